Context: an optimization exercise on an open-source flow, tuned for small area. The choices shown serve that exercise and are no tape-out recipe.
Where RTL was checked, it was by simulation tests only, not by an equivalence proof against the original.
The runs stand in the order in which they began. Some may have run side by side, so a run need not build on the results above it, and the first need not be the original design.
Some runs may be left out. An edit can pass the tests and still lose a function that they never use.
The RTL of runs 1, 26 and 27 was laid out without a check of its function.
In runs 4 to 7 and 9 to 29 the design's own scripts or RTL, not TritonCTS, make the clock network.
The clock input has no modelled driver; a real chip could not lean on it and would need a root buffer or a full tree.

===== flow/config.mk =====
export PLATFORM = sky130hd
export DESIGN_NAME = ATM_top
export DESIGN_NICKNAME = ATM_top
export VERILOG_FILES = /design/flow/design.v
export SDC_FILE = /design/flow/constraint.sdc
export NUM_CORES = 4
export LEC_CHECK = 0
export CAP_MARGIN = 20
export CORE_MARGIN = 2
export CORE_UTILIZATION = 40
export PLACE_DENSITY = 0.6
export SLEW_MARGIN = 20

===== flow/constraint.sdc =====
create_clock -name core_clock -period 10.0 [get_ports {clk}]
set_input_delay 2.0000 -clock core_clock [delete_from_list [all_inputs] [get_ports {clk}]]
set_output_delay 2.0000 -clock core_clock [all_outputs]
set_load 0.01 [all_outputs]

===== flow/design.v =====
`timescale 1ns / 1ps
module ATM(
    input            clk,           
    input            rst,           
    input  [1:0]     mode,
    input  [11:0]    keypad,
    input            load,
    output reg [11:0] keypad_buffer,
    output reg [2:0]  pstate,
    output reg [2:0]  nstate,
    output reg        auth,
    output reg [7:0]  bal
);
    parameter IDLE        = 3'b000;
    parameter AUTH        = 3'b001;
    parameter MENU        = 3'b010;
    parameter BALANCE     = 3'b011;
    parameter WITHDRAW    = 3'b100;
    parameter TRANSACTION = 3'b101;
    reg [1:0] acc_idx;
    reg [7:0] withdraw_amt;
    reg [7:0] trans_amt;
    reg [3:0] trans_acc;
    reg [1:0] tgt_idx;
    reg       v_trans_acc;
    reg  [7:0] bal_database [0:3];
    function [3:0] acc_database;
        input [1:0] idx;
        case (idx)
            2'd0: acc_database = 4'hA;
            2'd1: acc_database = 4'hB;
            2'd2: acc_database = 4'hC;
            default: acc_database = 4'hD;
        endcase
    endfunction
    function [7:0] pin_database;
        input [1:0] idx;
        case (idx)
            2'd0: pin_database = 8'h11;
            2'd1: pin_database = 8'h22;
            2'd2: pin_database = 8'h33;
            default: pin_database = 8'h44;
        endcase
    endfunction
    integer i;
    always @(posedge clk) begin
        if (rst) begin
            pstate        <= IDLE;
            nstate        <= IDLE;
            keypad_buffer <= 12'b0;
            auth          <= 1'b0;
            bal           <= 8'b0;
            acc_idx       <= 2'b0;
            bal_database[0] <= 8'd50;
            bal_database[1] <= 8'd175;
            bal_database[2] <= 8'd200;
            bal_database[3] <= 8'd40;
        end
        else begin
            pstate <= nstate;
            if (load)
                keypad_buffer <= keypad;
            case (nstate)
                IDLE: begin
                    auth <= 0;
                    nstate <= AUTH;
                end
                AUTH: begin
                    auth <= 0;
                    if (keypad_buffer != 12'b0) begin
                        for (i=0; i<4; i=i+1) begin
                            if ({acc_database(i[1:0]), pin_database(i[1:0])} == keypad_buffer) begin
                                acc_idx <= i[1:0];
                                auth <= 1;
                                nstate <= MENU;
                            end
                        end
                    end else begin
                        nstate <= AUTH;
                    end
                end
                MENU: begin
                    case (mode)
                        2'b00: nstate <= MENU;          
                        2'b01: nstate <= BALANCE;       
                        2'b10: nstate <= WITHDRAW;      
                        2'b11: nstate <= TRANSACTION;   
                        default: nstate <= IDLE;
                    endcase
                end
                BALANCE: begin
                    bal <= bal_database[acc_idx];
                    nstate <= MENU;
                end
                WITHDRAW: begin
                    if (load && auth) begin
                        withdraw_amt = keypad[7:0];
                        if ((withdraw_amt > 0) && (withdraw_amt <= bal_database[acc_idx])) begin
                            bal_database[acc_idx] <= bal_database[acc_idx] - withdraw_amt;
                            bal <= bal_database[acc_idx] - withdraw_amt;
                            auth <= 0;
                        end
                        nstate <= IDLE;
                    end else begin
                        nstate <= WITHDRAW;
                    end
                end
                TRANSACTION: begin
                    if (load && auth) begin
                        trans_acc = keypad[11:8];
                        trans_amt = keypad[7:0];
                        v_trans_acc = 0;
                        tgt_idx = 2'b0;
                        for (i=0; i<4; i=i+1) begin
                            if (acc_database(i[1:0]) == trans_acc) begin
                                tgt_idx = i[1:0];
                                v_trans_acc = 1;
                            end
                        end
                        if (v_trans_acc && tgt_idx != acc_idx && trans_amt > 0 &&
                            trans_amt <= bal_database[acc_idx] &&
                            ({1'b0, bal_database[tgt_idx]} + {1'b0, trans_amt}) < 9'd255) begin
                            bal_database[acc_idx] <= bal_database[acc_idx] - trans_amt;
                            bal_database[tgt_idx] <= bal_database[tgt_idx] + trans_amt;
                            auth <= 0;
                        end
                        nstate <= IDLE;
                    end else begin
                        nstate <= TRANSACTION;
                    end
                end
                default: nstate <= IDLE;
            endcase
        end
    end
endmodule
module seven_seg_display_bal(
    input            clk,         
    input            rst,         
    input      [7:0] bal,         
    output reg [6:0] seg,      
    output reg [3:0] an,       
    output           dp
);
    assign dp = 1'b1;  
    reg [16:0] refresh_counter;
    always @(posedge clk)
        if (rst)
            refresh_counter <= 17'd0;
        else
            refresh_counter <= refresh_counter + 1'b1;
    wire [1:0] digit_sel = refresh_counter[16:15];
    reg [3:0] ones, tens, hundreds;
    reg [15:0] temp;
    reg [3:0] digit;
    always @(*) begin
        temp     = bal;
        hundreds = temp / 100;
        temp     = temp % 100;
        tens     = temp / 10;
        ones     = temp % 10;
    end
    always @(*) begin
        case (digit_sel)
            2'b00: begin an = 4'b1110; digit = ones;     end
            2'b01: begin an = 4'b1101; digit = tens;     end
            2'b10: begin an = 4'b1011; digit = hundreds; end
            2'b11: begin an = 4'b0111; digit = 4'd0;     end
            default: begin an = 4'b1111; digit = 4'd0;   end
        endcase
    end
    always @(*) begin
        case (digit)
            4'd0: seg = 7'b1000000;
            4'd1: seg = 7'b1111001;
            4'd2: seg = 7'b0100100;
            4'd3: seg = 7'b0110000;
            4'd4: seg = 7'b0011001;
            4'd5: seg = 7'b0010010;
            4'd6: seg = 7'b0000010;
            4'd7: seg = 7'b1111000;
            4'd8: seg = 7'b0000000;
            4'd9: seg = 7'b0010000;
            default: seg = 7'b1111111;
        endcase
    end
endmodule
`timescale 1ns / 1ps
module ATM_top(
    input        clk,         
    input        rst,         
    input  [1:0] mode,
    input  [11:0] keypad,
    input        load,
    output       auth,
    output [2:0] nstate,
    output [6:0] seg,
    output [3:0] an,
    output       dp
);
    wire [7:0] bal;
    ATM atm_fsm(
        .clk(clk),
        .rst(rst),
        .mode(mode),
        .keypad(keypad),
        .nstate(nstate),
        .load(load),
        .auth(auth),
        .bal(bal),
        .keypad_buffer(),
        .pstate()
    );
    seven_seg_display_bal display_unit(
        .clk(clk),
        .rst(rst),
        .bal(bal),
        .seg(seg),
        .an(an),
        .dp(dp)
    );
endmodule

===== flow/run.sh =====
#!/bin/bash
# synth_recipe.tcl (not shown) runs the flow's synth.tcl, then flattens the netlist and writes it again
# the make line also repeats each setting of config.mk as NAME=value (left out here)
make -C /OpenROAD-flow-scripts/flow DESIGN_CONFIG=/design/flow/config.mk WORK_HOME=/design/flow/orfs CLKGATE_MAP_FILE= SYNTH_SCRIPT=/design/flow/synth_recipe.tcl finish

==> flow_summary.json, run 1 <==
{
  "grt_pass1_wl_mm": 25.4,
  "min_period_ns": 7.81,
  "core_area_mm2": 0.0139,
  "crit_start": "atm_fsm.bal[3]$_SDFFE_PP0P_",
  "cpLargestDelayFamily": "simple AND/OR/NAND/NOR gates",
  "syn-num-nets": 674,
  "vias_per_cell": 6.03,
  "ys.flop_type": "dfxtp_1",
  "hold_depth": 1,
  "numCtsBuffers": 9,
  "hold-path-endpoint": "display_unit.refresh_counter[0]$_SDFF_PP0_",
  "critPathKind": "reg2out",
  "critPathLaunchType": "register",
  "mostFrequentLayoutCells": "70 x nor2_1, 45 x dfxtp_1, 37 x nand2_1",
  "final_common_cell": "nor2_1",
  "antenna_cells": 0,
  "ctsHtreeMaxLevel": 3,
  "slowest_delay_ns": 0.53,
  "clk_pin_slew_ns": 0.06,
  "port_buffers": 31,
  "syn-cell-area_mm2": 0.00571,
  "max_cap_violations": 0,
  "crit_path_top_delay_cell": "or3b_1",
  "maxSlewViolCount": 0,
  "gr-total-overflow": 0,
  "finalHoldViolCount": 0,
  "rsz0062_at_grt": "no",
  "die_area_mm2": 0.0152,
  "timing.hold.ws_ns": 0.456,
  "drc_errors": 0,
  "critPathArrivalTime_ns": 5.81,
  "io_pins": 33,
  "die_w_um": 123,
  "clockBufferDepth": 2,
  "grtUsageTotal": 0.218,
  "tightest_slew_ns": 0.932,
  "synth_async_sr_flop_share": 0,
  "cts_sinks": 77,
  "crit_path_end_kind": "output pin",
  "cts_tree": "built",
  "cts_repair_resize_count": 0,
  "area_delta_synth_final_pct": 11.7,
  "r2r_cells": 13,
  "fin_setup_tns_ns": 0,
  "wl_per_cell_um": 19.3,
  "grt_pass1_vias": 4752,
  "status": "complete, no violations",
  "grt_antenna_before_repair": 0,
  "die_h_um": 123,
  "drive_gt1_frac": 0.0926,
  "cts_root_buf": "clkbuf_16",
  "gp_congestion": 0.946,
  "yosys_warnings": 2,
  "syn_inst": 634,
  "start_util": 0.411,
  "drt_iter0_markers": 428,
  "slew_headroom": 0.377,
  "fin_skew_ns": 0.0108,
  "min-delay-start": "display_unit.refresh_counter[0]$_SDFF_PP0_",
  "ys_seq_area_frac": 0.326,
  "worstPathRequired_ns": 8.00,
  "setup_violations": 0,
  "hp-class": "reg2reg",
  "ant_nets": 0,
  "nets": 683,
  "r2r_slack_ns": 5.10,
  "ys_seq_elements": 77,
  "period_share": 0.781,
  "synth_cell_types": 89,
  "clk_latency_ns": 0.34,
  "dr.pass1.iters": 5,
  "vias": 4991,
  "path_depth": 20,
  "totalWireLength_mm": 16.0,
  "synth_area_per_cell_um2": 9.00,
  "path_cells": "nor3_2 > nor2_1 > ha_1 > nor2b_1 > or3b_1 > inv_2 > nor2_1 > nand4b_1 > a31o_2 > o22ai_2 > o22ai_2 > a211oi_1 > o21bai_1 > or2_2 > ha_1 > nand2_1 > nor3b_1 > a2111oi_0 > mux2i_1 > clkdlybuf4s50_1",
  "std_cell_rows": 43,
  "cp_num_buf_inv": 2,
  "r2r_end": "atm_fsm.bal_database[1][5]$_DFFE_PP_",
  "cp_max_fo": 13,
  "ctsHoldBuffers": 0,
  "grt_start_max_net_pins": 45,
  "dp_hpwl_mm": 12.2,
  "post_cts_buffers": 0,
  "synth_edf_count": 32,
  "max_freq_ghz": 0.128
}
[routing by layer]
metal  GRT usage  wire length [µm]
met1       0.285              7010
met2       0.349              7500
met3      0.0341               861
met4       0.110               596
met5           0                 0
[Yosys cell counts, drive strengths merged, types with 3 or more instances]
master	n	area, µm²
inv	36	135
xor2	16	148
xnor2	18	158
a2bb2oi	4	35.0
a2111oi	4	47.6
o22a	3	26.3
nor4	5	31.3
buf	13	98.8
nor3b	4	35.0
or2	7	43.8
nand3	27	135
nor2b	4	25.0
nor3	11	65.1
clkbuf	21	78.8
nand4	3	18.8
ha	21	263
and3	10	67.6
a221oi	4	35.0
dfxtp	45	901
a21o	11	82.6
mux2i	25	250
a211oi	16	120
nand2b	7	43.8
o21bai	4	30.0
o21ai	31	170
o221ai	10	87.6
a21oi	28	151
o22ai	18	125
o21a	10	82.6
or4	4	30.0
o211ai	6	50.1
a22oi	9	81.3
nor2	70	263
nand2	38	145
or3	7	48.8
a31oi	6	67.6
or3b	3	26.3
edfxtp	32	961
mux4	8	180
o31ai	3	41.3
[per-stage QoR]
| stage | util | instances | setup WS (ns) | cell area (µm²) |
|---|---|---|---|---|
| after floorplan | - | 634 | 3.55 | 5710 |
| after global placement | 0.437 | 812 | 2.54 | 6070 |
| after detailed placement | 0.437 | 812 | 2.51 | 6070 |
| after CTS | 0.459 | 828 | 2.22 | 6370 |
| after global routing | 0.459 | 828 | 1.82 | 6370 |
| final | 0.459 | 828 | 2.19 | 6370 |
[cell type report]
| type | instances | area (µm²) |
|---|---|---|
| clock inverters | 7 | 73.8 |
| fillers | 1329 | 7510 |
| well taps | 180 | 225 |
| multi-input cells | 487 | 3530 |
| clock buffers | 9 | 225 |
| inverters | 36 | 135 |
| repair buffers | 32 | 318 |
| flip-flops and latches | 77 | 1860 |
[state kept, by name, summed over array words and instances, names as in the netlist, named ones only]
register                      count
atm_fsm.bal                       8
display_unit.refresh_counter     17
atm_fsm.acc_idx                   2
atm_fsm.bal_database             32
atm_fsm.nstate                    3
atm_fsm.auth                      1
atm_fsm.keypad_buffer            12
[logic make-up after synthesis]
logic type | synth area share
buffers and inverters | 0.0548
XOR/XNOR | 0.0535
other | 0.000657
AO/OA/AOI/OAI | 0.249
AND/OR/NAND/NOR | 0.183
multiplexers | 0.0794
flip-flops | 0.326
adder cells (fa/ha/maj) | 0.0531
[how the worst max path moves through the flow]
stage               slack (ns)                              endpoint
floorplan                 3.55  atm_fsm.bal_database[1][0]$_DFFE_PP_
global placement          2.54  atm_fsm.bal_database[2][3]$_DFFE_PP_
detailed placement        2.51  atm_fsm.bal_database[2][4]$_DFFE_PP_
CTS                       2.22                                seg[6]
global route              1.82                                seg[6]
finish                    2.19                                seg[6]
Power of run 1 is not shown: the default activity estimate is doubtful for this run.
==> run 2, diff against run 1 <==
==> flow/design.v (replaced) <==
`timescale 1ns / 1ps
module ATM(
    input            clk,
    input            rst,
    input  [1:0]     mode,
    input  [11:0]    keypad,
    input            load,
    output [2:0]     nstate,
    output           auth,
    output reg [7:0] bal
);
    reg [2:0] st;
    reg       kv;           
    reg [1:0] ki;           
    reg [1:0] acc;          
    reg [7:0] db0, db1, db2, db3;
    assign nstate = {st[2] & ~st[1], st[1] & ~st[2], st[0]};
    assign auth   = st[2] | st[1];
    wire s_idle = ~st[2] & ~st[1] & ~st[0];
    wire s_auth = st == 3'd1;
    wire s_menu = st == 3'd2;
    wire s_bal  = st == 3'd3;
    wire s_wd   = st == 3'd4;
    wire s_tr   = st == 3'd5;
    wire [3:0] ka = keypad[11:8];
    wire [7:0] kp = keypad[7:0];
    wire m0 = keypad == 12'hA11;
    wire m1 = keypad == 12'hB22;
    wire m2 = keypad == 12'hC33;
    wire m3 = keypad == 12'hD44;
    reg [7:0] src, tgb;
    always @(*) begin
        case (acc)
            2'd0: src = db0;
            2'd1: src = db1;
            2'd2: src = db2;
            default: src = db3;
        endcase
    end
    wire       tv = ka[3] & (ka[2] ^ ka[1]);      
    wire [1:0] ti = {~ka[1], ka[0]};              
    always @(*) begin
        case (ti)
            2'd0: tgb = db0;
            2'd1: tgb = db1;
            2'd2: tgb = db2;
            default: tgb = db3;
        endcase
    end
    wire [7:0] amt  = kp & {8{st[2]}};
    wire [8:0] dif9 = {1'b0, src} - {1'b0, amt};
    wire [7:0] diff = dif9[7:0];
    wire       a_le = ~dif9[8];                   
    wire       a_nz = |kp;
    wire [8:0] sum9 = {1'b0, tgb} + {1'b0, kp};
    wire       s_ok = ~sum9[8] & ~(&sum9[7:0]);   
    wire ok_w = a_nz & a_le;
    wire ok_t = ok_w & tv & (ti != acc) & s_ok;
    wire do_w = s_wd & load & ok_w;
    wire do_t = s_tr & load & ok_t;
    wire we_s = do_w | do_t;      
    wire [3:0] sa = {acc == 2'd3, acc == 2'd2, acc == 2'd1, acc == 2'd0};
    wire [3:0] ta = {ti == 2'd3, ti == 2'd2, ti == 2'd1, ti == 2'd0};
    wire [3:0] we = ({4{we_s}} & sa) | ({4{do_t}} & ta);
    wire we0 = we[0], we1 = we[1], we2 = we[2], we3 = we[3];
    wire [7:0] wd0 = sa[0] ? diff : sum9[7:0];
    wire [7:0] wd1 = sa[1] ? diff : sum9[7:0];
    wire [7:0] wd2 = sa[2] ? diff : sum9[7:0];
    wire [7:0] wd3 = sa[3] ? diff : sum9[7:0];
    always @(posedge clk) begin
        if (rst) begin
            st  <= 3'd0;
            kv  <= 1'b0;
            ki  <= 2'd0;
            acc <= 2'd0;
            bal <= 8'd0;
            db0 <= 8'd50;
            db1 <= 8'd175;
            db2 <= 8'd200;
            db3 <= 8'd40;
        end else begin
            if (load) begin
                kv <= m0 | m1 | m2 | m3;
                ki <= {m2 | m3, m1 | m3};
            end
            case (st)
                3'd1: if (kv) begin st <= 3'd2; acc <= ki; end
                3'd2: case (mode)
                        2'b00: st <= 3'd2;
                        2'b01: st <= 3'd3;
                        2'b10: st <= 3'd4;
                        default: st <= 3'd5;
                      endcase
                3'd3: st <= 3'd2;
                3'd4, 3'd5: if (load) st <= we_s ? 3'd0 : 3'd6;
                default: st <= 3'd1;
            endcase
            if (s_bal | do_w) bal <= diff;
            if (we0) db0 <= wd0;
            if (we1) db1 <= wd1;
            if (we2) db2 <= wd2;
            if (we3) db3 <= wd3;
        end
    end
endmodule
module seven_seg_display_bal(
    input            clk,
    input            rst,
    input      [7:0] bal,
    output reg [6:0] seg,
    output reg [3:0] an,
    output           dp
);
    assign dp = 1'b1;
    reg [14:0] lf;
    reg [1:0]  dg;
    wire z    = ~|lf[13:0];
    wire wrap = lf[14] & z;           
    always @(posedge clk)
        if (rst) begin
            lf <= 15'd0;
            dg <= 2'd0;
        end else begin
            lf <= {lf[13:0], lf[14] ^ lf[13] ^ z};
            if (wrap) dg <= dg + 2'd1;
        end
    function [3:0] a3;
        input [3:0] x;
        case (x)
            4'd5: a3 = 4'd8;
            4'd6: a3 = 4'd9;
            4'd7: a3 = 4'd10;
            4'd8: a3 = 4'd11;
            4'd9: a3 = 4'd12;
            default: a3 = x;
        endcase
    endfunction
    wire [3:0] c1 = a3({1'b0, bal[7:5]});
    wire [3:0] c2 = a3({c1[2:0], bal[4]});
    wire [3:0] c3 = a3({c2[2:0], bal[3]});
    wire [3:0] c4 = a3({1'b0, c1[3], c2[3], c3[3]});
    wire [3:0] c5 = a3({c3[2:0], bal[2]});
    wire [3:0] c6 = a3({c4[2:0], c5[3]});
    wire [3:0] c7 = a3({c5[2:0], bal[1]});
    wire [3:0] hundreds = {2'b0, c4[3], c6[3]};
    wire [3:0] tens     = {c6[2:0], c7[3]};
    wire [3:0] ones     = {c7[2:0], bal[0]};
    reg  [3:0] digit;
    always @(*) begin
        case (dg)
            2'b00: begin an = 4'b1110; digit = ones;     end
            2'b01: begin an = 4'b1101; digit = tens;     end
            2'b10: begin an = 4'b1011; digit = hundreds; end
            default: begin an = 4'b0111; digit = 4'd0;   end
        endcase
    end
    always @(*) begin
        case (digit)
            4'd0: seg = 7'b1000000;
            4'd1: seg = 7'b1111001;
            4'd2: seg = 7'b0100100;
            4'd3: seg = 7'b0110000;
            4'd4: seg = 7'b0011001;
            4'd5: seg = 7'b0010010;
            4'd6: seg = 7'b0000010;
            4'd7: seg = 7'b1111000;
            4'd8: seg = 7'b0000000;
            4'd9: seg = 7'b0010000;
            default: seg = 7'b1111111;
        endcase
    end
endmodule
`timescale 1ns / 1ps
module ATM_top(
    input        clk,         
    input        rst,         
    input  [1:0] mode,
    input  [11:0] keypad,
    input        load,
    output       auth,
    output [2:0] nstate,
    output [6:0] seg,
    output [3:0] an,
    output       dp
);
    wire [7:0] bal;
    ATM atm_fsm(
        .clk(clk),
        .rst(rst),
        .mode(mode),
        .keypad(keypad),
        .load(load),
        .auth(auth),
        .nstate(nstate),
        .bal(bal)
    );
    seven_seg_display_bal display_unit(
        .clk(clk),
        .rst(rst),
        .bal(bal),
        .seg(seg),
        .an(an),
        .dp(dp)
    );
endmodule
--- a/flow/config.mk
+++ b/flow/config.mk
@@ -5,6 +5,7 @@
 export SDC_FILE = /design/flow/constraint.sdc
 export NUM_CORES = 4
 export LEC_CHECK = 0
+export ABC_AREA = 1
 export CAP_MARGIN = 20
 export CORE_MARGIN = 2
 export CORE_UTILIZATION = 40
==> flow_summary.json, run 2 <==
{
  "status": "complete, no violations",
  "cp_num_buf_inv": 7,
  "cts_root_buf": "clkbuf_16",
  "wl_per_cell_um": 15.8,
  "totalWireLength_mm": 14.7,
  "syn-num-nets": 806,
  "largest_reg_flops": 15,
  "max_freq_ghz": 0.170,
  "tightest_slew_ns": 0.970,
  "synth.most_common_cell": "nand2_1",
  "clockBufferDepth": 2,
  "path_cells": "clkdlybuf4s50_1 > inv_1 > nor2_1 > inv_1 > o211ai_1 > o21ai_0 > inv_1 > ha_1 > a21oi_1 > nand2_1 > xnor2_1 > nor4_1 > nand4_1 > nand2_1 > inv_2 > nor2_2 > inv_2 > nand2_2 > inv_2 > nand2_1 > a21oi_1",
  "r2r_end": "atm_fsm.bal[7]$_SDFFE_PP0P_",
  "area_delta_synth_final_pct": 14.8,
  "yosysTopAreaCellShare": 0.272,
  "gp_congestion": 1.03,
  "rsz0062_at_grt": "no",
  "worstPathRequired_ns": 10.26,
  "grt_antenna_before_repair": 0,
  "fillerInstances": 1215,
  "dr.pass1.iters": 5,
  "vias_per_cell": 5.27,
  "clk_latency_ns": 0.33,
  "vias": 4916,
  "fin_setup_tns_ns": 0,
  "r2r_cells": 21,
  "die_h_um": 113,
  "post_cts_buffers": 0,
  "path_depth": 21,
  "dr_wl_met2_mm": 6.55,
  "fin_util": 0.475,
  "slew_headroom": 0.349,
  "regToRegStartpoint": "atm_fsm.acc[1]$_SDFFE_PP0P_",
  "synth_edf_count": 0,
  "core_area_mm2": 0.0116,
  "timing.hold.ws_ns": 0.418,
  "grt_pass1_vias": 4574,
  "critPathKind": "in2reg",
  "synth_cell_types": 41,
  "min_period_ns": 5.88,
  "ant_nets": 0,
  "ys.flop_type": "dfxtp_1",
  "maxSlewViolCount": 0,
  "min-delay-start": "display_unit.lf[6]$_SDFF_PP0_",
  "clk_pin_slew_ns": 0.06,
  "numCtsBuffers": 9,
  "yosysTopAreaCell": "dfxtp_1",
  "wl_met3_um": 929,
  "grt_start_max_net_pins": 38,
  "syn-cell-area_mm2": 0.00479,
  "synth_area_per_cell_um2": 6.30,
  "gr-total-overflow": 0,
  "die_w_um": 113,
  "grt_pass1_wl_mm": 23.9,
  "setup_violations": 0,
  "hold-path-endpoint": "display_unit.lf[7]$_SDFF_PP0_",
  "dp_hpwl_mm": 11.7,
  "start_util": 0.414,
  "mostFrequentLayoutCells": "210 x nand2_1, 105 x inv_1, 82 x o21ai_0",
  "syn_inst": 760,
  "critPathLaunchType": "input port",
  "period_share": 0.588,
  "wl_met1_mm": 7.04,
  "nets": 831,
  "cts_tree": "built",
  "hold_depth": 2,
  "synthTopCellsByCount": "210 x nand2_1, 105 x inv_1, 82 x o21ai_0",
  "synth_async_sr_flop_share": 0,
  "ctsHoldBuffers": 0,
  "std_cell_rows": 39,
  "drive_gt1_frac": 0.0835,
  "ys_seq_area_frac": 0.272,
  "finalHoldViolCount": 0,
  "grtUsageTotal": 0.240,
  "cts_repair_resize_count": 0,
  "crit_path_top_delay_cell": "xnor2_1",
  "drt_iter0_markers": 384,
  "largest-register": "display_unit.lf",
  "top_layer": "met4",
  "slowest_delay_ns": 0.71,
  "drc_errors": 0,
  "cpLargestDelayFamily": "buffers and inverters",
  "r2r_slack_ns": 5.44,
  "die_area_mm2": 0.0129,
  "regArea_mm2": 0.00130,
  "port_buffers": 31,
  "ys_seq_elements": 65,
  "stdcell_count": 933,
  "place_inst": 917,
  "yosys_warnings": 2,
  "io_pins": 33,
  "antenna_cells": 0,
  "critPathArrivalTime_ns": 6.14,
  "fin_skew_ns": 0.00659,
  "multi_input_area_mm2": 0.00296,
  "cp_max_fo": 9,
  "final_common_cell": "nand2_1",
  "synth_area_leaders": "dfxtp_1 27%, nand2_1 16%, o21ai_0 8.6%, inv_1 8.2%, ha_1 7.1%",
  "crit_path_end_kind": "register",
  "ctsHtreeMaxLevel": 3,
  "cts_sinks": 65,
  "max_cap_violations": 0,
  "hp-class": "reg2reg"
}
run 2: cell count changes in the layout (fill, tap and decap cells not counted), moves of 20 or more:
cell | before | now
dfxtp_1 | 45 | 65
edfxtp_1 | 32 | 0
inv_1 | 35 | 105
mux2i_1 | 25 | 0
nand2_1 | 37 | 210
nand3_1 | 27 | 47
nor2_1 | 70 | 40
o21ai_0 | 28 | 82
run 2: cells by family after synthesis:
| group | Yosys count | synth area share |
|---|---|---|
| AO/OA/AOI/OAI | 162 | 0.191 |
| XOR/XNOR | 13 | 0.0238 |
| other | 1 | 0.000783 |
| flip-flops | 65 | 0.272 |
| buffers and inverters | 137 | 0.110 |
| adder cells (fa/ha/maj) | 29 | 0.0789 |
| AND/OR/NAND/NOR | 353 | 0.324 |
run 2: routing by layer:
metal,up-vias,global-route usage
met1,2242,0.343
met3,14,0.0462
li1,2512,-
met5,-,0
met2,148,0.374
met4,0,0.0553
run 2: worst max-delay path by stage:
stage / startpoint / to / slack [ns]
floorplan: keypad[9] / atm_fsm.db1[2]$_SDFFE_PP1P_ / 4.85
global placement: keypad[9] / atm_fsm.db0[6]$_SDFFE_PP0P_ / 3.99
detailed placement: keypad[9] / atm_fsm.db1[5]$_SDFFE_PP1P_ / 3.88
CTS: keypad[9] / atm_fsm.db1[0]$_SDFFE_PP1P_ / 4.20
global route: keypad[9] / atm_fsm.db0[6]$_SDFFE_PP0P_ / 3.74
finish: keypad[9] / atm_fsm.db3[1]$_SDFFE_PP0P_ / 4.12
run 2: layout make-up:
class / instances / area share
multi-input combinational: 558 / 0.539
timing repair buffer: 33 / 0.0592
sequential: 65 / 0.237
inverter: 118 / 0.0811
clock inverter: 5 / 0.00729
clock buffer: 11 / 0.0442
tap: 143 / 0.0326
run 2: through the flow:
stage,worst slack (ns),area (µm²)
after floorplan,4.85,4790
after global placement,3.99,5210
after detailed placement,3.88,5210
after CTS,4.20,5490
after global routing,3.74,5490
final,4.12,5490
run 2: worst min-delay path, cell delays in order (launching register included):
cell,delay (ns)
dfxtp_1,0.30
inv_1,0.05
nor2_1,0.03
Power of run 2 is not shown: the default activity estimate is doubtful for this run.
==> run 3, diff against run 2 <==
==> flow/flow/run.sh (new file) <==
#!/bin/bash
# Own layout flow: the standard synthesis, then the combinational logic
# between the (unchanged) flip-flops is re-mapped for area with a stronger ABC
# script, then the standard layout with small port buffers and a lighter
# clock tree. Each tool's output goes to a log file in the work folder.
set -euo pipefail
WORK=$(pwd)
FLOWDIR=$WORK/flow
YOSYS=${YOSYS_EXE:-/OpenROAD-flow-scripts/tools/install/yosys/bin/yosys}
R=$WORK/orfs/results/$FLOW_PLATFORM/ATM_top/base

# 1. standard synthesis, unchanged
bash standard.sh synth > $WORK/1_synth_standard.log 2>&1

# 2. re-map the combinational logic (flip-flops kept as they are)
cp $R/1_2_yosys.v $WORK/1_2_yosys_standard.v
LIB=$FLOW_HOME/platforms/$FLOW_PLATFORM/lib/sky130_fd_sc_hd__tt_025C_1v80.lib \
TOP=$FLOW_TOP IN=$WORK/1_2_yosys_standard.v OUT=$WORK/1_2_yosys_remap.v \
ABCSCR=$FLOWDIR/remap.abc DONT_USE="*lpflow* *probe*" \
  $YOSYS -c $FLOWDIR/remap.tcl > $WORK/1_remap_yosys.log 2>&1
cp $WORK/1_2_yosys_remap.v $R/1_2_yosys.v
rm -f $R/1_synth.odb $R/1_synth.sdc

# 3. standard layout on the re-mapped netlist
export BUFFER_PORTS_ARGS="-buffer_cell sky130_fd_sc_hd__buf_1"
export CTS_ARGS="${OWN_CTS_ARGS:--sink_clustering_enable -repair_clock_nets -dont_use_dummy_load}"
bash standard.sh finish > $WORK/2_layout_standard.log 2>&1
==> flow/flow/remap.abc (new file) <==
strash; &get -n; &deepsyn -T 30; &put; dch -f; amap; topo
==> flow/flow/remap.tcl (new file) <==
# Re-map the combinational logic of a mapped netlist; sequential cells are
# black boxes, so every flip-flop keeps its instance name and cell type.
yosys -import
set lib $::env(LIB)
read_liberty -ignore_miss_func $lib
read_verilog $::env(IN)
hierarchy -top $::env(TOP)
blackbox sky130_fd_sc_hd__*df* sky130_fd_sc_hd__conb_1
flatten
# names made from flattened cells' pins are hidden so the netlist's own net
# names are kept
yosys rename -hide w:_*_.*
opt_clean
set dus {}
foreach c $::env(DONT_USE) { lappend dus -dont_use $c }
abc -liberty $lib {*}$dus -script $::env(ABCSCR)
opt_clean -purge
hilomap -singleton -hicell sky130_fd_sc_hd__conb_1 HI -locell sky130_fd_sc_hd__conb_1 LO
splitnets
opt_clean -purge
insbuf -buf sky130_fd_sc_hd__buf_1 A X

tee -o $::env(OUT).stat stat -liberty $lib
write_verilog -noattr -noexpr -nohex -nodec $::env(OUT)
==> flow/standard.sh (new file) <==
#!/bin/bash
# synth_recipe.tcl (not shown) runs the flow's synth.tcl, then flattens the netlist and writes it again
# the make line also repeats each setting of config.mk as NAME=value (left out here)
make -C /OpenROAD-flow-scripts/flow DESIGN_CONFIG=/design/flow/config.mk WORK_HOME=/design/flow/orfs CLKGATE_MAP_FILE= SYNTH_SCRIPT=/design/flow/synth_recipe.tcl "${@:-finish}"
removed: flow/run.sh
==> flow_summary.json, run 3 <==
{
  "maxSlewViolCount": 0,
  "io_pins": 33,
  "tightest_slew_ns": 0.940,
  "cts_root_buf": "clkbuf_8",
  "slew_headroom": 0.367,
  "gr-total-overflow": 0,
  "numCtsBuffers": 9,
  "hp-class": "reg2reg",
  "drt_iter0_markers": 484,
  "cts_sinks": 65,
  "r2r_end": "atm_fsm.db0[2]$_SDFFE_PP0P_",
  "grt_antenna_before_repair": 0,
  "syn-num-nets": 559,
  "grt_start_max_net_pins": 35,
  "clockBufferDepth": 2,
  "mostFrequentLayoutCells": "87 x nor2_1, 83 x clkinv_1, 65 x dfxtp_1",
  "vias_per_cell": 6.00,
  "setup_violations": 0,
  "worstPathRequired_ns": 10.19,
  "critPathKind": "in2reg",
  "rsz0062_at_grt": "no",
  "antenna_cells": 0,
  "wl_per_cell_um": 17.2,
  "grt_pass1_vias": 3661,
  "ctsHoldBuffers": 0,
  "grtUsageTotal": 0.245,
  "syn_inst": 542,
  "syn-cell-area_mm2": 0.00373,
  "endpoint": "atm_fsm.db0[3]$_SDFFE_PP0P_",
  "crit_path_end_kind": "register",
  "clk_latency_ns": 0.35,
  "dp_hpwl_mm": 9.07,
  "fin_setup_tns_ns": 0,
  "gp_congestion": 1.01,
  "port_buffers": 31,
  "max_freq_ghz": 0.132,
  "yosys_warnings": 2,
  "grt_pass1_wl_mm": 19.2,
  "die_w_um": 101,
  "ant_nets": 0,
  "cts_tree": "built",
  "drc_errors": 0,
  "nets": 603,
  "totalWireLength_mm": 12.0,
  "synth_area_per_cell_um2": 6.87,
  "min_period_ns": 7.59,
  "die_h_um": 101,
  "fin_util": 0.451,
  "die_area_mm2": 0.0101,
  "largest_reg_flops": 15,
  "cts_repair_resize_count": 0,
  "dr.pass1.iters": 7,
  "clk_pin_slew_ns": 0.09,
  "period_share": 0.759,
  "std_cell_rows": 35,
  "status": "complete, no violations",
  "max_cap_violations": 0,
  "post_cts_buffers": 0,
  "ctsHtreeMaxLevel": 3,
  "core_area_mm2": 0.00915,
  "finalHoldViolCount": 0,
  "drive_gt1_frac": 0.0205,
  "crit_start": "keypad[8]",
  "min-delay-start": "display_unit.lf[12]$_SDFF_PP0_",
  "critPathArrivalTime_ns": 7.77,
  "largest-register": "display_unit.lf",
  "critPathLaunchType": "input port",
  "r2r_slack_ns": 3.81,
  "r2r_cells": 27,
  "vias": 4172,
  "final_common_cell": "nor2_1",
  "regToRegStartpoint": "atm_fsm.acc[0]$_SDFFE_PP0P_",
  "cp_max_fo": 7,
  "fin_skew_ns": 0.0293,
  "area_delta_synth_final_pct": 10.7,
  "start_util": 0.407,
  "fillerInstances": 973
}
-- run 3: area by class of cell --
type	instances	area [µm²]	area share
Multi-Input combinational cell	393	2110	0.512
Sequential cell	65	1300	0.316
Inverter	83	312	0.0755
Timing Repair Buffer	34	139	0.0337
Tap cell	111	139	0.0337
Clock buffer	9	124	0.0300
-- run 3: how the worst min path moves through the flow --
| stage | depth (start not counted) | end | slack, ns |
|---|---|---|---|
| finish | 2 | display_unit.lf[13]$_SDFF_PP0_ | 0.40 |
| detailed placement | 2 | display_unit.lf[12]$_SDFF_PP0_ | 0.41 |
| floorplan | 2 | display_unit.lf[13]$_SDFF_PP0_ | 0.40 |
| global placement | 2 | display_unit.lf[12]$_SDFF_PP0_ | 0.40 |
| global route | 2 | display_unit.lf[13]$_SDFF_PP0_ | 0.43 |
| CTS | 2 | display_unit.lf[13]$_SDFF_PP0_ | 0.40 |
-- run 3: stage by stage --
step	area, µm²	hold WS [ns]	setup slack (ns)	std cells
after floorplan	3730	0.397	3.97	542
after detailed placement	4000	0.408	2.21	686
final	4120	0.395	2.41	695
after global routing	4120	0.425	1.89	695
after CTS	4120	0.400	2.58	695
after global placement	4000	0.401	2.42	686
-- run 3: worst max-delay path, stage by stage --
cell       delay (ns)
buf_1            0.14
clkinv_1         0.15
nor2_1           0.49
clkinv_1         0.31
o22ai_1          0.23
nor2_1           0.06
o21ai_0          0.12
o21ai_0          0.16
nor2_1           0.18
a21oi_1          0.07
nand2_1          0.08
o21ai_0          0.09
nand2_1          0.09
nand2_1          0.06
nand2_1          0.07
o21ai_0          0.09
nand2_1          0.10
o21ai_0          0.28
a2111oi_0        0.33
nor4bb_1         0.37
nor2_1           0.07
o21ai_0          0.47
nor2_1           0.09
o21ai_0          0.75
clkinv_1         0.26
nand3_1          0.38
o22a_1           0.18
o21ai_0          0.07
-- run 3: routing by layer --
metal | wire [µm] | up-vias | global-route usage | share of wire
met3 | 920 | 16 | 0.0395 | 0.077
met1 | 5390 | 1909 | 0.328 | 0.45
met4 | 163 | 0 | 0.0780 | 0.014
met5 | 0 | - | 0 | 0
li1 | - | 2044 | - | -
met2 | 5490 | 203 | 0.404 | 0.46
Power of run 3 is not shown: the default activity estimate is doubtful for this run.
==> run 4, diff against run 3 <==
--- a/flow/flow/run.sh
+++ b/flow/flow/run.sh
@@ -21,7 +21,15 @@
 cp $WORK/1_2_yosys_remap.v $R/1_2_yosys.v
 rm -f $R/1_synth.odb $R/1_synth.sdc
 
-# 3. standard layout on the re-mapped netlist
+# 3. standard floorplan and placement, with small port buffers
 export BUFFER_PORTS_ARGS="-buffer_cell sky130_fd_sc_hd__buf_1"
-export CTS_ARGS="${OWN_CTS_ARGS:--sink_clustering_enable -repair_clock_nets -dont_use_dummy_load}"
-bash standard.sh finish > $WORK/2_layout_standard.log 2>&1
+bash standard.sh place > $WORK/2_place_standard.log 2>&1
+
+# 4. clock distribution (flow/clock.tcl) in place of TritonCTS
+RESULTS_DIR=$R LIB=$FLOW_HOME/platforms/$FLOW_PLATFORM/lib/sky130_fd_sc_hd__tt_025C_1v80.lib \
+PLATFORM_DIR=$FLOW_HOME/platforms/$FLOW_PLATFORM CLOCK_PORT=clk \
+CLKBUF=${OWN_CLKBUF:-sky130_fd_sc_hd__clkbuf_8} NGROUP=${OWN_NGROUP:-4} \
+  ${OPENROAD_EXE:-$FLOW_HOME/../tools/install/OpenROAD/bin/openroad} -no_init -exit $FLOWDIR/clock.tcl > $WORK/3_clock_openroad.log 2>&1
+
+# 5. standard routing and finishing
+bash standard.sh finish > $WORK/4_route_standard.log 2>&1
==> flow/flow/clock.tcl (new file) <==
# Clock distribution in place of TritonCTS: the flip-flops are split into
# NGROUP groups by position (halves by x, then by y), and the clock port drives
# one clock buffer (CLKBUF) per group, placed at the group's centre, which
# drives that group's clock pins. All groups are alike (same buffer, similar
# loads), so no register's clock is made early or late on purpose. Then
# detailed placement and hold repair, as ORFS's cts step does.
set R $::env(RESULTS_DIR)
read_liberty $::env(LIB)
read_db $R/3_place.odb
read_sdc $R/3_place.sdc
source $::env(PLATFORM_DIR)/setRC.tcl
set block [ord::get_db_block]
set clk [$block findNet $::env(CLOCK_PORT)]
set master [[ord::get_db] findMaster $::env(CLKBUF)]
set sinks {}
foreach it [$clk getITerms] {
  set loc [[$it getInst] getLocation]
  lappend sinks [list $it [lindex $loc 0] [lindex $loc 1]]
}
proc split2 {l idx} {
  set l [lsort -integer -index $idx $l]
  set h [expr {[llength $l] / 2}]
  return [list [lrange $l 0 [expr {$h - 1}]] [lrange $l $h end]]
}
set groups [list $sinks]
set ng $::env(NGROUP)
set axis 1
while {[llength $groups] < $ng} {
  set new {}
  foreach g $groups { foreach h [split2 $g $axis] { lappend new $h } }
  set groups $new
  set axis [expr {3 - $axis}]
}
set k 0
foreach g $groups {
  set inst [odb::dbInst_create $block $master clkbuf_$k]
  set net [odb::dbNet_create $block clknet_$k]
  $net setSigType CLOCK
  set xs 0; set ys 0
  foreach s $g {
    set it [lindex $s 0]
    $it disconnect
    $it connect $net
    set xs [expr {$xs + [lindex $s 1]}]; set ys [expr {$ys + [lindex $s 2]}]
  }
  set n [llength $g]
  [$inst findITerm A] connect $clk
  [$inst findITerm X] connect $net
  $inst setLocation [expr {$xs / $n}] [expr {$ys / $n}]
  $inst setPlacementStatus PLACED
  puts "clock buffer clkbuf_$k drives $n sinks"
  incr k
}
set_propagated_clock [all_clocks]
detailed_placement
estimate_parasitics -placement
repair_timing -hold -setup_margin 0 -hold_margin 0
detailed_placement
check_placement
write_db $R/4_1_cts.odb
write_db $R/4_cts.odb
write_sdc $R/4_cts.sdc
==> flow_summary.json, run 4 <==
{
  "gp_congestion": 1.01,
  "crit_start": "keypad[8]",
  "clk_pin_slew_ns": 0.10,
  "grtUsageTotal": 0.232,
  "grt_pass1_wl_mm": 19.1,
  "clk_latency_ns": 0.17,
  "drt_iter0_markers": 441,
  "crit_path_end_kind": "register",
  "ant_nets": 0,
  "die_h_um": 101,
  "syn-num-nets": 559,
  "r2r_cells": 27,
  "yosys_warnings": 2,
  "dr.pass1.iters": 6,
  "drive_gt1_frac": 0.0121,
  "mostFrequentLayoutCells": "87 x nor2_1, 83 x clkinv_1, 65 x dfxtp_1",
  "nets": 598,
  "regToRegStartpoint": "atm_fsm.acc[0]$_SDFFE_PP0P_",
  "drc_errors": 0,
  "max_freq_ghz": 0.131,
  "area_delta_synth_final_pct": 8.83,
  "totalWireLength_mm": 11.7,
  "start_util": 0.407,
  "cpLargestDelayFamily": "compound AO/OA/AOI/OAI gates",
  "gr-total-overflow": 0,
  "final_common_cell": "nor2_1",
  "std_cell_rows": 35,
  "endpoint": "atm_fsm.db0[3]$_SDFFE_PP0P_",
  "core_area_mm2": 0.00915,
  "largest-register": "display_unit.lf",
  "setup_violations": 0,
  "min_period_ns": 7.62,
  "worstPathRequired_ns": 10.03,
  "path_depth": 28,
  "syn-cell-area_mm2": 0.00373,
  "port_buffers": 31,
  "cp_num_buf_inv": 4,
  "cp_max_fo": 7,
  "hp-class": "reg2reg",
  "period_share": 0.762,
  "tightest_slew_ns": 0.924,
  "r2r_end": "atm_fsm.db0[2]$_SDFFE_PP0P_",
  "fin_setup_tns_ns": 0,
  "slew_headroom": 0.377,
  "wl_per_cell_um": 17.0,
  "critPathArrivalTime_ns": 7.65,
  "syn_inst": 542,
  "finalHoldViolCount": 0,
  "fin_skew_ns": 0.0204,
  "synth_area_per_cell_um2": 6.87,
  "critPathLaunchType": "input port",
  "grt_start_max_net_pins": 35,
  "grt_antenna_before_repair": 0,
  "vias": 4131,
  "die_w_um": 101,
  "min-delay-start": "display_unit.lf[11]$_SDFF_PP0_",
  "maxSlewViolCount": 0,
  "antenna_cells": 0,
  "die_area_mm2": 0.0101,
  "rsz0062_at_grt": "no",
  "vias_per_cell": 5.99,
  "critPathKind": "in2reg",
  "r2r_slack_ns": 3.82,
  "status": "complete, no violations",
  "io_pins": 33,
  "max_cap_violations": 0,
  "cpMostUsedCell": "o21ai_0",
  "largest_reg_flops": 15,
  "grt_pass1_vias": 3635,
  "dp_hpwl_mm": 9.07,
  "crit_path_top_delay_cell": "o21ai_0",
  "slowest_delay_ns": 0.74
}
[run 4: changes by cell type in the layout (fill, tap and decap cells not counted)]
| cell | delta |
|---|---|
| clkbuf_8 | -5 |
[run 4: how the worst min path moves through the flow]
stage | cells past startpoint | endpoint | slack [ns]
6_report | 2 | display_unit.lf[12]$_SDFF_PP0_ | 0.42
3_5_place_dp | 2 | display_unit.lf[12]$_SDFF_PP0_ | 0.41
3_3_place_gp | 2 | display_unit.lf[12]$_SDFF_PP0_ | 0.40
2_1_floorplan | 2 | display_unit.lf[13]$_SDFF_PP0_ | 0.40
5_1_grt | 2 | display_unit.lf[13]$_SDFF_PP0_ | 0.45
[run 4: per-stage QoR]
| stage | hold WS, ns | setup slack, ns | std cells | area (µm²) | utilization |
|---|---|---|---|---|---|
| 2_1_floorplan | 0.397 | 3.97 | 542 | 3730 | - |
| 6_report | 0.417 | 2.38 | 690 | 4060 | 0.443 |
| 5_1_grt | 0.449 | 1.71 | 690 | 4060 | 0.443 |
| 3_3_place_gp | 0.401 | 2.42 | 686 | 4000 | 0.437 |
| 3_5_place_dp | 0.408 | 2.21 | 686 | 4000 | 0.437 |
[run 4: area by class of cell]
class / count / area (µm²)
multi-input combinational: 393 / 2110
buffer: 4 / 55.1
sequential: 65 / 1300
timing repair buffer: 34 / 139
inverter: 83 / 312
tap: 111 / 139
fill: 975 / 5100
[run 4: routing by layer]
metal / vias up / wire [µm] / GRT usage
met2: 203 / 5340 / 0.396
li1: 2038 / - / -
met3: 24 / 878 / 0.0125
met5: - / 0 / 0
met1: 1866 / 5240 / 0.325
met4: 0 / 286 / 0.0537
[run 4: worst register-to-register path, delay by kind of cell, from the launching register on]
kind | cells | cell delay [ns]
simple gates | 12 | 2.39
flops | 1 | 0.43
compound gates | 11 | 2.30
buf+inv | 4 | 0.95
Power of run 4 is not shown: the default activity estimate is doubtful for this run.
==> run 5, diff against run 4 <==
--- a/flow/design.v
+++ b/flow/design.v
@@ -7,21 +7,20 @@
     input            load,
     output [2:0]     nstate,
     output           auth,
-    output reg [7:0] bal
+    output [7:0]     bal
 );
     reg [2:0] st;
     reg       kv;           
     reg [1:0] ki;           
     reg [1:0] acc;          
+    reg [7:0] nbal;         
     reg [7:0] db0, db1, db2, db3;
+    assign bal    = ~nbal;
     assign nstate = {st[2] & ~st[1], st[1] & ~st[2], st[0]};
     assign auth   = st[2] | st[1];
-    wire s_idle = ~st[2] & ~st[1] & ~st[0];
-    wire s_auth = st == 3'd1;
-    wire s_menu = st == 3'd2;
-    wire s_bal  = st == 3'd3;
-    wire s_wd   = st == 3'd4;
-    wire s_tr   = st == 3'd5;
+    wire s_bal = st == 3'd3;
+    wire s_wd  = st == 3'd4;
+    wire s_tr  = st == 3'd5;
     wire [3:0] ka = keypad[11:8];
     wire [7:0] kp = keypad[7:0];
     wire m0 = keypad == 12'hA11;
@@ -59,47 +58,46 @@
     wire do_w = s_wd & load & ok_w;
     wire do_t = s_tr & load & ok_t;
     wire we_s = do_w | do_t;      
-    wire [3:0] sa = {acc == 2'd3, acc == 2'd2, acc == 2'd1, acc == 2'd0};
-    wire [3:0] ta = {ti == 2'd3, ti == 2'd2, ti == 2'd1, ti == 2'd0};
-    wire [3:0] we = ({4{we_s}} & sa) | ({4{do_t}} & ta);
-    wire we0 = we[0], we1 = we[1], we2 = we[2], we3 = we[3];
-    wire [7:0] wd0 = sa[0] ? diff : sum9[7:0];
-    wire [7:0] wd1 = sa[1] ? diff : sum9[7:0];
-    wire [7:0] wd2 = sa[2] ? diff : sum9[7:0];
-    wire [7:0] wd3 = sa[3] ? diff : sum9[7:0];
+    wire [3:0] sa  = {acc == 2'd3, acc == 2'd2, acc == 2'd1, acc == 2'd0};
+    wire [3:0] ta  = {ti == 2'd3, ti == 2'd2, ti == 2'd1, ti == 2'd0};
+    wire [3:0] wdv = {4{we_s}} & sa;
+    wire [3:0] wsv = {4{do_t}} & ta;
     always @(posedge clk) begin
         if (rst) begin
-            st  <= 3'd0;
-            kv  <= 1'b0;
-            ki  <= 2'd0;
-            acc <= 2'd0;
-            bal <= 8'd0;
             db0 <= 8'd50;
             db1 <= 8'd175;
             db2 <= 8'd200;
             db3 <= 8'd40;
         end else begin
-            if (load) begin
+            if (wdv[0]) db0 <= diff; else if (wsv[0]) db0 <= sum9[7:0];
+            if (wdv[1]) db1 <= diff; else if (wsv[1]) db1 <= sum9[7:0];
+            if (wdv[2]) db2 <= diff; else if (wsv[2]) db2 <= sum9[7:0];
+            if (wdv[3]) db3 <= diff; else if (wsv[3]) db3 <= sum9[7:0];
+        end
+    end
+    always @(posedge clk) begin
+        if (load) begin
+            ki <= {m2 | m3, m1 | m3};
+        end
+        if (st == 3'd1 && kv)
+            acc <= ki;
+    end
+    always @(posedge clk) begin
+        if (rst) begin
+            st   <= 3'd0;
+            kv   <= 1'b0;
+            nbal <= 8'hff;
+        end else begin
+            if (load)
                 kv <= m0 | m1 | m2 | m3;
-                ki <= {m2 | m3, m1 | m3};
-            end
             case (st)
-                3'd1: if (kv) begin st <= 3'd2; acc <= ki; end
-                3'd2: case (mode)
-                        2'b00: st <= 3'd2;
-                        2'b01: st <= 3'd3;
-                        2'b10: st <= 3'd4;
-                        default: st <= 3'd5;
-                      endcase
+                3'd1: if (kv) st <= 3'd2;
+                3'd2: st <= {mode[1], ~mode[1], mode[0]};
                 3'd3: st <= 3'd2;
                 3'd4, 3'd5: if (load) st <= we_s ? 3'd0 : 3'd6;
                 default: st <= 3'd1;
             endcase
-            if (s_bal | do_w) bal <= diff;
-            if (we0) db0 <= wd0;
-            if (we1) db1 <= wd1;
-            if (we2) db2 <= wd2;
-            if (we3) db3 <= wd3;
+            if (s_bal | do_w) nbal <= ~diff;
         end
     end
 endmodule
@@ -112,16 +110,19 @@
     output           dp
 );
     assign dp = 1'b1;
-    reg [14:0] lf;
-    reg [1:0]  dg;
-    wire z    = ~|lf[13:0];
-    wire wrap = lf[14] & z;           
+    localparam [14:0] POL = 15'h2aaa;
+    reg  [14:0] p;
+    reg  [1:0]  dg;
+    wire [14:0] lf   = p ^ POL;
+    wire        z    = ~|lf[13:0];
+    wire        wrap = lf[14] & z;          
+    wire [14:0] lfn  = {lf[13:0], lf[14] ^ lf[13] ^ z};
     always @(posedge clk)
         if (rst) begin
-            lf <= 15'd0;
+            p  <= POL;
             dg <= 2'd0;
         end else begin
-            lf <= {lf[13:0], lf[14] ^ lf[13] ^ z};
+            p <= lfn ^ POL;
             if (wrap) dg <= dg + 2'd1;
         end
     function [3:0] a3;
@@ -166,7 +167,7 @@
             4'd7: seg = 7'b1111000;
             4'd8: seg = 7'b0000000;
             4'd9: seg = 7'b0010000;
-            default: seg = 7'b1111111;
+            default: seg = 7'bxxxxxxx;
         endcase
     end
 endmodule
==> flow_summary.json, run 5 <==
{
  "status": "complete, no violations",
  "critPathArrivalTime_ns": 7.67,
  "ant_nets": 0,
  "drt_iter0_markers": 411,
  "r2r_end": "atm_fsm.db3[2]$_SDFFE_PP0P_",
  "hp-class": "reg2reg",
  "slowest_delay_ns": 0.43,
  "regToRegStartpoint": "atm_fsm.acc[1]$_DFFE_PP_",
  "cp_max_fo": 5,
  "vias_per_cell": 6.00,
  "setup_violations": 0,
  "tightest_slew_ns": 0.968,
  "critPathLaunchType": "input port",
  "port_buffers": 31,
  "die_w_um": 100,
  "busiest_layer": "met2",
  "drc_errors": 0,
  "max_freq_ghz": 0.131,
  "syn-cell-area_mm2": 0.00370,
  "grt_use_met2": 0.368,
  "gr-usage-met3": 0.0188,
  "final_common_cell": "nor2_1",
  "crit_path_top_delay_cell": "a2111oi_0",
  "fin_setup_tns_ns": 0,
  "crit_path_end_kind": "register",
  "yosys_warnings": 2,
  "min_period_ns": 7.64,
  "slew_headroom": 0.348,
  "largest_reg_flops": 15,
  "cpMostUsedCell": "nor2_1",
  "r2r_slack_ns": 3.08,
  "hold-path-endpoint": "display_unit.p[11]$_SDFF_PP1_",
  "worstPathRequired_ns": 10.03,
  "min-delay-start": "display_unit.p[10]$_SDFF_PP0_",
  "antenna_cells": 0,
  "max_cap_violations": 0,
  "grt_start_max_net_pins": 30,
  "hold_depth": 1,
  "die_area_mm2": 0.0100,
  "maxSlewViolCount": 0,
  "use_met1": 0.317,
  "grt_antenna_before_repair": 0,
  "nets": 591,
  "gr-total-overflow": 0,
  "syn-num-nets": 554,
  "gp_congestion": 1.01,
  "period_share": 0.764,
  "largest-register": "display_unit.p",
  "crit_start": "keypad[0]",
  "area_delta_synth_final_pct": 8.49,
  "die_h_um": 100,
  "vias": 4099,
  "clk_pin_slew_ns": 0.11,
  "fin_util": 0.441,
  "critPathKind": "in2reg",
  "fin_skew_ns": 0.0186,
  "io_pins": 33,
  "start_util": 0.406,
  "grt_pass1_wl_mm": 18.5,
  "grt_pass1_vias": 3727,
  "synth_area_per_cell_um2": 6.89,
  "grtUsageTotal": 0.224,
  "syn_inst": 537,
  "core_area_mm2": 0.00911,
  "wl_per_cell_um": 16.6,
  "fillerInstances": 976,
  "dr.pass1.iters": 5,
  "totalWireLength_mm": 11.3,
  "mostFrequentLayoutCells": "108 x nor2_1, 74 x clkinv_1, 61 x nand2_1, 61 x dfxtp_1, 48 x o21ai_0",
  "dp_hpwl_mm": 8.96,
  "clk_latency_ns": 0.16,
  "rsz0062_at_grt": "no",
  "finalHoldViolCount": 0,
  "timing.hold.ws_ns": 0.394,
  "std_cell_rows": 35,
  "r2r_cells": 31,
  "drive_gt1_frac": 0.00874
}
-- run 5: worst max path at each step --
stage                                        to  cells past startpoint
detailed placement  atm_fsm.db3[2]$_SDFFE_PP0P_                     30
global route        atm_fsm.db3[2]$_SDFFE_PP0P_                     30
floorplan           atm_fsm.db3[5]$_SDFFE_PP1P_                     27
finish              atm_fsm.db3[2]$_SDFFE_PP0P_                     30
global placement    atm_fsm.db3[5]$_SDFFE_PP1P_                     27
-- run 5: routing by layer --
layer  wire length (µm)  share of wire  vias to the layer above
met4                327          0.029                        0
met2               5120           0.45                      175
li1                   -              -                     1989
met5                  0              0                        -
met1               5190           0.46                     1907
met3                684          0.060                       28
-- run 5: worst max-delay path, delay by kind of cell --
kind                   cells  cell delay (ns)
AOI/OAI and AO/OA         15             3.20
buffers and inverters      3             0.32
and+or+nand+nor           12             2.14
-- run 5: layout make-up --
class	count	area, µm²	area share
sequential	65	1340	0.334
inverter	74	278	0.0692
tap	111	139	0.0346
buffer	4	55.1	0.0137
timing repair buffer	32	124	0.0309
multi-input combinational	397	2080	0.518
-- run 5: metrics by stage --
step	area, µm²	setup slack [ns]	instances
after floorplan	3700	3.59	537
after global placement	3960	2.44	679
after detailed placement	3960	2.37	679
after global routing	4020	1.76	683
final	4020	2.36	683
Power of run 5 is not shown: the default activity estimate is doubtful for this run.
==> run 6, diff against run 5 <==
--- a/flow/config.mk
+++ b/flow/config.mk
@@ -9,5 +9,6 @@
 export CAP_MARGIN = 20
 export CORE_MARGIN = 2
 export CORE_UTILIZATION = 40
+export GPL_TIMING_DRIVEN = 0
 export PLACE_DENSITY = 0.6
 export SLEW_MARGIN = 20
==> flow_summary.json, run 6 <==
{
  "status": "complete, no violations",
  "critPathLaunchType": "input port",
  "syn_inst": 537,
  "crit_path_end_kind": "register",
  "vias": 3987,
  "core_area_mm2": 0.00911,
  "grt_pass1_wl_mm": 17.9,
  "path_cells": "buf_1 > clkinv_1 > nand2_1 > o22ai_1 > nor2_1 > o21ai_0 > o21ai_0 > o22ai_1 > nand2_1 > o21ai_0 > nand2_1 > o21ai_0 > o21ai_0 > nor3_1 > nor2_1 > a21oi_1 > a2111oi_0 > o21ai_0 > a211oi_1 > nor2_1 > nor2_1 > clkinv_1 > or2_0 > a31oi_1",
  "hp-class": "reg2reg",
  "crit_path_top_delay_cell": "o21ai_0",
  "cp_num_buf_inv": 3,
  "critPathKind": "in2reg",
  "fin_setup_tns_ns": 0,
  "min_period_ns": 7.91,
  "grt_start_max_net_pins": 30,
  "dr.pass1.iters": 6,
  "cpMostUsedCell": "o21ai_0",
  "maxSlewViolCount": 0,
  "clk_pin_slew_ns": 0.11,
  "fin_skew_ns": 0.0202,
  "max_freq_ghz": 0.127,
  "stdcell_count": 683,
  "die_w_um": 100,
  "period_share": 0.791,
  "mostFrequentLayoutCells": "108 x nor2_1, 74 x clkinv_1, 61 x nand2_1, 61 x dfxtp_1, 48 x o21ai_0",
  "final_common_cell": "nor2_1",
  "gp_congestion": 0.929,
  "start_util": 0.406,
  "grtUsageTotal": 0.220,
  "timing.hold.ws_ns": 0.401,
  "die_h_um": 100,
  "setup_violations": 0,
  "drt_iter0_markers": 324,
  "worstPathRequired_ns": 10.10,
  "rsz0062_at_grt": "no",
  "dp_hpwl_mm": 8.49,
  "drc_errors": 0,
  "ant_nets": 0,
  "port_buffers": 31,
  "max_cap_violations": 0,
  "std_cell_rows": 35,
  "totalWireLength_mm": 11.1,
  "slew_headroom": 0.430,
  "finalHoldViolCount": 0,
  "yosys_warnings": 2,
  "place_inst": 679,
  "largest_reg_flops": 15,
  "cpLargestDelayFamily": "compound AO/OA/AOI/OAI gates",
  "grt_pass1_vias": 3652,
  "syn-num-nets": 554,
  "gr-total-overflow": 0,
  "grt_antenna_before_repair": 0,
  "synth_area_per_cell_um2": 6.89,
  "critPathArrivalTime_ns": 8.00,
  "tightest_slew_ns": 0.855,
  "syn-cell-area_mm2": 0.00370,
  "area_delta_synth_final_pct": 8.42,
  "largest-register": "display_unit.p",
  "io_pins": 33,
  "antenna_cells": 0,
  "drive_gt1_frac": 0.00874,
  "die_area_mm2": 0.0100,
  "wl_per_cell_um": 16.2,
  "vias_per_cell": 5.84,
  "clk_latency_ns": 0.17,
  "nets": 591,
  "finalInstanceArea_mm2": 0.00401,
  "placedInstanceArea_mm2": 0.00396,
  "slowest_delay_ns": 0.65,
  "cp_max_fo": 11
}
-- run 6: path summary, 6_finish.rpt --
path,start,end,slack (ns),cells after the start
worst min-delay path,display_unit.p[0]$_SDFF_PP0_,display_unit.p[1]$_SDFF_PP1_,0.40,1
worst min register to register,display_unit.p[0]$_SDFF_PP0_,display_unit.p[1]$_SDFF_PP1_,0.40,1
worst max register to register,atm_fsm.acc[0]$_DFFE_PP_,atm_fsm.db0[2]$_SDFFE_PP0P_,2.88,29
worst max-delay path,keypad[9],atm_fsm.db0[2]$_SDFFE_PP0P_,2.09,24
-- run 6: layer usage --
layer,wire length (µm),GRT usage,vias up
met1,5140,0.313,1844
met3,583,0.00975,26
met4,359,0.0643,0
met2,4980,0.363,120
li1,-,-,1997
met5,0,0,-
-- run 6: worst register-to-register path, delay by kind of cell, from the launching register on --
family          cells  cell delay [ns]
flops               1             0.45
compound gates     15             3.61
simple gates       12             2.65
buf+inv             2             0.37
-- run 6: layout make-up --
type / count / area [µm²]
buffer: 5 / 58.8
fill: 956 / 5100
inverter: 74 / 278
multi-input combinational: 397 / 2080
sequential: 65 / 1340
tap: 111 / 139
timing repair buffer: 31 / 118
-- run 6: stage by stage --
step | worst slack (ns) | utilization
after floorplan | 3.59 | -
after global placement | 2.20 | 0.434
after detailed placement | 2.20 | 0.434
after global routing | 1.65 | 0.441
final | 2.09 | 0.441
Power of run 6 is not shown: the default activity estimate is doubtful for this run.
==> run 7, diff against run 6 <==
--- a/flow/flow/run.sh
+++ b/flow/flow/run.sh
@@ -28,7 +28,7 @@
 # 4. clock distribution (flow/clock.tcl) in place of TritonCTS
 RESULTS_DIR=$R LIB=$FLOW_HOME/platforms/$FLOW_PLATFORM/lib/sky130_fd_sc_hd__tt_025C_1v80.lib \
 PLATFORM_DIR=$FLOW_HOME/platforms/$FLOW_PLATFORM CLOCK_PORT=clk \
-CLKBUF=${OWN_CLKBUF:-sky130_fd_sc_hd__clkbuf_8} NGROUP=${OWN_NGROUP:-4} \
+CLKBUF_LIST="sky130_fd_sc_hd__clkbuf_2 sky130_fd_sc_hd__clkbuf_4 sky130_fd_sc_hd__clkbuf_8 sky130_fd_sc_hd__clkbuf_16" SLEW_TARGET=0.115 NGROUP=4 \
   ${OPENROAD_EXE:-$FLOW_HOME/../tools/install/OpenROAD/bin/openroad} -no_init -exit $FLOWDIR/clock.tcl > $WORK/3_clock_openroad.log 2>&1
 
 # 5. standard routing and finishing
--- a/flow/flow/clock.tcl
+++ b/flow/flow/clock.tcl
@@ -1,9 +1,10 @@
 # Clock distribution in place of TritonCTS: the flip-flops are split into
-# NGROUP groups by position (halves by x, then by y), and the clock port drives
-# one clock buffer (CLKBUF) per group, placed at the group's centre, which
-# drives that group's clock pins. All groups are alike (same buffer, similar
-# loads), so no register's clock is made early or late on purpose. Then
-# detailed placement and hold repair, as ORFS's cts step does.
+# NGROUP groups by position (halves by y, then by x), and the clock port
+# drives one clock buffer per group, placed at the group's centre, which
+# drives that group's clock pins. All groups get the same buffer: the
+# smallest of CLKBUF_LIST whose clock-pin slew, estimated from placement,
+# stays under SLEW_TARGET. No register's clock is made early or late on
+# purpose. Then detailed placement and hold repair, as ORFS's cts step does.
 set R $::env(RESULTS_DIR)
 read_liberty $::env(LIB)
 read_db $R/3_place.odb
@@ -11,7 +12,7 @@
 source $::env(PLATFORM_DIR)/setRC.tcl
 set block [ord::get_db_block]
 set clk [$block findNet $::env(CLOCK_PORT)]
-set master [[ord::get_db] findMaster $::env(CLKBUF)]
+set master [[ord::get_db] findMaster [lindex $::env(CLKBUF_LIST) end]]
 set sinks {}
 foreach it [$clk getITerms] {
   set loc [[$it getInst] getLocation]
@@ -53,6 +54,31 @@
 }
 set_propagated_clock [all_clocks]
 detailed_placement
+
+# smallest clock buffer (all groups alike) whose clock pins' slew, estimated
+# from placement, stays under SLEW_TARGET (ns)
+proc worst_clk_slew {} {
+  estimate_parasitics -placement
+  set worst 0.0
+  foreach pin [get_pins -hierarchical */CLK] {
+    foreach e {rise fall} { foreach a {min max} {
+      set s [get_property $pin slew_${a}_$e]
+      if {$s > $worst} { set worst $s }
+    }}
+  }
+  return $worst
+}
+set chosen ""
+foreach b $::env(CLKBUF_LIST) {
+  set m [[ord::get_db] findMaster $b]
+  for {set i 0} {$i < $k} {incr i} { [$block findInst clkbuf_$i] swapMaster $m }
+  set w [worst_clk_slew]
+  puts "clock buffer $b: worst clock pin slew $w"
+  set chosen $b
+  if {$w <= $::env(SLEW_TARGET)} { break }
+}
+puts "clock buffer chosen: $chosen"
+detailed_placement
 estimate_parasitics -placement
 repair_timing -hold -setup_margin 0 -hold_margin 0
 detailed_placement
--- a/flow/config.mk
+++ b/flow/config.mk
@@ -8,7 +8,7 @@
 export ABC_AREA = 1
 export CAP_MARGIN = 20
 export CORE_MARGIN = 2
-export CORE_UTILIZATION = 40
+export CORE_UTILIZATION = 65
 export GPL_TIMING_DRIVEN = 0
-export PLACE_DENSITY = 0.6
+export PLACE_DENSITY = 0.8
 export SLEW_MARGIN = 20
==> flow_summary.json, run 7 <==
{
  "period_share": 0.790,
  "worstPathRequired_ns": 10.09,
  "totalWireLength_mm": 11.1,
  "die_area_mm2": 0.00631,
  "critPathArrivalTime_ns": 7.99,
  "stdcell_count": 644,
  "nets": 591,
  "hp-class": "reg2reg",
  "min_period_ns": 7.90,
  "finalHoldViolCount": 0,
  "die_h_um": 79.5,
  "dr.pass1.iters": 9,
  "fin_setup_tns_ns": 0,
  "setup_violations": 0,
  "slowest_delay_ns": 0.49,
  "drive_gt1_frac": 0.00874,
  "gr-total-overflow": 0,
  "fillerInstances": 444,
  "crit_path_end_kind": "register",
  "syn_inst": 537,
  "grt_antenna_before_repair": 0,
  "cpMostUsedCell": "nor2_1",
  "antenna_cells": 0,
  "tightest_slew_ns": 0.832,
  "syn-num-nets": 554,
  "vias_per_cell": 6.59,
  "clk_pin_slew_ns": 0.10,
  "syn-cell-area_mm2": 0.00370,
  "largest-register": "display_unit.p",
  "vias": 4244,
  "max_cap_violations": 0,
  "start_util": 0.672,
  "io_pins": 33,
  "drc_errors": 0,
  "gp_congestion": 1.01,
  "final_common_cell": "nor2_1",
  "clk_latency_ns": 0.17,
  "grt_pass1_wl_mm": 18.0,
  "ant_nets": 0,
  "worst_slack_ns": 2.10,
  "yosys_warnings": 2,
  "dp_slack_ns": 2.29,
  "wl_per_cell_um": 17.2,
  "port_buffers": 31,
  "mostFrequentLayoutCells": "108 x nor2_1, 74 x clkinv_1, 61 x nand2_1, 61 x dfxtp_1, 48 x o21ai_0",
  "die_w_um": 79.5,
  "grt_start_max_net_pins": 30,
  "rsz0062_at_grt": "no",
  "critPathKind": "in2reg",
  "area_delta_synth_final_pct": 7.10,
  "place_inst": 640,
  "crit_path_top_delay_cell": "a2111oi_0",
  "synth_area_per_cell_um2": 6.89,
  "drt_iter0_markers": 498,
  "dp_hpwl_mm": 8.30,
  "grt_pass1_vias": 3799,
  "cp_max_fo": 6,
  "grtUsageTotal": 0.355,
  "fin_skew_ns": 0.0229,
  "core_area_mm2": 0.00551,
  "slew_headroom": 0.445,
  "std_cell_rows": 27,
  "maxSlewViolCount": 0,
  "max_freq_ghz": 0.127,
  "critPathLaunchType": "input port",
  "largest_reg_flops": 15,
  "status": "complete, no violations"
}
==> run 7: through the flow <==
step	util	instance area, µm²	hold slack [ns]
2_1_floorplan	-	3700	0.361
3_3_place_gp	0.710	3910	0.375
3_5_place_dp	0.710	3910	0.373
5_1_grt	0.720	3960	0.425
6_report	0.720	3960	0.396
==> run 7: final timing paths <==
kind,startpoint,end,slack [ns],cells after the start
setup / recovery,keypad[0],atm_fsm.db0[2]$_SDFFE_PP0P_,2.10,28
hold / removal,display_unit.p[0]$_SDFF_PP0_,display_unit.p[1]$_SDFF_PP1_,0.40,1
setup reg to reg,atm_fsm.acc[1]$_DFFE_PP_,atm_fsm.db0[2]$_SDFFE_PP0P_,2.78,30
hold reg to reg,display_unit.p[0]$_SDFF_PP0_,display_unit.p[1]$_SDFF_PP1_,0.40,1
==> run 7: per-layer routing <==
layer,part of all wire,track usage,up-vias
met5,0,0,-
met4,0.027,0.0966,0
met3,0.10,0.0385,37
met2,0.46,0.600,286
met1,0.41,0.482,1930
li1,-,-,1991
==> run 7: final cells by class <==
class	count	area, µm²	area share
multi-input combinational	397	2080	0.524
sequential	65	1340	0.338
inverter	74	278	0.0701
timing repair buffer	31	118	0.0297
tap	72	90.1	0.0227
buffer	5	58.8	0.0148
==> run 7: critical path, delay by kind of cell <==
family	cells	cell delay (ns)
AO/OA/AOI/OAI	13	2.99
buffers and inverters	4	0.79
AND/OR/NAND/NOR	11	2.23
Power of run 7 is not shown: the default activity estimate is doubtful for this run.
==> run 8, diff against run 7 <==
--- a/flow/config.mk
+++ b/flow/config.mk
@@ -8,7 +8,7 @@
 export ABC_AREA = 1
 export CAP_MARGIN = 20
 export CORE_MARGIN = 2
-export CORE_UTILIZATION = 65
+export CORE_UTILIZATION = 80
 export GPL_TIMING_DRIVEN = 0
-export PLACE_DENSITY = 0.8
+export PLACE_DENSITY = 0.9
 export SLEW_MARGIN = 20
==> flow_summary.json, run 8 <==
{
  "stop_error": "[ERROR GPL-0301] Utilization 101.872 % exceeds 100%.",
  "syn-cell-area_mm2": 0.00370,
  "io_pins": 33,
  "std_cell_rows": 24,
  "die_w_um": 72.0,
  "status": "stopped before the end",
  "start_util": 0.838,
  "haltStage": "global placement",
  "synth_area_per_cell_um2": 6.89,
  "die_h_um": 72.0,
  "yosys_warnings": 2,
  "syn-num-nets": 554,
  "syn_inst": 537,
  "port_buffers": 31
}
==> run 9, diff against run 8 <==
--- a/flow/flow/run.sh
+++ b/flow/flow/run.sh
@@ -12,13 +12,44 @@
 # 1. standard synthesis, unchanged
 bash standard.sh synth > $WORK/1_synth_standard.log 2>&1
 
-# 2. re-map the combinational logic (flip-flops kept as they are)
+# 2. re-map the combinational logic (flip-flops kept as they are): ABC's
+#    deepsyn with several random seeds and two mappings, in rounds, each round
+#    starting from the smallest netlist so far; keep the smallest
+LIBF=$FLOW_HOME/platforms/$FLOW_PLATFORM/lib/sky130_fd_sc_hd__tt_025C_1v80.lib
+RM=$WORK/remap
+mkdir -p $RM
 cp $R/1_2_yosys.v $WORK/1_2_yosys_standard.v
-LIB=$FLOW_HOME/platforms/$FLOW_PLATFORM/lib/sky130_fd_sc_hd__tt_025C_1v80.lib \
-TOP=$FLOW_TOP IN=$WORK/1_2_yosys_standard.v OUT=$WORK/1_2_yosys_remap.v \
-ABCSCR=$FLOWDIR/remap.abc DONT_USE="*lpflow* *probe*" \
-  $YOSYS -c $FLOWDIR/remap.tcl > $WORK/1_remap_yosys.log 2>&1
-cp $WORK/1_2_yosys_remap.v $R/1_2_yosys.v
+remap_one() {  # round seed map
+  local tag=r$1_s$2_m$3 amap="amap"
+  [[ $3 == 2 ]] && amap="amap -x"
+  echo "strash; &get -n; &deepsyn -T 10 -S $2; &put; dch -f; $amap; topo" > $RM/$tag.abc
+  LIB=$LIBF TOP=$FLOW_TOP IN=$RM/in_r$1.v OUT=$RM/$tag.v ABCSCR=$RM/$tag.abc \
+  DONT_USE="*lpflow* *probe*" timeout 600 $YOSYS -c $FLOWDIR/remap.tcl > $RM/$tag.log 2>&1 || true
+}
+export -f remap_one
+export RM LIBF FLOW_TOP YOSYS FLOWDIR
+best=$WORK/1_2_yosys_standard.v
+for round in 1 2; do
+  cp $best $RM/in_r$round.v
+  for seed in $(seq 1 ${REMAP_SEEDS:-12}); do for m in 1 2; do echo "$round $seed $m"; done; done \
+    | xargs -P ${NUM_CORES:-4} -L 1 bash -c 'remap_one $0 $1 $2'
+  for f in $RM/r${round}_*.v.stat; do
+    a=$(awk '/Chip area for module/ {print $NF}' $f)
+    echo "$(basename $f .stat) $a" >> $WORK/1_remap_choice.log
+  done
+  # smallest candidate that is proven equivalent to the standard netlist
+  for b in $(for f in $RM/r${round}_*.v.stat; do echo "$(awk '/Chip area for module/ {print $NF}' $f) ${f%.stat}"; done | sort -g | cut -d' ' -f2); do
+    if LIB=$LIBF TOP=$FLOW_TOP GOLD=$WORK/1_2_yosys_standard.v GATE=$b \
+         timeout 900 $YOSYS -c $FLOWDIR/eq.tcl > $b.eq.log 2>&1; then
+      best=$b
+      break
+    fi
+    echo "$b not proven equivalent" >> $WORK/1_remap_choice.log
+  done
+  echo "round $round best $best" >> $WORK/1_remap_choice.log
+done
+cp $best $WORK/1_2_yosys_remap.v
+cp $best $R/1_2_yosys.v
 rm -f $R/1_synth.odb $R/1_synth.sdc
 
 # 3. standard floorplan and placement, with small port buffers
==> flow/flow/eq.tcl (new file) <==
# Equivalence of two mapped netlists (GOLD, GATE) of TOP, flip-flops paired by
# name; exits with an error unless every output and flip-flop input is proven.
yosys -import
set lib $::env(LIB)
read_liberty -ignore_miss_func $lib
read_verilog $::env(GOLD)
hierarchy -top $::env(TOP)
yosys rename $::env(TOP) gold
flatten gold
design -stash g
read_liberty -ignore_miss_func $lib
read_verilog $::env(GATE)
hierarchy -top $::env(TOP)
yosys rename $::env(TOP) gate
flatten gate
design -stash t
design -copy-from g -as gold gold
design -copy-from t -as gate gate
equiv_make gold gate eq
hierarchy -top eq
equiv_simple -seq 2
equiv_induct
equiv_status -assert
--- a/flow/config.mk
+++ b/flow/config.mk
@@ -8,7 +8,7 @@
 export ABC_AREA = 1
 export CAP_MARGIN = 20
 export CORE_MARGIN = 2
-export CORE_UTILIZATION = 80
+export CORE_UTILIZATION = 40
 export GPL_TIMING_DRIVEN = 0
-export PLACE_DENSITY = 0.9
+export PLACE_DENSITY = 0.6
 export SLEW_MARGIN = 20
removed: flow/flow/remap.abc
==> flow_summary.json, run 9 <==
{
  "drc_errors": 0,
  "grtUsageTotal": 0.229,
  "wl_per_cell_um": 17.3,
  "start_util": 0.414,
  "max_freq_ghz": 0.149,
  "min-delay-start": "display_unit.p[12]$_SDFF_PP0_",
  "critPathKind": "in2reg",
  "port_buffers": 31,
  "hp-class": "reg2reg",
  "drive_gt1_frac": 0.00901,
  "die_area_mm2": 0.00984,
  "setup_violations": 0,
  "multi_input_area_mm2": 0.00201,
  "rsz0062_at_grt": "no",
  "min_period_ns": 6.69,
  "totalWireLength_mm": 11.4,
  "dp_hpwl_mm": 8.35,
  "grt_antenna_before_repair": 0,
  "dr.pass1.iters": 7,
  "vias": 4022,
  "hold-path-endpoint": "display_unit.p[13]$_SDFF_PP1_",
  "drt_iter0_markers": 324,
  "regToRegStartpoint": "atm_fsm.acc[0]$_DFFE_PP_",
  "regArea_mm2": 0.00134,
  "crit_path_end_kind": "register",
  "gr-total-overflow": 0,
  "gp_congestion": 0.936,
  "grt_pass1_vias": 3669,
  "area_delta_synth_final_pct": 9.73,
  "max_cap_violations": 0,
  "ant_nets": 0,
  "syn-num-nets": 537,
  "antenna_cells": 0,
  "slew_headroom": 0.335,
  "r2r_slack_ns": 4.43,
  "fillerInstances": 918,
  "mostFrequentLayoutCells": "107 x nor2_1, 73 x clkinv_1, 69 x nand2_1",
  "timing.hold.ws_ns": 0.381,
  "stdcell_count": 663,
  "std_cell_rows": 34,
  "cp_max_fo": 10,
  "place_inst": 659,
  "clk_latency_ns": 0.15,
  "largest_reg_flops": 15,
  "finalHoldViolCount": 0,
  "worstPathRequired_ns": 10.00,
  "die_h_um": 99.2,
  "fin_util": 0.454,
  "clk_pin_slew_ns": 0.07,
  "grt_pass1_wl_mm": 18.5,
  "r2r_end": "atm_fsm.db1[6]$_SDFFE_PP0P_",
  "fin_skew_ns": 0.0132,
  "io_pins": 33,
  "synth_area_per_cell_um2": 6.97,
  "tightest_slew_ns": 0.987,
  "syn_inst": 520,
  "critPathLaunchType": "input port",
  "critPathArrivalTime_ns": 6.69,
  "nets": 574,
  "vias_per_cell": 6.07,
  "largest-register": "display_unit.p",
  "r2r_cells": 28,
  "hold_depth": 1,
  "core_area_mm2": 0.00876,
  "status": "complete, no violations",
  "final_common_cell": "nor2_1",
  "maxSlewViolCount": 0,
  "grt_start_max_net_pins": 37,
  "syn-cell-area_mm2": 0.00362,
  "period_share": 0.669,
  "yosys_warnings": 2,
  "fin_setup_tns_ns": 0,
  "die_w_um": 99.2
}
==> run 9: how the worst max path moves through the flow <==
stage	from	end	slack, ns	cells past startpoint
6_report	keypad[9]	atm_fsm.db1[6]$_SDFFE_PP0P_	3.31	23
3_3_place_gp	keypad[9]	atm_fsm.db1[2]$_SDFFE_PP1P_	3.37	23
5_1_grt	keypad[9]	atm_fsm.db1[2]$_SDFFE_PP1P_	2.67	23
3_5_place_dp	keypad[9]	atm_fsm.db1[2]$_SDFFE_PP1P_	3.25	23
2_1_floorplan	atm_fsm.nbal[5]$_SDFFE_PP1P_	seg[0]	4.45	16
==> run 9: per-stage QoR <==
stage / worst slack (ns) / cell area (µm²)
6_report: 3.31 / 3980
5_1_grt: 2.67 / 3980
3_5_place_dp: 3.25 / 3880
3_3_place_gp: 3.37 / 3880
2_1_floorplan: 4.45 / 3620
==> run 9: layout make-up <==
cell class | count | area share
multi-input combinational | 381 | 0.504
inverter | 73 | 0.0689
timing repair buffer | 31 | 0.0296
sequential | 65 | 0.337
tap | 108 | 0.0340
buffer | 5 | 0.0261
==> run 9: critical path, cell delays in order <==
cell and delay, ns:
buf_1 0.20, clkinv_1 0.14, nand2_1 0.41, o22ai_1 0.15, nor2_1 0.15, nor2_1 0.07, a21o_1 0.18, nor2_1 0.12
nor2_1 0.08, o21ai_0 0.21, nand2_1 0.09, nand2_1 0.09, nand2_1 0.06, o21ai_0 0.11, clkinv_1 0.19, nand4_1 0.19
a21oi_1 0.08, nor4_1 0.36, nor2_1 0.22, nor2_1 0.72, nor2_1 0.42, a222oi_1 0.36, nor2_1 0.07
==> run 9: metal layers <==
| metal | global-route usage | part of all wire | vias to the layer above |
|---|---|---|---|
| li1 | - | - | 1948 |
| met1 | 0.315 | 0.43 | 1854 |
| met2 | 0.391 | 0.46 | 194 |
| met3 | 0.0190 | 0.079 | 26 |
| met4 | 0.0590 | 0.028 | 0 |
| met5 | 0 | 0 | - |
Power of run 9 is not shown: the default activity estimate is doubtful for this run.
==> run 10, diff against run 9 <==
--- a/flow/flow/run.sh
+++ b/flow/flow/run.sh
@@ -59,7 +59,7 @@
 # 4. clock distribution (flow/clock.tcl) in place of TritonCTS
 RESULTS_DIR=$R LIB=$FLOW_HOME/platforms/$FLOW_PLATFORM/lib/sky130_fd_sc_hd__tt_025C_1v80.lib \
 PLATFORM_DIR=$FLOW_HOME/platforms/$FLOW_PLATFORM CLOCK_PORT=clk \
-CLKBUF_LIST="sky130_fd_sc_hd__clkbuf_2 sky130_fd_sc_hd__clkbuf_4 sky130_fd_sc_hd__clkbuf_8 sky130_fd_sc_hd__clkbuf_16" SLEW_TARGET=0.115 NGROUP=4 \
+CLKBUF_LIST="sky130_fd_sc_hd__clkbuf_2 sky130_fd_sc_hd__clkbuf_4 sky130_fd_sc_hd__clkbuf_8 sky130_fd_sc_hd__clkbuf_16" SLEW_TARGET=0.118 NGROUP=4 \
   ${OPENROAD_EXE:-$FLOW_HOME/../tools/install/OpenROAD/bin/openroad} -no_init -exit $FLOWDIR/clock.tcl > $WORK/3_clock_openroad.log 2>&1
 
 # 5. standard routing and finishing
==> flow_summary.json, run 10 <==
{
  "path_cells": "buf_1 > clkinv_1 > nand2_1 > o22ai_1 > nor2_1 > nor2_1 > a21o_1 > nor2_1 > nor2_1 > o21ai_0 > nand2_1 > nand2_1 > nand2_1 > o21ai_0 > clkinv_1 > nand4_1 > a21oi_1 > nor4_1 > nor2_1 > nor2_1 > nor2_1 > a222oi_1 > nor2_1",
  "totalWireLength_mm": 11.5,
  "crit_path_end_kind": "register",
  "drt_iter0_markers": 334,
  "std_cell_rows": 34,
  "slew_headroom": 0.308,
  "fin_skew_ns": 0.0217,
  "max_cap_violations": 0,
  "critPathLaunchType": "input port",
  "status": "complete, no violations",
  "critPathArrivalTime_ns": 6.65,
  "min_period_ns": 6.63,
  "dr.pass1.iters": 7,
  "grtUsageTotal": 0.229,
  "critPathKind": "in2reg",
  "crit_path_top_delay_cell": "nor2_1",
  "finalHoldViolCount": 0,
  "vias": 3992,
  "io_pins": 33,
  "core_area_mm2": 0.00876,
  "fin_setup_tns_ns": 0,
  "largest-register": "display_unit.p",
  "nets": 574,
  "die_h_um": 99.2,
  "clk_latency_ns": 0.17,
  "synth_area_per_cell_um2": 6.97,
  "die_area_mm2": 0.00984,
  "r2r_slack_ns": 4.46,
  "mostFrequentLayoutCells": "107 x nor2_1, 73 x clkinv_1, 69 x nand2_1",
  "grt_pass1_wl_mm": 18.5,
  "drive_gt1_frac": 0.00901,
  "wl_per_cell_um": 17.3,
  "gp_congestion": 0.936,
  "syn-cell-area_mm2": 0.00362,
  "die_w_um": 99.2,
  "grt_antenna_before_repair": 0,
  "largest_reg_flops": 15,
  "hp-class": "reg2reg",
  "grt_start_max_net_pins": 37,
  "maxSlewViolCount": 0,
  "worstPathRequired_ns": 10.02,
  "area_delta_synth_final_pct": 8.49,
  "cpMostUsedCell": "nor2_1",
  "setup_violations": 0,
  "max_freq_ghz": 0.151,
  "tightest_slew_ns": 1.03,
  "drc_errors": 0,
  "regToRegStartpoint": "atm_fsm.acc[0]$_DFFE_PP_",
  "endpoint": "atm_fsm.db1[4]$_SDFFE_PP0P_",
  "dp_hpwl_mm": 8.35,
  "vias_per_cell": 6.02,
  "period_share": 0.663,
  "gr-total-overflow": 0,
  "grt_pass1_vias": 3667,
  "syn_inst": 520,
  "r2r_cells": 28,
  "syn-num-nets": 537,
  "port_buffers": 31,
  "crit_start": "keypad[9]",
  "slowest_delay_ns": 0.69,
  "cp_max_fo": 10,
  "yosys_warnings": 2,
  "fillerInstances": 924,
  "ant_nets": 0,
  "start_util": 0.414,
  "final_common_cell": "nor2_1",
  "antenna_cells": 0,
  "rsz0062_at_grt": "no",
  "clk_pin_slew_ns": 0.10,
  "r2r_end": "atm_fsm.db1[4]$_SDFFE_PP0P_"
}
run 10: metrics by stage:
stage          hold WS (ns)  std cells  setup slack [ns]  utilization  area [µm²]
2_1_floorplan         0.353        520              4.45            -        3620
3_3_place_gp          0.360        659              3.37        0.442        3880
3_5_place_dp          0.366        659              3.25        0.442        3880
5_1_grt               0.404        663              2.71        0.449        3930
6_report              0.389        663              3.37        0.449        3930
run 10: cell type report:
class,instances,area (µm²),share of cell area
Tap cell,108,135,0.0344
Timing Repair Buffer,31,118,0.0299
Buffer,5,58.8,0.0150
Sequential cell,65,1340,0.341
Inverter,73,274,0.0697
Multi-Input combinational cell,381,2010,0.510
run 10: worst min-delay path by stage:
stage	start	endpoint	slack, ns	depth (start not counted)
3_5_place_dp	display_unit.p[8]$_SDFF_PP0_	display_unit.p[9]$_SDFF_PP1_	0.37	1
2_1_floorplan	display_unit.p[12]$_SDFF_PP0_	display_unit.p[13]$_SDFF_PP1_	0.35	1
6_report	display_unit.p[12]$_SDFF_PP0_	display_unit.p[13]$_SDFF_PP1_	0.39	1
3_3_place_gp	display_unit.p[12]$_SDFF_PP0_	display_unit.p[13]$_SDFF_PP1_	0.36	1
5_1_grt	display_unit.p[8]$_SDFF_PP0_	display_unit.p[9]$_SDFF_PP1_	0.40	1
run 10: metal layers:
layer / up-vias / wire length [µm] / global-route usage
met3: 21 / 893 / 0.0176
li1: 1942 / - / -
met2: 170 / 5310 / 0.393
met5: - / 0 / 0
met1: 1859 / 5010 / 0.315
met4: 0 / 247 / 0.0537
run 10: critical path: cells and delay by family:
| kind | cells | cell delay, ns |
|---|---|---|
| AO/OA/AOI/OAI | 6 | 1.07 |
| AND/OR/NAND/NOR | 14 | 3.03 |
| buffers and inverters | 3 | 0.53 |
Power of run 10 is not shown: the default activity estimate is doubtful for this run.
==> run 11, diff against run 10 <==
--- a/flow/design.v
+++ b/flow/design.v
@@ -62,19 +62,18 @@
     wire [3:0] ta  = {ti == 2'd3, ti == 2'd2, ti == 2'd1, ti == 2'd0};
     wire [3:0] wdv = {4{we_s}} & sa;
     wire [3:0] wsv = {4{do_t}} & ta;
-    always @(posedge clk) begin
-        if (rst) begin
-            db0 <= 8'd50;
-            db1 <= 8'd175;
-            db2 <= 8'd200;
-            db3 <= 8'd40;
-        end else begin
-            if (wdv[0]) db0 <= diff; else if (wsv[0]) db0 <= sum9[7:0];
-            if (wdv[1]) db1 <= diff; else if (wsv[1]) db1 <= sum9[7:0];
-            if (wdv[2]) db2 <= diff; else if (wsv[2]) db2 <= sum9[7:0];
-            if (wdv[3]) db3 <= diff; else if (wsv[3]) db3 <= sum9[7:0];
-        end
-    end
+    wire [3:0] sd = wdv & {4{~rst}};
+    wire [3:0] ss = wsv & {4{~rst}};
+    wire [3:0] sh = ~wdv & ~wsv & {4{~rst}};
+    localparam [31:0] INIT = {8'd40, 8'd200, 8'd175, 8'd50};
+    wire [31:0] dbq = {db3, db2, db1, db0};
+    wire [31:0] dbd;
+    genvar gi;
+    generate for (gi = 0; gi < 32; gi = gi + 1) begin : g_db
+        assign dbd[gi] = (INIT[gi] & rst) | (sd[gi/8] & diff[gi%8]) |
+                         (ss[gi/8] & sum9[gi%8]) | (sh[gi/8] & dbq[gi]);
+    end endgenerate
+    always @(posedge clk) {db3, db2, db1, db0} <= dbd;
     always @(posedge clk) begin
         if (load) begin
             ki <= {m2 | m3, m1 | m3};
==> flow_summary.json, run 11 <==
{
  "status": "complete, no violations",
  "period_share": 0.716,
  "worstPathRequired_ns": 10.02,
  "finalInstanceArea_mm2": 0.00389,
  "fin_skew_ns": 0.0283,
  "slowest_delay_ns": 0.48,
  "largest_reg_flops": 15,
  "synth_area_per_cell_um2": 7.00,
  "syn-cell-area_mm2": 0.00358,
  "yosys_warnings": 2,
  "dr.pass1.iters": 5,
  "critPathArrivalTime_ns": 7.18,
  "grt_antenna_before_repair": 0,
  "crit_path_top_delay_cell": "nor2_1",
  "core_area_mm2": 0.00872,
  "antenna_cells": 0,
  "vias": 3893,
  "placedInstanceArea_mm2": 0.00383,
  "drc_errors": 0,
  "grt_pass1_wl_mm": 17.3,
  "drive_gt1_frac": 0.00914,
  "max_freq_ghz": 0.140,
  "vias_per_cell": 5.94,
  "port_buffers": 31,
  "die_h_um": 98.6,
  "clk_latency_ns": 0.17,
  "dp_slack_ns": 2.80,
  "grt_start_max_net_pins": 29,
  "nets": 566,
  "final_common_cell": "nor2_1",
  "start_util": 0.411,
  "worst_slack_ns": 2.84,
  "dp_hpwl_mm": 8.25,
  "rsz0062_at_grt": "no",
  "gr-total-overflow": 0,
  "grtUsageTotal": 0.216,
  "ant_nets": 0,
  "totalWireLength_mm": 11.0,
  "die_area_mm2": 0.00973,
  "area_delta_synth_final_pct": 8.59,
  "drt_iter0_markers": 368,
  "grt_pass1_vias": 3437,
  "crit_path_end_kind": "register",
  "min_period_ns": 7.16,
  "place_inst": 651,
  "mostFrequentLayoutCells": "101 x nor2_1, 73 x nand2_1, 61 x dfxtp_1",
  "io_pins": 33,
  "cp_num_buf_inv": 4,
  "syn_inst": 512,
  "gp_congestion": 0.932,
  "tightest_slew_ns": 0.982,
  "clk_pin_slew_ns": 0.09,
  "maxSlewViolCount": 0,
  "critPathLaunchType": "input port",
  "syn-num-nets": 529,
  "max_cap_violations": 0,
  "fin_setup_tns_ns": 0,
  "die_w_um": 98.6,
  "cpLargestDelayFamily": "compound AO/OA/AOI/OAI gates",
  "wl_per_cell_um": 16.8,
  "std_cell_rows": 34,
  "finalHoldViolCount": 0,
  "stdcell_count": 655,
  "setup_violations": 0,
  "hp-class": "reg2reg",
  "largest-register": "display_unit.p",
  "cpMostUsedCell": "o21ai_0",
  "critPathKind": "in2reg",
  "slew_headroom": 0.338,
  "cp_max_fo": 7
}
==> run 11: cell type report <==
class,count,area [µm²]
Fill cell,905,4830
Multi-Input combinational cell,399,2060
Sequential cell,65,1340
Inverter,47,176
Tap cell,108,135
Timing Repair Buffer,31,118
Buffer,5,58.8
==> run 11: final timing paths <==
check	slack, ns	cells after the start	to	startpoint
setup / recovery	2.84	25	atm_fsm.db3[1]$_DFF_P_	keypad[0]
hold / removal	0.39	1	display_unit.p[7]$_SDFF_PP1_	display_unit.p[6]$_SDFF_PP0_
setup reg to reg	4.06	26	atm_fsm.db3[1]$_DFF_P_	atm_fsm.acc[1]$_DFFE_PP_
hold reg to reg	0.39	1	display_unit.p[7]$_SDFF_PP1_	display_unit.p[6]$_SDFF_PP0_
==> run 11: stage by stage <==
| step | utilization | hold slack [ns] |
|---|---|---|
| 5_1_grt | 0.446 | 0.415 |
| 2_1_floorplan | - | 0.361 |
| 3_5_place_dp | 0.440 | 0.371 |
| 6_report | 0.446 | 0.389 |
| 3_3_place_gp | 0.440 | 0.369 |
==> run 11: metal layers <==
layer  vias up  wire (µm)  global-route usage  part of all wire
met2       150       5040               0.352              0.46
met1      1770       5010               0.313              0.46
li1       1949          -                   -                 -
met5         -          0                   0                 0
met4         0        237              0.0632             0.022
met3        24        696             0.00922             0.063
Power of run 11 is not shown: the default activity estimate is doubtful for this run.
==> run 12, diff against run 11 <==
--- a/flow/design.v
+++ b/flow/design.v
@@ -74,6 +74,9 @@
                          (ss[gi/8] & sum9[gi%8]) | (sh[gi/8] & dbq[gi]);
     end endgenerate
     always @(posedge clk) {db3, db2, db1, db0} <= dbd;
+    wire be = (s_bal | do_w) & ~rst;
+    wire bh = ~(s_bal | do_w) & ~rst;
+    always @(posedge clk) nbal <= {8{rst}} | ({8{be}} & ~diff) | ({8{bh}} & nbal);
     always @(posedge clk) begin
         if (load) begin
             ki <= {m2 | m3, m1 | m3};
@@ -85,7 +88,6 @@
         if (rst) begin
             st   <= 3'd0;
             kv   <= 1'b0;
-            nbal <= 8'hff;
         end else begin
             if (load)
                 kv <= m0 | m1 | m2 | m3;
@@ -96,7 +98,6 @@
                 3'd4, 3'd5: if (load) st <= we_s ? 3'd0 : 3'd6;
                 default: st <= 3'd1;
             endcase
-            if (s_bal | do_w) nbal <= ~diff;
         end
     end
 endmodule
==> flow_summary.json, run 12 <==
{
  "port_buffers": 31,
  "drive_gt1_frac": 0.0112,
  "largest_reg_flops": 15,
  "synth_area_per_cell_um2": 7.12,
  "clk_latency_ns": 0.15,
  "cp_max_fo": 10,
  "std_cell_rows": 34,
  "grt_pass1_wl_mm": 18.3,
  "critPathLaunchType": "input port",
  "die_h_um": 98.4,
  "grt_start_max_net_pins": 28,
  "die_w_um": 98.4,
  "fin_skew_ns": 0.0169,
  "dp_hpwl_mm": 8.29,
  "crit_start": "keypad[9]",
  "start_util": 0.411,
  "min_period_ns": 7.30,
  "finalHoldViolCount": 0,
  "max_freq_ghz": 0.137,
  "crit_path_top_delay_cell": "nor3_1",
  "ant_nets": 0,
  "gp_congestion": 0.917,
  "largest-register": "display_unit.p",
  "die_area_mm2": 0.00968,
  "critPathKind": "in2reg",
  "endpoint": "atm_fsm.db2[5]$_DFF_P_",
  "antenna_cells": 0,
  "r2r_slack_ns": 4.01,
  "period_share": 0.730,
  "crit_path_end_kind": "register",
  "drc_errors": 0,
  "path_depth": 25,
  "dr.pass1.iters": 6,
  "hp-class": "reg2reg",
  "syn-cell-area_mm2": 0.00356,
  "slew_headroom": 0.316,
  "grt_pass1_vias": 3641,
  "syn_inst": 501,
  "status": "complete, no violations",
  "max_cap_violations": 0,
  "fin_setup_tns_ns": 0,
  "totalWireLength_mm": 11.2,
  "critPathArrivalTime_ns": 7.35,
  "grtUsageTotal": 0.226,
  "cpMostUsedCell": "nand2_1",
  "io_pins": 33,
  "worstPathRequired_ns": 10.06,
  "gr-total-overflow": 0,
  "yosys_warnings": 2,
  "mostFrequentLayoutCells": "91 x nor2_1, 78 x nand2_1, 61 x dfxtp_1",
  "maxSlewViolCount": 0,
  "regToRegStartpoint": "atm_fsm.acc[1]$_DFFE_PP_",
  "grt_antenna_before_repair": 0,
  "tightest_slew_ns": 1.02,
  "r2r_cells": 34,
  "final_common_cell": "nor2_1",
  "vias": 3889,
  "cpLargestDelayFamily": "simple AND/OR/NAND/NOR gates",
  "slowest_delay_ns": 0.80,
  "rsz0062_at_grt": "no",
  "r2r_end": "atm_fsm.db2[5]$_DFF_P_",
  "fillerInstances": 919,
  "area_delta_synth_final_pct": 10.0,
  "nets": 555,
  "cp_num_buf_inv": 3,
  "core_area_mm2": 0.00868,
  "wl_per_cell_um": 17.4,
  "clk_pin_slew_ns": 0.07,
  "syn-num-nets": 518,
  "drt_iter0_markers": 310,
  "setup_violations": 0,
  "timing.hold.ws_ns": 0.385,
  "vias_per_cell": 6.04
}
==> run 12: through the flow <==
step           area (µm²)  std cells   util  worst slack (ns)
2_1_floorplan        3560        501      -              4.12
3_3_place_gp         3820        640  0.440              2.61
3_5_place_dp         3820        640  0.440              2.64
5_1_grt              3920        644  0.452              2.24
6_report             3920        644  0.452              2.70
==> run 12: final cells by class <==
| type | count | area (µm²) | area share |
|---|---|---|---|
| inverters | 48 | 180 | 0.0459 |
| multi-input cells | 387 | 2040 | 0.521 |
| repair buffers | 31 | 118 | 0.0300 |
| plain buffers | 5 | 104 | 0.0265 |
| well taps | 108 | 135 | 0.0344 |
| flip-flops and latches | 65 | 1340 | 0.342 |
==> run 12: worst min-delay path by stage <==
stage / from / end / slack, ns / cells after the start
finish: display_unit.p[8]$_SDFF_PP0_ / display_unit.p[9]$_SDFF_PP1_ / 0.39 / 1
global route: display_unit.p[4]$_SDFF_PP0_ / display_unit.p[5]$_SDFF_PP1_ / 0.40 / 1
global placement: display_unit.p[2]$_SDFF_PP0_ / display_unit.p[3]$_SDFF_PP1_ / 0.36 / 1
floorplan: display_unit.p[2]$_SDFF_PP0_ / display_unit.p[3]$_SDFF_PP1_ / 0.35 / 1
detailed placement: display_unit.p[2]$_SDFF_PP0_ / display_unit.p[3]$_SDFF_PP1_ / 0.37 / 1
==> run 12: layer usage <==
| layer | track usage | vias up | wire length, µm |
|---|---|---|---|
| met3 | 0.0157 | 19 | 717 |
| met1 | 0.316 | 1804 | 5040 |
| li1 | - | 1912 | - |
| met5 | 0 | - | 0 |
| met4 | 0.0558 | 0 | 254 |
| met2 | 0.381 | 154 | 5180 |
Power of run 12 is not shown: the default activity estimate is doubtful for this run.
==> run 13, diff against run 12 <==
--- a/flow/design.v
+++ b/flow/design.v
@@ -74,9 +74,6 @@
                          (ss[gi/8] & sum9[gi%8]) | (sh[gi/8] & dbq[gi]);
     end endgenerate
     always @(posedge clk) {db3, db2, db1, db0} <= dbd;
-    wire be = (s_bal | do_w) & ~rst;
-    wire bh = ~(s_bal | do_w) & ~rst;
-    always @(posedge clk) nbal <= {8{rst}} | ({8{be}} & ~diff) | ({8{bh}} & nbal);
     always @(posedge clk) begin
         if (load) begin
             ki <= {m2 | m3, m1 | m3};
@@ -88,6 +85,7 @@
         if (rst) begin
             st   <= 3'd0;
             kv   <= 1'b0;
+            nbal <= 8'hff;
         end else begin
             if (load)
                 kv <= m0 | m1 | m2 | m3;
@@ -98,6 +96,7 @@
                 3'd4, 3'd5: if (load) st <= we_s ? 3'd0 : 3'd6;
                 default: st <= 3'd1;
             endcase
+            if (s_bal | do_w) nbal <= ~diff;
         end
     end
 endmodule
--- a/flow/flow/run.sh
+++ b/flow/flow/run.sh
@@ -29,6 +29,7 @@
 export -f remap_one
 export RM LIBF FLOW_TOP YOSYS FLOWDIR
 best=$WORK/1_2_yosys_standard.v
+besta=""
 for round in 1 2; do
   cp $best $RM/in_r$round.v
   for seed in $(seq 1 ${REMAP_SEEDS:-12}); do for m in 1 2; do echo "$round $seed $m"; done; done \
@@ -37,11 +38,14 @@
     a=$(awk '/Chip area for module/ {print $NF}' $f)
     echo "$(basename $f .stat) $a" >> $WORK/1_remap_choice.log
   done
-  # smallest candidate that is proven equivalent to the standard netlist
+  # smallest candidate so far that is proven equivalent to the standard netlist
   for b in $(for f in $RM/r${round}_*.v.stat; do echo "$(awk '/Chip area for module/ {print $NF}' $f) ${f%.stat}"; done | sort -g | cut -d' ' -f2); do
+    a=$(awk '/Chip area for module/ {print $NF}' $b.stat)
+    if [[ -n "$besta" ]] && ! awk -v a="$a" -v b="$besta" 'BEGIN{exit !(a < b)}'; then break; fi
     if LIB=$LIBF TOP=$FLOW_TOP GOLD=$WORK/1_2_yosys_standard.v GATE=$b \
          timeout 900 $YOSYS -c $FLOWDIR/eq.tcl > $b.eq.log 2>&1; then
       best=$b
+      besta=$a
       break
     fi
     echo "$b not proven equivalent" >> $WORK/1_remap_choice.log
@@ -59,7 +63,7 @@
 # 4. clock distribution (flow/clock.tcl) in place of TritonCTS
 RESULTS_DIR=$R LIB=$FLOW_HOME/platforms/$FLOW_PLATFORM/lib/sky130_fd_sc_hd__tt_025C_1v80.lib \
 PLATFORM_DIR=$FLOW_HOME/platforms/$FLOW_PLATFORM CLOCK_PORT=clk \
-CLKBUF_LIST="sky130_fd_sc_hd__clkbuf_2 sky130_fd_sc_hd__clkbuf_4 sky130_fd_sc_hd__clkbuf_8 sky130_fd_sc_hd__clkbuf_16" SLEW_TARGET=0.118 NGROUP=4 \
+CLKBUF_LIST="sky130_fd_sc_hd__clkbuf_4 sky130_fd_sc_hd__buf_6 sky130_fd_sc_hd__clkbuf_8 sky130_fd_sc_hd__buf_8 sky130_fd_sc_hd__buf_12 sky130_fd_sc_hd__clkbuf_16" SLEW_TARGET=0.112 NGROUP=4 \
   ${OPENROAD_EXE:-$FLOW_HOME/../tools/install/OpenROAD/bin/openroad} -no_init -exit $FLOWDIR/clock.tcl > $WORK/3_clock_openroad.log 2>&1
 
 # 5. standard routing and finishing
==> flow_summary.json, run 13 <==
{
  "status": "complete, no violations",
  "maxSlewViolCount": 0,
  "setup_violations": 0,
  "grtUsageTotal": 0.228,
  "max_freq_ghz": 0.121,
  "antenna_cells": 0,
  "place_inst": 639,
  "max_cap_violations": 0,
  "port_buffers": 31,
  "fin_skew_ns": 0.0117,
  "io_pins": 33,
  "clk_latency_ns": 0.16,
  "period_share": 0.827,
  "tightest_slew_ns": 1.01,
  "syn_inst": 500,
  "yosys_warnings": 2,
  "fin_setup_tns_ns": 0,
  "crit_path_top_delay_cell": "o21ai_0",
  "critPathLaunchType": "input port",
  "grt_start_max_net_pins": 27,
  "cp_max_fo": 8,
  "slew_headroom": 0.320,
  "min_period_ns": 8.27,
  "rsz0062_at_grt": "no",
  "largest-register": "display_unit.p",
  "synth_area_per_cell_um2": 7.14,
  "std_cell_rows": 34,
  "die_h_um": 98.5,
  "die_w_um": 98.5,
  "dp_hpwl_mm": 8.22,
  "grt_pass1_vias": 3600,
  "mostFrequentLayoutCells": "84 x nor2_1, 69 x nand2_1, 67 x clkinv_1",
  "drive_gt1_frac": 0.00935,
  "vias": 3970,
  "slowest_delay_ns": 0.60,
  "core_area_mm2": 0.00868,
  "totalWireLength_mm": 11.3,
  "die_area_mm2": 0.00970,
  "nets": 554,
  "ant_nets": 0,
  "gp_congestion": 0.917,
  "drt_iter0_markers": 564,
  "clk_pin_slew_ns": 0.10,
  "finalHoldViolCount": 0,
  "grt_antenna_before_repair": 0,
  "largest_reg_flops": 15,
  "fin_util": 0.447,
  "wl_per_cell_um": 17.6,
  "vias_per_cell": 6.17,
  "stdcell_count": 643,
  "grt_pass1_wl_mm": 18.4,
  "critPathKind": "in2reg",
  "worstPathRequired_ns": 10.05,
  "area_delta_synth_final_pct": 8.62,
  "drc_errors": 0,
  "syn-num-nets": 517,
  "crit_path_end_kind": "register",
  "hp-class": "reg2reg",
  "syn-cell-area_mm2": 0.00357,
  "final_common_cell": "nor2_1",
  "start_util": 0.411,
  "gr-total-overflow": 0,
  "dr.pass1.iters": 6,
  "critPathArrivalTime_ns": 8.31,
  "timing.hold.ws_ns": 0.381
}
==> run 13: final timing paths <==
path,depth (start not counted),slack (ns),from,to
setup / recovery,31,1.73,keypad[0],atm_fsm.db1[4]$_DFF_P_
hold / removal,1,0.38,display_unit.p[8]$_SDFF_PP0_,display_unit.p[9]$_SDFF_PP1_
setup reg to reg,31,2.67,atm_fsm.st[2]$_SDFFE_PP0P_,atm_fsm.db1[4]$_DFF_P_
hold reg to reg,1,0.38,display_unit.p[8]$_SDFF_PP0_,display_unit.p[9]$_SDFF_PP1_
==> run 13: per-layer routing <==
metal	wire [µm]	vias to the layer above	GRT usage
li1	-	1920	-
met4	418	0	0.0695
met5	0	-	0
met1	4750	1782	0.327
met2	4880	223	0.361
met3	1230	45	0.0284
==> run 13: cell type report <==
type | instances | area (µm²)
Multi-Input combinational cell | 367 | 1970
Fill cell | 921 | 4800
Timing Repair Buffer | 31 | 118
Buffer | 5 | 58.8
Sequential cell | 65 | 1340
Tap cell | 108 | 135
Inverter | 67 | 251
==> run 13: critical path, delay by kind of cell <==
family / cells / cell delay (ns)
AO/OA/AOI/OAI: 19 / 4.09
buffers and inverters: 2 / 0.29
AND/OR/NAND/NOR: 10 / 1.90
==> run 13: through the flow <==
stage	worst slack, ns	area [µm²]
2_1_floorplan	3.21	3570
3_3_place_gp	1.98	3820
3_5_place_dp	1.81	3820
5_1_grt	1.01	3880
6_report	1.73	3880
Power of run 13 is not shown: the default activity estimate is doubtful for this run.
==> run 14, diff against run 13 <==
--- a/flow/design.v
+++ b/flow/design.v
@@ -74,6 +74,9 @@
                          (ss[gi/8] & sum9[gi%8]) | (sh[gi/8] & dbq[gi]);
     end endgenerate
     always @(posedge clk) {db3, db2, db1, db0} <= dbd;
+    wire be = (s_bal | do_w) & ~rst;
+    wire bh = ~(s_bal | do_w) & ~rst;
+    always @(posedge clk) nbal <= {8{rst}} | ({8{be}} & ~diff) | ({8{bh}} & nbal);
     always @(posedge clk) begin
         if (load) begin
             ki <= {m2 | m3, m1 | m3};
@@ -85,7 +88,6 @@
         if (rst) begin
             st   <= 3'd0;
             kv   <= 1'b0;
-            nbal <= 8'hff;
         end else begin
             if (load)
                 kv <= m0 | m1 | m2 | m3;
@@ -96,7 +98,6 @@
                 3'd4, 3'd5: if (load) st <= we_s ? 3'd0 : 3'd6;
                 default: st <= 3'd1;
             endcase
-            if (s_bal | do_w) nbal <= ~diff;
         end
     end
 endmodule
==> flow_summary.json, run 14 <==
{
  "status": "complete, no violations",
  "slowest_delay_ns": 0.54,
  "core_area_mm2": 0.00868,
  "ant_nets": 0,
  "fin_skew_ns": 0.0226,
  "worstPathRequired_ns": 10.03,
  "drive_gt1_frac": 0.0112,
  "grt_pass1_vias": 3641,
  "critPathLaunchType": "input port",
  "fillerInstances": 923,
  "io_pins": 33,
  "clk_latency_ns": 0.14,
  "critPathKind": "in2reg",
  "largest-register": "display_unit.p",
  "max_freq_ghz": 0.137,
  "final_common_cell": "nor2_1",
  "fin_setup_tns_ns": 0,
  "synth_area_per_cell_um2": 7.12,
  "r2r_end": "atm_fsm.db3[0]$_DFF_P_",
  "crit_path_end_kind": "register",
  "syn_inst": 501,
  "dp_hpwl_mm": 8.29,
  "port_buffers": 31,
  "multi_input_area_mm2": 0.00204,
  "regArea_mm2": 0.00134,
  "vias_per_cell": 6.07,
  "dr.pass1.iters": 5,
  "area_delta_synth_final_pct": 8.92,
  "largest_reg_flops": 15,
  "crit_path_top_delay_cell": "o21ai_0",
  "clk_pin_slew_ns": 0.09,
  "cp_max_fo": 10,
  "mostFrequentLayoutCells": "91 x nor2_1, 78 x nand2_1, 61 x dfxtp_1",
  "hold_depth": 1,
  "yosys_warnings": 2,
  "nets": 555,
  "min_period_ns": 7.30,
  "critPathArrivalTime_ns": 7.33,
  "grt_start_max_net_pins": 28,
  "wl_per_cell_um": 17.5,
  "std_cell_rows": 34,
  "start_util": 0.411,
  "drc_errors": 0,
  "cpLargestDelayFamily": "simple AND/OR/NAND/NOR gates",
  "gr-total-overflow": 0,
  "rsz0062_at_grt": "no",
  "min-delay-start": "display_unit.p[8]$_SDFF_PP0_",
  "totalWireLength_mm": 11.2,
  "die_area_mm2": 0.00968,
  "syn-cell-area_mm2": 0.00356,
  "syn-num-nets": 518,
  "period_share": 0.730,
  "grtUsageTotal": 0.226,
  "r2r_slack_ns": 4.00,
  "gp_congestion": 0.917,
  "hold-path-endpoint": "display_unit.p[9]$_SDFF_PP1_",
  "hp-class": "reg2reg",
  "tightest_slew_ns": 0.989,
  "grt_antenna_before_repair": 0,
  "drt_iter0_markers": 308,
  "regToRegStartpoint": "atm_fsm.acc[0]$_DFFE_PP_",
  "slew_headroom": 0.335,
  "setup_violations": 0,
  "finalHoldViolCount": 0,
  "die_h_um": 98.4,
  "antenna_cells": 0,
  "grt_pass1_wl_mm": 18.3,
  "max_cap_violations": 0,
  "maxSlewViolCount": 0,
  "r2r_cells": 34,
  "cpMostUsedCell": "nor2_1",
  "vias": 3909,
  "cp_num_buf_inv": 4,
  "die_w_um": 98.4
}
[run 14: layout make-up]
class / count / share of cell area
multi-input cells: 387 / 0.527
inverters: 48 / 0.0464
repair buffers: 31 / 0.0303
well taps: 108 / 0.0348
plain buffers: 5 / 0.0164
flip-flops and latches: 65 / 0.345
[run 14: how the worst max path moves through the flow]
| stage | slack, ns | endpoint | depth (start not counted) | start |
|---|---|---|---|---|
| 2_1_floorplan | 4.12 | atm_fsm.db3[5]$_DFF_P_ | 30 | keypad[0] |
| 3_3_place_gp | 2.61 | atm_fsm.db1[2]$_DFF_P_ | 25 | keypad[9] |
| 3_5_place_dp | 2.64 | atm_fsm.db1[2]$_DFF_P_ | 25 | keypad[9] |
| 5_1_grt | 2.23 | atm_fsm.db2[1]$_DFF_P_ | 25 | keypad[9] |
| 6_report | 2.70 | atm_fsm.db3[0]$_DFF_P_ | 25 | keypad[9] |
[run 14: metrics by stage]
stage	instances	instance area, µm²	worst slack, ns	util	hold WS (ns)
2_1_floorplan	501	3560	4.12	-	0.353
3_3_place_gp	640	3820	2.61	0.440	0.360
3_5_place_dp	640	3820	2.64	0.440	0.367
5_1_grt	644	3880	2.23	0.447	0.405
6_report	644	3880	2.70	0.447	0.390
[run 14: routing by layer]
metal	vias up	wire (µm)	global-route usage	part of all wire
li1	1909	-	-	-
met1	1809	5060	0.316	0.45
met2	168	5140	0.381	0.46
met3	23	757	0.0157	0.067
met4	0	284	0.0558	0.025
met5	-	0	0	0
Power of run 14 is not shown: the default activity estimate is doubtful for this run.
==> run 15, diff against run 14 <==
--- a/flow/flow/run.sh
+++ b/flow/flow/run.sh
@@ -32,7 +32,8 @@
 besta=""
 for round in 1 2; do
   cp $best $RM/in_r$round.v
-  for seed in $(seq 1 ${REMAP_SEEDS:-12}); do for m in 1 2; do echo "$round $seed $m"; done; done \
+  nseed=24; [[ $round == 2 ]] && nseed=8
+  for seed in $(seq 1 $nseed); do for m in 1 2; do echo "$round $seed $m"; done; done \
     | xargs -P ${NUM_CORES:-4} -L 1 bash -c 'remap_one $0 $1 $2'
   for f in $RM/r${round}_*.v.stat; do
     a=$(awk '/Chip area for module/ {print $NF}' $f)
==> flow_summary.json, run 15 <==
{
  "gp_congestion": 0.917,
  "worstPathRequired_ns": 10.03,
  "gr-total-overflow": 0,
  "synth_area_per_cell_um2": 7.12,
  "drt_iter0_markers": 308,
  "grt_start_max_net_pins": 28,
  "die_area_mm2": 0.00968,
  "final_common_cell": "nor2_1",
  "largest-register": "display_unit.p",
  "max_cap_violations": 0,
  "std_cell_rows": 34,
  "period_share": 0.730,
  "dr.pass1.iters": 5,
  "critPathLaunchType": "input port",
  "maxSlewViolCount": 0,
  "status": "complete, no violations",
  "clk_pin_slew_ns": 0.09,
  "hold-path-endpoint": "display_unit.p[9]$_SDFF_PP1_",
  "min-delay-start": "display_unit.p[8]$_SDFF_PP0_",
  "vias_per_cell": 6.07,
  "die_h_um": 98.4,
  "tightest_slew_ns": 0.989,
  "grt_pass1_wl_mm": 18.3,
  "r2r_cells": 34,
  "largest_reg_flops": 15,
  "crit_path_end_kind": "register",
  "yosys_warnings": 2,
  "totalWireLength_mm": 11.2,
  "nets": 555,
  "wl_per_cell_um": 17.5,
  "syn_inst": 501,
  "ant_nets": 0,
  "cp_max_fo": 10,
  "critPathKind": "in2reg",
  "clk_latency_ns": 0.14,
  "grt_pass1_vias": 3641,
  "vias": 3909,
  "fin_setup_tns_ns": 0,
  "setup_violations": 0,
  "drive_gt1_frac": 0.0112,
  "syn-num-nets": 518,
  "port_buffers": 31,
  "r2r_slack_ns": 4.00,
  "io_pins": 33,
  "mostFrequentLayoutCells": "91 x nor2_1, 78 x nand2_1, 61 x dfxtp_1",
  "grtUsageTotal": 0.226,
  "regToRegStartpoint": "atm_fsm.acc[0]$_DFFE_PP_",
  "dp_hpwl_mm": 8.29,
  "grt_antenna_before_repair": 0,
  "finalHoldViolCount": 0,
  "max_freq_ghz": 0.137,
  "hold_depth": 1,
  "syn-cell-area_mm2": 0.00356,
  "critPathArrivalTime_ns": 7.33,
  "hp-class": "reg2reg",
  "antenna_cells": 0,
  "min_period_ns": 7.30,
  "fillerInstances": 923,
  "start_util": 0.411,
  "die_w_um": 98.4,
  "slew_headroom": 0.335,
  "drc_errors": 0,
  "fin_skew_ns": 0.0226,
  "rsz0062_at_grt": "no",
  "r2r_end": "atm_fsm.db3[0]$_DFF_P_",
  "core_area_mm2": 0.00868,
  "area_delta_synth_final_pct": 8.92
}
==> run 15: how the worst max path moves through the flow <==
stage                     slack (ns)  cells past startpoint       from                      to
after detailed placement        2.64                     25  keypad[9]  atm_fsm.db1[2]$_DFF_P_
after global placement          2.61                     25  keypad[9]  atm_fsm.db1[2]$_DFF_P_
final                           2.70                     25  keypad[9]  atm_fsm.db3[0]$_DFF_P_
after global routing            2.23                     25  keypad[9]  atm_fsm.db2[1]$_DFF_P_
after floorplan                 4.12                     30  keypad[0]  atm_fsm.db3[5]$_DFF_P_
==> run 15: metrics by stage <==
step,area [µm²],hold slack (ns),utilization,setup slack (ns),instances
6_report,3880,0.390,0.447,2.70,644
2_1_floorplan,3560,0.353,-,4.12,501
3_3_place_gp,3820,0.360,0.440,2.61,640
3_5_place_dp,3820,0.367,0.440,2.64,640
5_1_grt,3880,0.405,0.447,2.23,644
==> run 15: cell type report <==
type / count / area [µm²] / area share
inverters: 48 / 180 / 0.0464
repair buffers: 31 / 118 / 0.0303
flip-flops and latches: 65 / 1340 / 0.345
plain buffers: 5 / 63.8 / 0.0164
well taps: 108 / 135 / 0.0348
multi-input cells: 387 / 2040 / 0.527
==> run 15: worst max-delay path, cell delays in order <==
cell      delay (ns)
buf_1           0.17
clkinv_1        0.15
nand2_1         0.39
o22ai_1         0.14
nor2_1          0.19
a21o_1          0.21
nor2_1          0.07
nor2_1          0.11
nand2_1         0.08
nand2_1         0.08
nand2_1         0.06
and2_0          0.16
nand2_1         0.08
o21ai_0         0.16
o21ai_0         0.54
clkinv_1        0.20
or4_1           0.44
nor4_1          0.29
o21a_1          0.18
nor3_1          0.07
nor2_1          0.36
nor2_1          0.18
nor2_1          0.51
clkinv_1        0.19
a311oi_1        0.29
==> run 15: routing by layer <==
| layer | global-route usage | up-vias | share of wire |
|---|---|---|---|
| li1 | - | 1909 | - |
| met1 | 0.316 | 1809 | 0.45 |
| met2 | 0.381 | 168 | 0.46 |
| met3 | 0.0157 | 23 | 0.067 |
| met4 | 0.0558 | 0 | 0.025 |
| met5 | 0 | - | 0 |
Power of run 15 is not shown: the default activity estimate is doubtful for this run.
==> run 16, diff against run 15 <==
--- a/flow/design.v
+++ b/flow/design.v
@@ -74,9 +74,6 @@
                          (ss[gi/8] & sum9[gi%8]) | (sh[gi/8] & dbq[gi]);
     end endgenerate
     always @(posedge clk) {db3, db2, db1, db0} <= dbd;
-    wire be = (s_bal | do_w) & ~rst;
-    wire bh = ~(s_bal | do_w) & ~rst;
-    always @(posedge clk) nbal <= {8{rst}} | ({8{be}} & ~diff) | ({8{bh}} & nbal);
     always @(posedge clk) begin
         if (load) begin
             ki <= {m2 | m3, m1 | m3};
@@ -88,6 +85,7 @@
         if (rst) begin
             st   <= 3'd0;
             kv   <= 1'b0;
+            nbal <= 8'hff;
         end else begin
             if (load)
                 kv <= m0 | m1 | m2 | m3;
@@ -98,6 +96,7 @@
                 3'd4, 3'd5: if (load) st <= we_s ? 3'd0 : 3'd6;
                 default: st <= 3'd1;
             endcase
+            if (s_bal | do_w) nbal <= ~diff;
         end
     end
 endmodule
==> flow_summary.json, run 16 <==
{
  "grt_antenna_before_repair": 0,
  "worstPathRequired_ns": 10.02,
  "start_util": 0.409,
  "gp_congestion": 0.888,
  "grt_pass1_wl_mm": 18.3,
  "nets": 555,
  "grtUsageTotal": 0.229,
  "synth_area_per_cell_um2": 7.08,
  "fin_skew_ns": 0.0167,
  "setup_violations": 0,
  "grt_pass1_vias": 3594,
  "clk_latency_ns": 0.14,
  "drive_gt1_frac": 0.0112,
  "io_pins": 33,
  "wl_per_cell_um": 17.5,
  "port_buffers": 31,
  "hp-class": "reg2reg",
  "tightest_slew_ns": 0.884,
  "std_cell_rows": 34,
  "max_freq_ghz": 0.135,
  "vias_per_cell": 6.10,
  "finalHoldViolCount": 0,
  "top_layer": "met4",
  "syn_inst": 501,
  "worst_slack_ns": 2.58,
  "gr-total-overflow": 0,
  "cp_max_fo": 8,
  "critPathKind": "in2reg",
  "fin_util": 0.446,
  "critPathArrivalTime_ns": 7.44,
  "clk_pin_slew_ns": 0.09,
  "die_area_mm2": 0.00964,
  "final_common_cell": "nor2_1",
  "regArea_mm2": 0.00134,
  "min_period_ns": 7.42,
  "max_cap_violations": 0,
  "vias": 3927,
  "ant_nets": 0,
  "critPathLaunchType": "input port",
  "area_delta_synth_final_pct": 8.96,
  "dr_wl_met2_mm": 5.09,
  "largest-register": "display_unit.p",
  "wl_met3_mm": 1.06,
  "status": "complete, no violations",
  "wl_met1_mm": 4.87,
  "dr.pass1.iters": 5,
  "maxSlewViolCount": 0,
  "dp_hpwl_mm": 8.17,
  "rsz0062_at_grt": "no",
  "grt_start_max_net_pins": 30,
  "syn-cell-area_mm2": 0.00355,
  "crit_path_end_kind": "register",
  "dp_slack_ns": 2.55,
  "fin_setup_tns_ns": 0,
  "drt_iter0_markers": 329,
  "slew_headroom": 0.404,
  "drc_errors": 0,
  "fillerInstances": 901,
  "die_h_um": 98.2,
  "yosys_warnings": 2,
  "largest_reg_flops": 15,
  "multi_input_area_mm2": 0.00204,
  "core_area_mm2": 0.00868,
  "syn-num-nets": 518,
  "mostFrequentLayoutCells": "92 x nor2_1, 72 x nand2_1, 61 x dfxtp_1",
  "totalWireLength_mm": 11.3,
  "antenna_cells": 0,
  "period_share": 0.742,
  "die_w_um": 98.2
}
## run 16: path summary, 6_finish.rpt
check | startpoint | end | depth (start not counted) | slack [ns]
min | display_unit.p[2]$_SDFF_PP0_ | display_unit.p[3]$_SDFF_PP1_ | 1 | 0.39
max reg2reg | atm_fsm.acc[0]$_DFFE_PP_ | atm_fsm.db0[3]$_DFF_P_ | 29 | 3.73
min reg2reg | display_unit.p[2]$_SDFF_PP0_ | display_unit.p[3]$_SDFF_PP1_ | 1 | 0.39
max | keypad[0] | atm_fsm.db0[3]$_DFF_P_ | 28 | 2.58
## run 16: routing by layer
layer | up-vias | track usage
met2 | 209 | 0.368
met5 | - | 0
met4 | 0 | 0.0759
met1 | 1772 | 0.323
met3 | 27 | 0.0229
li1 | 1919 | -
## run 16: worst max-delay path, stage by stage
cell,delay (ns)
buf_1,0.23
clkinv_1,0.16
nor2_1,0.17
nand2_1,0.14
nand2_1,0.10
o21ai_0,0.11
o21ai_0,0.23
nor2_1,0.09
a21oi_1,0.20
a21oi_1,0.13
nand2_1,0.08
o21ai_0,0.12
o21ai_0,0.29
o21ai_0,0.19
o21ai_0,0.27
o21ai_0,0.18
o21ai_0,0.33
o21ai_0,0.20
o21ai_0,0.22
nor2_1,0.10
a211oi_1,0.16
o21ai_0,0.14
nor4_1,0.30
clkinv_1,0.22
nor2_1,0.23
clkinv_1,0.14
and3_1,0.31
a221o_1,0.40
## run 16: per-stage QoR
step | instances | area (µm²) | hold WS (ns)
2_1_floorplan | 501 | 3550 | 0.361
3_3_place_gp | 640 | 3800 | 0.365
3_5_place_dp | 640 | 3800 | 0.370
5_1_grt | 644 | 3870 | 0.401
6_report | 644 | 3870 | 0.392
## run 16: final cells by class
class                   count  share of cell area
plain buffers               5              0.0165
inverters                  46              0.0447
multi-input cells         389               0.527
flip-flops and latches     65               0.347
well taps                 108              0.0350
repair buffers             31              0.0304
Power of run 16 is not shown: the default activity estimate is doubtful for this run.
==> run 17, diff against run 16 <==
--- a/flow/flow/run.sh
+++ b/flow/flow/run.sh
@@ -14,7 +14,8 @@
 
 # 2. re-map the combinational logic (flip-flops kept as they are): ABC's
 #    deepsyn with several random seeds and two mappings, in rounds, each round
-#    starting from the smallest netlist so far; keep the smallest
+#    starting from the smallest netlist so far, until a round brings no
+#    improvement; keep the smallest
 LIBF=$FLOW_HOME/platforms/$FLOW_PLATFORM/lib/sky130_fd_sc_hd__tt_025C_1v80.lib
 RM=$WORK/remap
 mkdir -p $RM
@@ -30,9 +31,10 @@
 export RM LIBF FLOW_TOP YOSYS FLOWDIR
 best=$WORK/1_2_yosys_standard.v
 besta=""
-for round in 1 2; do
+for round in 1 2 3 4 5; do
+  prev=$besta
   cp $best $RM/in_r$round.v
-  nseed=24; [[ $round == 2 ]] && nseed=8
+  nseed=8; if [[ $round == 1 ]]; then nseed=24; fi
   for seed in $(seq 1 $nseed); do for m in 1 2; do echo "$round $seed $m"; done; done \
     | xargs -P ${NUM_CORES:-4} -L 1 bash -c 'remap_one $0 $1 $2'
   for f in $RM/r${round}_*.v.stat; do
@@ -52,6 +54,8 @@
     echo "$b not proven equivalent" >> $WORK/1_remap_choice.log
   done
   echo "round $round best $best" >> $WORK/1_remap_choice.log
+  # stop once a round brings no improvement
+  if [[ "$besta" == "$prev" ]]; then break; fi
 done
 cp $best $WORK/1_2_yosys_remap.v
 cp $best $R/1_2_yosys.v
==> flow_summary.json, run 17 <==
{
  "status": "complete, no violations",
  "r2r_cells": 29,
  "wl_per_cell_um": 17.5,
  "fin_setup_tns_ns": 0,
  "final_common_cell": "nor2_1",
  "setup_violations": 0,
  "syn-cell-area_mm2": 0.00355,
  "max_cap_violations": 0,
  "dr.pass1.iters": 5,
  "clk_latency_ns": 0.14,
  "grt_antenna_before_repair": 0,
  "tightest_slew_ns": 0.884,
  "max_freq_ghz": 0.135,
  "grtUsageTotal": 0.229,
  "grt_pass1_vias": 3594,
  "drive_gt1_frac": 0.0112,
  "die_area_mm2": 0.00964,
  "multi_input_area_mm2": 0.00204,
  "vias_per_cell": 6.10,
  "start_util": 0.409,
  "min_period_ns": 7.42,
  "die_w_um": 98.2,
  "r2r_slack_ns": 3.73,
  "endpoint": "atm_fsm.db0[3]$_DFF_P_",
  "critPathArrivalTime_ns": 7.44,
  "vias": 3927,
  "mostFrequentLayoutCells": "92 x nor2_1, 72 x nand2_1, 61 x dfxtp_1",
  "largest_reg_flops": 15,
  "grt_pass1_wl_mm": 18.3,
  "stdcell_count": 644,
  "r2r_end": "atm_fsm.db0[3]$_DFF_P_",
  "regArea_mm2": 0.00134,
  "period_share": 0.742,
  "rsz0062_at_grt": "no",
  "finalHoldViolCount": 0,
  "slew_headroom": 0.404,
  "grt_start_max_net_pins": 30,
  "cpMostUsedCell": "o21ai_0",
  "port_buffers": 31,
  "drc_errors": 0,
  "totalWireLength_mm": 11.3,
  "std_cell_rows": 34,
  "placedInstanceArea_mm2": 0.00380,
  "cp_max_fo": 8,
  "largest-register": "display_unit.p",
  "yosys_warnings": 2,
  "gp_congestion": 0.888,
  "clk_pin_slew_ns": 0.09,
  "place_inst": 640,
  "fin_skew_ns": 0.0167,
  "crit_start": "keypad[0]",
  "dp_hpwl_mm": 8.17,
  "die_h_um": 98.2,
  "synth_area_per_cell_um2": 7.08,
  "drt_iter0_markers": 329,
  "ant_nets": 0,
  "crit_path_top_delay_cell": "a221o_1",
  "slowest_delay_ns": 0.40,
  "syn_inst": 501,
  "timing.hold.ws_ns": 0.392,
  "io_pins": 33,
  "critPathKind": "in2reg",
  "hp-class": "reg2reg",
  "nets": 555,
  "critPathLaunchType": "input port",
  "area_delta_synth_final_pct": 8.96,
  "fillerInstances": 901,
  "finalInstanceArea_mm2": 0.00387,
  "worstPathRequired_ns": 10.02,
  "syn-num-nets": 518,
  "maxSlewViolCount": 0,
  "core_area_mm2": 0.00868,
  "crit_path_end_kind": "register",
  "regToRegStartpoint": "atm_fsm.acc[0]$_DFFE_PP_",
  "gr-total-overflow": 0,
  "antenna_cells": 0
}
[run 17: how the worst min path moves through the flow]
stage,from,to,slack (ns),depth (start not counted)
floorplan,display_unit.p[2]$_SDFF_PP0_,display_unit.p[3]$_SDFF_PP1_,0.36,1
global placement,display_unit.p[2]$_SDFF_PP0_,display_unit.p[3]$_SDFF_PP1_,0.36,1
detailed placement,display_unit.p[2]$_SDFF_PP0_,display_unit.p[3]$_SDFF_PP1_,0.37,1
global route,display_unit.p[2]$_SDFF_PP0_,display_unit.p[3]$_SDFF_PP1_,0.40,1
finish,display_unit.p[2]$_SDFF_PP0_,display_unit.p[3]$_SDFF_PP1_,0.39,1
[run 17: routing by layer]
layer / track usage / wire length [µm] / vias to the layer above
met3: 0.0229 / 1060 / 27
met5: 0 / 0 / -
met2: 0.368 / 5090 / 209
li1: - / - / 1919
met4: 0.0759 / 278 / 0
met1: 0.323 / 4870 / 1772
[run 17: critical path, delay by kind of cell]
kind                   cells  cell delay, ns
AND/OR/NAND/NOR            9            1.52
AO/OA/AOI/OAI             15            3.17
buffers and inverters      4            0.75
[run 17: cell type report]
cell class / instances / share of cell area
Buffer: 5 / 0.0165
Inverter: 46 / 0.0447
Multi-Input combinational cell: 389 / 0.527
Sequential cell: 65 / 0.347
Tap cell: 108 / 0.0350
Timing Repair Buffer: 31 / 0.0304
[run 17: metrics by stage]
stage	setup WS (ns)	utilization
floorplan	3.88	-
finish	2.58	0.446
detailed placement	2.55	0.438
global placement	2.61	0.438
global route	1.98	0.446
Power of run 17 is not shown: the default activity estimate is doubtful for this run.
==> run 18, diff against run 17 <==
--- a/flow/design.v
+++ b/flow/design.v
@@ -135,16 +135,16 @@
             default: a3 = x;
         endcase
     endfunction
-    wire [3:0] c1 = a3({1'b0, bal[7:5]});
-    wire [3:0] c2 = a3({c1[2:0], bal[4]});
-    wire [3:0] c3 = a3({c2[2:0], bal[3]});
-    wire [3:0] c4 = a3({1'b0, c1[3], c2[3], c3[3]});
-    wire [3:0] c5 = a3({c3[2:0], bal[2]});
-    wire [3:0] c6 = a3({c4[2:0], c5[3]});
-    wire [3:0] c7 = a3({c5[2:0], bal[1]});
-    wire [3:0] hundreds = {2'b0, c4[3], c6[3]};
-    wire [3:0] tens     = {c6[2:0], c7[3]};
-    wire [3:0] ones     = {c7[2:0], bal[0]};
+    wire       h1 = bal >= 8'd200;
+    wire       h0 = ~h1 & (bal >= 8'd100);
+    wire [7:0] r8 = bal - (h1 ? 8'd200 : h0 ? 8'd100 : 8'd0);
+    wire [3:0] c1 = a3({1'b0, r8[6:4]});
+    wire [3:0] c2 = a3({c1[2:0], r8[3]});
+    wire [3:0] c3 = a3({c2[2:0], r8[2]});
+    wire [3:0] c4 = a3({c3[2:0], r8[1]});
+    wire [3:0] hundreds = {2'b0, h1, h0};
+    wire [3:0] tens     = {c1[3], c2[3], c3[3], c4[3]};
+    wire [3:0] ones     = {c4[2:0], r8[0]};
     reg  [3:0] digit;
     always @(*) begin
         case (dg)
==> flow_summary.json, run 18 <==
{
  "maxSlewViolCount": 0,
  "syn_inst": 502,
  "grt_start_max_net_pins": 27,
  "grt_antenna_before_repair": 0,
  "totalWireLength_mm": 11.1,
  "final_common_cell": "nor2_1",
  "ant_nets": 0,
  "fin_skew_ns": 0.0182,
  "place_inst": 641,
  "slew_headroom": 0.254,
  "clk_pin_slew_ns": 0.11,
  "drt_iter0_markers": 327,
  "cp_num_buf_inv": 3,
  "max_freq_ghz": 0.125,
  "multi_input_area_mm2": 0.00204,
  "regToRegStartpoint": "atm_fsm.acc[0]$_DFFE_PP_",
  "mostFrequentLayoutCells": "95 x nor2_1, 76 x nand2_1, 61 x dfxtp_1",
  "vias": 3873,
  "slowest_delay_ns": 0.75,
  "worstPathRequired_ns": 10.06,
  "min-delay-start": "display_unit.p[4]$_SDFF_PP0_",
  "r2r_cells": 34,
  "crit_path_end_kind": "register",
  "vias_per_cell": 6.00,
  "die_area_mm2": 0.00970,
  "hold_depth": 1,
  "largest-register": "display_unit.p",
  "drc_errors": 0,
  "path_depth": 33,
  "io_pins": 33,
  "clk_latency_ns": 0.17,
  "start_util": 0.411,
  "drive_gt1_frac": 0.0130,
  "gp_congestion": 0.893,
  "gr-total-overflow": 0,
  "die_h_um": 98.5,
  "antenna_cells": 0,
  "std_cell_rows": 34,
  "critPathLaunchType": "input port",
  "crit_start": "keypad[0]",
  "grt_pass1_vias": 3462,
  "status": "complete, no violations",
  "nets": 556,
  "timing.hold.ws_ns": 0.387,
  "die_w_um": 98.5,
  "dp_hpwl_mm": 8.11,
  "stdcell_count": 645,
  "hp-class": "reg2reg",
  "largest_reg_flops": 15,
  "core_area_mm2": 0.00868,
  "critPathArrivalTime_ns": 8.07,
  "syn-num-nets": 519,
  "setup_violations": 0,
  "syn-cell-area_mm2": 0.00357,
  "critPathKind": "in2reg",
  "fillerInstances": 932,
  "fin_setup_tns_ns": 0,
  "rsz0062_at_grt": "no",
  "max_cap_violations": 0,
  "cpLargestDelayFamily": "simple AND/OR/NAND/NOR gates",
  "grtUsageTotal": 0.222,
  "cp_max_fo": 9,
  "synth_area_per_cell_um2": 7.11,
  "yosys_warnings": 2,
  "period_share": 0.801,
  "regArea_mm2": 0.00134,
  "area_delta_synth_final_pct": 8.90,
  "port_buffers": 31,
  "crit_path_top_delay_cell": "nor3_2",
  "wl_per_cell_um": 17.2,
  "dr.pass1.iters": 5,
  "min_period_ns": 8.01,
  "grt_pass1_wl_mm": 17.7,
  "tightest_slew_ns": 1.11,
  "finalHoldViolCount": 0
}
run 18: area by class of cell:
class	count	area share
multi-input cells	383	0.524
flip-flops and latches	65	0.345
inverters	53	0.0512
well taps	108	0.0347
repair buffers	31	0.0302
plain buffers	5	0.0151
run 18: layer usage:
metal	GRT usage	routed length, µm
met2	0.374	5030
met5	0	0
met4	0.0348	206
met3	0.0241	849
met1	0.315	5020
run 18: worst paths after layout:
kind | slack (ns) | end
worst max-delay path | 1.99 | atm_fsm.db1[0]$_DFF_P_
worst min-delay path | 0.39 | display_unit.p[5]$_SDFF_PP1_
worst max register to register | 2.82 | atm_fsm.db1[0]$_DFF_P_
worst min register to register | 0.39 | display_unit.p[5]$_SDFF_PP1_
run 18: stage by stage:
step	utilization	instance area [µm²]	worst slack, ns
floorplan	-	3570	3.63
global placement	0.440	3820	1.72
detailed placement	0.441	3830	1.94
global route	0.448	3890	1.46
finish	0.448	3890	1.99
Power of run 18 is not shown: the default activity estimate is doubtful for this run.
==> run 19, diff against run 18 <==
--- a/flow/design.v
+++ b/flow/design.v
@@ -135,16 +135,16 @@
             default: a3 = x;
         endcase
     endfunction
-    wire       h1 = bal >= 8'd200;
-    wire       h0 = ~h1 & (bal >= 8'd100);
-    wire [7:0] r8 = bal - (h1 ? 8'd200 : h0 ? 8'd100 : 8'd0);
-    wire [3:0] c1 = a3({1'b0, r8[6:4]});
-    wire [3:0] c2 = a3({c1[2:0], r8[3]});
-    wire [3:0] c3 = a3({c2[2:0], r8[2]});
-    wire [3:0] c4 = a3({c3[2:0], r8[1]});
-    wire [3:0] hundreds = {2'b0, h1, h0};
-    wire [3:0] tens     = {c1[3], c2[3], c3[3], c4[3]};
-    wire [3:0] ones     = {c4[2:0], r8[0]};
+    wire [3:0] c1 = a3({1'b0, bal[7:5]});
+    wire [3:0] c2 = a3({c1[2:0], bal[4]});
+    wire [3:0] c3 = a3({c2[2:0], bal[3]});
+    wire [3:0] c4 = a3({1'b0, c1[3], c2[3], c3[3]});
+    wire [3:0] c5 = a3({c3[2:0], bal[2]});
+    wire [3:0] c6 = a3({c4[2:0], c5[3]});
+    wire [3:0] c7 = a3({c5[2:0], bal[1]});
+    wire [3:0] hundreds = {2'b0, c4[3], c6[3]};
+    wire [3:0] tens     = {c6[2:0], c7[3]};
+    wire [3:0] ones     = {c7[2:0], bal[0]};
     reg  [3:0] digit;
     always @(*) begin
         case (dg)
--- a/flow/config.mk
+++ b/flow/config.mk
@@ -8,7 +8,7 @@
 export ABC_AREA = 1
 export CAP_MARGIN = 20
 export CORE_MARGIN = 2
-export CORE_UTILIZATION = 40
+export CORE_UTILIZATION = 55
 export GPL_TIMING_DRIVEN = 0
-export PLACE_DENSITY = 0.6
+export PLACE_DENSITY = 0.7
 export SLEW_MARGIN = 20
==> flow_summary.json, run 19 <==
{
  "syn-cell-area_mm2": 0.00355,
  "critPathArrivalTime_ns": 7.49,
  "fillerInstances": 597,
  "max_freq_ghz": 0.135,
  "mostFrequentLayoutCells": "92 x nor2_1, 72 x nand2_1, 61 x dfxtp_1",
  "min_period_ns": 7.43,
  "die_area_mm2": 0.00711,
  "period_share": 0.743,
  "stdcell_count": 613,
  "min-delay-start": "display_unit.p[2]$_SDFF_PP0_",
  "cp_max_fo": 8,
  "fin_util": 0.608,
  "port_buffers": 31,
  "grt_antenna_before_repair": 0,
  "r2r_cells": 28,
  "ant_nets": 0,
  "dp_hpwl_mm": 7.81,
  "cpMostUsedCell": "o21ai_0",
  "core_area_mm2": 0.00628,
  "place_inst": 609,
  "antenna_cells": 0,
  "grt_pass1_vias": 3503,
  "regToRegStartpoint": "atm_fsm.acc[1]$_DFFE_PP_",
  "wl_per_cell_um": 17.3,
  "grtUsageTotal": 0.296,
  "totalWireLength_mm": 10.6,
  "gp_congestion": 0.937,
  "start_util": 0.565,
  "rsz0062_at_grt": "no",
  "std_cell_rows": 29,
  "drive_gt1_frac": 0.00933,
  "slowest_delay_ns": 0.40,
  "status": "complete, no violations",
  "finalHoldViolCount": 0,
  "syn-num-nets": 518,
  "crit_path_end_kind": "register",
  "hold_depth": 1,
  "finalInstanceArea_mm2": 0.00382,
  "tightest_slew_ns": 1.00,
  "die_h_um": 84.3,
  "drt_iter0_markers": 381,
  "vias": 3857,
  "fin_skew_ns": 0.0184,
  "fin_setup_tns_ns": 0,
  "syn_inst": 501,
  "area_delta_synth_final_pct": 7.58,
  "yosys_warnings": 2,
  "worstPathRequired_ns": 10.07,
  "die_w_um": 84.3,
  "final_common_cell": "nor2_1",
  "vias_per_cell": 6.29,
  "slew_headroom": 0.325,
  "max_cap_violations": 0,
  "largest_reg_flops": 15,
  "setup_violations": 0,
  "clk_pin_slew_ns": 0.11,
  "io_pins": 33,
  "critPathLaunchType": "input port",
  "synth_area_per_cell_um2": 7.08,
  "clk_latency_ns": 0.17,
  "nets": 555,
  "largest-register": "display_unit.p",
  "maxSlewViolCount": 0,
  "gr-total-overflow": 0,
  "dr.pass1.iters": 6,
  "placedInstanceArea_mm2": 0.00376,
  "grt_pass1_wl_mm": 17.3,
  "crit_start": "keypad[0]",
  "grt_start_max_net_pins": 30,
  "hp-class": "reg2reg",
  "crit_path_top_delay_cell": "o21ai_0",
  "drc_errors": 0,
  "critPathKind": "in2reg"
}
==> run 19: layer usage <==
| metal | global-route usage | routed length (µm) | part of all wire | up-vias |
|---|---|---|---|---|
| met3 | 0.0236 | 867 | 0.082 | 26 |
| met1 | 0.435 | 4780 | 0.45 | 1729 |
| met2 | 0.476 | 4690 | 0.44 | 183 |
| met5 | 0 | 0 | 0 | - |
| li1 | - | - | - | 1919 |
| met4 | 0.0674 | 258 | 0.024 | 0 |
==> run 19: worst paths after layout <==
path | end | slack (ns)
max | atm_fsm.db0[3]$_DFF_P_ | 2.57
min | display_unit.p[3]$_SDFF_PP1_ | 0.39
max reg2reg | atm_fsm.db0[3]$_DFF_P_ | 3.70
min reg2reg | display_unit.p[3]$_SDFF_PP1_ | 0.39
==> run 19: worst max-delay path: cells and delay by family <==
kind | cells | cell delay, ns
compound gates | 15 | 3.21
buf+inv | 4 | 0.75
simple gates | 9 | 1.54
==> run 19: per-stage QoR <==
step                      setup WS [ns]  hold WS, ns
after floorplan                    3.88        0.361
after global placement             2.55        0.365
after detailed placement           2.43        0.370
after global routing               1.75        0.400
final                              2.57        0.389
==> run 19: final cells by class <==
type	instances	area [µm²]	share of cell area
Sequential cell	65	1340	0.351
Tap cell	77	96.3	0.0252
Inverter	46	173	0.0452
Multi-Input combinational cell	389	2030	0.532
Timing Repair Buffer	31	118	0.0308
Buffer	5	58.8	0.0154
Power of run 19 is not shown: the default activity estimate is doubtful for this run.
==> run 20, diff against run 19 <==
--- a/flow/config.mk
+++ b/flow/config.mk
@@ -8,7 +8,7 @@
 export ABC_AREA = 1
 export CAP_MARGIN = 20
 export CORE_MARGIN = 2
-export CORE_UTILIZATION = 55
+export CORE_UTILIZATION = 40
 export GPL_TIMING_DRIVEN = 0
-export PLACE_DENSITY = 0.7
+export PLACE_DENSITY = 0.8
 export SLEW_MARGIN = 20
==> flow_summary.json, run 20 <==
{
  "largest-register": "display_unit.p",
  "vias": 4017,
  "area_delta_synth_final_pct": 8.67,
  "grt_pass1_wl_mm": 18.2,
  "critPathLaunchType": "input port",
  "fin_skew_ns": 0.00873,
  "core_area_mm2": 0.00868,
  "die_w_um": 98.2,
  "r2r_end": "atm_fsm.db1[2]$_DFF_P_",
  "syn_inst": 501,
  "cp_max_fo": 7,
  "grt_antenna_before_repair": 0,
  "cp_num_buf_inv": 2,
  "syn-num-nets": 518,
  "grt_start_max_net_pins": 30,
  "largest_reg_flops": 15,
  "die_area_mm2": 0.00964,
  "vias_per_cell": 6.24,
  "port_buffers": 31,
  "slew_headroom": 0.190,
  "crit_start": "keypad[0]",
  "worstPathRequired_ns": 10.08,
  "totalWireLength_mm": 11.2,
  "setup_violations": 0,
  "fillerInstances": 896,
  "cpMostUsedCell": "o21ai_0",
  "io_pins": 33,
  "min_period_ns": 7.57,
  "rsz0062_at_grt": "no",
  "r2r_slack_ns": 3.61,
  "synth_area_per_cell_um2": 7.08,
  "drt_iter0_markers": 478,
  "clk_latency_ns": 0.16,
  "endpoint": "atm_fsm.db1[2]$_DFF_P_",
  "crit_path_top_delay_cell": "nor3_1",
  "dr.pass1.iters": 5,
  "dp_hpwl_mm": 8.05,
  "r2r_cells": 29,
  "hp-class": "reg2reg",
  "critPathKind": "in2reg",
  "clk_pin_slew_ns": 0.10,
  "std_cell_rows": 34,
  "fin_setup_tns_ns": 0,
  "maxSlewViolCount": 0,
  "drc_errors": 0,
  "tightest_slew_ns": 1.21,
  "finalHoldViolCount": 0,
  "wl_per_cell_um": 17.4,
  "slowest_delay_ns": 0.93,
  "ant_nets": 0,
  "max_freq_ghz": 0.132,
  "start_util": 0.409,
  "critPathArrivalTime_ns": 7.64,
  "max_cap_violations": 0,
  "cpLargestDelayFamily": "compound AO/OA/AOI/OAI gates",
  "yosys_warnings": 2,
  "status": "complete, no violations",
  "final_common_cell": "nor2_1",
  "grt_pass1_vias": 3772,
  "syn-cell-area_mm2": 0.00355,
  "drive_gt1_frac": 0.00933,
  "mostFrequentLayoutCells": "92 x nor2_1, 72 x nand2_1, 61 x dfxtp_1",
  "path_depth": 28,
  "period_share": 0.757,
  "regToRegStartpoint": "atm_fsm.acc[0]$_DFFE_PP_",
  "antenna_cells": 0,
  "nets": 555,
  "crit_path_end_kind": "register",
  "die_h_um": 98.2,
  "gp_congestion": 1.02,
  "grtUsageTotal": 0.225,
  "gr-total-overflow": 0
}
-- run 20: how the worst min path moves through the flow --
| stage | slack [ns] | end | from | cells after the start |
|---|---|---|---|---|
| after floorplan | 0.36 | display_unit.p[3]$_SDFF_PP1_ | display_unit.p[2]$_SDFF_PP0_ | 1 |
| after global placement | 0.37 | display_unit.p[3]$_SDFF_PP1_ | display_unit.p[2]$_SDFF_PP0_ | 1 |
| after detailed placement | 0.37 | display_unit.p[3]$_SDFF_PP1_ | display_unit.p[2]$_SDFF_PP0_ | 1 |
| after global routing | 0.42 | display_unit.p[3]$_SDFF_PP1_ | display_unit.p[2]$_SDFF_PP0_ | 1 |
| final | 0.39 | display_unit.p[3]$_SDFF_PP1_ | display_unit.p[2]$_SDFF_PP0_ | 1 |
-- run 20: layout make-up --
cell class,count,area (µm²),share of cell area
timing repair buffer,31,118,0.0305
sequential,65,1340,0.348
buffer,5,58.8,0.0152
tap,108,135,0.0350
inverter,46,173,0.0448
multi-input combinational,389,2030,0.527
-- run 20: per-stage QoR --
| step | hold slack [ns] | instances | cell area [µm²] | setup WS, ns | util |
|---|---|---|---|---|---|
| after floorplan | 0.361 | 501 | 3550 | 3.88 | - |
| after global placement | 0.367 | 640 | 3800 | 2.68 | 0.438 |
| after detailed placement | 0.369 | 640 | 3800 | 2.56 | 0.438 |
| after global routing | 0.418 | 644 | 3860 | 1.89 | 0.444 |
| final | 0.392 | 644 | 3860 | 2.43 | 0.444 |
-- run 20: routing by layer --
layer,global-route usage,part of all wire
met1,0.296,0.41
met3,0.0265,0.10
met4,0.0706,0.038
met5,0,0
met2,0.387,0.45
Power of run 20 is not shown: the default activity estimate is doubtful for this run.
==> run 21, diff against run 20 <==
--- a/flow/config.mk
+++ b/flow/config.mk
@@ -10,5 +10,5 @@
 export CORE_MARGIN = 2
 export CORE_UTILIZATION = 40
 export GPL_TIMING_DRIVEN = 0
-export PLACE_DENSITY = 0.8
+export PLACE_DENSITY = 0.9
 export SLEW_MARGIN = 20
==> flow_summary.json, run 21 <==
{
  "gp_congestion": 1.01,
  "slowest_delay_ns": 0.38,
  "vias_per_cell": 6.33,
  "clk_pin_slew_ns": 0.09,
  "cp_max_fo": 5,
  "slew_headroom": 0.423,
  "wl_per_cell_um": 16.7,
  "worstPathRequired_ns": 10.07,
  "drt_iter0_markers": 606,
  "timing.hold.ws_ns": 0.394,
  "drive_gt1_frac": 0.0112,
  "max_cap_violations": 0,
  "critPathKind": "in2reg",
  "maxSlewViolCount": 0,
  "finalHoldViolCount": 0,
  "critPathArrivalTime_ns": 7.41,
  "crit_path_end_kind": "register",
  "vias": 4076,
  "die_h_um": 98.2,
  "fin_setup_tns_ns": 0,
  "io_pins": 33,
  "clk_latency_ns": 0.16,
  "core_area_mm2": 0.00868,
  "fin_skew_ns": 0.0139,
  "area_delta_synth_final_pct": 8.82,
  "status": "complete, no violations",
  "grtUsageTotal": 0.213,
  "critPathLaunchType": "input port",
  "std_cell_rows": 34,
  "syn-num-nets": 518,
  "dr.pass1.iters": 8,
  "die_area_mm2": 0.00964,
  "crit_path_top_delay_cell": "nor2_1",
  "port_buffers": 31,
  "setup_violations": 0,
  "grt_pass1_vias": 3843,
  "period_share": 0.734,
  "gr-total-overflow": 0,
  "min_period_ns": 7.34,
  "max_freq_ghz": 0.136,
  "ant_nets": 0,
  "grt_antenna_before_repair": 0,
  "nets": 555,
  "yosys_warnings": 2,
  "cpMostUsedCell": "o21ai_0",
  "synth_area_per_cell_um2": 7.08,
  "syn-cell-area_mm2": 0.00355,
  "antenna_cells": 0,
  "grt_start_max_net_pins": 30,
  "drc_errors": 0,
  "final_common_cell": "nor2_1",
  "largest-register": "display_unit.p",
  "rsz0062_at_grt": "no",
  "largest_reg_flops": 15,
  "mostFrequentLayoutCells": "92 x nor2_1, 72 x nand2_1, 61 x dfxtp_1",
  "syn_inst": 501,
  "die_w_um": 98.2,
  "hp-class": "reg2reg",
  "tightest_slew_ns": 0.862,
  "start_util": 0.409,
  "dp_hpwl_mm": 7.82,
  "grt_pass1_wl_mm": 17.5,
  "totalWireLength_mm": 10.8
}
## run 21: layer usage
layer	global-route usage	share of wire	routed length [µm]	up-vias
met1	0.287	0.39	4230	1814
met3	0.0308	0.12	1290	72
met4	0.0875	0.046	492	0
met5	0	0	0	-
met2	0.345	0.44	4740	270
li1	-	-	-	1920
## run 21: layout make-up
cell class,instances,area (µm²)
Sequential cell,65,1340
Tap cell,108,135
Buffer,5,58.8
Multi-Input combinational cell,389,2040
Timing Repair Buffer,31,118
Inverter,46,173
Fill cell,884,4820
## run 21: stage by stage
| step | std cells | instance area (µm²) | utilization | setup WS, ns |
|---|---|---|---|---|
| 3_3_place_gp | 640 | 3800 | 0.438 | 2.82 |
| 2_1_floorplan | 501 | 3550 | - | 3.88 |
| 3_5_place_dp | 640 | 3800 | 0.438 | 2.64 |
| 5_1_grt | 644 | 3860 | 0.445 | 2.28 |
| 6_report | 644 | 3860 | 0.445 | 2.66 |
## run 21: critical path, delay by kind of cell
family	cells	cell delay, ns
AOI/OAI and AO/OA	17	3.15
buffers and inverters	4	0.92
and+or+nand+nor	8	1.34
## run 21: path summary, 6_finish.rpt
path,startpoint,slack (ns),endpoint,cells after the start
hold / removal,display_unit.p[6]$_SDFF_PP0_,0.39,display_unit.p[7]$_SDFF_PP1_,1
setup / recovery,keypad[0],2.66,atm_fsm.db1[0]$_DFF_P_,29
setup reg to reg,atm_fsm.acc[0]$_DFFE_PP_,3.83,atm_fsm.db1[0]$_DFF_P_,30
hold reg to reg,display_unit.p[6]$_SDFF_PP0_,0.39,display_unit.p[7]$_SDFF_PP1_,1
Power of run 21 is not shown: the default activity estimate is doubtful for this run.
==> run 22, diff against run 21 <==
--- a/flow/config.mk
+++ b/flow/config.mk
@@ -6,9 +6,9 @@
 export NUM_CORES = 4
 export LEC_CHECK = 0
 export ABC_AREA = 1
-export CAP_MARGIN = 20
+export CAP_MARGIN = 0
 export CORE_MARGIN = 2
 export CORE_UTILIZATION = 40
 export GPL_TIMING_DRIVEN = 0
-export PLACE_DENSITY = 0.9
-export SLEW_MARGIN = 20
+export PLACE_DENSITY = 0.8
+export SLEW_MARGIN = 0
==> flow_summary.json, run 22 <==
{
  "drive_gt1_frac": 0.00746,
  "syn_inst": 501,
  "mostFrequentLayoutCells": "92 x nor2_1, 72 x nand2_1, 61 x dfxtp_1",
  "start_util": 0.409,
  "drt_iter0_markers": 469,
  "min-delay-start": "display_unit.p[2]$_SDFF_PP0_",
  "vias": 4013,
  "clk_latency_ns": 0.16,
  "fin_setup_tns_ns": 0,
  "period_share": 0.755,
  "max_cap_violations": 0,
  "use_met1": 0.290,
  "grt_use_met2": 0.386,
  "critPathLaunchType": "input port",
  "largest_reg_flops": 15,
  "nets": 555,
  "maxSlewViolCount": 0,
  "setup_violations": 0,
  "synth_area_per_cell_um2": 7.08,
  "rsz0062_at_grt": "no",
  "fin_skew_ns": 0.00885,
  "wl_per_cell_um": 17.3,
  "slew_headroom": 0.0365,
  "dr.pass1.iters": 6,
  "grt_start_max_net_pins": 30,
  "dp_hpwl_mm": 8.01,
  "totalWireLength_mm": 11.1,
  "critPathArrivalTime_ns": 7.61,
  "drc_errors": 0,
  "ant_nets": 0,
  "crit_start": "keypad[0]",
  "critPathKind": "in2reg",
  "status": "complete, no violations",
  "worstPathRequired_ns": 10.07,
  "final_common_cell": "nor2_1",
  "grt_pass1_wl_mm": 18.0,
  "tightest_slew_ns": 1.45,
  "hp-class": "reg2reg",
  "gp_congestion": 1.02,
  "clk_pin_slew_ns": 0.10,
  "regArea_mm2": 0.00134,
  "grt_antenna_before_repair": 0,
  "max_freq_ghz": 0.133,
  "vias_per_cell": 6.23,
  "antenna_cells": 0,
  "cp_max_fo": 7,
  "die_w_um": 98.2,
  "yosys_warnings": 2,
  "area_delta_synth_final_pct": 8.64,
  "multi_input_area_mm2": 0.00203,
  "gr-usage-met3": 0.0265,
  "finalHoldViolCount": 0,
  "core_area_mm2": 0.00868,
  "syn-num-nets": 518,
  "die_area_mm2": 0.00964,
  "min_period_ns": 7.55,
  "port_buffers": 31,
  "die_h_um": 98.2,
  "busiest_layer": "met2",
  "std_cell_rows": 34,
  "regToRegStartpoint": "atm_fsm.acc[0]$_DFFE_PP_",
  "io_pins": 33,
  "gr-total-overflow": 0,
  "syn-cell-area_mm2": 0.00355,
  "grt_pass1_vias": 3784,
  "crit_path_end_kind": "register",
  "grtUsageTotal": 0.223,
  "largest-register": "display_unit.p",
  "fillerInstances": 890
}
run 22: cell count changes in the layout (fill, tap and decap cells not counted):
cell	delta
nor3_2	-1
buf_1	+1
nor3_1	+1
buf_2	-1
run 22: final cells by class:
class                   count  area share
multi-input cells         389       0.527
flip-flops and latches     65       0.348
inverters                  46      0.0448
well taps                 108      0.0351
repair buffers             31      0.0302
plain buffers               5      0.0153
run 22: worst paths after layout:
path / to / slack (ns) / cells after the start
max: atm_fsm.db1[2]$_DFF_P_ / 2.45 / 28
min: display_unit.p[3]$_SDFF_PP1_ / 0.39 / 1
max reg2reg: atm_fsm.db1[2]$_DFF_P_ / 3.65 / 29
min reg2reg: display_unit.p[3]$_SDFF_PP1_ / 0.39 / 1
run 22: through the flow:
step           hold WS, ns  setup slack (ns)   util  cells  cell area [µm²]
3_3_place_gp         0.367              2.68  0.438    640             3800
6_report             0.391              2.45  0.444    644             3850
5_1_grt              0.415              1.85  0.444    644             3850
3_5_place_dp         0.369              2.53  0.438    640             3800
2_1_floorplan        0.361              3.88      -    501             3550
run 22: critical path, stage by stage:
cell and delay [ns]:
buf_1 0.25, clkinv_1 0.15, nor2_1 0.21, nand2_1 0.12, o21ai_0 0.26, o21ai_0 0.15
nor2_1 0.16, a21oi_1 0.08, a21oi_1 0.28, nand2_1 0.10, o21ai_0 0.13, o21ai_0 0.16
o21ai_0 0.28, o21ai_0 0.15, nand2_1 0.09, o21ai_0 0.12, o21ai_0 0.33, nand2_1 0.10
o21ai_0 0.14, o21ai_0 0.17, and2_0 0.18, o21ai_0 0.23, nor4_1 0.10, nor2_1 0.35
nor2_1 0.11, nor3_1 0.92, a21oi_1 0.17, o211ai_1 0.13
run 22: routing by layer:
layer	wire (µm)	up-vias
li1	-	1923
met1	4440	1778
met2	5020	254
met3	1270	58
met4	418	0
met5	0	-
Power of run 22 is not shown: the default activity estimate is doubtful for this run.
==> run 23, diff against run 22 <==
--- a/flow/design.v
+++ b/flow/design.v
@@ -37,7 +37,7 @@
         endcase
     end
     wire       tv = ka[3] & (ka[2] ^ ka[1]);      
-    wire [1:0] ti = {~ka[1], ka[0]};              
+    wire [1:0] ti = ka[1:0];                      
     always @(*) begin
         case (ti)
             2'd0: tgb = db0;
@@ -65,7 +65,7 @@
     wire [3:0] sd = wdv & {4{~rst}};
     wire [3:0] ss = wsv & {4{~rst}};
     wire [3:0] sh = ~wdv & ~wsv & {4{~rst}};
-    localparam [31:0] INIT = {8'd40, 8'd200, 8'd175, 8'd50};
+    localparam [31:0] INIT = {8'd175, 8'd50, 8'd40, 8'd200};    
     wire [31:0] dbq = {db3, db2, db1, db0};
     wire [31:0] dbd;
     genvar gi;
@@ -76,7 +76,7 @@
     always @(posedge clk) {db3, db2, db1, db0} <= dbd;
     always @(posedge clk) begin
         if (load) begin
-            ki <= {m2 | m3, m1 | m3};
+            ki <= keypad[9:8];
         end
         if (st == 3'd1 && kv)
             acc <= ki;
--- a/flow/config.mk
+++ b/flow/config.mk
@@ -6,9 +6,9 @@
 export NUM_CORES = 4
 export LEC_CHECK = 0
 export ABC_AREA = 1
-export CAP_MARGIN = 0
+export CAP_MARGIN = 20
 export CORE_MARGIN = 2
 export CORE_UTILIZATION = 40
 export GPL_TIMING_DRIVEN = 0
 export PLACE_DENSITY = 0.8
-export SLEW_MARGIN = 0
+export SLEW_MARGIN = 20
==> flow_summary.json, run 23 <==
{
  "ant_nets": 0,
  "grt_pass1_vias": 3606,
  "nets": 549,
  "critPathLaunchType": "input port",
  "drive_gt1_frac": 0.00943,
  "critPathArrivalTime_ns": 7.86,
  "grtUsageTotal": 0.222,
  "cp_max_fo": 9,
  "clk_pin_slew_ns": 0.09,
  "syn_inst": 495,
  "endpoint": "atm_fsm.db1[3]$_DFF_P_",
  "grt_antenna_before_repair": 0,
  "worstPathRequired_ns": 10.05,
  "grt_start_max_net_pins": 36,
  "max_freq_ghz": 0.128,
  "core_area_mm2": 0.00864,
  "drt_iter0_markers": 486,
  "die_h_um": 98.0,
  "maxSlewViolCount": 0,
  "crit_start": "keypad[8]",
  "max_cap_violations": 0,
  "finalHoldViolCount": 0,
  "cpMostUsedCell": "nand2_1",
  "syn-cell-area_mm2": 0.00353,
  "period_share": 0.781,
  "antenna_cells": 0,
  "clk_latency_ns": 0.16,
  "crit_path_top_delay_cell": "a2111oi_0",
  "final_common_cell": "nor2_1",
  "hp-class": "reg2reg",
  "min_period_ns": 7.81,
  "area_delta_synth_final_pct": 8.71,
  "port_buffers": 31,
  "regToRegStartpoint": "atm_fsm.acc[1]$_DFFE_PP_",
  "gp_congestion": 0.962,
  "gr-total-overflow": 0,
  "slew_headroom": 0.280,
  "status": "complete, no violations",
  "yosys_warnings": 2,
  "vias_per_cell": 6.28,
  "vias": 4006,
  "dr.pass1.iters": 5,
  "die_area_mm2": 0.00960,
  "start_util": 0.409,
  "r2r_slack_ns": 3.11,
  "drc_errors": 0,
  "std_cell_rows": 34,
  "synth_area_per_cell_um2": 7.14,
  "grt_pass1_wl_mm": 17.8,
  "syn-num-nets": 512,
  "critPathKind": "in2reg",
  "io_pins": 33,
  "die_w_um": 98.0,
  "rsz0062_at_grt": "no",
  "setup_violations": 0,
  "hold_depth": 1,
  "mostFrequentLayoutCells": "104 x nor2_1, 61 x dfxtp_1, 58 x nand2_1",
  "totalWireLength_mm": 11.2,
  "crit_path_end_kind": "register",
  "r2r_cells": 28,
  "largest-register": "display_unit.p",
  "largest_reg_flops": 15,
  "fin_skew_ns": 0.00901,
  "fin_setup_tns_ns": 0,
  "slowest_delay_ns": 0.69,
  "wl_per_cell_um": 17.5,
  "r2r_end": "atm_fsm.db1[3]$_DFF_P_",
  "tightest_slew_ns": 1.07,
  "dp_hpwl_mm": 8.31
}
run 23: cell count changes in the layout (fill, tap and decap cells not counted), moves of 5 or more:
cell      previous run  this run
nor4_1               6         1
clkinv_1            46        52
a22oi_1              0        11
a221o_1              1         6
o221ai_1            27        12
o22a_1              10         3
nor2_1              92       104
nand2_1             72        58
nand3_1             17         8
run 23: layout make-up:
cell class                 instances  area (µm²)
fill                             867        4790
multi-input combinational        377        1990
sequential                        65        1340
inverter                          52         195
tap                              108         135
timing repair buffer              31         118
buffer                             5        58.8
run 23: per-layer routing:
metal  share of wire  routed length [µm]  global-route usage
met1            0.42                4670               0.298
met4           0.028                 312              0.0759
met3           0.093                1040              0.0315
met5               0                   0                   0
met2            0.46                5140               0.367
run 23: how the worst min path moves through the flow:
| stage | startpoint | to | slack [ns] |
|---|---|---|---|
| final | display_unit.p[8]$_SDFF_PP0_ | display_unit.p[9]$_SDFF_PP1_ | 0.39 |
| after detailed placement | display_unit.p[8]$_SDFF_PP0_ | display_unit.p[9]$_SDFF_PP1_ | 0.37 |
| after global routing | display_unit.p[8]$_SDFF_PP0_ | display_unit.p[9]$_SDFF_PP1_ | 0.41 |
| after global placement | display_unit.p[8]$_SDFF_PP0_ | display_unit.p[9]$_SDFF_PP1_ | 0.37 |
| after floorplan | display_unit.p[10]$_SDFF_PP0_ | display_unit.p[11]$_SDFF_PP1_ | 0.36 |
run 23: stage by stage:
stage          instance area, µm²  utilization  cells  worst slack, ns  hold slack, ns
6_report                     3840        0.445    638             2.19           0.392
2_1_floorplan                3530            -    495             4.06           0.361
3_3_place_gp                 3780        0.438    634             2.30           0.368
5_1_grt                      3840        0.445    638             1.75           0.413
3_5_place_dp                 3790        0.438    634             2.31           0.371
run 23: critical path: cells and delay by family:
kind,cells,cell delay [ns]
AOI/OAI and AO/OA,11,2.42
and+or+nand+nor,13,2.30
buffers and inverters,5,1.13
Power of run 23 is not shown: the default activity estimate is doubtful for this run.
==> run 24, diff against run 23 <==
--- a/flow/config.mk
+++ b/flow/config.mk
@@ -6,9 +6,9 @@
 export NUM_CORES = 4
 export LEC_CHECK = 0
 export ABC_AREA = 1
-export CAP_MARGIN = 20
+export CAP_MARGIN = 0
 export CORE_MARGIN = 2
 export CORE_UTILIZATION = 40
 export GPL_TIMING_DRIVEN = 0
 export PLACE_DENSITY = 0.8
-export SLEW_MARGIN = 20
+export SLEW_MARGIN = 0
==> flow_summary.json, run 24 <==
{
  "status": "complete, no violations",
  "gr-total-overflow": 0,
  "finalHoldViolCount": 0,
  "drc_errors": 0,
  "grt_antenna_before_repair": 0,
  "nets": 549,
  "drt_iter0_markers": 486,
  "syn_inst": 495,
  "synth_area_per_cell_um2": 7.14,
  "slew_headroom": 0.280,
  "drive_gt1_frac": 0.00943,
  "dr.pass1.iters": 5,
  "totalWireLength_mm": 11.2,
  "ant_nets": 0,
  "crit_path_end_kind": "register",
  "die_w_um": 98.0,
  "gp_congestion": 0.962,
  "fin_setup_tns_ns": 0,
  "rsz0062_at_grt": "no",
  "grt_pass1_vias": 3606,
  "vias": 4006,
  "critPathKind": "in2reg",
  "tightest_slew_ns": 1.07,
  "clk_pin_slew_ns": 0.09,
  "dp_hpwl_mm": 8.31,
  "grt_start_max_net_pins": 36,
  "min_period_ns": 7.81,
  "maxSlewViolCount": 0,
  "fillerInstances": 867,
  "max_cap_violations": 0,
  "cpLargestDelayFamily": "compound AO/OA/AOI/OAI gates",
  "area_delta_synth_final_pct": 8.71,
  "worstPathRequired_ns": 10.05,
  "grt_pass1_wl_mm": 17.8,
  "grtUsageTotal": 0.222,
  "largest_reg_flops": 15,
  "std_cell_rows": 34,
  "min-delay-start": "display_unit.p[8]$_SDFF_PP0_",
  "start_util": 0.409,
  "yosys_warnings": 2,
  "io_pins": 33,
  "largest-register": "display_unit.p",
  "antenna_cells": 0,
  "mostFrequentLayoutCells": "104 x nor2_1, 61 x dfxtp_1, 58 x nand2_1",
  "die_area_mm2": 0.00960,
  "fin_skew_ns": 0.00901,
  "cpMostUsedCell": "nand2_1",
  "wl_per_cell_um": 17.5,
  "clk_latency_ns": 0.16,
  "critPathLaunchType": "input port",
  "critPathArrivalTime_ns": 7.86,
  "slowest_delay_ns": 0.69,
  "crit_path_top_delay_cell": "a2111oi_0",
  "cp_max_fo": 9,
  "syn-cell-area_mm2": 0.00353,
  "crit_start": "keypad[8]",
  "core_area_mm2": 0.00864,
  "regToRegStartpoint": "atm_fsm.acc[1]$_DFFE_PP_",
  "die_h_um": 98.0,
  "period_share": 0.781,
  "final_common_cell": "nor2_1",
  "setup_violations": 0,
  "hp-class": "reg2reg",
  "syn-num-nets": 512,
  "vias_per_cell": 6.28,
  "port_buffers": 31,
  "max_freq_ghz": 0.128,
  "cp_num_buf_inv": 5
}
==> run 24: metal layers <==
| metal | vias to the layer above | track usage | wire [µm] |
|---|---|---|---|
| li1 | 1885 | - | - |
| met1 | 1847 | 0.298 | 4670 |
| met2 | 237 | 0.367 | 5140 |
| met3 | 37 | 0.0315 | 1040 |
| met4 | 0 | 0.0759 | 312 |
| met5 | - | 0 | 0 |
==> run 24: stage by stage <==
step / instance area (µm²) / utilization / instances / setup slack [ns] / hold slack [ns]
floorplan: 3530 / - / 495 / 4.06 / 0.361
global placement: 3780 / 0.438 / 634 / 2.30 / 0.368
detailed placement: 3790 / 0.438 / 634 / 2.31 / 0.371
global route: 3840 / 0.445 / 638 / 1.75 / 0.413
finish: 3840 / 0.445 / 638 / 2.19 / 0.392
==> run 24: path summary, 6_finish.rpt <==
kind / slack [ns] / cells after the start / endpoint
worst max-delay path: 2.19 / 29 / atm_fsm.db1[3]$_DFF_P_
worst min-delay path: 0.39 / 1 / display_unit.p[9]$_SDFF_PP1_
worst max register to register: 3.11 / 28 / atm_fsm.db1[3]$_DFF_P_
worst min register to register: 0.39 / 1 / display_unit.p[9]$_SDFF_PP1_
==> run 24: area by class of cell <==
cell class / instances / area (µm²) / share of cell area
inverter: 52 / 195 / 0.0508
multi-input combinational: 377 / 1990 / 0.519
timing repair buffer: 31 / 118 / 0.0306
buffer: 5 / 58.8 / 0.0153
tap: 108 / 135 / 0.0352
sequential: 65 / 1340 / 0.349
Power of run 24 is not shown: the default activity estimate is doubtful for this run.
==> run 25, diff against run 24 <==
--- a/flow/flow/run.sh
+++ b/flow/flow/run.sh
@@ -13,7 +13,7 @@
 bash standard.sh synth > $WORK/1_synth_standard.log 2>&1
 
 # 2. re-map the combinational logic (flip-flops kept as they are): ABC's
-#    deepsyn with several random seeds and two mappings, in rounds, each round
+#    deepsyn with several random seeds and three mappings, in rounds, each round
 #    starting from the smallest netlist so far, until a round brings no
 #    improvement; keep the smallest
 LIBF=$FLOW_HOME/platforms/$FLOW_PLATFORM/lib/sky130_fd_sc_hd__tt_025C_1v80.lib
@@ -21,9 +21,10 @@
 mkdir -p $RM
 cp $R/1_2_yosys.v $WORK/1_2_yosys_standard.v
 remap_one() {  # round seed map
-  local tag=r$1_s$2_m$3 amap="amap"
-  [[ $3 == 2 ]] && amap="amap -x"
-  echo "strash; &get -n; &deepsyn -T 10 -S $2; &put; dch -f; $amap; topo" > $RM/$tag.abc
+  local tag=r$1_s$2_m$3 map="dch -f; amap"
+  [[ $3 == 2 ]] && map="dch -f; amap -x"
+  [[ $3 == 3 ]] && map="dch; amap -x"
+  echo "strash; &get -n; &deepsyn -T 10 -S $2; &put; $map; topo" > $RM/$tag.abc
   LIB=$LIBF TOP=$FLOW_TOP IN=$RM/in_r$1.v OUT=$RM/$tag.v ABCSCR=$RM/$tag.abc \
   DONT_USE="*lpflow* *probe*" timeout 600 $YOSYS -c $FLOWDIR/remap.tcl > $RM/$tag.log 2>&1 || true
 }
@@ -35,7 +36,7 @@
   prev=$besta
   cp $best $RM/in_r$round.v
   nseed=8; if [[ $round == 1 ]]; then nseed=24; fi
-  for seed in $(seq 1 $nseed); do for m in 1 2; do echo "$round $seed $m"; done; done \
+  for seed in $(seq 1 $nseed); do for m in 1 2 3; do echo "$round $seed $m"; done; done \
     | xargs -P ${NUM_CORES:-4} -L 1 bash -c 'remap_one $0 $1 $2'
   for f in $RM/r${round}_*.v.stat; do
     a=$(awk '/Chip area for module/ {print $NF}' $f)
==> flow_summary.json, run 25 <==
{
  "critPathLaunchType": "input port",
  "die_h_um": 98.0,
  "finalInstanceArea_mm2": 0.00384,
  "fin_setup_tns_ns": 0,
  "place_inst": 634,
  "min-delay-start": "display_unit.p[8]$_SDFF_PP0_",
  "vias": 4006,
  "worstPathRequired_ns": 10.05,
  "std_cell_rows": 34,
  "placedInstanceArea_mm2": 0.00379,
  "synth_area_per_cell_um2": 7.14,
  "period_share": 0.781,
  "largest-register": "display_unit.p",
  "critPathArrivalTime_ns": 7.86,
  "drt_iter0_markers": 486,
  "mostFrequentLayoutCells": "104 x nor2_1, 61 x dfxtp_1, 58 x nand2_1",
  "setup_violations": 0,
  "hold_depth": 1,
  "cp_max_fo": 9,
  "r2r_end": "atm_fsm.db1[3]$_DFF_P_",
  "r2r_slack_ns": 3.11,
  "final_common_cell": "nor2_1",
  "vias_per_cell": 6.28,
  "min_period_ns": 7.81,
  "slew_headroom": 0.280,
  "clk_latency_ns": 0.16,
  "largest_reg_flops": 15,
  "grt_antenna_before_repair": 0,
  "antenna_cells": 0,
  "grt_pass1_wl_mm": 17.8,
  "max_cap_violations": 0,
  "ant_nets": 0,
  "hp-class": "reg2reg",
  "core_area_mm2": 0.00864,
  "die_area_mm2": 0.00960,
  "dr.pass1.iters": 5,
  "critPathKind": "in2reg",
  "clk_pin_slew_ns": 0.09,
  "rsz0062_at_grt": "no",
  "maxSlewViolCount": 0,
  "syn_inst": 495,
  "tightest_slew_ns": 1.07,
  "regToRegStartpoint": "atm_fsm.acc[1]$_DFFE_PP_",
  "fin_util": 0.445,
  "hold-path-endpoint": "display_unit.p[9]$_SDFF_PP1_",
  "die_w_um": 98.0,
  "r2r_cells": 28,
  "grt_pass1_vias": 3606,
  "max_freq_ghz": 0.128,
  "drc_errors": 0,
  "crit_path_top_delay_cell": "a2111oi_0",
  "wl_per_cell_um": 17.5,
  "stdcell_count": 638,
  "nets": 549,
  "fin_skew_ns": 0.00901,
  "status": "complete, no violations",
  "totalWireLength_mm": 11.2,
  "drive_gt1_frac": 0.00943,
  "area_delta_synth_final_pct": 8.71,
  "grt_start_max_net_pins": 36,
  "gp_congestion": 0.962,
  "grtUsageTotal": 0.222,
  "finalHoldViolCount": 0,
  "yosys_warnings": 2,
  "syn-cell-area_mm2": 0.00353,
  "port_buffers": 31,
  "syn-num-nets": 512,
  "dp_hpwl_mm": 8.31,
  "slowest_delay_ns": 0.69,
  "start_util": 0.409,
  "io_pins": 33,
  "crit_path_end_kind": "register",
  "gr-total-overflow": 0,
  "cpMostUsedCell": "nand2_1"
}
==> run 25: how the worst max path moves through the flow <==
stage	startpoint	to	slack, ns	cells after the start
finish	keypad[8]	atm_fsm.db1[3]$_DFF_P_	2.19	29
global route	keypad[9]	atm_fsm.db1[3]$_DFF_P_	1.75	29
detailed placement	keypad[9]	atm_fsm.db2[4]$_DFF_P_	2.31	30
global placement	keypad[9]	atm_fsm.db2[3]$_DFF_P_	2.30	30
floorplan	keypad[0]	atm_fsm.db1[2]$_DFF_P_	4.06	26
==> run 25: through the flow <==
step	setup WS, ns	hold WS, ns
after floorplan	4.06	0.361
after global placement	2.30	0.368
after detailed placement	2.31	0.371
after global routing	1.75	0.413
final	2.19	0.392
==> run 25: cell type report <==
cell class | count | area, µm²
plain buffers | 5 | 58.8
fillers | 867 | 4790
flip-flops and latches | 65 | 1340
well taps | 108 | 135
repair buffers | 31 | 118
multi-input cells | 377 | 1990
inverters | 52 | 195
==> run 25: critical path, delay by kind of cell <==
kind                   cells  cell delay, ns
AO/OA/AOI/OAI             11            2.42
AND/OR/NAND/NOR           13            2.30
buffers and inverters      5            1.13
==> run 25: metal layers <==
metal / track usage / share of wire
met3: 0.0315 / 0.093
met4: 0.0759 / 0.028
met1: 0.298 / 0.42
met2: 0.367 / 0.46
met5: 0 / 0
Power of run 25 is not shown: the default activity estimate is doubtful for this run.
==> run 26, diff against run 25 <==
--- a/flow/design.v
+++ b/flow/design.v
@@ -9,7 +9,8 @@
     output           auth,
     output [7:0]     bal
 );
-    reg [2:0] st;
+    reg [2:0] nst;          
+    wire [2:0] st = ~nst;
     reg       kv;           
     reg [1:0] ki;           
     reg [1:0] acc;          
@@ -83,18 +84,18 @@
     end
     always @(posedge clk) begin
         if (rst) begin
-            st   <= 3'd0;
+            nst  <= 3'b111;
             kv   <= 1'b0;
             nbal <= 8'hff;
         end else begin
             if (load)
                 kv <= m0 | m1 | m2 | m3;
             case (st)
-                3'd1: if (kv) st <= 3'd2;
-                3'd2: st <= {mode[1], ~mode[1], mode[0]};
-                3'd3: st <= 3'd2;
-                3'd4, 3'd5: if (load) st <= we_s ? 3'd0 : 3'd6;
-                default: st <= 3'd1;
+                3'd1: if (kv) nst <= ~3'd2;
+                3'd2: nst <= ~{mode[1], ~mode[1], mode[0]};
+                3'd3: nst <= ~3'd2;
+                3'd4, 3'd5: if (load) nst <= we_s ? ~3'd0 : ~3'd6;
+                default: nst <= ~3'd1;
             endcase
             if (s_bal | do_w) nbal <= ~diff;
         end
--- a/flow/flow/run.sh
+++ b/flow/flow/run.sh
@@ -13,7 +13,7 @@
 bash standard.sh synth > $WORK/1_synth_standard.log 2>&1
 
 # 2. re-map the combinational logic (flip-flops kept as they are): ABC's
-#    deepsyn with several random seeds and three mappings, in rounds, each round
+#    deepsyn with several random seeds and two mappings, in rounds, each round
 #    starting from the smallest netlist so far, until a round brings no
 #    improvement; keep the smallest
 LIBF=$FLOW_HOME/platforms/$FLOW_PLATFORM/lib/sky130_fd_sc_hd__tt_025C_1v80.lib
@@ -21,10 +21,9 @@
 mkdir -p $RM
 cp $R/1_2_yosys.v $WORK/1_2_yosys_standard.v
 remap_one() {  # round seed map
-  local tag=r$1_s$2_m$3 map="dch -f; amap"
-  [[ $3 == 2 ]] && map="dch -f; amap -x"
-  [[ $3 == 3 ]] && map="dch; amap -x"
-  echo "strash; &get -n; &deepsyn -T 10 -S $2; &put; $map; topo" > $RM/$tag.abc
+  local tag=r$1_s$2_m$3 amap="amap"
+  [[ $3 == 2 ]] && amap="amap -x"
+  echo "strash; &get -n; &deepsyn -T 10 -S $2; &put; dch -f; $amap; topo" > $RM/$tag.abc
   LIB=$LIBF TOP=$FLOW_TOP IN=$RM/in_r$1.v OUT=$RM/$tag.v ABCSCR=$RM/$tag.abc \
   DONT_USE="*lpflow* *probe*" timeout 600 $YOSYS -c $FLOWDIR/remap.tcl > $RM/$tag.log 2>&1 || true
 }
@@ -36,7 +35,7 @@
   prev=$besta
   cp $best $RM/in_r$round.v
   nseed=8; if [[ $round == 1 ]]; then nseed=24; fi
-  for seed in $(seq 1 $nseed); do for m in 1 2 3; do echo "$round $seed $m"; done; done \
+  for seed in $(seq 1 $nseed); do for m in 1 2; do echo "$round $seed $m"; done; done \
     | xargs -P ${NUM_CORES:-4} -L 1 bash -c 'remap_one $0 $1 $2'
   for f in $RM/r${round}_*.v.stat; do
     a=$(awk '/Chip area for module/ {print $NF}' $f)
==> flow_summary.json, run 26 <==
{
  "status": "complete, no violations",
  "vias": 4054,
  "multi_input_area_mm2": 0.00206,
  "maxSlewViolCount": 0,
  "vias_per_cell": 6.37,
  "port_buffers": 31,
  "drc_errors": 0,
  "largest_reg_flops": 15,
  "antenna_cells": 0,
  "min_period_ns": 8.21,
  "ant_nets": 0,
  "grt_antenna_before_repair": 0,
  "grt_start_max_net_pins": 25,
  "clk_latency_ns": 0.17,
  "yosys_warnings": 2,
  "drive_gt1_frac": 0.00758,
  "drt_iter0_markers": 399,
  "critPathLaunchType": "register",
  "slew_headroom": 0.149,
  "setup_violations": 0,
  "critPathArrivalTime_ns": 6.21,
  "area_delta_synth_final_pct": 8.58,
  "max_freq_ghz": 0.122,
  "start_util": 0.411,
  "dr.pass1.iters": 5,
  "grtUsageTotal": 0.204,
  "io_pins": 33,
  "grt_pass1_wl_mm": 17.0,
  "fin_skew_ns": 0.0168,
  "core_area_mm2": 0.00868,
  "largest-register": "display_unit.p",
  "grt_pass1_vias": 3622,
  "mostFrequentLayoutCells": "86 x nor2_1, 69 x nand2_1, 61 x dfxtp_1",
  "period_share": 0.821,
  "syn-num-nets": 510,
  "totalWireLength_mm": 10.1,
  "critPathKind": "reg2out",
  "nets": 547,
  "max_cap_violations": 0,
  "tightest_slew_ns": 1.28,
  "crit_path_end_kind": "output pin",
  "fillerInstances": 894,
  "gr-total-overflow": 0,
  "finalHoldViolCount": 0,
  "synth_area_per_cell_um2": 7.24,
  "die_h_um": 98.5,
  "syn-cell-area_mm2": 0.00357,
  "rsz0062_at_grt": "no",
  "hp-class": "reg2reg",
  "dp_hpwl_mm": 7.58,
  "gp_congestion": 0.939,
  "fin_setup_tns_ns": 0,
  "final_common_cell": "nor2_1",
  "regArea_mm2": 0.00134,
  "cp_max_fo": 7,
  "worstPathRequired_ns": 8.00,
  "syn_inst": 493,
  "die_area_mm2": 0.00970,
  "die_w_um": 98.5,
  "std_cell_rows": 34,
  "fin_util": 0.447,
  "wl_per_cell_um": 15.9,
  "clk_pin_slew_ns": 0.09
}
-- run 26: final timing paths --
check,cells past startpoint,end,start,slack [ns]
worst max-delay path,24,seg[6],atm_fsm.nbal[7]$_SDFFE_PP1P_,1.79
worst min-delay path,1,display_unit.p[13]$_SDFF_PP1_,display_unit.p[12]$_SDFF_PP0_,0.39
worst max register to register,27,atm_fsm.db3[0]$_DFF_P_,atm_fsm.acc[1]$_DFFE_PP_,3.97
worst min register to register,1,display_unit.p[13]$_SDFF_PP1_,display_unit.p[12]$_SDFF_PP0_,0.39
-- run 26: area by class of cell --
cell class                 instances  area share
buffer                             4      0.0142
sequential                        65       0.346
timing repair buffer              31      0.0300
tap                              108      0.0349
multi-input combinational        382       0.530
inverter                          46      0.0445
-- run 26: critical path, cell delays in order, from the launching register on --
cell and delay, ns:
dfxtp_1 0.44, clkinv_1 0.13, nand2_1 0.12, o21ai_0 0.12, o31ai_1 0.11, o21ai_0 0.24
a31oi_1 0.42, clkinv_1 0.21, o22ai_1 0.35, nor2_1 0.13, o21ai_0 0.26, nor2_1 0.10
a221oi_1 0.75, nand2_1 0.17, o21a_1 0.18, a211oi_1 0.28, o21ai_0 0.26, o21ai_0 0.33
nor2_1 0.13, o21ai_0 0.46, clkinv_1 0.18, nor3_1 0.27, o21bai_1 0.12, a21oi_1 0.13
buf_1 0.16
-- run 26: through the flow --
| step | cell area, µm² | hold slack [ns] | instances | worst slack [ns] |
|---|---|---|---|---|
| final | 3880 | 0.392 | 636 | 1.79 |
| after global routing | 3880 | 0.412 | 636 | 1.11 |
| after detailed placement | 3820 | 0.369 | 632 | 2.33 |
| after global placement | 3820 | 0.360 | 632 | 2.71 |
| after floorplan | 3570 | 0.353 | 493 | 3.15 |
-- run 26: per-layer routing --
metal | share of wire | vias to the layer above | track usage
met5 | 0 | - | 0
met4 | 0.032 | 0 | 0.0653
met3 | 0.079 | 33 | 0.0170
met2 | 0.46 | 212 | 0.340
met1 | 0.43 | 1889 | 0.282
li1 | - | 1920 | -
Power of run 26 is not shown: the default activity estimate is doubtful for this run.
==> run 27, diff against run 26 <==
--- a/flow/design.v
+++ b/flow/design.v
@@ -9,11 +9,11 @@
     output           auth,
     output [7:0]     bal
 );
-    reg [2:0] nst;          
-    wire [2:0] st = ~nst;
+    reg [2:0] st;
     reg       kv;           
-    reg [1:0] ki;           
-    reg [1:0] acc;          
+    reg [1:0] nki;          
+    reg [1:0] nacc;         
+    wire [1:0] acc = ~nacc;
     reg [7:0] nbal;         
     reg [7:0] db0, db1, db2, db3;
     assign bal    = ~nbal;
@@ -77,25 +77,25 @@
     always @(posedge clk) {db3, db2, db1, db0} <= dbd;
     always @(posedge clk) begin
         if (load) begin
-            ki <= keypad[9:8];
+            nki <= ~keypad[9:8];
         end
         if (st == 3'd1 && kv)
-            acc <= ki;
+            nacc <= nki;
     end
     always @(posedge clk) begin
         if (rst) begin
-            nst  <= 3'b111;
+            st   <= 3'd0;
             kv   <= 1'b0;
             nbal <= 8'hff;
         end else begin
             if (load)
                 kv <= m0 | m1 | m2 | m3;
             case (st)
-                3'd1: if (kv) nst <= ~3'd2;
-                3'd2: nst <= ~{mode[1], ~mode[1], mode[0]};
-                3'd3: nst <= ~3'd2;
-                3'd4, 3'd5: if (load) nst <= we_s ? ~3'd0 : ~3'd6;
-                default: nst <= ~3'd1;
+                3'd1: if (kv) st <= 3'd2;
+                3'd2: st <= {mode[1], ~mode[1], mode[0]};
+                3'd3: st <= 3'd2;
+                3'd4, 3'd5: if (load) st <= we_s ? 3'd0 : 3'd6;
+                default: st <= 3'd1;
             endcase
             if (s_bal | do_w) nbal <= ~diff;
         end
==> flow_summary.json, run 27 <==
{
  "grt_pass1_wl_mm": 17.3,
  "hp-class": "reg2reg",
  "period_share": 0.812,
  "nets": 553,
  "crit_path_top_delay_cell": "nor3_1",
  "cpMostUsedCell": "nor2_1",
  "largest-register": "display_unit.p",
  "cp_max_fo": 8,
  "regToRegStartpoint": "atm_fsm.nacc[0]$_DFFE_PP_",
  "mostFrequentLayoutCells": "91 x nor2_1, 67 x nand2_1, 61 x dfxtp_1",
  "die_h_um": 98.0,
  "antenna_cells": 0,
  "finalHoldViolCount": 0,
  "worstPathRequired_ns": 10.01,
  "fin_skew_ns": 0.0268,
  "clk_pin_slew_ns": 0.09,
  "slowest_delay_ns": 1.01,
  "min_period_ns": 8.12,
  "max_freq_ghz": 0.123,
  "vias_per_cell": 6.15,
  "critPathKind": "in2reg",
  "syn-cell-area_mm2": 0.00354,
  "max_cap_violations": 0,
  "fillerInstances": 875,
  "gr-total-overflow": 0,
  "grt_pass1_vias": 3532,
  "grt_start_max_net_pins": 36,
  "r2r_slack_ns": 3.13,
  "ant_nets": 0,
  "yosys_warnings": 2,
  "maxSlewViolCount": 0,
  "io_pins": 33,
  "critPathLaunchType": "input port",
  "std_cell_rows": 34,
  "die_w_um": 98.0,
  "finalInstanceArea_mm2": 0.00385,
  "setup_violations": 0,
  "start_util": 0.409,
  "synth_area_per_cell_um2": 7.09,
  "drive_gt1_frac": 0.00749,
  "grt_antenna_before_repair": 0,
  "fin_setup_tns_ns": 0,
  "vias": 3948,
  "slew_headroom": 0.153,
  "crit_path_end_kind": "register",
  "placedInstanceArea_mm2": 0.00379,
  "drt_iter0_markers": 357,
  "port_buffers": 31,
  "syn_inst": 499,
  "drc_errors": 0,
  "area_delta_synth_final_pct": 8.81,
  "hold_depth": 1,
  "dr.pass1.iters": 5,
  "die_area_mm2": 0.00961,
  "core_area_mm2": 0.00864,
  "rsz0062_at_grt": "no",
  "clk_latency_ns": 0.14,
  "hold-path-endpoint": "display_unit.p[11]$_SDFF_PP1_",
  "totalWireLength_mm": 10.8,
  "tightest_slew_ns": 1.26,
  "largest_reg_flops": 15,
  "gp_congestion": 1.05,
  "final_common_cell": "nor2_1",
  "dp_hpwl_mm": 8.13,
  "grtUsageTotal": 0.214,
  "status": "complete, no violations",
  "r2r_cells": 31,
  "wl_per_cell_um": 16.8,
  "syn-num-nets": 516,
  "min-delay-start": "display_unit.p[10]$_SDFF_PP0_",
  "critPathArrivalTime_ns": 8.12,
  "r2r_end": "atm_fsm.db1[0]$_DFF_P_"
}
==> run 27: final cells by class <==
| type | instances | area (µm²) | area share |
|---|---|---|---|
| multi-input combinational | 379 | 1990 | 0.517 |
| timing repair buffer | 31 | 116 | 0.0302 |
| sequential | 65 | 1340 | 0.349 |
| inverter | 54 | 203 | 0.0527 |
| buffer | 5 | 63.8 | 0.0166 |
| tap | 108 | 135 | 0.0351 |
==> run 27: critical path: cells and delay by family <==
| family | cells | cell delay [ns] |
|---|---|---|
| simple gates | 12 | 2.54 |
| compound gates | 13 | 2.31 |
| buf+inv | 5 | 1.26 |
==> run 27: how the worst max path moves through the flow <==
stage	startpoint	to	slack, ns	depth (start not counted)
floorplan	keypad[0]	atm_fsm.db3[0]$_DFF_P_	3.81	27
global route	keypad[0]	atm_fsm.db1[0]$_DFF_P_	1.51	30
finish	keypad[0]	atm_fsm.db1[0]$_DFF_P_	1.88	30
global placement	keypad[0]	atm_fsm.db1[0]$_DFF_P_	2.32	30
detailed placement	keypad[0]	atm_fsm.db1[0]$_DFF_P_	2.12	30
==> run 27: stage by stage <==
step	instances	hold WS (ns)	setup slack (ns)	util
floorplan	499	0.353	3.81	-
global placement	638	0.362	2.32	0.439
detailed placement	638	0.367	2.12	0.439
global route	642	0.398	1.51	0.446
finish	642	0.385	1.88	0.446
==> run 27: metal layers <==
| layer | track usage | part of all wire | up-vias |
|---|---|---|---|
| li1 | - | - | 1893 |
| met1 | 0.285 | 0.42 | 1798 |
| met2 | 0.364 | 0.46 | 216 |
| met3 | 0.0258 | 0.087 | 41 |
| met4 | 0.0662 | 0.034 | 0 |
| met5 | 0 | 0 | - |
Power of run 27 is not shown: the default activity estimate is doubtful for this run.
==> run 28, diff against run 27 <==
--- a/flow/design.v
+++ b/flow/design.v
@@ -11,9 +11,8 @@
 );
     reg [2:0] st;
     reg       kv;           
-    reg [1:0] nki;          
-    reg [1:0] nacc;         
-    wire [1:0] acc = ~nacc;
+    reg [1:0] ki;           
+    reg [1:0] acc;          
     reg [7:0] nbal;         
     reg [7:0] db0, db1, db2, db3;
     assign bal    = ~nbal;
@@ -77,10 +76,10 @@
     always @(posedge clk) {db3, db2, db1, db0} <= dbd;
     always @(posedge clk) begin
         if (load) begin
-            nki <= ~keypad[9:8];
+            ki <= keypad[9:8];
         end
         if (st == 3'd1 && kv)
-            nacc <= nki;
+            acc <= ki;
     end
     always @(posedge clk) begin
         if (rst) begin
--- a/flow/config.mk
+++ b/flow/config.mk
@@ -5,7 +5,7 @@
 export SDC_FILE = /design/flow/constraint.sdc
 export NUM_CORES = 4
 export LEC_CHECK = 0
-export ABC_AREA = 1
+export ABC_AREA = 0
 export CAP_MARGIN = 0
 export CORE_MARGIN = 2
 export CORE_UTILIZATION = 40
==> flow_summary.json, run 28 <==
{
  "status": "complete, no violations",
  "r2r_cells": 27,
  "crit_path_end_kind": "register",
  "syn-num-nets": 511,
  "period_share": 0.807,
  "maxSlewViolCount": 0,
  "mostFrequentLayoutCells": "109 x nor2_1, 61 x dfxtp_1, 54 x nand2_1",
  "multi_input_area_mm2": 0.00201,
  "largest_reg_flops": 15,
  "dr.pass1.iters": 6,
  "syn-cell-area_mm2": 0.00354,
  "rsz0062_at_grt": "no",
  "gr-total-overflow": 0,
  "hp-class": "reg2reg",
  "tightest_slew_ns": 1.23,
  "slew_headroom": 0.180,
  "grtUsageTotal": 0.208,
  "die_h_um": 98.0,
  "fin_setup_tns_ns": 0,
  "yosys_warnings": 2,
  "max_freq_ghz": 0.124,
  "finalHoldViolCount": 0,
  "drive_gt1_frac": 0.00756,
  "regArea_mm2": 0.00134,
  "critPathKind": "in2reg",
  "grt_start_max_net_pins": 39,
  "grt_antenna_before_repair": 0,
  "r2r_end": "atm_fsm.db3[0]$_DFF_P_",
  "core_area_mm2": 0.00864,
  "fin_skew_ns": 0.0104,
  "max_cap_violations": 0,
  "regToRegStartpoint": "atm_fsm.acc[0]$_DFFE_PP_",
  "synth_area_per_cell_um2": 7.16,
  "grt_pass1_vias": 3624,
  "fillerInstances": 871,
  "dp_hpwl_mm": 7.59,
  "totalWireLength_mm": 10.4,
  "critPathArrivalTime_ns": 8.14,
  "std_cell_rows": 34,
  "drt_iter0_markers": 492,
  "worstPathRequired_ns": 10.07,
  "nets": 548,
  "largest-register": "display_unit.p",
  "min-delay-start": "display_unit.p[6]$_SDFF_PP0_",
  "min_period_ns": 8.07,
  "vias_per_cell": 6.19,
  "start_util": 0.409,
  "wl_per_cell_um": 16.4,
  "syn_inst": 494,
  "setup_violations": 0,
  "ant_nets": 0,
  "die_area_mm2": 0.00961,
  "antenna_cells": 0,
  "port_buffers": 31,
  "final_common_cell": "nor2_1",
  "clk_latency_ns": 0.14,
  "area_delta_synth_final_pct": 8.39,
  "drc_errors": 0,
  "hold-path-endpoint": "display_unit.p[7]$_SDFF_PP1_",
  "r2r_slack_ns": 3.33,
  "vias": 3944,
  "die_w_um": 98.0,
  "io_pins": 33,
  "clk_pin_slew_ns": 0.11,
  "hold_depth": 1,
  "gp_congestion": 0.931,
  "grt_pass1_wl_mm": 17.0,
  "cp_max_fo": 8,
  "critPathLaunchType": "input port"
}
[run 28: per-layer routing]
metal	routed length (µm)	GRT usage	vias to the layer above
li1	-	-	1893
met1	4430	0.274	1778
met2	4730	0.351	229
met3	956	0.0236	44
met4	316	0.0759	0
met5	0	0	-
[run 28: how the worst max path moves through the flow]
| stage | start | end | slack, ns | cells after the start |
|---|---|---|---|---|
| after floorplan | keypad[0] | atm_fsm.db0[6]$_DFF_P_ | 3.87 | 27 |
| after global placement | keypad[0] | atm_fsm.db3[0]$_DFF_P_ | 2.14 | 27 |
| after detailed placement | keypad[0] | atm_fsm.db3[0]$_DFF_P_ | 2.01 | 27 |
| after global routing | keypad[0] | atm_fsm.db3[0]$_DFF_P_ | 1.29 | 27 |
| final | keypad[0] | atm_fsm.db3[0]$_DFF_P_ | 1.93 | 27 |
[run 28: cell type report]
cell class | instances | share of cell area
inverter | 47 | 0.0460
timing repair buffer | 31 | 0.0304
buffer | 5 | 0.0127
tap | 108 | 0.0353
sequential | 65 | 0.350
multi-input combinational | 381 | 0.526
[run 28: critical path: stages]
cell and delay (ns):
buf_1 0.31, clkinv_1 0.32, nor2_1 0.19, nand2_1 0.09, nor2_1 0.13, nor3_1 0.09
a21oi_1 0.22, o21ai_0 0.13, o21ai_0 0.15, o21ai_0 0.20, o21ai_0 0.33, nand2_1 0.10
and2_0 0.18, o21ai_0 0.29, o21ai_0 0.15, nand2_1 0.08, o21ai_0 0.12, o21ai_0 0.39
a21oi_1 0.06, or4b_1 0.55, nor3_1 0.31, nor2_1 0.20, nor2_1 0.63, nor2_1 0.40
nor3_1 0.28, nor3_1 0.07, a21oi_1 0.17
[run 28: stage by stage]
step	worst slack [ns]	area, µm²	hold slack [ns]	cells	util
5_1_grt	1.29	3830	0.419	637	0.444
3_3_place_gp	2.14	3790	0.365	633	0.439
6_report	1.93	3830	0.394	637	0.444
3_5_place_dp	2.01	3790	0.374	633	0.439
2_1_floorplan	3.87	3540	0.361	494	-
Power of run 28 is not shown: the default activity estimate is doubtful for this run.
==> run 29, diff against run 28 <==
--- a/flow/flow/run.sh
+++ b/flow/flow/run.sh
@@ -14,28 +14,34 @@
 
 # 2. re-map the combinational logic (flip-flops kept as they are): ABC's
 #    deepsyn with several random seeds and two mappings, in rounds, each round
-#    starting from the smallest netlist so far, until a round brings no
+#    starting from the smallest netlist so far (round 1 also from a second
+#    synthesis with the other ABC script), until a round brings no
 #    improvement; keep the smallest
 LIBF=$FLOW_HOME/platforms/$FLOW_PLATFORM/lib/sky130_fd_sc_hd__tt_025C_1v80.lib
 RM=$WORK/remap
 mkdir -p $RM
 cp $R/1_2_yosys.v $WORK/1_2_yosys_standard.v
+bash standard.sh WORK_HOME=$WORK/orfs_alt ABC_AREA=1 synth > $WORK/1_synth_alt.log 2>&1 || true
+ALT=$WORK/orfs_alt/results/$FLOW_PLATFORM/ATM_top/base/1_2_yosys.v
 remap_one() {  # round seed map
-  local tag=r$1_s$2_m$3 amap="amap"
-  [[ $3 == 2 ]] && amap="amap -x"
+  local tag=r$1_s$2_m$3 amap="amap" in=$RM/in_r$1.v
+  if [[ $3 == 2 || $3 == 4 ]]; then amap="amap -x"; fi
+  if [[ $3 -ge 3 ]]; then in=$RM/in_alt.v; fi
   echo "strash; &get -n; &deepsyn -T 10 -S $2; &put; dch -f; $amap; topo" > $RM/$tag.abc
-  LIB=$LIBF TOP=$FLOW_TOP IN=$RM/in_r$1.v OUT=$RM/$tag.v ABCSCR=$RM/$tag.abc \
+  LIB=$LIBF TOP=$FLOW_TOP IN=$in OUT=$RM/$tag.v ABCSCR=$RM/$tag.abc \
   DONT_USE="*lpflow* *probe*" timeout 600 $YOSYS -c $FLOWDIR/remap.tcl > $RM/$tag.log 2>&1 || true
 }
 export -f remap_one
-export RM LIBF FLOW_TOP YOSYS FLOWDIR
+export RM LIBF FLOW_TOP YOSYS FLOWDIR ALT
 best=$WORK/1_2_yosys_standard.v
 besta=""
 for round in 1 2 3 4 5; do
   prev=$besta
   cp $best $RM/in_r$round.v
   nseed=8; if [[ $round == 1 ]]; then nseed=24; fi
-  for seed in $(seq 1 $nseed); do for m in 1 2; do echo "$round $seed $m"; done; done \
+  maps="1 2"
+  if [[ $round == 1 && -s $ALT ]]; then cp $ALT $RM/in_alt.v; maps="1 2 3 4"; fi
+  for seed in $(seq 1 $nseed); do for m in $maps; do echo "$round $seed $m"; done; done \
     | xargs -P ${NUM_CORES:-4} -L 1 bash -c 'remap_one $0 $1 $2'
   for f in $RM/r${round}_*.v.stat; do
     a=$(awk '/Chip area for module/ {print $NF}' $f)
==> flow_summary.json, run 29 <==
{
  "status": "complete, no violations",
  "cp_max_fo": 9,
  "totalWireLength_mm": 11.2,
  "finalHoldViolCount": 0,
  "syn_inst": 495,
  "syn-num-nets": 512,
  "slowest_delay_ns": 0.69,
  "min_period_ns": 7.81,
  "finalInstanceArea_mm2": 0.00384,
  "largest_reg_flops": 15,
  "vias_per_cell": 6.28,
  "max_cap_violations": 0,
  "critPathArrivalTime_ns": 7.86,
  "gr-total-overflow": 0,
  "tightest_slew_ns": 1.07,
  "yosys_warnings": 2,
  "period_share": 0.781,
  "drt_iter0_markers": 486,
  "dp_hpwl_mm": 8.31,
  "wl_per_cell_um": 17.5,
  "hp-class": "reg2reg",
  "final_common_cell": "nor2_1",
  "critPathLaunchType": "input port",
  "placedInstanceArea_mm2": 0.00379,
  "grt_antenna_before_repair": 0,
  "fin_setup_tns_ns": 0,
  "port_buffers": 31,
  "mostFrequentLayoutCells": "104 x nor2_1, 61 x dfxtp_1, 58 x nand2_1",
  "maxSlewViolCount": 0,
  "area_delta_synth_final_pct": 8.71,
  "drive_gt1_frac": 0.00943,
  "ant_nets": 0,
  "fin_util": 0.445,
  "fin_skew_ns": 0.00901,
  "dr.pass1.iters": 5,
  "syn-cell-area_mm2": 0.00353,
  "io_pins": 33,
  "gp_congestion": 0.962,
  "die_area_mm2": 0.00960,
  "timing.hold.ws_ns": 0.392,
  "cpLargestDelayFamily": "compound AO/OA/AOI/OAI gates",
  "max_freq_ghz": 0.128,
  "antenna_cells": 0,
  "grt_pass1_vias": 3606,
  "slew_headroom": 0.280,
  "cpMostUsedCell": "nand2_1",
  "vias": 4006,
  "synth_area_per_cell_um2": 7.14,
  "core_area_mm2": 0.00864,
  "grt_start_max_net_pins": 36,
  "grtUsageTotal": 0.222,
  "drc_errors": 0,
  "cp_num_buf_inv": 5,
  "crit_path_end_kind": "register",
  "rsz0062_at_grt": "no",
  "setup_violations": 0,
  "worstPathRequired_ns": 10.05,
  "clk_pin_slew_ns": 0.09,
  "nets": 549,
  "die_w_um": 98.0,
  "std_cell_rows": 34,
  "critPathKind": "in2reg",
  "crit_path_top_delay_cell": "a2111oi_0",
  "grt_pass1_wl_mm": 17.8,
  "die_h_um": 98.0,
  "start_util": 0.409,
  "largest-register": "display_unit.p",
  "clk_latency_ns": 0.16
}
==> run 29: changes by cell type in the layout (fill, tap and decap cells not counted), moves of 5 or more <==
cell      before  now
a21oi_1       29   23
a221o_1       12    6
a221oi_1       0    5
a22oi_1        2   11
clkinv_1      47   52
nand3_1       14    8
nor2_1       109  104
nor3_1        18   10
o21ai_0       42   51
o22a_1         9    3
==> run 29: metal layers <==
metal / global-route usage / share of wire / vias to the layer above
li1: - / - / 1885
met1: 0.298 / 0.42 / 1847
met2: 0.367 / 0.46 / 237
met3: 0.0315 / 0.093 / 37
met4: 0.0759 / 0.028 / 0
met5: 0 / 0 / -
==> run 29: layout make-up <==
class | instances | area (µm²)
Tap cell | 108 | 135
Sequential cell | 65 | 1340
Timing Repair Buffer | 31 | 118
Fill cell | 867 | 4790
Inverter | 52 | 195
Multi-Input combinational cell | 377 | 1990
Buffer | 5 | 58.8
==> run 29: path summary, 6_finish.rpt <==
kind / from / end / slack, ns / cells after the start
worst min-delay path: display_unit.p[8]$_SDFF_PP0_ / display_unit.p[9]$_SDFF_PP1_ / 0.39 / 1
worst max register to register: atm_fsm.acc[1]$_DFFE_PP_ / atm_fsm.db1[3]$_DFF_P_ / 3.11 / 28
worst max-delay path: keypad[8] / atm_fsm.db1[3]$_DFF_P_ / 2.19 / 29
worst min register to register: display_unit.p[8]$_SDFF_PP0_ / display_unit.p[9]$_SDFF_PP1_ / 0.39 / 1
==> run 29: metrics by stage <==
step | instances | setup WS, ns
after floorplan | 495 | 4.06
after global placement | 634 | 2.30
after detailed placement | 634 | 2.31
after global routing | 638 | 1.75
final | 638 | 2.19
Power of run 29 is not shown: the default activity estimate is doubtful for this run.

separate check: timing with driven ports:
How much do the figures lean on ideal ports? The routed layouts below were timed once more, with nothing changed but the port constraints.
Step 1, drivers: a clkbuf_16 drives clk and a buf_2 each remaining input, both assumed.
Step 2 times the ports against the registers' clock, not the clock port: input delays grow and output delays shrink by t, the midpoint of the rising clock arrivals with the driver on.
a / b / c = ideal ports / drivers / drivers and shift; a / b = the first two.
run	t, ns	setup slack, ns	worst setup path after step 2	cell pins on the clock port's net
run 1	0.376	2.190 / 2.152 / 2.406	input to register	1
run 2	0.367	4.120 / 4.129 / 3.762	input to register	1
run 3	0.366	2.414 / 2.424 / 2.058	input to register	1
run 4	0.225	2.376 / 2.420 / 2.195	input to register	4
run 5	0.213	2.359 / 2.395 / 2.182	input to register	4
run 6	0.217	2.095 / 2.128 / 1.911	input to register	4
run 7	0.220	2.098 / 2.139 / 1.920	input to register	4
run 9	0.216	3.307 / 3.363 / 3.147	input to register	4
run 10	0.223	3.366 / 3.407 / 3.184	input to register	4
run 11	0.224	2.839 / 2.881 / 2.657	input to register	4
run 12	0.218	2.703 / 2.758 / 2.540	input to register	4
run 13	0.217	1.733 / 1.776 / 1.558	input to register	4
run 14	0.200	2.702 / 2.753 / 2.553	input to register	4
run 15	0.200	2.702 / 2.753 / 2.553	input to register	4
run 16	0.204	2.581 / 2.632 / 2.428	input to register	4
run 17	0.204	2.581 / 2.632 / 2.428	input to register	4
run 18	0.218	1.987 / 2.025 / 1.807	input to register	4
run 19	0.214	2.574 / 2.611 / 2.397	input to register	4
run 20	0.217	2.435 / 2.470 / 2.253	input to register	4
run 21	0.217	2.663 / 2.692 / 2.475	input to register	4
run 22	0.218	2.454 / 2.494 / 2.276	input to register	4
run 23	0.220	2.189 / 2.228 / 2.009	input to register	4
run 24	0.220	2.189 / 2.228 / 2.009	input to register	4
run 25	0.220	2.189 / 2.228 / 2.009	input to register	4
run 26	0.222	1.787 / 1.723 / 1.945	register to output	4
run 27	0.203	1.881 / 1.925 / 1.723	input to register	4
run 28	0.192	1.926 / 1.961 / 1.769	input to register	4
run 29	0.220	2.189 / 2.228 / 2.009	input to register	4
After both steps every run listed still meets setup and hold. For run 2, which loses most, drivers alone change the setup slack by +0.009 ns; drivers and shift together by -0.358 ns.
